Source: an optimization exercise on an open RTL-to-GDS flow (aim: a short achievable clock period and few clock cycles). Production flows keep margins and buffers that such runs may drop. At most, simulation tests tie the RTL to the original design; equivalence was not proved. Order is by start time. A run may have started before the one above it ended, and the first run may already hold edits. Not every run is shown, and edits may drop behaviour that the tests do not exercise. Only the layout flow was run in run 2; the RTL was not checked for function there. Power and IR drop assume default switching activity.

==> design.v <==
`timescale 1ns / 1ps
module LC3(reset, clk, mem_addr, mem_wdata, mem_we, mem_rdata);
	input reset, clk;
	output [15:0] mem_addr, mem_wdata;
	output mem_we;
	input [15:0] mem_rdata;
	reg [15:0] R [0:7];
	reg fN, fZ, fP;
	reg [15:0] fpc;           
	reg ev;                   
	reg e_wr;                 
	reg e_setcc;              
	reg e_ld, e_st, e_br, e_jsr, e_jmp;
	reg [1:0] e_op;           
	reg [2:0] e_dr;
	reg [2:0] e_cc;           
	reg [15:0] e_a, e_b, e_sv, e_tgt;
	wire [15:0] alu = (e_op == 2'd0) ? e_a + e_b :
	                  (e_op == 2'd1) ? e_a & e_b : ~e_a;
	wire [15:0] wb = e_jsr ? fpc : alu;
	wire taken = (fN & e_cc[2]) | (fZ & e_cc[1]) | (fP & e_cc[0]);
	wire sel_tgt = ev & (e_ld | e_st | e_jsr | (e_br & taken));
	wire sel_a = ev & e_jmp;
	wire fetch = ~(ev & (e_ld | e_st));
	assign mem_addr = sel_tgt ? e_tgt : sel_a ? e_a : fpc;
	assign mem_wdata = e_sv;
	assign mem_we = ev & e_st;
	wire fwd_en = ev & e_wr;
	wire [15:0] ldv = mem_rdata;
	wire [15:0] ccv = e_ld ? ldv : alu;
	wire [15:0] ir = mem_rdata;
	wire [3:0] opc = ir[15:12];
	wire [15:0] s9 = {{7{ir[8]}}, ir[8:0]};
	wire [15:0] s11 = {{5{ir[10]}}, ir[10:0]};
	wire [15:0] s5 = {{11{ir[4]}}, ir[4:0]};
	wire [15:0] t9 = mem_addr + s9 + 16'd1;
	wire [15:0] t11 = mem_addr + s11 + 16'd1;
	function [15:0] rd;
		input [2:0] idx;
		begin
			rd = (fwd_en && e_dr == idx) ? wb : R[idx];
		end
	endfunction
	integer i;
	always @(posedge clk) begin
		if (reset) begin
			for (i = 0; i < 8; i = i + 1) R[i] <= 16'd0;
			fN <= 1'b0; fZ <= 1'b0; fP <= 1'b0;
			fpc <= 16'd0;
			ev <= 1'b0;
		end else begin
			if (ev & e_wr) R[e_dr] <= wb;
			if (ev & e_ld) R[e_dr] <= ldv;
			if (ev & (e_setcc | e_ld)) begin
				fN <= ccv[15];
				fZ <= (ccv == 16'd0);
				fP <= ~ccv[15] & (ccv != 16'd0);
			end
			ev <= fetch;
			if (fetch) fpc <= mem_addr + 16'd1;
		end
		e_setcc <= (opc == 4'b0001) | (opc == 4'b0101) | (opc == 4'b1001);
		e_wr <= (opc == 4'b0001) | (opc == 4'b0101) | (opc == 4'b1001) | (opc == 4'b0100);
		e_ld <= (opc == 4'b0010);
		e_st <= (opc == 4'b0011);
		e_br <= (opc == 4'b0000);
		e_jsr <= (opc == 4'b0100);
		e_jmp <= (opc == 4'b1100);
		e_op <= (opc == 4'b0001) ? 2'd0 : (opc == 4'b0101) ? 2'd1 : 2'd2;
		e_dr <= (opc == 4'b0100) ? 3'd7 : ir[11:9];
		e_cc <= ir[11:9];
		e_a <= rd(ir[8:6]);
		e_b <= ir[5] ? s5 : rd(ir[2:0]);
		e_sv <= rd(ir[11:9]);
		e_tgt <= (opc == 4'b0100) ? t11 : t9;
	end
endmodule
==> run.sh <==
#!/bin/bash
# synth_recipe.tcl (not shown) runs the flow's synth.tcl, then flattens the netlist and writes it again
# the make line also repeats each setting of config.mk as NAME=value (left out here)
make -C /OpenROAD-flow-scripts/flow DESIGN_CONFIG=/design/flow/config.mk WORK_HOME=/design/flow/orfs CLKGATE_MAP_FILE= SYNTH_SCRIPT=/design/flow/synth_recipe.tcl finish
==> config.mk <==
export PLATFORM = sky130hd
export DESIGN_NAME = LC3
export DESIGN_NICKNAME = LC3
export VERILOG_FILES = /design/flow/design.v
export SDC_FILE = /design/flow/constraint.sdc
export NUM_CORES = 4
export LEC_CHECK = 0
export CAP_MARGIN = 20
export CORE_MARGIN = 2
export CORE_UTILIZATION = 40
export SLEW_MARGIN = 20
==> constraint.sdc <==
create_clock -name core_clock -period 7.0 [get_ports {clk}]
set_input_delay 1.4000 -clock core_clock [delete_from_list [all_inputs] [get_ports {clk}]]
set_output_delay 1.4000 -clock core_clock [all_outputs]
set_load 0.01 [all_outputs]
==> out/qor.txt, run 1 <==
gr usage total -> 22.45%
Lkg Pwr -> 5.903 nW
endpoints failing setup -> 0
post-DP HPWL -> 28.61 mm
Core Area -> 34290 sq um
setup bufs post-CTS -> 0
cell area after synthesis -> 13820 sq um
FFs w/ async S/R, synth -> 0%
die area -> 36050 sq um
dominant cell by count in the synthesized netlist -> nor2_1
Mapped Cells -> 1266
Max stage delay on crit path -> 0.58 ns
CP bufs+invs -> 2
WL/cell -> 22.78 um
EDFF count, synth -> 128
CP top delay family -> multiplexers
Worst Path Arrival -> 3.19 ns
Ant. Diodes -> 0
Total Routed Length -> 40.07 mm
I/O pins -> 51
Fillers -> 3166
vias per cell -> 5.945
clock skew -> 0.01468 ns
Die Ht -> 189.9 um
Yosys top cell area share -> 27.81%
Slew HR -> 22.42%
vias in the first global route -> 10310
post-synthesis sequential area ratio -> 42.15%
PD cells -> 254.7 nW/um^2
unrepaired setup endpoints after global routing -> no
CTS buffer count -> 27
row count -> 68
Antenna Nets Post-Route -> 0
setup TNS -> 0 ns
clk latency of the worst-skew pair -> 0.54 ns
P&R area growth vs syn -> 12.94%
CP Cell Sequence -> nand2_1 -> mux2_2 -> mux2i_1 -> inv_1 -> clkdlybuf4s50_1
status -> no timing/DRC/antenna violations
initial antenna violation count -> 0
Avg Inst Size Synth -> 10.92 sq um
Die Wd -> 189.9 um
Initial DRC Count -> 934
Final nets -> 1345
fin util -> 45.52%
Yosys reg bits -> 227
Worst Path Max Fanout -> 16
Crit Path Category -> flop to output port
Fmax achieved -> 217.8 MHz
first-pass GRT wire length -> 62.47 mm
Port Buffers -> 50
largest net degree at the start of global routing -> 40
clock period minus worst slack -> 4.592 ns
layout cells sized above 1 -> 16.95%
Post-CTS Resized -> 0
Slowest cell on crit path -> dfxtp_1
Post-Syn Nets -> 1327
Primary FF master, synth -> edfxtp_1
distinct cell type count of the synthesized netlist -> 83
Root Buffer -> clkbuf_16
Area contributors post-synth -> edfxtp_1 (28%), mux4_2 (16%), dfxtp_1 (14%), nor2_1 (5.0%), mux2i_1 (4.2%)
critical path data required time -> 5.60 ns
final hold viol count -> 0
CTS tree -> built
Crit. End Element -> output port
number of H-tree levels -> 1
Worst Hold Class -> flop to flop
Worst Max-Slew Pin Slew -> 1.164 ns
gpl congestion -> 0.8848
Yosys warning total -> 1
1st-pass router iterations -> 7
Starting Density -> 40.31%
Max Transition Viols Final -> 0
max-cap violations -> 0
Max IR drop VDD -> 168.1 uV
cell taking the most area after synthesis -> edfxtp_1
Pwr Total -> 3.975 mW
Critical Path Start Type -> flop
Max clock buf depth -> 3
top cells by count, synth -> nor2_1 (185), edfxtp_1 (128), dfxtp_1 (99), mux4_2 (96), nand2_1 (90)
final period utilization -> 65.59%
GRT overflow -> 0
Num Clock Sinks -> 227
Post-CTS Hold Buffers -> 0
Clk pin slew, worst setup/hold paths -> 0.06 ns
via count -> 10460
DRC viols -> 0
==> path summary, 6_finish.rpt <==
kind	slack, ns	cells past startpoint	to	startpoint
max	2.41	5	mem_addr[15]	ev
min	0.47	2	fZ	fZ
max reg2reg	2.58	12	e_tgt[15]	ev
min reg2reg	0.47	2	fZ	fZ
==> worst reg2reg max path: stages (launching register included) <==
cell       delay (ns)
dfxtp_1          0.58
nand2_1          0.54
a221oi_1         0.63
nor2_1           0.19
ha_1             0.37
o21ai_0          0.17
a21oi_1          0.11
a211oi_1         0.54
o21ai_0          0.25
a2111oi_0        0.56
a211o_1          0.18
nand2_1          0.05
nor3_1           0.18
==> cells in the final DEF (no fill, tap or decap), types with 5 or more instances in the layout <==
| cell type | instances |
|---|---|
| clkdlybuf4s50_1 | 43 |
| nor3b_1 | 9 |
| nand3_1 | 15 |
| dfxtp_1 | 99 |
| o21ai_0 | 76 |
| nor2b_1 | 22 |
| clkbuf_16 | 29 |
| xnor2_1 | 23 |
| clkbuf_1 | 6 |
| mux4_2 | 96 |
| o21bai_1 | 5 |
| nand2b_1 | 15 |
| nor2_1 | 185 |
| o211ai_1 | 5 |
| nor4_2 | 5 |
| nor4_1 | 10 |
| mux2_2 | 27 |
| buf_2 | 7 |
| a21o_1 | 7 |
| nand2_1 | 90 |
| or3_1 | 15 |
| buf_4 | 18 |
| inv_1 | 23 |
| a211oi_1 | 26 |
| edfxtp_1 | 128 |
| xor2_1 | 17 |
| ha_1 | 41 |
| and3_1 | 7 |
| a21oi_1 | 65 |
| nor3_1 | 31 |
| mux2i_1 | 58 |
==> sequential cells by signal, indices dropped and copies added (netlist names), 2 cells and up <==
signal / flops
e_dr: 3
e_tgt: 16
e_b: 16
e_a: 16
fpc: 16
e_sv: 16
R: 128
e_cc: 3
e_op: 2
==> power breakdown <==
part	internal (mW)	switching, mW	leakage, nW	total (mW)
clock network	0.946	0.575	0.474	1.52
registers	1.52	0.0697	2.15	1.59
logic	0.358	0.503	3.28	0.862
total	2.83	1.15	5.90	3.97
==> metrics by stage <==
stage / hold slack, ns / worst slack (ns) / instance area, sq um / instances
6_report: 0.4735 / 2.408 / 15610 / 1759
4_1_cts: 0.4772 / 2.350 / 15610 / 1759
2_1_floorplan: 0.4240 / 2.463 / 13820 / 1266
5_1_grt: 0.5081 / 2.100 / 15610 / 1759
3_3_place_gp: 0.4515 / 2.151 / 14650 / 1710
3_5_place_dp: 0.4639 / 2.135 / 14650 / 1710
==> per-layer routing <==
layer | global-route usage [%] | vias to the layer above | share of wire, %
met5 | 0 | - | 0
met4 | 7.484 | 0 | 3.4
met3 | 3.339 | 94 | 7.0
met2 | 36.79 | 390 | 47
met1 | 30.59 | 5178 | 43
li1 | - | 4796 | -
==> cell families after synthesis <==
logic type / after synthesis / share of synthesized area [%]
compound gates: 239 / 10.86
mux: 181 / 22.04
simple gates: 433 / 15.10
flops: 227 / 42.15
buf+inv: 103 / 3.304
fa+ha+maj: 43 / 4.001
xor+xnor: 40 / 2.535
==> layout make-up <==
type | count | area [sq um] | share of cell area (%)
Clock inverter | 9 | 153.9 | 0.9860
Inverter | 24 | 90.09 | 0.5772
Clock buffer | 40 | 808.3 | 5.178
Multi-Input combinational cell | 936 | 7561 | 48.44
Sequential cell | 227 | 5826 | 37.32
Tap cell | 455 | 569.3 | 3.647
Timing Repair Buffer | 68 | 600.6 | 3.848
Testbench counts, summed over its fixed seeds: cycles 82,095.
==> run 2, diff against run 1 <==
==> design.v (replaced) <==
`timescale 1ns / 1ps
module LC3(reset, clk, mem_addr, mem_wdata, mem_we, mem_rdata);
	input reset, clk;
	output [15:0] mem_addr, mem_wdata;
	output mem_we;
	input [15:0] mem_rdata;
	reg [15:0] R [0:7];
	reg fN, fZ, fP;
	reg [15:0] ma, mw;
	reg we;
	reg fv;                   
	reg [15:0] npc;           
	reg ev;                   
	reg e_setcc;              
	reg e_ld;
	reg [1:0] e_op;           
	reg [2:0] e_dr;
	reg [15:0] e_a, e_b;
	assign mem_addr = ma;
	assign mem_wdata = mw;
	assign mem_we = we;
	wire [15:0] alu = (e_op == 2'd0) ? e_a + e_b :
	                  (e_op == 2'd1) ? e_a & e_b :
	                  (e_op == 2'd2) ? ~e_a : e_a;
	wire e_wr = ev & ~e_ld;               
	wire aN = alu[15];
	wire aZ = (alu == 16'd0);
	wire cN = (ev & e_setcc) ? aN : fN;
	wire cZ = (ev & e_setcc) ? aZ : fZ;
	wire cP = (ev & e_setcc) ? (~aN & ~aZ) : fP;
	wire [15:0] ir = mem_rdata;
	wire [3:0] opc = ir[15:12];
	wire i_add = (opc == 4'b0001);
	wire i_and = (opc == 4'b0101);
	wire i_not = (opc == 4'b1001);
	wire i_br  = (opc == 4'b0000);
	wire i_ld  = (opc == 4'b0010);
	wire i_st  = (opc == 4'b0011);
	wire i_jsr = (opc == 4'b0100);
	wire i_jmp = (opc == 4'b1100);
	wire [15:0] s9 = {{7{ir[8]}}, ir[8:0]};
	wire [15:0] s11 = {{5{ir[10]}}, ir[10:0]};
	wire [15:0] s5 = {{11{ir[4]}}, ir[4:0]};
	wire [15:0] pc1 = ma + 16'd1;
	wire [15:0] t9 = pc1 + s9;
	wire [15:0] t11 = pc1 + s11;
	wire taken = (cN & ir[11]) | (cZ & ir[10]) | (cP & ir[9]);
	function [15:0] rd;
		input [2:0] idx;
		begin
			rd = (e_wr && e_dr == idx) ? alu : R[idx];
		end
	endfunction
	wire [15:0] base = rd(ir[8:6]);
	wire [15:0] nfetch = (i_ld | i_st | (i_br & taken)) ? t9 :
	                     i_jsr ? t11 :
	                     i_jmp ? base : pc1;
	integer i;
	always @(posedge clk) begin
		if (reset) begin
			for (i = 0; i < 8; i = i + 1) R[i] <= 16'd0;
			fN <= 1'b0; fZ <= 1'b0; fP <= 1'b0;
			ma <= 16'd0;
			we <= 1'b0;
			fv <= 1'b1;
			ev <= 1'b0;
		end else begin
			if (e_wr) R[e_dr] <= alu;
			if (ev & e_ld) R[e_dr] <= mem_rdata;
			if (ev & e_setcc) begin
				fN <= aN; fZ <= aZ; fP <= ~aN & ~aZ;
			end
			if (ev & e_ld) begin
				fN <= mem_rdata[15];
				fZ <= (mem_rdata == 16'd0);
				fP <= ~mem_rdata[15] & (mem_rdata != 16'd0);
			end
			if (fv) begin
				ma <= nfetch;
				we <= i_st;
				fv <= ~(i_ld | i_st);
				ev <= i_add | i_and | i_not | i_jsr | i_ld;
			end else begin
				ma <= npc;
				we <= 1'b0;
				fv <= 1'b1;
				ev <= 1'b0;
			end
		end
		npc <= pc1;
		mw <= rd(ir[11:9]);
		e_setcc <= i_add | i_and | i_not;
		e_ld <= i_ld;
		e_op <= i_add ? 2'd0 : i_and ? 2'd1 : i_not ? 2'd2 : 2'd3;
		e_dr <= i_jsr ? 3'd7 : ir[11:9];
		e_a <= i_jsr ? pc1 : base;
		e_b <= ir[5] ? s5 : rd(ir[2:0]);
	end
endmodule
--- a/config.mk
+++ b/config.mk
@@ -7,2 +7,3 @@
 export LEC_CHECK = 0
+export ABC_CLOCK_PERIOD_IN_PS = 2200
 export CAP_MARGIN = 20
@@ -10,2 +11,3 @@
 export CORE_UTILIZATION = 40
+export SETUP_SLACK_MARGIN = 4.6
 export SLEW_MARGIN = 20
==> run 2 against run 1 <==
  * First-iteration DRC count grew 41%
  * Via count up 20%
  * Highest routed layer unchanged
  * Combinational power is 58% higher
  * Sequential power decreased by 3%
  * Critical path type is now flop to flop
  * Count of clock-buffer cells in the layout decreased by 9
  * Largest power group unchanged
  * Maximum frequency grew 22%
  * Sequential share of layout area decreased by 9.2 points
==> out/qor.txt, run 2 <==
status -> no timing/DRC/antenna violations
Post-Syn Nets -> 1367 (+3.0%)
Root Buffer -> clkbuf_16
max-cap violations -> 0 (unchanged)
register area -> 5761 sq um (-1.1%)
top cells by count, synth -> nor2_1 (217), edfxtp_1 (128), mux4_2 (96), dfxtp_1 (93), nand2_1 (85)
post-synthesis compound-gate area fraction -> 11.95% (+1.1 points)
Max IR drop VDD -> 169.5 uV (+0.84%)
largest net degree at the start of global routing -> 31 (-23%)
Avg Inst Size Synth -> 10.64 sq um (-2.6%)
clk latency of the worst-skew pair -> 0.55 ns (about the same)
vias in the first global route -> 12440 (+21%)
Die Ht -> 190.6 um (+0.37%)
Post-CTS Hold Buffers -> 0 (unchanged)
Lkg Pwr -> 7.626 nW (+29%)
most frequent cells in the layout -> nor2_1 (182), edfxtp_1 (128), buf_4 (97)
Clk pin slew, worst setup/hold paths -> 0.06 ns (about the same)
Ant. Diodes -> 0 (unchanged)
Yosys reg bits -> 221 (-2.6%)
post-DP HPWL -> 30.09 mm (+5.2%)
Final nets -> 1571 (+17%)
dominant cell by count in the synthesized netlist -> nor2_1
row count -> 68 (unchanged)
clock period minus worst slack -> 3.764 ns (-0.8276 ns)
Final Hold Slack -> 0.4361 ns (-0.03733 ns)
Largest register FFs -> 128 (unchanged)
P&R area growth vs syn -> 46.98%
clock skew -> 0.02721 ns (+0.01253 ns)
EDFF count, synth -> 128 (unchanged)
number of H-tree levels -> 1 (unchanged)
Initial DRC Count -> 1317 (+41%)
distinct cell type count of the synthesized netlist -> 75 (-9.6%)
Max Transition Viols Final -> 0 (unchanged)
Reg-to-Reg Start -> e_a[0]
Primary FF master, synth -> edfxtp_1
Yosys top cell area share -> 27.60% (-0.21 points)
Worst Path Arrival -> 4.20 ns (+1.01 ns)
Crit Path Category -> flop to flop
design internal power -> 2.949 mW (+4.3%)
setup TNS -> 0 ns (unchanged)
FFs w/ async S/R, synth -> 0% (unchanged)
Area contributors post-synth -> edfxtp_1 (28%), mux4_2 (16%), dfxtp_1 (13%), nor2_1 (5.8%), mux2i_1 (4.0%)
Worst Path Max Fanout -> 8 (-8)
Slew HR -> 36.61% (+14 points)
Core Area -> 34370 sq um (+0.25%)
placed inst area -> 15540 sq um (+6.1%)
Yosys warning total -> 1 (unchanged)
Fillers -> 2671 (-16%)
cell taking the most area after synthesis -> edfxtp_1
design area -> 20470 sq um (+31%)
first-pass GRT wire length -> 78.46 mm (+26%)
clock power share -> 32.5% (-5.8 points)
Max clock buf depth -> 3 (unchanged)
Adder-Cell Fraction of Synth Area -> 3.702% (-0.30 points)
layout cells sized above 1 -> 46.08% (+29 points)
Num Clock Sinks -> 221 (-2.6%)
fin util -> 59.54% (+14 points)
gpl congestion -> 0.8614 (-2.6%)
final hold viol count -> 0 (unchanged)
Worst Max-Slew Pin Slew -> 0.9324 ns (-0.2313 ns)
via count -> 12510 (+20%)
Starting Density -> 40.51% (+0.20 points)
switching share of total power -> 31.25% (+2.4 points)
1st-pass router iterations -> 5 (-2)
Critical Path Start Type -> flop
Comb power frac -> 31.7% (+10 points)
die area -> 36320 sq um (+0.74%)
Total Routed Length -> 54.07 mm (+35%)
combinational family with the most area after synthesis -> multiplexers
Hold Crit Start -> npc[3]
final period utilization -> 53.77% (-12 points)
Worst Hold Class -> flop to flop
CTS buffer count -> 26 (-3.7%)
simple-gate share of the synthesized area -> 15.69% (+0.59 points)
I/O pins -> 51 (unchanged)
commonest non-fill, non-tap cell in the layout -> nor2_1
Fmax achieved -> 265.7 MHz (+22%)
Multi-input gate area -> 9828 sq um (+30%)
WL/cell -> 27.21 um (+19%)
post-synthesis sequential area ratio -> 40.97% (-1.2 points)
vias per cell -> 6.296 (+5.9%)
mux share of post-synthesis cell area -> 20.94% (-1.1 points)
Antenna Nets Post-Route -> 0 (unchanged)
GRT overflow -> 0 (unchanged)
Crit. End Element -> flop
endpoints failing setup -> 0 (unchanged)
unrepaired setup endpoints after global routing -> yes
PD cells -> 209.6 nW/um^2 (-18%)
NetSw -> 1.341 mW (+17%)
largest reg by FF count -> R
initial antenna violation count -> 0 (unchanged)
Die Wd -> 190.6 um (+0.37%)
Port Buffers -> 50 (unchanged)
DRC viols -> 0 (unchanged)
CTS tree -> built
Worst Setup SP -> e_a[0]
Mapped Cells -> 1309 (+3.4%)
cell area after synthesis -> 13920 sq um (+0.75%)
Synth Area in XOR/XNOR -> 3.837% (+1.3 points)
Flop pwr share -> 35.9% (-4.2 points)
critical path data required time -> 7.44 ns (+1.84 ns)
gr usage total -> 29.18% (+6.7 points)
[run 2: changes by cell type after synthesis, sizes merged, moves of 10 or more]
cell    previous run  this run
a211oi            29        16
a21oi             66        78
buf               15        25
nand3             16        28
nor2             185       217
nor2b             22        11
o21ai             81        66
xor2              17        31
[run 2: worst paths after layout]
| check | slack, ns | end | cells past startpoint |
|---|---|---|---|
| max | 3.24 | ma[2] | 13 |
| min | 0.44 | ma[3] | 2 |
| max reg2reg | 3.24 | ma[2] | 13 |
| min reg2reg | 0.44 | ma[3] | 2 |
[run 2: critical path: stages (launching register included)]
cell and delay, ns:
dfxtp_2 0.34, ha_4 0.17, fa_2 0.40, a211oi_4 0.29, nor3_4 0.09, o31ai_4 0.32
a21oi_2 0.09, o211ai_1 0.19, buf_4 0.17, or4b_4 0.50, nor4b_4 0.32, a311oi_4 0.26
o31a_1 0.34, a22o_1 0.19
[run 2: final cells by class]
class / instances / area share (%)
Clock buffer: 31 / 3.375
Multi-Input combinational cell: 986 / 48.02
Inverter: 21 / 0.4096
Sequential cell: 221 / 28.15
Clock inverter: 16 / 0.8742
Timing Repair Buffer: 257 / 16.39
Tap cell: 455 / 2.782
[run 2: cells by family after synthesis]
family,Yosys count
multiplexers,169
AO/OA/AOI/OAI,253
XOR/XNOR,61
flip-flops,221
AND/OR/NAND/NOR,463
adder cells (fa/ha/maj),40
buffers and inverters,102
[run 2: power by group through the flow]
stage          logic (mW)  registers, mW  clock network [mW]
2_1_floorplan       0.686           1.54                   0
3_3_place_gp        0.942           1.55                   0
3_5_place_dp        0.946           1.56                   0
4_1_cts              1.21           1.53                1.40
5_1_grt              1.43           1.55                1.46
6_report             1.36           1.54                1.39
[run 2: through the flow]
stage	setup WS, ns	power [mW]	instances
global placement	2.384	2.495	1754
detailed placement	2.352	2.504	1754
floorplan	3.389	2.231	1309
CTS	3.294	4.145	1953
finish	3.236	4.289	1987
global route	3.114	4.432	1987
[run 2: layer usage]
metal	vias to the layer above	global-route usage, %	share of wire [%]
met5	-	0	0
met4	0	17.56	6.9
met3	238	4.122	8.8
met2	735	49.08	48
met1	6164	35.63	36
li1	5374	-	-
[run 2: what timing repair did]
item                                   in CTS  in global routing
gates resized for setup                   477                122
setup buffers                             130                 32
pin swaps                                  61                 47
endpoints found under the hold margin       0                  0
setup endpoints to repair                 362                346
gates cloned                               22                  2
==> run 3, diff against run 2 <==
==> design.v (replaced) <==
`timescale 1ns / 1ps
module LC3(reset, clk, mem_addr, mem_wdata, mem_we, mem_rdata);
	input reset, clk;
	output [15:0] mem_addr, mem_wdata;
	output mem_we;
	input [15:0] mem_rdata;
	reg [15:0] R [0:7];
	reg fN, fZ, fP;
	reg [15:0] fpc;           
	reg ev;                   
	reg e_wr;                 
	reg e_setcc;              
	reg e_ld, e_st, e_br, e_jsr, e_jmp;
	reg [1:0] e_op;           
	reg [2:0] e_dr;
	reg [2:0] e_cc;           
	reg [15:0] e_a, e_b, e_sv, e_tgt;
	wire [15:0] alu = (e_op == 2'd0) ? e_a + e_b :
	                  (e_op == 2'd1) ? e_a & e_b : ~e_a;
	wire [15:0] wb = e_jsr ? fpc : alu;
	wire taken = (fN & e_cc[2]) | (fZ & e_cc[1]) | (fP & e_cc[0]);
	wire sel_tgt = ev & (e_ld | e_st | e_jsr | (e_br & taken));
	wire sel_a = ev & e_jmp;
	wire fetch = ~(ev & (e_ld | e_st));
	assign mem_addr = sel_tgt ? e_tgt : sel_a ? e_a : fpc;
	assign mem_wdata = e_sv;
	assign mem_we = ev & e_st;
	wire fwd_en = ev & e_wr;
	wire [15:0] ldv = mem_rdata;
	wire [15:0] ccv = e_ld ? ldv : alu;
	wire [15:0] ir = mem_rdata;
	wire [3:0] opc = ir[15:12];
	wire [15:0] s9 = {{7{ir[8]}}, ir[8:0]};
	wire [15:0] s11 = {{5{ir[10]}}, ir[10:0]};
	wire [15:0] s5 = {{11{ir[4]}}, ir[4:0]};
	wire [15:0] t9 = mem_addr + s9 + 16'd1;
	wire [15:0] t11 = mem_addr + s11 + 16'd1;
	function [15:0] rd;
		input [2:0] idx;
		begin
			rd = (fwd_en && e_dr == idx) ? wb : R[idx];
		end
	endfunction
	integer i;
	always @(posedge clk) begin
		if (reset) begin
			for (i = 0; i < 8; i = i + 1) R[i] <= 16'd0;
			fN <= 1'b0; fZ <= 1'b0; fP <= 1'b0;
			fpc <= 16'd0;
			ev <= 1'b0;
		end else begin
			if (ev & e_wr) R[e_dr] <= wb;
			if (ev & e_ld) R[e_dr] <= ldv;
			if (ev & (e_setcc | e_ld)) begin
				fN <= ccv[15];
				fZ <= (ccv == 16'd0);
				fP <= ~ccv[15] & (ccv != 16'd0);
			end
			ev <= fetch;
			if (fetch) fpc <= mem_addr + 16'd1;
		end
		e_setcc <= (opc == 4'b0001) | (opc == 4'b0101) | (opc == 4'b1001);
		e_wr <= (opc == 4'b0001) | (opc == 4'b0101) | (opc == 4'b1001) | (opc == 4'b0100);
		e_ld <= (opc == 4'b0010);
		e_st <= (opc == 4'b0011);
		e_br <= (opc == 4'b0000);
		e_jsr <= (opc == 4'b0100);
		e_jmp <= (opc == 4'b1100);
		e_op <= (opc == 4'b0001) ? 2'd0 : (opc == 4'b0101) ? 2'd1 : 2'd2;
		e_dr <= (opc == 4'b0100) ? 3'd7 : ir[11:9];
		e_cc <= ir[11:9];
		e_a <= rd(ir[8:6]);
		e_b <= ir[5] ? s5 : rd(ir[2:0]);
		e_sv <= rd(ir[11:9]);
		e_tgt <= (opc == 4'b0100) ? t11 : t9;
	end
endmodule
==> run 3 against run 2 <==
  * Core utilization is 2.0 points lower
  * Hold slack improved by 0.016 ns
  * Critical path type is now flop to output port
  * Largest power group unchanged
  * First-iteration DRC count is 29% lower
  * Total power is 1.5% higher
  * Synthesized area decreased by 0.75%
==> out/qor.txt, run 3 <==
Max IR drop VDD -> 181.2 uV (+6.9%)
Crit. End Element -> output port
critical path data required time -> 5.60 ns (-1.84 ns)
Max clock buf depth -> 3 (unchanged)
switching share of total power -> 31.11% (-0.15 points)
Primary FF master, synth -> edfxtp_1
clk latency of the worst-skew pair -> 0.57 ns (+0.02 ns)
setup TNS -> 0 ns (unchanged)
Die Wd -> 189.9 um (-0.37%)
Slew HR -> 47.38% (+11 points)
vias in the first global route -> 11320 (-9.0%)
commonest non-fill, non-tap cell in the layout -> nor2_1
Worst Setup SP -> e_cc[1]
post-synthesis sequential area ratio -> 42.15% (+1.2 points)
Num Clock Sinks -> 227 (+2.7%)
CTS tree -> built
final worst setup slack -> 3.292 ns (+0.05630 ns)
Ant. Diodes -> 0 (unchanged)
PD cells -> 220.8 nW/um^2 (+5.3%)
Port Buffers -> 50 (unchanged)
Clk pin slew, worst setup/hold paths -> 0.06 ns (about the same)
initial antenna violation count -> 0 (unchanged)
Final nets -> 1550 (-1.3%)
via count -> 11660 (-6.8%)
Flop pwr share -> 37.2% (+1.3 points)
1st-pass router iterations -> 5 (unchanged)
max-cap violations -> 0 (unchanged)
Worst Path Arrival -> 2.31 ns (-1.89 ns)
vias per cell -> 5.942 (-5.6%)
number of H-tree levels -> 1 (unchanged)
Max Transition Viols Final -> 0 (unchanged)
Mapped Cells -> 1266 (-3.3%)
Crit Path Category -> flop to output port
largest net degree at the start of global routing -> 46 (+48%)
Yosys top cell area share -> 27.81% (+0.21 points)
post-DP HPWL -> 27.90 mm (-7.3%)
Total Routed Length -> 48.47 mm (-10%)
unrepaired setup endpoints after global routing -> yes
Worst R2R End -> e_tgt[14]
Worst Max-Slew Pin Slew -> 0.7877 ns (-0.1447 ns)
FFs w/ async S/R, synth -> 0% (unchanged)
clock period minus worst slack -> 3.708 ns (-0.05630 ns)
Reg2Reg Setup Slack -> 3.38 ns (+0.14 ns)
die area -> 36050 sq um (-0.73%)
worst slack at placement -> 2.465 ns (+0.1121 ns)
status -> no timing/DRC/antenna violations
cell area after synthesis -> 13820 sq um (-0.75%)
Avg Inst Size Synth -> 10.92 sq um (+2.6%)
largest reg by FF count -> R
Final Hold Slack -> 0.4520 ns (+0.01584 ns)
Fmax achieved -> 269.7 MHz (+1.5%)
Worst Path Max Fanout -> 6 (-2)
row count -> 68 (unchanged)
Antenna Nets Post-Route -> 0 (unchanged)
Worst Hold Class -> flop to flop
endpoints failing setup -> 0 (unchanged)
distinct cell type count of the synthesized netlist -> 83 (+11%)
worst setup path end -> mem_addr[1]
Critical Path Start Type -> flop
GRT overflow -> 0 (unchanged)
DRC viols -> 0 (unchanged)
clock skew -> 0.03382 ns (+0.006612 ns)
NetSw -> 1.355 mW (+1.1%)
WL/cell -> 24.69 um (-9.3%)
R2R cell count -> 17 (+4)
Initial DRC Count -> 933 (-29%)
most frequent cells in the layout -> nor2_1 (170), buf_4 (144), edfxtp_1 (128)
EDFF count, synth -> 128 (unchanged)
final hold viol count -> 0 (unchanged)
clock power share -> 32.0% (-0.5 points)
Post-Syn Nets -> 1327 (-2.9%)
I/O pins -> 51 (unchanged)
design internal power -> 3.001 mW (+1.8%)
gr usage total -> 25.82% (-3.4 points)
Core Area -> 34290 sq um (-0.25%)
Reg-to-Reg Start -> e_cc[1]
dominant cell by count in the synthesized netlist -> nor2_1
Lkg Pwr -> 7.619 nW (about the same)
Yosys warning total -> 1 (unchanged)
Die Ht -> 189.9 um (-0.37%)
Fillers -> 2713 (+1.6%)
Area contributors post-synth -> edfxtp_1 (28%), mux4_2 (16%), dfxtp_1 (14%), nor2_1 (5.0%), mux2i_1 (4.2%)
cell taking the most area after synthesis -> edfxtp_1
CTS buffer count -> 26 (unchanged)
Largest register FFs -> 128 (unchanged)
final period utilization -> 52.97% (-0.80 points)
Root Buffer -> clkbuf_16
P&R area growth vs syn -> 42.76%
gpl congestion -> 0.8735 (+1.4%)
Comb power frac -> 30.8% (-0.9 points)
first-pass GRT wire length -> 69.86 mm (-11%)
Yosys reg bits -> 227 (+2.7%)
top cells by count, synth -> nor2_1 (185), edfxtp_1 (128), dfxtp_1 (99), mux4_2 (96), nand2_1 (90)
Starting Density -> 40.31% (-0.20 points)
fin util -> 57.54% (-2.0 points)
layout cells sized above 1 -> 45.42% (-0.66 points)
[run 3: worst min path at each step]
stage / from / end / slack, ns / depth (start not counted)
5_1_grt: fZ / fZ / 0.47 / 2
3_3_place_gp: fZ / fZ / 0.45 / 2
6_report: fZ / fZ / 0.45 / 2
4_1_cts: fZ / fZ / 0.44 / 2
2_1_floorplan: fZ / fZ / 0.42 / 2
3_5_place_dp: fZ / fZ / 0.44 / 2
[run 3: kinds of logic (layout without fill, tap and decap cells)]
| group | after synthesis | after routing | synth area share (%) |
|---|---|---|---|
| flops | 227 | 227 | 42.15 |
| compound gates | 239 | 239 | 10.86 |
| xor+xnor | 40 | 40 | 2.535 |
| buf+inv | 103 | 345 | 3.304 |
| simple gates | 433 | 433 | 15.10 |
| mux | 181 | 181 | 22.04 |
| fa+ha+maj | 43 | 43 | 4.001 |
[run 3: layout make-up]
type / instances / area [sq um] / share of cell area [%]
Sequential cell: 227 / 5873 / 29.77
Multi-Input combinational cell: 936 / 9338 / 47.33
Clock buffer: 37 / 742.0 / 3.761
Timing Repair Buffer: 274 / 2978 / 15.09
Inverter: 24 / 100.1 / 0.5073
Tap cell: 455 / 569.3 / 2.885
Clock inverter: 10 / 130.1 / 0.6595
[run 3: stage by stage]
step	instances	instance area [sq um]	power, mW
final	1963	19730	4.355
after floorplan	1266	14970	2.302
after global routing	1963	19730	4.512
after global placement	1708	15410	2.561
after detailed placement	1708	15410	2.568
after CTS	1893	18600	4.218
[run 3: critical path, cell delays in order (launching register included)]
cell	delay, ns
dfxtp_1	0.30
a222oi_1	0.33
buf_4	0.19
buf_4	0.10
buf_6	0.08
o21a_4	0.19
nor3_2	0.08
or2_4	0.30
inv_4	0.06
buf_6	0.09
[run 3: power groups by stage]
stage / Clock [mW] / Sequential (mW) / Combinational [mW]
detailed placement: 0 / 1.63 / 0.936
global placement: 0 / 1.63 / 0.929
finish: 1.39 / 1.62 / 1.34
CTS: 1.41 / 1.61 / 1.20
floorplan: 0 / 1.60 / 0.700
global route: 1.47 / 1.63 / 1.42
[run 3: repair_timing]
action / 4_1_cts / 5_1_grt
hold buffers: 0 / 0
hold endpoints to repair: 0 / 0
pin swaps: 77 / 69
endpoints found under the setup margin: 376 / 321
gates resized for setup: 371 / 124
gates cloned: 8 / 3
setup buffers: 130 / 67
[run 3: per-layer routing]
layer  GRT usage, %  share of wire [%]  up-vias  wire [um]
met4          9.094                3.7        0       1805
met5              0                  0        -          0
met2          44.62                 50      498      24160
met3          4.243                7.9      105       3827
met1          32.78                 39     5826      18670
li1               -                  -     5235          -
Testbench counts for the RTL of run 3, summed over its fixed seeds: cycles 82,095.
==> run 4, diff against run 3 <==
==> design.v (replaced) <==
`timescale 1ns / 1ps
module LC3(reset, clk, mem_addr, mem_wdata, mem_we, mem_rdata);
	input reset, clk;
	output [15:0] mem_addr, mem_wdata;
	output mem_we;
	input [15:0] mem_rdata;
	function [16:0] ks16;
		input [15:0] a, b;
		input cin;
		reg [15:0] g, p, G, P;
		integer i, d;
		begin
			g = a & b;
			p = a ^ b;
			G = g;
			P = p;
			G[0] = g[0] | (p[0] & cin);
			for (d = 1; d < 16; d = d * 2)
				for (i = 15; i >= d; i = i - 1) begin
					G[i] = G[i] | (P[i] & G[i-d]);
					P[i] = P[i] & P[i-d];
				end
			ks16 = {G[15], p ^ {G[14:0], cin}};
		end
	endfunction
	reg [15:0] R [0:7];
	reg fN, fZ, fP;
	reg [15:0] ma, mw;
	reg we;
	reg fv;                   
	reg [15:0] npc;           
	reg ev;                   
	reg e_setcc;              
	reg e_ld;
	reg [1:0] e_op;           
	reg [2:0] e_dr;
	reg [15:0] e_a, e_b;
	assign mem_addr = ma;
	assign mem_wdata = mw;
	assign mem_we = we;
	wire [16:0] sum = ks16(e_a, e_b, 1'b0);
	wire [15:0] alu = (e_op == 2'd0) ? sum[15:0] :
	                  (e_op == 2'd1) ? e_a & e_b :
	                  (e_op == 2'd2) ? ~e_a : e_a;
	wire e_wr = ev & ~e_ld;               
	wire zadd = &((e_a ^ e_b) ~^ {e_a[14:0] | e_b[14:0], 1'b0});
	wire aN = alu[15];
	wire aZ = (e_op == 2'd0) ? zadd :
	          (e_op == 2'd1) ? ~|(e_a & e_b) :
	          (e_op == 2'd2) ? &e_a : ~|e_a;
	wire cN = (ev & e_setcc) ? aN : fN;
	wire cZ = (ev & e_setcc) ? aZ : fZ;
	wire cP = (ev & e_setcc) ? (~aN & ~aZ) : fP;
	wire [15:0] ir = mem_rdata;
	wire [3:0] opc = ir[15:12];
	wire i_add = (opc == 4'b0001);
	wire i_and = (opc == 4'b0101);
	wire i_not = (opc == 4'b1001);
	wire i_br  = (opc == 4'b0000);
	wire i_ld  = (opc == 4'b0010);
	wire i_st  = (opc == 4'b0011);
	wire i_jsr = (opc == 4'b0100);
	wire i_jmp = (opc == 4'b1100);
	wire [15:0] s5 = {{11{ir[4]}}, ir[4:0]};
	wire [16:0] pc1x = ks16(ma, 16'd0, 1'b1);
	wire [15:0] pc1 = pc1x[15:0];
	wire [16:0] hi_inc = ks16({9'd0, ma[15:9]}, 16'd0, 1'b1);
	wire [16:0] hi_dec = ks16({9'd0, ma[15:9]}, 16'hffff, 1'b0);
	wire [16:0] lo9 = ks16({7'd0, ma[8:0]}, {7'd0, ir[8:0]}, 1'b1);
	wire [6:0] t9hi = (ir[8] == lo9[9]) ? ma[15:9] : lo9[9] ? hi_inc[6:0] : hi_dec[6:0];
	wire [15:0] t9 = {t9hi, lo9[8:0]};
	wire [16:0] h5_inc = ks16({11'd0, ma[15:11]}, 16'd0, 1'b1);
	wire [16:0] h5_dec = ks16({11'd0, ma[15:11]}, 16'hffff, 1'b0);
	wire [16:0] lo11 = ks16({5'd0, ma[10:0]}, {5'd0, ir[10:0]}, 1'b1);
	wire [4:0] t11hi = (ir[10] == lo11[11]) ? ma[15:11] : lo11[11] ? h5_inc[4:0] : h5_dec[4:0];
	wire [15:0] t11 = {t11hi, lo11[10:0]};
	wire taken = (cN & ir[11]) | (cZ & ir[10]) | (cP & ir[9]);
	function [15:0] rd;
		input [2:0] idx;
		begin
			rd = (e_wr && e_dr == idx) ? alu : R[idx];
		end
	endfunction
	wire [15:0] base = rd(ir[8:6]);
	wire [15:0] nobr = i_jmp ? base :
	                   i_jsr ? t11 :
	                   (i_ld | i_st) ? t9 : pc1;
	wire [15:0] nfetch = (i_br & taken) ? t9 : nobr;
	integer i;
	always @(posedge clk) begin
		if (reset) begin
			for (i = 0; i < 8; i = i + 1) R[i] <= 16'd0;
			fN <= 1'b0; fZ <= 1'b0; fP <= 1'b0;
			ma <= 16'd0;
			we <= 1'b0;
			fv <= 1'b1;
			ev <= 1'b0;
		end else begin
			if (e_wr) R[e_dr] <= alu;
			if (ev & e_ld) R[e_dr] <= mem_rdata;
			if (ev & e_setcc) begin
				fN <= aN; fZ <= aZ; fP <= ~aN & ~aZ;
			end
			if (ev & e_ld) begin
				fN <= mem_rdata[15];
				fZ <= (mem_rdata == 16'd0);
				fP <= ~mem_rdata[15] & (mem_rdata != 16'd0);
			end
			if (fv) begin
				ma <= nfetch;
				we <= i_st;
				fv <= ~(i_ld | i_st);
				ev <= i_add | i_and | i_not | i_jsr | i_ld;
			end else begin
				ma <= npc;
				we <= 1'b0;
				fv <= 1'b1;
				ev <= 1'b0;
			end
		end
		npc <= pc1;
		mw <= rd(ir[11:9]);
		e_setcc <= i_add | i_and | i_not;
		e_ld <= i_ld;
		e_op <= i_add ? 2'd0 : i_and ? 2'd1 : i_not ? 2'd2 : 2'd3;
		e_dr <= i_jsr ? 3'd7 : ir[11:9];
		e_a <= i_jsr ? pc1 : base;
		e_b <= ir[5] ? s5 : rd(ir[2:0]);
	end
endmodule
==> run 4 against run 3 <==
  * Cell area increased by 7.2%
  * Cell count rose by 6.6%
  * Combinational power rose by 11%
  * Core utilization increased by 2.2 points
  * Die area grew 3.3%
  * Hold slack got worse by 0.023 ns
  * Via count increased by 9.8%
  * Total power up 2.6%
  * Global-route usage grew 3.2 points
  * Clock power hardly changed
  * Critical path depth up 4
  * Critical endpoint is now ma[13]
==> out/qor.txt, run 4 <==
Root Buffer -> clkbuf_16
distinct cell type count of the synthesized netlist -> 75 (-9.6%)
Crit. End Element -> flop
dominant cell by count in the synthesized netlist -> nor2_1
Worst R2R End -> ma[12]
CTS buffer count -> 27 (+3.8%)
routed wl met3 -> 5.031 mm (+31%)
Lkg Pwr -> 8.009 nW (+5.1%)
Reg2Reg Setup Slack -> 3.99 ns (+0.61 ns)
Largest register FFs -> 128 (unchanged)
Port Buffers -> 50 (unchanged)
gpl congestion -> 0.8973 (+2.7%)
Primary FF master, synth -> edfxtp_1
Avg Inst Size Synth -> 10.34 sq um (-5.3%)
Yosys reg bits -> 221 (-2.6%)
Critical Path Start Type -> primary input
Total Routed Length -> 55.79 mm (+15%)
critical path data required time -> 7.49 ns (+1.89 ns)
cell taking the most area after synthesis -> edfxtp_1
Mapped Cells -> 1382 (+9.2%)
via count -> 12810 (+9.8%)
Initial DRC Count -> 1284 (+38%)
clock skew -> 0.01560 ns (-0.01822 ns)
Num Clock Sinks -> 221 (-2.6%)
P&R area growth vs syn -> 48.08%
Area contributors post-synth -> edfxtp_1 (27%), mux4_2 (15%), dfxtp_1 (13%), nor2_1 (5.5%), ha_1 (4.1%)
Worst Hold Class -> flop to flop
Yosys warning total -> 1 (unchanged)
design internal power -> 3.000 mW (about the same)
Worst Path Arrival -> 3.75 ns (+1.44 ns)
DRC viols -> 0 (unchanged)
largest net degree at the start of global routing -> 53 (+15%)
hold path cells -> 2 (unchanged)
top cells by count, synth -> nor2_1 (209), edfxtp_1 (128), mux4_2 (96), nand2_1 (96), dfxtp_1 (93)
GRT overflow -> 0 (unchanged)
status -> no timing/DRC/antenna violations
setup TNS -> 0 ns (unchanged)
CTS tree -> built
vias in the first global route -> 12380 (+9.4%)
final period utilization -> 46.60% (-6.4 points)
row count -> 69 (+1.5%)
Post-Syn Nets -> 1449 (+9.2%)
number of H-tree levels -> 1 (unchanged)
Met2 Wirelength -> 27.24 mm (+13%)
final hold viol count -> 0 (unchanged)
die area -> 37250 sq um (+3.3%)
max-cap violations -> 0 (unchanged)
vias per cell -> 6.124 (+3.1%)
Final Hold Slack -> 0.4293 ns (-0.02270 ns)
NetSw -> 1.469 mW (+8.4%)
EDFF count, synth -> 128 (unchanged)
Flop pwr share -> 34.7% (-2.5 points)
Worst Max-Slew Pin Slew -> 0.7862 ns (-0.001561 ns)
endpoints failing setup -> 0 (unchanged)
Crit Path Category -> primary input to flop
Die Wd -> 193 um (+1.6%)
commonest non-fill, non-tap cell in the layout -> nor2_1
Worst Path Max Fanout -> 8 (+2)
switching share of total power -> 32.87% (+1.8 points)
Max Transition Viols Final -> 0 (unchanged)
Max clock buf depth -> 3 (unchanged)
Starting Density -> 40.37% (+0.060 points)
Inst Count DP -> 1826 (+6.9%)
Post-CTS Hold Buffers -> 0 (unchanged)
Worst Hold End -> ma[1]
Hold Crit Start -> npc[1]
unrepaired setup endpoints after global routing -> yes
Clk pin slew, worst setup/hold paths -> 0.06 ns (about the same)
DR top layer -> met4
Reg-to-Reg Start -> e_b[2]
Comb power frac -> 33.4% (+2.6 points)
Slew HR -> 47.48% (+0.10 points)
Fillers -> 2802 (+3.3%)
initial antenna violation count -> 0 (unchanged)
clock period minus worst slack -> 3.262 ns (-0.4454 ns)
worst slack at placement -> 1.956 ns (-0.5084 ns)
Ant. Diodes -> 0 (unchanged)
post-synthesis sequential area ratio -> 39.93% (-2.2 points)
clock power share -> 31.8% (-0.2 points)
clk latency of the worst-skew pair -> 0.57 ns (about the same)
I/O pins -> 51 (unchanged)
first-pass GRT wire length -> 79.44 mm (+14%)
FFs w/ async S/R, synth -> 0% (unchanged)
final non-filler cell total -> 2092 (+6.6%)
final worst setup slack -> 3.738 ns (+0.4454 ns)
WL/cell -> 26.67 um (+8.0%)
cell area after synthesis -> 14290 sq um (+3.4%)
Routed met1 length -> 20.98 mm (+12%)
Max IR drop VDD -> 187.2 uV (+3.4%)
Pwr Total -> 4.469 mW (+2.6%)
Fmax achieved -> 306.5 MHz (+14%)
Core Area -> 35400 sq um (+3.2%)
gr usage total -> 29.05% (+3.2 points)
most frequent cells in the layout -> nor2_1 (156), buf_4 (130), edfxtp_1 (128)
Die Ht -> 193 um (+1.6%)
Final nets -> 1677 (+8.2%)
layout cells sized above 1 -> 49.97% (+4.5 points)
PD cells -> 211.2 nW/um^2 (-4.3%)
Yosys top cell area share -> 26.90% (-0.91 points)
R2R cell count -> 14 (-3)
largest reg by FF count -> R
1st-pass router iterations -> 6 (+1)
post-DP HPWL -> 30.94 mm (+11%)
Antenna Nets Post-Route -> 0 (unchanged)
==> run 4: changes by cell type after synthesis, sizes merged, moves of 8 or more <==
cell | previous run | this run
or3 | 15 | 4
nand3 | 16 | 24
mux2 | 27 | 17
a211oi | 29 | 15
xnor2 | 23 | 34
mux2i | 58 | 47
nand2b | 15 | 7
o211ai | 5 | 14
o21a | 5 | 17
xor2 | 17 | 39
inv | 24 | 55
nor2 | 185 | 209
nor3 | 33 | 25
==> run 4: worst max-delay path: stages <==
cell	delay (ns)
buf_12	0.10
buf_12	0.12
ha_4	0.23
o21a_1	0.17
o31a_1	0.13
o31a_1	0.34
o211a_1	0.31
nor3_2	0.18
o211ai_1	0.11
buf_4	0.18
and2_4	0.15
a31o_1	0.20
a31oi_1	0.12
==> run 4: power by group through the flow <==
stage	combinational [mW]	clock [mW]	sequential, mW
after floorplan	0.681	0	1.55
final	1.49	1.42	1.55
after detailed placement	0.938	0	1.57
after global routing	1.57	1.49	1.56
after CTS	1.26	1.43	1.54
after global placement	0.935	0	1.57
==> run 4: what timing repair did <==
action,CTS,global route
buffers inserted,129,66
endpoints found under the setup margin,364,226
pin swaps,119,112
gates resized for setup,538,239
cloned,19,2
endpoints found under the hold margin,0,0
==> run 4: worst max-delay path by stage <==
stage	from	to	cells past startpoint
after detailed placement	mem_rdata[2]	ma[13]	12
after global routing	mem_rdata[1]	ma[15]	11
final	mem_rdata[2]	ma[13]	13
after CTS	mem_rdata[1]	ma[12]	11
after floorplan	mem_rdata[0]	ma[13]	13
after global placement	mem_rdata[2]	ma[13]	12
==> run 4: cell type report <==
type | instances | area (sq um) | share of cell area (%)
Clock buffer | 33 | 718.2 | 3.394
Clock inverter | 17 | 168.9 | 0.7983
Inverter | 57 | 265.3 | 1.254
Multi-Input combinational cell | 1020 | 10370 | 49.00
Sequential cell | 221 | 5832 | 27.56
Tap cell | 461 | 576.8 | 2.726
Timing Repair Buffer | 283 | 3229 | 15.26
==> run 4: kinds of logic after synthesis <==
family / Yosys count / synth area share, %
AOI/OAI and AO/OA: 290 / 13.35
and+or+nand+nor: 444 / 14.10
muxes: 160 / 19.79
adders and majority gates: 49 / 4.396
DFF: 221 / 39.93
buffers and inverters: 145 / 3.958
xor gates and xnor gates: 73 / 4.475
==> run 4: per-layer routing <==
metal	up-vias	track usage [%]
li1	5635	-
met5	-	0
met3	149	4.633
met2	681	48.55
met4	0	11.83
met1	6346	37.77
==> run 4: stage by stage <==
stage / instance area [sq um] / utilization (%)
final: 21160 / 59.78
after global routing: 21160 / 59.78
after global placement: 15870 / 44.83
after CTS: 19680 / 55.60
after detailed placement: 15870 / 44.83
after floorplan: 15460 / -
Testbench counts for the RTL of run 4, summed over its fixed seeds: cycles 82,095.
==> run 5, diff against run 4 <==
==> design.v (replaced) <==
`timescale 1ns / 1ps
module LC3_amux(s_t9, s_t11, s_base, s_pc1, s_npc, s_ma, t9, t11, base, pc1, npc, ma, y);
	input s_t9, s_t11, s_base, s_pc1, s_npc, s_ma;
	input [15:0] t9, t11, base, pc1, npc, ma;
	output [15:0] y;
	assign y = ({16{s_t9}} & t9) | ({16{s_t11}} & t11) | ({16{s_base}} & base) |
	           ({16{s_pc1}} & pc1) | ({16{s_npc}} & npc) | ({16{s_ma}} & ma);
endmodule
`timescale 1ns / 1ps
module LC3_nsel(reset, fv, opc, cc, setcc, aN, aZ, fN, fZ, fP, stall,
                s_t9, s_t11, s_base, s_pc1, s_npc, s_ma);
	input reset;
	input fv;                 
	input [3:0] opc;
	input [2:0] cc;           
	input setcc;              
	input aN, aZ, fN, fZ, fP;
	input stall;
	output s_t9, s_t11, s_base, s_pc1, s_npc, s_ma;
	wire f = fv & ~reset;
	wire i_br  = (opc == 4'b0000);
	wire i_ld  = (opc == 4'b0010);
	wire i_st  = (opc == 4'b0011);
	wire i_jsr = (opc == 4'b0100);
	wire i_jmp = (opc == 4'b1100);
	wire brE = f & i_br & setcc;          
	wire brR = f & i_br & ~setcc;         
	wire tR = (fN & cc[2]) | (fZ & cc[1]) | (fP & cc[0]);
	wire tE = (aN & cc[2]) | (aZ & cc[1]) | (~aN & ~aZ & cc[0]);
	wire seq = f & ~(i_br | i_ld | i_st | i_jsr | i_jmp);
	assign s_t9 = (f & (i_ld | i_st)) | (brR & tR) | (brE & tE);
	assign s_pc1 = seq | (brR & ~tR) | (brE & ~tE);
	assign s_t11 = f & i_jsr;
	assign s_base = f & i_jmp & ~stall;
	assign s_ma = f & i_jmp & stall;
	assign s_npc = ~fv & ~reset;
endmodule
`timescale 1ns / 1ps
module LC3_alu(a, b, op, y, n, z);
	input [15:0] a, b;
	input [1:0] op;           
	output [15:0] y;
	output n, z;
	reg [15:0] G, P;
	integer i, d;
	always @(*) begin
		G = a & b;
		P = a ^ b;
		for (d = 1; d < 16; d = d * 2)
			for (i = 15; i >= d; i = i - 1) begin
				G[i] = G[i] | (P[i] & G[i-d]);
				P[i] = P[i] & P[i-d];
			end
	end
	wire [15:0] sum = a ^ b ^ {G[14:0], 1'b0};
	assign y = (op == 2'd0) ? sum :
	           (op == 2'd1) ? a & b :
	           (op == 2'd2) ? ~a : a;
	wire zadd = &((a ^ b) ~^ {a[14:0] | b[14:0], 1'b0});
	assign n = y[15];
	assign z = (op == 2'd0) ? zadd :
	           (op == 2'd1) ? ~|(a & b) :
	           (op == 2'd2) ? &a : ~|a;
endmodule
`timescale 1ns / 1ps
module LC3_tgt(pc, off, t);
	parameter W = 9;
	input [15:0] pc;
	input [W-1:0] off;
	output [15:0] t;
	wire [W-1:0] a = pc[W-1:0];
	reg [W-1:0] G, P;
	integer i, d;
	always @(*) begin
		G = a & off;
		P = a ^ off;
		G[0] = G[0] | P[0];
		for (d = 1; d < W; d = d * 2)
			for (i = W - 1; i >= d; i = i - 1) begin
				G[i] = G[i] | (P[i] & G[i-d]);
				P[i] = P[i] & P[i-d];
			end
	end
	wire cout = G[W-1];
	assign t[W-1:0] = a ^ off ^ {G[W-2:0], 1'b1};
	wire [15-W:0] hi = pc[15:W];
	reg [15-W:0] hi_inc, hi_dec;
	integer k;
	always @(*)
		for (k = 0; k <= 15 - W; k = k + 1) begin
			hi_inc[k] = hi[k] ^ (&(hi | ~({{(16-W){1'b1}}} >> (16 - W - k))));
			hi_dec[k] = hi[k] ^ ~(|(hi & ({{(16-W){1'b1}}} >> (16 - W - k))));
		end
	assign t[15:W] = (off[W-1] == cout) ? hi : cout ? hi_inc : hi_dec;
endmodule
`timescale 1ns / 1ps
module LC3_inc(a, y);
	input [15:0] a;
	output [15:0] y;
	reg [15:0] P;
	integer i, d;
	always @(*) begin
		P = a;
		for (d = 1; d < 16; d = d * 2)
			for (i = 15; i >= d; i = i - 1)
				P[i] = P[i] & P[i-d];
	end
	assign y = a ^ {P[14:0], 1'b1};
endmodule
`timescale 1ns / 1ps
module LC3_rread(r0, r1, r2, r3, r4, r5, r6, r7, idx, fwd, wsel, wval, y);
	input [15:0] r0, r1, r2, r3, r4, r5, r6, r7;
	input [2:0] idx, wsel;
	input fwd;
	input [15:0] wval;
	output [15:0] y;
	reg [15:0] r;
	always @(*)
		case (idx)
			3'd0: r = r0;
			3'd1: r = r1;
			3'd2: r = r2;
			3'd3: r = r3;
			3'd4: r = r4;
			3'd5: r = r5;
			3'd6: r = r6;
			default: r = r7;
		endcase
	assign y = (fwd && wsel == idx) ? wval : r;
endmodule
`timescale 1ns / 1ps
module LC3(reset, clk, mem_addr, mem_wdata, mem_we, mem_rdata);
	input reset, clk;
	output [15:0] mem_addr, mem_wdata;
	output mem_we;
	input [15:0] mem_rdata;
	reg [15:0] R0, R1, R2, R3, R4, R5, R6, R7;
	reg fN, fZ, fP;
	reg [15:0] ma, mw;
	reg we;
	reg fv;                   
	reg [15:0] npc;           
	reg ev;                   
	reg e_setcc;              
	reg e_ld;
	reg [1:0] e_op;           
	reg [2:0] e_dr;
	reg [15:0] e_a, e_b;
	assign mem_addr = ma;
	assign mem_wdata = mw;
	assign mem_we = we;
	wire [15:0] alu;
	wire aN, aZ;
	LC3_alu ualu(.a(e_a), .b(e_b), .op(e_op), .y(alu), .n(aN), .z(aZ));
	wire e_wr = ev & ~e_ld;               
	wire [15:0] ir = mem_rdata;
	wire [3:0] opc = ir[15:12];
	wire i_add = (opc == 4'b0001);
	wire i_and = (opc == 4'b0101);
	wire i_not = (opc == 4'b1001);
	wire i_ld  = (opc == 4'b0010);
	wire i_st  = (opc == 4'b0011);
	wire i_jsr = (opc == 4'b0100);
	wire i_jmp = (opc == 4'b1100);
	wire [15:0] s5 = {{11{ir[4]}}, ir[4:0]};
	wire [15:0] pc1, t9, t11;
	LC3_inc uinc(.a(ma), .y(pc1));
	LC3_tgt #(.W(9)) ut9(.pc(ma), .off(ir[8:0]), .t(t9));
	LC3_tgt #(.W(11)) ut11(.pc(ma), .off(ir[10:0]), .t(t11));
	wire [15:0] base, rsv, rsb;
	LC3_rread urb(.r0(R0), .r1(R1), .r2(R2), .r3(R3), .r4(R4), .r5(R5), .r6(R6), .r7(R7),
	              .idx(ir[8:6]), .fwd(1'b0), .wsel(e_dr), .wval(alu), .y(base));
	LC3_rread urs(.r0(R0), .r1(R1), .r2(R2), .r3(R3), .r4(R4), .r5(R5), .r6(R6), .r7(R7),
	              .idx(ir[11:9]), .fwd(e_wr), .wsel(e_dr), .wval(alu), .y(rsv));
	LC3_rread urt(.r0(R0), .r1(R1), .r2(R2), .r3(R3), .r4(R4), .r5(R5), .r6(R6), .r7(R7),
	              .idx(ir[2:0]), .fwd(e_wr), .wsel(e_dr), .wval(alu), .y(rsb));
	wire [15:0] ra = (e_wr && e_dr == ir[8:6]) ? alu : base;
	wire jstall = e_wr & (e_dr == ir[8:6]);
	wire s_t9, s_t11, s_base, s_pc1, s_npc, s_ma;
	LC3_nsel unsel(.reset(reset), .fv(fv), .opc(opc), .cc(ir[11:9]), .setcc(ev & e_setcc),
	               .aN(aN), .aZ(aZ), .fN(fN), .fZ(fZ), .fP(fP), .stall(jstall & i_jmp),
	               .s_t9(s_t9), .s_t11(s_t11), .s_base(s_base), .s_pc1(s_pc1),
	               .s_npc(s_npc), .s_ma(s_ma));
	wire [15:0] nma;
	LC3_amux umux(.s_t9(s_t9), .s_t11(s_t11), .s_base(s_base), .s_pc1(s_pc1),
	              .s_npc(s_npc), .s_ma(s_ma), .t9(t9), .t11(t11), .base(base),
	              .pc1(pc1), .npc(npc), .ma(ma), .y(nma));
	wire [15:0] wval = (ev & e_ld) ? mem_rdata : alu;
	wire wen = ev;            
	always @(posedge clk) begin
		if (reset) begin
			R0 <= 16'd0; R1 <= 16'd0; R2 <= 16'd0; R3 <= 16'd0;
			R4 <= 16'd0; R5 <= 16'd0; R6 <= 16'd0; R7 <= 16'd0;
			fN <= 1'b0; fZ <= 1'b0; fP <= 1'b0;
			we <= 1'b0;
			fv <= 1'b1;
			ev <= 1'b0;
		end else begin
			if (wen && e_dr == 3'd0) R0 <= wval;
			if (wen && e_dr == 3'd1) R1 <= wval;
			if (wen && e_dr == 3'd2) R2 <= wval;
			if (wen && e_dr == 3'd3) R3 <= wval;
			if (wen && e_dr == 3'd4) R4 <= wval;
			if (wen && e_dr == 3'd5) R5 <= wval;
			if (wen && e_dr == 3'd6) R6 <= wval;
			if (wen && e_dr == 3'd7) R7 <= wval;
			if (ev & e_setcc) begin
				fN <= aN; fZ <= aZ; fP <= ~aN & ~aZ;
			end
			if (ev & e_ld) begin
				fN <= mem_rdata[15];
				fZ <= (mem_rdata == 16'd0);
				fP <= ~mem_rdata[15] & (mem_rdata != 16'd0);
			end
			if (fv) begin
				we <= i_st;
				fv <= ~(i_ld | i_st);
				ev <= i_add | i_and | i_not | i_jsr | i_ld;
			end else begin
				we <= 1'b0;
				fv <= 1'b1;
				ev <= 1'b0;
			end
		end
		ma <= nma;
		npc <= pc1;
		mw <= rsv;
		e_setcc <= i_add | i_and | i_not;
		e_ld <= i_ld;
		e_op <= i_add ? 2'd0 : i_and ? 2'd1 : i_not ? 2'd2 : 2'd3;
		e_dr <= i_jsr ? 3'd7 : ir[11:9];
		e_a <= i_jsr ? pc1 : ra;
		e_b <= ir[5] ? s5 : rsb;
	end
endmodule
--- a/config.mk
+++ b/config.mk
@@ -7,3 +7,2 @@
 export LEC_CHECK = 0
-export ABC_CLOCK_PERIOD_IN_PS = 2200
 export CAP_MARGIN = 20
@@ -13 +12,3 @@
 export SLEW_MARGIN = 20
+export SYNTH_HIERARCHICAL = 1
+export SYNTH_MINIMUM_KEEP_SIZE = 0
==> run 5 against run 4 <==
  * The layout now fails its checks (max-slew violations)
  * Non-clock buffer count down 64
  * Core utilization down 5.7 points
  * Global-route usage down 0.72 points
  * Combinational power down about 20%
  * Sequential power down about 10%
  * Sequential cell count unchanged
  * Count of clock-buffer cells in the layout up 7
  * Sequential share of layout area down 5.7 points
  * Clock skew up 0.0030 ns
  * Die area up 8.8%
  * Via count up 23%
  * Total power down 9.1%
  * Largest cell class unchanged
  * Largest power group is now the clock network
==> out/qor.txt, run 5 <==
gr usage total -> 28.33% (-0.72 points)
vias in the first global route -> 14750 (+19%)
Primary FF master, synth -> dfxtp_1
SO Faults -> max-slew violations
Num Clock Sinks -> 221 (unchanged)
status -> failed layout checks
Hold Crit Start -> npc[7]
Critical Path Start Type -> flop
P&R area growth vs syn -> 33.80%
cell area after synthesis -> 15570 sq um (+9.0%)
1st-pass router iterations -> 6 (unchanged)
hold path cells -> 2 (unchanged)
cell taking the most area after synthesis -> dfxtp_1
CTS tree -> built
final worst setup slack -> 3.683 ns (-0.05510 ns)
Crit. End Element -> flop
dominant cell by count in the synthesized netlist -> nor2_1
vias per cell -> 6.256 (+2.2%)
Total Routed Length -> 61.35 mm (+10%)
final non-filler cell total -> 2522 (+21%)
Root Buffer -> clkbuf_16
Die Ht -> 201.3 um (+4.3%)
WL/cell -> 24.33 um (-8.8%)
Mapped Cells -> 1884 (+36%)
Area contributors post-synth -> dfxtp_1 (28%), mux2i_1 (8.0%), a211oi_1 (6.8%), nor2_1 (6.5%), ha_1 (4.2%)
I/O pins -> 51 (unchanged)
distinct cell type count of the synthesized netlist -> 89 (+19%)
EDFF count, synth -> 0 (-100%)
die area -> 40520 sq um (+8.8%)
GRT overflow -> 0 (unchanged)
final hold viol count -> 0 (unchanged)
unrepaired setup endpoints after global routing -> yes
Worst Max-Slew Pin Slew -> 2.214 ns (+1.428 ns)
clk latency of the worst-skew pair -> 0.56 ns (about the same)
Avg Inst Size Synth -> 8.265 sq um (-20%)
Clk pin slew, worst setup/hold paths -> 0.06 ns (about the same)
Starting Density -> 40.38% (about the same)
row count -> 72 (+4.3%)
post-synthesis sequential area ratio -> 28.41% (-12 points)
critical path data required time -> 7.43 ns (-0.06 ns)
Worst Hold Class -> flop to flop
R2R cell count -> 16 (+2)
Worst Path Arrival -> 3.75 ns (about the same)
largest net degree at the start of global routing -> 84 (+58%)
DRC viols -> 0 (unchanged)
clock period minus worst slack -> 3.317 ns (+0.05510 ns)
Die Wd -> 201.3 um (+4.3%)
Core Area -> 38560 sq um (+8.9%)
Antenna Nets Post-Route -> 0 (unchanged)
Max Transition Viols Final -> 33 (+33)
first-pass GRT wire length -> 90.10 mm (+13%)
max-cap violations -> 0 (unchanged)
Slew HR -> -47.58% (-95 points)
Reg2Reg Setup Slack -> 3.68 ns (-0.31 ns)
Lkg Pwr -> 7.528 nW (-6.0%)
number of H-tree levels -> 1 (unchanged)
clock skew -> 0.01862 ns (+0.003014 ns)
initial antenna violation count -> 2 (+2)
layout cells sized above 1 -> 32.40% (-18 points)
Worst R2R End -> ma[12]
Yosys top cell area share -> 28.41% (+1.5 points)
worst slack at placement -> 2.639 ns (+0.6826 ns)
Initial DRC Count -> 1615 (+26%)
Reg-to-Reg Start -> e_a[1]
Yosys warning total -> 12 (+11)
Final nets -> 2058 (+23%)
Port Buffers -> 50 (unchanged)
Max clock buf depth -> 3 (unchanged)
Max IR drop VDD -> 169.4 uV (-9.5%)
endpoints failing setup -> 0 (unchanged)
Worst Path Max Fanout -> 8 (unchanged)
Inst Count DP -> 2331 (+28%)
Fmax achieved -> 301.4 MHz (-1.7%)
gpl congestion -> 0.8776 (-2.2%)
via count -> 15780 (+23%)
Yosys reg bits -> 221 (unchanged)
final period utilization -> 47.39% (+0.79 points)
FFs w/ async S/R, synth -> 0% (unchanged)
setup TNS -> 0 ns (unchanged)
post-DP HPWL -> 35.58 mm (+15%)
Worst Hold End -> ma[7]
CTS buffer count -> 26 (-3.7%)
Fillers -> 3402 (+21%)
most frequent cells in the layout -> nor2_1 (258), dfxtp_1 (172), mux2i_1 (111)
PD cells -> 194.9 nW/um^2 (-7.7%)
commonest non-fill, non-tap cell in the layout -> nor2_1
top cells by count, synth -> nor2_1 (270), dfxtp_1 (221), a211oi_1 (142), mux2i_1 (124), nand2_1 (107)
Post-Syn Nets -> 1957 (+35%)
Crit Path Category -> flop to flop
-- run 5: area by class of cell --
type	instances	area (sq um)	area share [%]
clock buffers	40	815.8	3.915
flip-flops and latches	221	4546	21.82
inverters	67	280.3	1.345
repair buffers	219	2630	12.62
multi-input cells	1450	11810	56.67
well taps	518	648.1	3.111
clock inverters	6	105.1	0.5044
diodes	1	2.502	0.01201
-- run 5: worst max path at each step --
stage                 startpoint      to  slack [ns]  cells past startpoint
floorplan           mem_rdata[0]  ma[10]        3.84                     12
global placement    mem_rdata[2]  ma[12]        2.72                      9
detailed placement  mem_rdata[2]  ma[14]        2.64                      9
CTS                       e_b[1]  ma[12]        3.70                     16
global route              e_a[3]  ma[12]        3.61                     16
finish                    e_a[1]  ma[12]        3.68                     16
-- run 5: critical path, stage by stage (launching register included) --
cell,delay (ns)
dfxtp_4,0.37
inv_2,0.05
ha_4,0.24
a21oi_4,0.14
nor2b_4,0.05
a311o_1,0.34
a31oi_4,0.18
o21ai_2,0.10
xnor2_1,0.20
a21oi_2,0.10
buf_6,0.15
or3b_4,0.38
a32oi_2,0.23
o22ai_2,0.16
buf_6,0.19
a22oi_2,0.22
nand3_1,0.09
-- run 5: logic make-up (layout without fill, tap and decap cells) --
| logic type | Yosys count | after routing | share of synthesized area, % |
|---|---|---|---|
| AND/OR/NAND/NOR | 632 | 633 | 19.82 |
| AO/OA/AOI/OAI | 537 | 539 | 25.62 |
| flip-flops | 221 | 221 | 28.41 |
| buffers and inverters | 216 | 332 | 7.770 |
| multiplexers | 136 | 136 | 8.951 |
| XOR/XNOR | 86 | 86 | 4.837 |
| adder cells (fa/ha/maj) | 55 | 55 | 4.564 |
| other | 1 | 2 | 0.02408 |
-- run 5: Yosys stat by module (local to each module, per instance), a selection --
module	copies in the design	flops+latches	cells
LC3_inc	1	0	38
LC3_rread	3	0	209
LC3_alu	1	0	254
LC3_amux	1	0	76
LC3	1	221	676
LC3_nsel	1	0	26
-- run 5: metal layers --
metal,vias up,track usage [%],wire length [um]
met4,2,13.94,3646
met3,235,5.232,5666
li1,7125,-,-
met1,7555,36.91,24380
met5,-,0,18
met2,860,45.08,27640
-- run 5: what timing repair did --
action | CTS | global route
pin swaps | 38 | 60
gates cloned | 11 | 5
hold buffers | 0 | 0
setup buffers | 102 | 26
resized for setup | 411 | 176
endpoints found under the setup margin | 234 | 220
hold endpoints to repair | 0 | 0
-- run 5: power breakdown --
part	internal [mW]	switching, mW
Combinational	0.524	0.668
Sequential	1.32	0.0723
Clock	0.906	0.571
Total	2.75	1.31
-- run 5: through the flow --
step | instance area, sq um | hold slack (ns) | util (%) | total power, mW
floorplan | 16170 | 0.4248 | - | 2.002
global placement | 16470 | 0.4419 | 42.73 | 2.232
detailed placement | 16470 | 0.4476 | 42.73 | 2.241
CTS | 19690 | 0.4609 | 51.06 | 3.917
global route | 20830 | 0.4767 | 54.03 | 4.185
finish | 20840 | 0.4617 | 54.04 | 4.061
Testbench counts for the RTL of run 5, summed over its fixed seeds: cycles 82,095.
==> run 6, diff against run 5 <==
--- a/design.v
+++ b/design.v
@@ -1,8 +1,14 @@
 `timescale 1ns / 1ps
-module LC3_amux(s_t9, s_t11, s_base, s_pc1, s_npc, s_ma, t9, t11, base, pc1, npc, ma, y);
-	input s_t9, s_t11, s_base, s_pc1, s_npc, s_ma;
-	input [15:0] t9, t11, base, pc1, npc, ma;
-	output [15:0] y;
-	assign y = ({16{s_t9}} & t9) | ({16{s_t11}} & t11) | ({16{s_base}} & base) |
+module LC3_amux(s_t11, s_base, s_pc1, s_npc, s_ma, t11, base, pc1, npc, ma, y);
+	input s_t11, s_base, s_pc1, s_npc, s_ma;
+	input [15:0] t11, base, pc1, npc, ma;
+	output [15:0] y;
+	assign y = ({16{s_t11}} & t11) | ({16{s_base}} & base) |
 	           ({16{s_pc1}} & pc1) | ({16{s_npc}} & npc) | ({16{s_ma}} & ma);
+endmodule
+module LC3_fmux(s, a, b, y);
+	input s;
+	input [15:0] a, b;
+	output [15:0] y;
+	assign y = s ? b : a;
 endmodule
@@ -29,5 +35,4 @@
 	wire tE = (aN & cc[2]) | (aZ & cc[1]) | (~aN & ~aZ & cc[0]);
-	wire seq = f & ~(i_br | i_ld | i_st | i_jsr | i_jmp);
 	assign s_t9 = (f & (i_ld | i_st)) | (brR & tR) | (brE & tE);
-	assign s_pc1 = seq | (brR & ~tR) | (brE & ~tE);
+	assign s_pc1 = (f & ~(i_ld | i_st | i_jsr | i_jmp) & ~(i_br & ~setcc & tR));
 	assign s_t11 = f & i_jsr;
@@ -38,3 +43,3 @@
 `timescale 1ns / 1ps
-module LC3_alu(a, b, op, y, n, z);
+module LC3_alu(a, b, op, y);
 	input [15:0] a, b;
@@ -42,3 +47,2 @@
 	output [15:0] y;
-	output n, z;
 	reg [15:0] G, P;
@@ -58,7 +62,2 @@
 	           (op == 2'd2) ? ~a : a;
-	wire zadd = &((a ^ b) ~^ {a[14:0] | b[14:0], 1'b0});
-	assign n = y[15];
-	assign z = (op == 2'd0) ? zadd :
-	           (op == 2'd1) ? ~|(a & b) :
-	           (op == 2'd2) ? &a : ~|a;
 endmodule
@@ -94,2 +93,27 @@
 	assign t[15:W] = (off[W-1] == cout) ? hi : cout ? hi_inc : hi_dec;
+endmodule
+`timescale 1ns / 1ps
+module LC3_flags(a, b, op, n, z);
+	input [15:0] a, b;
+	input [1:0] op;           
+	output n, z;
+	reg [14:0] G, P;
+	integer i, d;
+	always @(*) begin
+		G = a[14:0] & b[14:0];
+		P = a[14:0] ^ b[14:0];
+		for (d = 1; d < 15; d = d * 2)
+			for (i = 14; i >= d; i = i - 1) begin
+				G[i] = G[i] | (P[i] & G[i-d]);
+				P[i] = P[i] & P[i-d];
+			end
+	end
+	wire n_add = a[15] ^ b[15] ^ G[14];
+	wire z_add = &((a ^ b) ~^ {a[14:0] | b[14:0], 1'b0});
+	assign n = (op == 2'd0) ? n_add :
+	           (op == 2'd1) ? a[15] & b[15] :
+	           (op == 2'd2) ? ~a[15] : a[15];
+	assign z = (op == 2'd0) ? z_add :
+	           (op == 2'd1) ? ~|(a & b) :
+	           (op == 2'd2) ? &a : ~|a;
 endmodule
@@ -129,2 +153,18 @@
 	assign y = (fwd && wsel == idx) ? wval : r;
+endmodule
+module LC3_rmux(r0, r1, r2, r3, r4, r5, r6, r7, idx, y);
+	input [15:0] r0, r1, r2, r3, r4, r5, r6, r7;
+	input [2:0] idx;
+	output reg [15:0] y;
+	always @(*)
+		case (idx)
+			3'd0: y = r0;
+			3'd1: y = r1;
+			3'd2: y = r2;
+			3'd3: y = r3;
+			3'd4: y = r4;
+			3'd5: y = r5;
+			3'd6: y = r6;
+			default: y = r7;
+		endcase
 endmodule
@@ -153,3 +193,4 @@
 	wire aN, aZ;
-	LC3_alu ualu(.a(e_a), .b(e_b), .op(e_op), .y(alu), .n(aN), .z(aZ));
+	LC3_alu ualu(.a(e_a), .b(e_b), .op(e_op), .y(alu));
+	LC3_flags uflags(.a(e_a), .b(e_b), .op(e_op), .n(aN), .z(aZ));
 	wire e_wr = ev & ~e_ld;               
@@ -170,4 +211,4 @@
 	wire [15:0] base, rsv, rsb;
-	LC3_rread urb(.r0(R0), .r1(R1), .r2(R2), .r3(R3), .r4(R4), .r5(R5), .r6(R6), .r7(R7),
-	              .idx(ir[8:6]), .fwd(1'b0), .wsel(e_dr), .wval(alu), .y(base));
+	LC3_rmux urb(.r0(R0), .r1(R1), .r2(R2), .r3(R3), .r4(R4), .r5(R5), .r6(R6), .r7(R7),
+	             .idx(ir[8:6]), .y(base));
 	LC3_rread urs(.r0(R0), .r1(R1), .r2(R2), .r3(R3), .r4(R4), .r5(R5), .r6(R6), .r7(R7),
@@ -183,6 +224,7 @@
 	               .s_npc(s_npc), .s_ma(s_ma));
-	wire [15:0] nma;
-	LC3_amux umux(.s_t9(s_t9), .s_t11(s_t11), .s_base(s_base), .s_pc1(s_pc1),
-	              .s_npc(s_npc), .s_ma(s_ma), .t9(t9), .t11(t11), .base(base),
-	              .pc1(pc1), .npc(npc), .ma(ma), .y(nma));
+	wire [15:0] nrest, nma;
+	LC3_amux umux(.s_t11(s_t11), .s_base(s_base), .s_pc1(s_pc1),
+	              .s_npc(s_npc), .s_ma(s_ma), .t11(t11), .base(base),
+	              .pc1(pc1), .npc(npc), .ma(ma), .y(nrest));
+	LC3_fmux ufmux(.s(s_t9), .a(nrest), .b(t9), .y(nma));
 	wire [15:0] wval = (ev & e_ld) ? mem_rdata : alu;
==> run 6 against run 5 <==
  * Now clean on timing, DRC and antenna
  * Cell count increased by 1.5%
  * Count of clock-buffer cells in the layout decreased by 6
  * Core utilization increased by 2.9 points
  * Critical path depth decreased by 2
  * Sequential share of layout area decreased by 0.98 points
  * Global-route usage increased by 1.8 points
  * Largest cell class unchanged
  * Non-clock buffer count increased by 48
  * Die area decreased by 0.42%
  * Critical endpoint is now ma[8]
  * Sequential power about the same
  * Largest power group unchanged
==> out/qor.txt, run 6 <==
status -> no timing/DRC/antenna violations
hold path cells -> 2 (unchanged)
Crit. End Element -> flop
Area contributors post-synth -> dfxtp_1 (29%), a211oi_1 (6.9%), mux2i_1 (6.2%), nor2_1 (5.9%), ha_1 (5.5%)
setup TNS -> 0 ns (unchanged)
initial antenna violation count -> 2 (unchanged)
Post-CTS Hold Buffers -> 0 (unchanged)
Fillers -> 3229 (-5.1%)
Port Buffers -> 50 (unchanged)
clock period minus worst slack -> 3.229 ns (-0.08853 ns)
max-cap violations -> 0 (unchanged)
P&R area growth vs syn -> 41.17%
Worst Path Arrival -> 3.67 ns (-0.08 ns)
1st-pass router iterations -> 6 (unchanged)
final hold viol count -> 0 (unchanged)
commonest non-fill, non-tap cell in the layout -> nor2_1
largest net degree at the start of global routing -> 73 (-13%)
most frequent cells in the layout -> nor2_1 (230), dfxtp_1 (172), buf_4 (124)
register area -> 4561 sq um (+0.33%)
Final nets -> 2109 (+2.5%)
EDFF count, synth -> 0 (unchanged)
CTS tree -> built
unrepaired setup endpoints after global routing -> yes
Starting Density -> 40.31% (-0.078 points)
Initial DRC Count -> 1723 (+6.7%)
Critical Path Start Type -> primary input
Primary FF master, synth -> dfxtp_1
CTS buffer count -> 27 (+3.8%)
Fmax achieved -> 309.7 MHz (+2.7%)
Num Clock Sinks -> 221 (unchanged)
gr usage total -> 30.15% (+1.8 points)
PD cells -> 197.1 nW/um^2 (+1.1%)
Avg Inst Size Synth -> 8.349 sq um (+1.0%)
post-DP HPWL -> 37.98 mm (+6.7%)
final period utilization -> 46.13% (-1.3 points)
switching share of total power -> 33.49% (+1.2 points)
DRC viols -> 0 (unchanged)
Core Area -> 38470 sq um (-0.23%)
dominant cell by count in the synthesized netlist -> nor2_1
R2R cell count -> 12 (-4)
Slew HR -> 32.50% (+80 points)
distinct cell type count of the synthesized netlist -> 96 (+7.9%)
Multi-input gate area -> 12360 sq um (+4.7%)
clock skew -> 0.03594 ns (+0.01732 ns)
gpl congestion -> 0.9524 (+8.5%)
layout cells sized above 1 -> 37.78% (+5.4 points)
Root Buffer -> clkbuf_16
Die Ht -> 200.9 um (-0.21%)
Yosys reg bits -> 221 (unchanged)
fin util -> 56.90% (+2.9 points)
vias in the first global route -> 15420 (+4.5%)
endpoints failing setup -> 0 (unchanged)
post-synthesis sequential area ratio -> 28.53% (+0.12 points)
Crit Path Category -> primary input to flop
Worst Max-Slew Pin Slew -> 1.009 ns (-1.205 ns)
cell taking the most area after synthesis -> dfxtp_1
clock power share -> 34.0% (-2.4 points)
Yosys warning total -> 14 (+2)
Ant. Diodes -> 0 (-1)
WL/cell -> 25.50 um (+4.8%)
clk latency of the worst-skew pair -> 0.56 ns (about the same)
design internal power -> 2.869 mW (+4.4%)
via count -> 16320 (+3.4%)
Comb power frac -> 33.3% (+4.0 points)
GRT overflow -> 0 (unchanged)
NetSw -> 1.445 mW (+10%)
die area -> 40350 sq um (-0.42%)
Post-Syn Nets -> 1946 (-0.56%)
Clk pin slew, worst setup/hold paths -> 0.06 ns (about the same)
Worst Hold Class -> flop to flop
critical path data required time -> 7.45 ns (+0.02 ns)
Mapped Cells -> 1857 (-1.4%)
Antenna Nets Post-Route -> 0 (unchanged)
Lkg Pwr -> 8.248 nW (+9.6%)
cell area after synthesis -> 15500 sq um (-0.43%)
Flop pwr share -> 32.7% (-1.6 points)
I/O pins -> 51 (unchanged)
number of H-tree levels -> 1 (unchanged)
Die Wd -> 200.9 um (-0.21%)
first-pass GRT wire length -> 95.09 mm (+5.5%)
Max clock buf depth -> 3 (unchanged)
Yosys top cell area share -> 28.53% (+0.12 points)
FFs w/ async S/R, synth -> 0% (unchanged)
row count -> 72 (unchanged)
vias per cell -> 6.377 (+1.9%)
Max Transition Viols Final -> 0 (-100%)
Max IR drop VDD -> 169.4 uV (about the same)
top cells by count, synth -> nor2_1 (243), dfxtp_1 (221), a211oi_1 (143), nand2_1 (133), a21oi_1 (97)
Worst Path Max Fanout -> 3 (-5)
Total Routed Length -> 65.25 mm (+6.3%)
==> run 6: modules after synthesis (local to each module, per instance), a selection <==
module / area [sq um] / flops+latches
LC3: 7042 / 221
LC3_alu: 1171 / 0
LC3_flags: 953.4 / 0
LC3_fmux: 249.0 / 0
LC3_inc: 282.8 / 0
LC3_nsel: 138.9 / 0
LC3_rmux: 1026 / 0
LC3_rread: 1451 / 0
==> run 6: cell families after synthesis <==
kind of cell,Yosys count,share of synthesized area [%]
xor+xnor,87,4.914
buf+inv,201,6.883
flops,221,28.53
simple gates,599,18.73
mux,127,8.828
fa+ha+maj,71,5.875
compound gates,551,26.24
==> run 6: critical path: stages <==
cell and delay, ns:
buf_16 0.12, inv_12 0.04, ha_4 0.12, inv_2 0.03, fa_2 0.34, a211oi_2 0.22
o21bai_2 0.11, a31oi_2 0.20, nand2b_1 0.10, a21oi_2 0.16, xnor2_1 0.11, a222oi_1 0.36
nand2_1 0.08, mux2_4 0.27
==> run 6: layout make-up <==
class	instances	area share [%]
Multi-Input combinational cell	1437	56.48
Sequential cell	221	20.84
Inverter	66	1.246
Tap cell	518	2.961
Clock inverter	16	0.8917
Clock buffer	34	3.298
Timing Repair Buffer	267	14.29
==> run 6: what timing repair did <==
| action | 4_1_cts | 5_1_grt |
|---|---|---|
| gates resized for setup | 526 | 219 |
| pin swaps | 83 | 100 |
| gates cloned | 14 | 2 |
| setup endpoints to repair | 234 | 218 |
| endpoints found under the hold margin | 0 | 0 |
| buffers inserted | 118 | 53 |
==> run 6: path summary, 6_finish.rpt <==
kind                              startpoint  endpoint  slack, ns
worst max register to register        e_a[1]     ma[5]       3.87
worst min register to register            fv        ev       0.52
worst max-delay path            mem_rdata[0]     ma[8]       3.77
worst min-delay path                      fv        ev       0.52
==> run 6: metal layers <==
metal	global-route usage, %	wire (um)	share of wire, %	vias to the layer above
met4	16.98	4560	7.0	0
met1	39.20	25710	39	7896
met5	0	0	0	-
li1	-	-	-	7202
met2	46.24	28390	44	916
met3	6.591	6578	10	306
==> run 6: stage by stage <==
step / setup slack (ns) / std cells / hold slack, ns / total power, mW / area [sq um]
global placement: 2.282 / 2322 / 0.4908 / 2.341 / 16540
finish: 3.771 / 2559 / 0.5240 / 4.314 / 21890
detailed placement: 2.234 / 2322 / 0.5214 / 2.354 / 16550
global route: 3.600 / 2559 / 0.5581 / 4.440 / 21890
floorplan: 3.542 / 1857 / 0.4578 / 2.078 / 16120
CTS: 3.752 / 2504 / 0.5296 / 4.078 / 20280
==> run 6: power groups by stage <==
stage	clock network, mW	registers, mW	logic (mW)
after floorplan	0	1.42	0.654
after global placement	0	1.45	0.892
after detailed placement	0	1.45	0.904
after CTS	1.47	1.40	1.20
after global routing	1.52	1.42	1.50
final	1.47	1.41	1.44
Testbench counts for the RTL of run 6, summed over its fixed seeds: cycles 82,095.
==> run 7, diff against run 6 <==
--- a/design.v
+++ b/design.v
@@ -1,14 +1,17 @@
 `timescale 1ns / 1ps
-module LC3_amux(s_t11, s_base, s_pc1, s_npc, s_ma, t11, base, pc1, npc, ma, y);
-	input s_t11, s_base, s_pc1, s_npc, s_ma;
-	input [15:0] t11, base, pc1, npc, ma;
-	output [15:0] y;
-	assign y = ({16{s_t11}} & t11) | ({16{s_base}} & base) |
-	           ({16{s_pc1}} & pc1) | ({16{s_npc}} & npc) | ({16{s_ma}} & ma);
-endmodule
-module LC3_fmux(s, a, b, y);
-	input s;
-	input [15:0] a, b;
-	output [15:0] y;
-	assign y = s ? b : a;
+module LC3_amux(s_base, s_pc1, s_npc, s_ma, base, pc1, npc, ma, y);
+	input s_base, s_pc1, s_npc, s_ma;
+	input [15:0] base, pc1, npc, ma;
+	output [15:0] y;
+	assign y = ({16{s_base}} & base) | ({16{s_pc1}} & pc1) |
+	           ({16{s_npc}} & npc) | ({16{s_ma}} & ma);
+endmodule
+module LC3_fmux(s_t9, s_t11, lo, t9hi, t11hi, rest, y);
+	input s_t9, s_t11;
+	input [8:0] lo;
+	input [6:0] t9hi, t11hi;
+	input [15:0] rest;
+	output [15:0] y;
+	assign y[8:0] = (s_t9 | s_t11) ? lo : rest[8:0];
+	assign y[15:9] = s_t9 ? t9hi : s_t11 ? t11hi : rest[15:9];
 endmodule
@@ -64,16 +67,18 @@
 `timescale 1ns / 1ps
-module LC3_tgt(pc, off, t);
-	parameter W = 9;
+module LC3_tgt(pc, ir, lo, t9hi, t11hi);
 	input [15:0] pc;
-	input [W-1:0] off;
-	output [15:0] t;
-	wire [W-1:0] a = pc[W-1:0];
-	reg [W-1:0] G, P;
-	integer i, d;
-	always @(*) begin
-		G = a & off;
-		P = a ^ off;
+	input [10:0] ir;
+	output [8:0] lo;
+	output [6:0] t9hi;        
+	output [6:0] t11hi;       
+	wire [8:0] a = pc[8:0];
+	wire [8:0] b = ir[8:0];
+	reg [8:0] G, P;
+	integer i, d;
+	always @(*) begin
+		G = a & b;
+		P = a ^ b;
 		G[0] = G[0] | P[0];
-		for (d = 1; d < W; d = d * 2)
-			for (i = W - 1; i >= d; i = i - 1) begin
+		for (d = 1; d < 9; d = d * 2)
+			for (i = 8; i >= d; i = i - 1) begin
 				G[i] = G[i] | (P[i] & G[i-d]);
@@ -82,13 +87,28 @@
 	end
-	wire cout = G[W-1];
-	assign t[W-1:0] = a ^ off ^ {G[W-2:0], 1'b1};
-	wire [15-W:0] hi = pc[15:W];
-	reg [15-W:0] hi_inc, hi_dec;
+	wire c9 = G[8];
+	assign lo = a ^ b ^ {G[7:0], 1'b1};
+	wire [6:0] h = pc[15:9];
+	reg [6:0] h_inc, h_dec;
+	reg [4:0] g_inc, g_dec;
 	integer k;
-	always @(*)
-		for (k = 0; k <= 15 - W; k = k + 1) begin
-			hi_inc[k] = hi[k] ^ (&(hi | ~({{(16-W){1'b1}}} >> (16 - W - k))));
-			hi_dec[k] = hi[k] ^ ~(|(hi & ({{(16-W){1'b1}}} >> (16 - W - k))));
+	always @(*) begin
+		for (k = 0; k < 7; k = k + 1) begin
+			h_inc[k] = h[k] ^ (&(h | ~(7'h7f >> (7 - k))));
+			h_dec[k] = h[k] ^ ~(|(h & (7'h7f >> (7 - k))));
 		end
-	assign t[15:W] = (off[W-1] == cout) ? hi : cout ? hi_inc : hi_dec;
+		for (k = 0; k < 5; k = k + 1) begin
+			g_inc[k] = h[k+2] ^ (&(h[6:2] | ~(5'h1f >> (5 - k))));
+			g_dec[k] = h[k+2] ^ ~(|(h[6:2] & (5'h1f >> (5 - k))));
+		end
+	end
+	assign t9hi = (ir[8] == c9) ? h : c9 ? h_inc : h_dec;
+	wire [1:0] m = pc[10:9];
+	wire [1:0] n = ir[10:9];
+	wire [1:0] s0 = {m[1] ^ n[1] ^ (m[0] & n[0]), m[0] ^ n[0]};
+	wire [1:0] s1 = {m[1] ^ n[1] ^ (m[0] | n[0]), ~(m[0] ^ n[0])};
+	wire c11_0 = (m[1] & n[1]) | ((m[1] | n[1]) & m[0] & n[0]);
+	wire c11_1 = (m[1] & n[1]) | ((m[1] | n[1]) & (m[0] | n[0]));
+	wire c11 = c9 ? c11_1 : c11_0;
+	assign t11hi[1:0] = c9 ? s1 : s0;
+	assign t11hi[6:2] = (ir[10] == c11) ? h[6:2] : c11 ? g_inc : g_dec;
 endmodule
@@ -206,6 +226,7 @@
 	wire [15:0] s5 = {{11{ir[4]}}, ir[4:0]};
-	wire [15:0] pc1, t9, t11;
+	wire [15:0] pc1;
+	wire [8:0] tlo;
+	wire [6:0] t9hi, t11hi;
 	LC3_inc uinc(.a(ma), .y(pc1));
-	LC3_tgt #(.W(9)) ut9(.pc(ma), .off(ir[8:0]), .t(t9));
-	LC3_tgt #(.W(11)) ut11(.pc(ma), .off(ir[10:0]), .t(t11));
+	LC3_tgt utgt(.pc(ma), .ir(ir[10:0]), .lo(tlo), .t9hi(t9hi), .t11hi(t11hi));
 	wire [15:0] base, rsv, rsb;
@@ -225,6 +246,6 @@
 	wire [15:0] nrest, nma;
-	LC3_amux umux(.s_t11(s_t11), .s_base(s_base), .s_pc1(s_pc1),
-	              .s_npc(s_npc), .s_ma(s_ma), .t11(t11), .base(base),
-	              .pc1(pc1), .npc(npc), .ma(ma), .y(nrest));
-	LC3_fmux ufmux(.s(s_t9), .a(nrest), .b(t9), .y(nma));
+	LC3_amux umux(.s_base(s_base), .s_pc1(s_pc1), .s_npc(s_npc), .s_ma(s_ma),
+	              .base(base), .pc1(pc1), .npc(npc), .ma(ma), .y(nrest));
+	LC3_fmux ufmux(.s_t9(s_t9), .s_t11(s_t11), .lo(tlo), .t9hi(t9hi), .t11hi(t11hi),
+	               .rest(nrest), .y(nma));
 	wire [15:0] wval = (ev & e_ld) ? mem_rdata : alu;
==> run 7 against run 6 <==
  * Largest cell class unchanged
  * Sequential cell count unchanged
  * Still clean
  * Die area down 1.5%
  * Synthesized cell count down 2.0%
  * Critical endpoint is now ma[15]
  * Cell count down 1.1%
  * Highest routed layer unchanged
==> out/qor.txt, run 7 <==
Multi-input gate area -> 12330 sq um (-0.28%)
vias in the first global route -> 15260 (-1.1%)
Port Buffers -> 50 (unchanged)
Die Wd -> 199.3 um (-0.77%)
Crit. End Element -> flop
GR peak layer -> met2
PD cells -> 190.3 nW/um^2 (-3.4%)
Antenna Nets Post-Route -> 0 (unchanged)
Yosys top cell area share -> 28.99% (+0.45 points)
fin util -> 58.66% (+1.8 points)
CTS buffer count -> 26 (-3.7%)
CTS tree -> built
Max stage delay on crit path -> 0.38 ns (+0.02 ns)
cell taking the most area after synthesis -> dfxtp_1
I/O pins -> 51 (unchanged)
clk latency of the worst-skew pair -> 0.57 ns (about the same)
first-pass GRT wire length -> 93.76 mm (-1.4%)
row count -> 71 (-1.4%)
met2 GRT Util -> 50.17% (+3.9 points)
design area -> 22100 sq um (+0.95%)
most frequent cells in the layout -> nor2_1 (232), dfxtp_1 (169), buf_4 (131)
final hold viol count -> 0 (unchanged)
Slew HR -> 46.94% (+14 points)
via count -> 16280 (-0.24%)
Fmax achieved -> 309.7 MHz (about the same)
Avg Inst Size Synth -> 8.386 sq um (+0.44%)
Max Transition Viols Final -> 0 (unchanged)
Die Ht -> 199.3 um (-0.77%)
Critical Path Start Type -> primary input
Worst Path Arrival -> 3.71 ns (+0.04 ns)
Max clock buf depth -> 3 (unchanged)
final worst setup slack -> 3.771 ns (-0.0001500 ns)
Worst Path Max Fanout -> 4 (+1)
gpl congestion -> 0.9355 (-1.8%)
die area -> 39740 sq um (-1.5%)
Post-Syn Nets -> 1901 (-2.3%)
GRT overflow -> 0 (unchanged)
Primary FF master, synth -> dfxtp_1
Max IR drop VDD -> 168.5 uV (-0.54%)
Yosys reg bits -> 221 (unchanged)
top cells by count, synth -> nor2_1 (248), dfxtp_1 (221), a211oi_1 (144), nand2_1 (136), mux2i_1 (101)
number of H-tree levels -> 1 (unchanged)
Slowest cell on crit path -> o31ai_4
cell area after synthesis -> 15260 sq um (-1.6%)
Num Clock Sinks -> 221 (unchanged)
most frequent CP cell -> buf_12
gr usage total -> 30.99% (+0.84 points)
Final nets -> 2081 (-1.3%)
dominant cell by count in the synthesized netlist -> nor2_1
WL/cell -> 26.10 um (+2.4%)
distinct cell type count of the synthesized netlist -> 90 (-6.3%)
Lkg Pwr -> 8.098 nW (-1.8%)
Pwr Total -> 4.205 mW (-2.5%)
unrepaired setup endpoints after global routing -> yes
Area contributors post-synth -> dfxtp_1 (29%), a211oi_1 (7.1%), mux2i_1 (6.6%), nor2_1 (6.1%), ha_1 (5.0%)
status -> no timing/DRC/antenna violations
FFs w/ async S/R, synth -> 0% (unchanged)
post-synthesis sequential area ratio -> 28.99% (+0.45 points)
CP top delay family -> compound AO/OA/AOI/OAI gates
CP bufs+invs -> 3 (unchanged)
GRT met3 Usage -> 5.722% (-0.87 points)
largest net degree at the start of global routing -> 81 (+11%)
initial antenna violation count -> 0 (-2)
1st-pass router iterations -> 6 (unchanged)
CP Cell Sequence -> buf_12 -> buf_12 -> ha_4 -> nor2b_4 -> o2111a_2 -> o21a_4 -> o31ai_4 -> buf_12 -> o21ai_2 -> a221oi_2 -> mux2i_1 -> o21ai_1
Yosys warning total -> 13 (-1)
max-cap violations -> 0 (unchanged)
Worst Hold Class -> flop to flop
Clk pin slew, worst setup/hold paths -> 0.06 ns (about the same)
Crit Path Category -> primary input to flop
Starting Density -> 40.52% (+0.22 points)
post-DP HPWL -> 36.73 mm (-3.3%)
register area -> 4589 sq um (+0.63%)
final period utilization -> 46.13% (about the same)
Mapped Cells -> 1820 (-2.0%)
EDFF count, synth -> 0 (unchanged)
commonest non-fill, non-tap cell in the layout -> nor2_1
Initial DRC Count -> 1721 (-0.12%)
Fillers -> 3084 (-4.5%)
clock skew -> 0.03298 ns (-0.002962 ns)
P&R area growth vs syn -> 44.77%
GRT met1 Usage -> 38.92% (-0.28 points)
DRC viols -> 0 (unchanged)
Root Buffer -> clkbuf_16
critical path data required time -> 7.48 ns (+0.03 ns)
Post-CTS Hold Buffers -> 0 (unchanged)
worst slack at placement -> 2.378 ns (+0.1449 ns)
endpoints failing setup -> 0 (unchanged)
vias per cell -> 6.430 (+0.82%)
Worst Max-Slew Pin Slew -> 0.7951 ns (-0.2136 ns)
Total Routed Length -> 66.08 mm (+1.3%)
clock period minus worst slack -> 3.229 ns (+0.0001500 ns)
setup TNS -> 0 ns (unchanged)
placed inst area -> 16190 sq um (-2.1%)
Core Area -> 37670 sq um (-2.1%)
layout cells sized above 1 -> 43.12% (+5.3 points)
run 7: cell type report:
| cell class | instances | area share, % |
|---|---|---|
| clock inverters | 12 | 0.3398 |
| flip-flops and latches | 221 | 20.77 |
| diodes | 1 | 0.01133 |
| multi-input cells | 1395 | 55.79 |
| clock buffers | 36 | 3.573 |
| well taps | 511 | 2.894 |
| inverters | 69 | 1.302 |
| repair buffers | 287 | 15.32 |
run 7: cells by family after synthesis:
| kind of cell | count (synthesis) | synth area share, % |
|---|---|---|
| mux | 125 | 8.755 |
| compound gates | 540 | 26.70 |
| simple gates | 581 | 18.27 |
| buf+inv | 207 | 7.263 |
| flops | 221 | 28.99 |
| fa+ha+maj | 63 | 5.263 |
| xor+xnor | 83 | 4.763 |
run 7: metal layers:
metal,share of wire (%),vias to the layer above
met3,9.1,348
met2,45,985
met1,39,7875
li1,-,7073
met4,7.3,0
met5,0,-
run 7: worst paths after layout:
| kind | start | cells past startpoint | end | slack [ns] |
|---|---|---|---|---|
| setup / recovery | mem_rdata[1] | 12 | ma[15] | 3.77 |
| hold / removal | ma[0] | 1 | npc[0] | 0.51 |
| setup reg to reg | e_a[0] | 15 | R1[12] | 3.88 |
| hold reg to reg | ma[0] | 1 | npc[0] | 0.51 |
run 7: power breakdown:
group	switching (mW)	leakage (nW)	internal, mW
sequential	0.0857	1.83	1.33
combinational	0.765	5.84	0.644
clock	0.596	0.428	0.788
total	1.45	8.10	2.76
run 7: per-module statistics from Yosys (local to each module, per instance):
module	times used	cell area, sq um	cells inside
LC3_alu	1	1200	170
LC3_amux	1	464.2	56
LC3_flags	1	953.4	131
LC3_inc	1	282.8	38
LC3_nsel	1	138.9	22
LC3	1	7042	675
LC3_tgt	1	950.9	123
LC3_fmux	1	302.8	33
LC3_rread	2	1451	209
LC3_rmux	1	1026	154
run 7: through the flow:
stage / cells / hold slack (ns)
global placement: 2272 / 0.5052
floorplan: 1820 / 0.4578
detailed placement: 2272 / 0.5127
CTS: 2457 / 0.5202
finish: 2532 / 0.5088
global route: 2531 / 0.5211
run 7: what timing repair did:
item / 4_1_cts / 5_1_grt
pin swaps: 71 / 119
setup buffers: 119 / 71
setup endpoints to repair: 232 / 213
gates resized for setup: 514 / 322
cloned: 18 / 3
Testbench counts for the RTL of run 7, summed over its fixed seeds: cycles 82,095.
==> run 8, diff against run 7 <==
==> flow/run.sh (new file) <==
#!/bin/bash
# The standard layout (standard.sh: the standard flow's own ORFS run, unchanged synthesis,
# floorplan, power grid, placement, CTS and routing), with one change: the
# buffers ORFS puts on every input and output port are buf_8 instead of the
# smallest buffer, which the later repair does not always upsize.
# make's output goes to standard.log; each ORFS step logs to orfs/logs/.
set -euo pipefail
bash standard.sh 'BUFFER_PORTS_ARGS=-buffer_cell sky130_fd_sc_hd__buf_8' finish > standard.log 2>&1
==> standard.sh (new file) <==
#!/bin/bash
# synth_recipe.tcl (not shown) runs the flow's synth.tcl, then flattens the netlist and writes it again
# the make line also repeats each setting of config.mk as NAME=value (left out here)
make -C /OpenROAD-flow-scripts/flow DESIGN_CONFIG=/design/flow/config.mk WORK_HOME=/design/flow/orfs CLKGATE_MAP_FILE= SYNTH_SCRIPT=/design/flow/synth_recipe.tcl "${@:-finish}"
removed: run.sh
==> run 8 against run 7 <==
  * Register-to-register slack gained 0.04 ns
  * Synthesized cell count unchanged
  * Routed wire length decreased by 8.2%
  * Clock power up 9%
  * Sequential power hardly changed
  * Via count down 5.3%
  * Maximum frequency up 5.0%
==> out/qor.txt, run 8 <==
final hold viol count -> 0 (unchanged)
FFs w/ async S/R, synth -> 0% (unchanged)
cell area after synthesis -> 15260 sq um (unchanged)
distinct cell type count of the synthesized netlist -> 90 (unchanged)
Worst Max-Slew Pin Slew -> 1.245 ns (+0.4503 ns)
clock skew -> 0.01924 ns (-0.01374 ns)
Area contributors post-synth -> dfxtp_1 (29%), a211oi_1 (7.1%), mux2i_1 (6.6%), nor2_1 (6.1%), ha_1 (5.0%)
via count -> 15420 (-5.3%)
Comb power frac -> 30.7% (-2.8 points)
Worst Hold Class -> flop to flop
top cells by count, synth -> nor2_1 (248), dfxtp_1 (221), a211oi_1 (144), nand2_1 (136), mux2i_1 (101)
WL/cell -> 24.77 um (-5.1%)
Clk pin slew, worst setup/hold paths -> 0.06 ns (about the same)
P&R area growth vs syn -> 36.08%
simple-gate share of the synthesized area -> 18.27% (unchanged)
most frequent cells in the layout -> nor2_1 (237), dfxtp_1 (165), nand2_1 (106)
GR peak layer -> met2
combinational family with the most area after synthesis -> compound AO/OA/AOI/OAI gates
Post-Syn Nets -> 1901 (unchanged)
layout cells sized above 1 -> 35.81% (-7.3 points)
Avg Inst Size Synth -> 8.386 sq um (unchanged)
Crit Path Category -> flop to flop
Max stage delay on crit path -> 0.51 ns (+0.13 ns)
max-cap violations -> 0 (unchanged)
final period utilization -> 43.95% (-2.2 points)
Lkg Pwr -> 7.505 nW (-7.3%)
first-pass GRT wire length -> 87.37 mm (-6.8%)
Synth Area in XOR/XNOR -> 4.763% (unchanged)
Fmax achieved -> 325.1 MHz (+5.0%)
vias in the first global route -> 14370 (-5.8%)
Worst Path Max Fanout -> 4 (unchanged)
EDFF count, synth -> 0 (unchanged)
critical path data required time -> 7.45 ns (-0.03 ns)
vias per cell -> 6.294 (-2.1%)
I/O pins -> 51 (unchanged)
Flop pwr share -> 33.5% (about the same)
Starting Density -> 40.52% (unchanged)
Core Area -> 37670 sq um (unchanged)
cell taking the most area after synthesis -> dfxtp_1
Max IR drop VDD -> 187.0 uV (+11%)
post-synthesis sequential area ratio -> 28.99% (unchanged)
Slowest cell on crit path -> or4_4
NetSw -> 1.372 mW (-5.1%)
gr usage total -> 28.50% (-2.5 points)
Root Buffer -> clkbuf_16
clk latency of the worst-skew pair -> 0.56 ns (about the same)
Yosys warning total -> 13 (unchanged)
CP Cell Sequence -> inv_1 -> ha_1 -> nand2_1 -> o21a_1 -> nor2_1 -> or4_4 -> a31o_4 -> a22o_1 -> a211oi_2 -> o21ai_4 -> nor2_4 -> mux2_4
clock period minus worst slack -> 3.076 ns (-0.1527 ns)
final non-filler cell total -> 2450 (-3.2%)
Adder-Cell Fraction of Synth Area -> 5.263% (unchanged)
design internal power -> 2.852 mW (+3.4%)
Antenna Nets Post-Route -> 0 (unchanged)
dominant cell by count in the synthesized netlist -> nor2_1
Reg2Reg Setup Slack -> 3.92 ns (+0.04 ns)
Yosys reg bits -> 221 (unchanged)
DRC viols -> 0 (unchanged)
unrepaired setup endpoints after global routing -> yes
setup TNS -> 0 ns (unchanged)
1st-pass router iterations -> 7 (+1)
final worst setup slack -> 3.924 ns (+0.1527 ns)
Fillers -> 3297 (+6.9%)
Num Clock Sinks -> 221 (unchanged)
Yosys top cell area share -> 28.99% (unchanged)
Final nets -> 1999 (-3.9%)
die area -> 39740 sq um (unchanged)
largest net degree at the start of global routing -> 138 (+70%)
mux share of post-synthesis cell area -> 8.755% (unchanged)
status -> no timing/DRC/antenna violations
Critical Path Start Type -> flop
GRT met1 Usage -> 37.42% (-1.5 points)
gpl congestion -> 0.8839 (-5.5%)
GRT overflow -> 0 (unchanged)
Die Wd -> 199.3 um (unchanged)
row count -> 71 (unchanged)
Mapped Cells -> 1820 (unchanged)
Initial DRC Count -> 1549 (-10%)
Max Transition Viols Final -> 0 (unchanged)
Primary FF master, synth -> dfxtp_1
Max clock buf depth -> 3 (unchanged)
clock power share -> 35.7% (+2.8 points)
Crit. End Element -> flop
post-synthesis compound-gate area fraction -> 26.70% (unchanged)
worst slack at placement -> 2.886 ns (+0.5076 ns)
GRT met3 Usage -> 3.797% (-1.9 points)
CTS tree -> built
post-DP HPWL -> 35.87 mm (-2.3%)
CTS buffer count -> 27 (+3.8%)
switching share of total power -> 32.49% (-1.9 points)
register area -> 4582 sq um (-0.16%)
commonest non-fill, non-tap cell in the layout -> nor2_1
Slew HR -> 16.97% (-30 points)
Total Routed Length -> 60.69 mm (-8.2%)
Die Ht -> 199.3 um (unchanged)
Port Buffers -> 50 (unchanged)
PD cells -> 203.4 nW/um^2 (+6.9%)
initial antenna violation count -> 2 (+2)
endpoints failing setup -> 0 (unchanged)
Multi-input gate area -> 11730 sq um (-4.8%)
Worst Path Arrival -> 3.52 ns (-0.19 ns)
met2 GRT Util -> 46.30% (-3.9 points)
Inst Count DP -> 2261 (-0.48%)
number of H-tree levels -> 1 (unchanged)
Post-CTS Hold Buffers -> 0 (unchanged)
run 8: cell type report:
cell class,count,area share (%)
Multi-Input combinational cell,1397,56.49
Sequential cell,221,22.06
Timing Repair Buffer,202,12.34
Clock buffer,42,4.054
Tap cell,511,3.078
Inverter,69,1.373
Clock inverter,7,0.5904
Antenna cell,1,0.01205
run 8: cell families after synthesis:
group | after synthesis
AO/OA/AOI/OAI | 540
flip-flops | 221
adder cells (fa/ha/maj) | 63
AND/OR/NAND/NOR | 581
multiplexers | 125
buffers and inverters | 207
XOR/XNOR | 83
run 8: per-stage QoR:
stage	cell area (sq um)	power [mW]	util (%)	hold slack [ns]
6_report	20770	4.224	55.14	0.5319
4_1_cts	19610	4.065	52.07	0.5270
3_5_place_dp	16390	2.314	43.51	0.5194
2_1_floorplan	15820	2.024	-	0.4578
5_1_grt	20770	4.353	55.14	0.5588
3_3_place_gp	16390	2.304	43.51	0.5160
run 8: power by group through the flow:
stage          registers [mW]  logic, mW  clock network [mW]
6_report                 1.42       1.30                1.51
5_1_grt                  1.42       1.36                1.57
4_1_cts                  1.42       1.13                1.52
3_5_place_dp             1.46      0.855                   0
3_3_place_gp             1.46      0.845                   0
2_1_floorplan            1.42      0.606                   0
run 8: critical path, delay by kind of cell (launching register included):
kind | cells | cell delay [ns]
AOI/OAI and AO/OA | 5 | 0.99
adders and majority gates | 1 | 0.30
buffers and inverters | 1 | 0.07
DFF | 1 | 0.40
muxes | 1 | 0.32
and+or+nand+nor | 4 | 0.88
run 8: path summary, 6_finish.rpt:
check | startpoint | end | cells past startpoint
worst min register to register | fv | ev | 2
worst min-delay path | fv | ev | 2
worst max-delay path | e_b[9] | ma[4] | 12
worst max register to register | e_b[9] | ma[4] | 12
run 8: Yosys stat by module, one instance, submodules excluded, a selection:
module | cells inside | area [sq um] | times used
LC3_rread | 209 | 1451 | 2
LC3_tgt | 123 | 950.9 | 1
LC3_inc | 38 | 282.8 | 1
LC3 | 675 | 7042 | 1
LC3_nsel | 22 | 138.9 | 1
LC3_amux | 56 | 464.2 | 1
LC3_fmux | 33 | 302.8 | 1
run 8: metal layers:
metal | routed length [um] | share of wire (%)
met1 | 24930 | 41
met2 | 27850 | 46
met3 | 4807 | 7.9
met4 | 3109 | 5.1
met5 | 0 | 0
run 8: timing repair:
action                                  4_1_cts  5_1_grt
gates cloned                                  8        6
endpoints found under the setup margin      218      222
gates resized for setup                     303      130
pin swaps                                    63       55
setup buffers                                86       38
==> run 9, diff against run 8 <==
--- a/design.v
+++ b/design.v
@@ -1,21 +1,33 @@
 `timescale 1ns / 1ps
-module LC3_amux(s_base, s_pc1, s_npc, s_ma, base, pc1, npc, ma, y);
-	input s_base, s_pc1, s_npc, s_ma;
+module LC3_amux(s_t11, s_base, s_pc1, s_npc, s_ma, lo, t11_c1, t11_c0, base, pc1, npc, ma,
+                ylo, yhi_c1, yhi_c0);
+	input s_t11, s_base, s_pc1, s_npc, s_ma;
+	input [8:0] lo;
+	input [6:0] t11_c1, t11_c0;
 	input [15:0] base, pc1, npc, ma;
-	output [15:0] y;
-	assign y = ({16{s_base}} & base) | ({16{s_pc1}} & pc1) |
-	           ({16{s_npc}} & npc) | ({16{s_ma}} & ma);
+	output [8:0] ylo;
+	output [6:0] yhi_c1, yhi_c0;
+	wire [15:0] rest = ({16{s_base}} & base) | ({16{s_pc1}} & pc1) |
+	                   ({16{s_npc}} & npc) | ({16{s_ma}} & ma);
+	assign ylo = s_t11 ? lo : rest[8:0];
+	assign yhi_c1 = s_t11 ? t11_c1 : rest[15:9];
+	assign yhi_c0 = s_t11 ? t11_c0 : rest[15:9];
 endmodule
-module LC3_fmux(s_t9, s_t11, lo, t9hi, t11hi, rest, y);
-	input s_t9, s_t11;
-	input [8:0] lo;
-	input [6:0] t9hi, t11hi;
-	input [15:0] rest;
+module LC3_cmux(c9, t9_c1, t9_c0, yhi_c1, yhi_c0, t9hi, yhi);
+	input c9;
+	input [6:0] t9_c1, t9_c0, yhi_c1, yhi_c0;
+	output [6:0] t9hi, yhi;
+	assign t9hi = c9 ? t9_c1 : t9_c0;
+	assign yhi = c9 ? yhi_c1 : yhi_c0;
+endmodule
+module LC3_fmux(s_t9, lo, t9hi, ylo, yhi, y);
+	input s_t9;
+	input [8:0] lo, ylo;
+	input [6:0] t9hi, yhi;
 	output [15:0] y;
-	assign y[8:0] = (s_t9 | s_t11) ? lo : rest[8:0];
-	assign y[15:9] = s_t9 ? t9hi : s_t11 ? t11hi : rest[15:9];
+	assign y = s_t9 ? {t9hi, lo} : {yhi, ylo};
 endmodule
 `timescale 1ns / 1ps
-module LC3_nsel(reset, fv, opc, cc, setcc, aN, aZ, fN, fZ, fP, stall,
-                s_t9, s_t11, s_base, s_pc1, s_npc, s_ma);
+module LC3_nsel(reset, fv, opc, cc, setcc, aZ, fN, fZ, fP, stall,
+                t9_n1, t9_n0, s_t11, s_base, s_pc1, s_npc, s_ma);
 	input reset;
@@ -25,5 +37,6 @@
 	input setcc;              
-	input aN, aZ, fN, fZ, fP;
+	input aZ;                 
+	input fN, fZ, fP;
 	input stall;
-	output s_t9, s_t11, s_base, s_pc1, s_npc, s_ma;
+	output t9_n1, t9_n0, s_t11, s_base, s_pc1, s_npc, s_ma;
 	wire f = fv & ~reset;
@@ -35,7 +48,7 @@
 	wire brE = f & i_br & setcc;          
-	wire brR = f & i_br & ~setcc;         
 	wire tR = (fN & cc[2]) | (fZ & cc[1]) | (fP & cc[0]);
-	wire tE = (aN & cc[2]) | (aZ & cc[1]) | (~aN & ~aZ & cc[0]);
-	assign s_t9 = (f & (i_ld | i_st)) | (brR & tR) | (brE & tE);
-	assign s_pc1 = (f & ~(i_ld | i_st | i_jsr | i_jmp) & ~(i_br & ~setcc & tR));
+	wire early9 = f & (i_ld | i_st | (i_br & ~setcc & tR));
+	assign t9_n1 = early9 | (brE & cc[2]);
+	assign t9_n0 = early9 | (brE & (aZ ? cc[1] : cc[0]));
+	assign s_pc1 = f & ~(i_ld | i_st | i_jsr | i_jmp);
 	assign s_t11 = f & i_jsr;
@@ -45,2 +58,7 @@
 endmodule
+module LC3_tsel(n, t9_n1, t9_n0, s_t9);
+	input n, t9_n1, t9_n0;
+	output s_t9;
+	assign s_t9 = n ? t9_n1 : t9_n0;
+endmodule
 `timescale 1ns / 1ps
@@ -67,10 +85,7 @@
 `timescale 1ns / 1ps
-module LC3_tgt(pc, ir, lo, t9hi, t11hi);
+module LC3_tadd(pc, ir, lo, c9);
 	input [15:0] pc;
-	input [10:0] ir;
+	input [8:0] ir;
 	output [8:0] lo;
-	output [6:0] t9hi;        
-	output [6:0] t11hi;       
-	wire [8:0] a = pc[8:0];
-	wire [8:0] b = ir[8:0];
+	output c9;
 	reg [8:0] G, P;
@@ -78,4 +93,4 @@
 	always @(*) begin
-		G = a & b;
-		P = a ^ b;
+		G = pc[8:0] & ir;
+		P = pc[8:0] ^ ir;
 		G[0] = G[0] | P[0];
@@ -87,4 +102,10 @@
 	end
-	wire c9 = G[8];
-	assign lo = a ^ b ^ {G[7:0], 1'b1};
+	assign c9 = G[8];
+	assign lo = pc[8:0] ^ ir ^ {G[7:0], 1'b1};
+endmodule
+module LC3_hsel(pc, ir, t9_c1, t9_c0, t11_c1, t11_c0);
+	input [15:0] pc;
+	input [10:8] ir;
+	output [6:0] t9_c1, t9_c0;        
+	output [6:0] t11_c1, t11_c0;      
 	wire [6:0] h = pc[15:9];
@@ -103,3 +124,4 @@
 	end
-	assign t9hi = (ir[8] == c9) ? h : c9 ? h_inc : h_dec;
+	assign t9_c1 = ir[8] ? h : h_inc;
+	assign t9_c0 = ir[8] ? h_dec : h;
 	wire [1:0] m = pc[10:9];
@@ -110,11 +132,10 @@
 	wire c11_1 = (m[1] & n[1]) | ((m[1] | n[1]) & (m[0] | n[0]));
-	wire c11 = c9 ? c11_1 : c11_0;
-	assign t11hi[1:0] = c9 ? s1 : s0;
-	assign t11hi[6:2] = (ir[10] == c11) ? h[6:2] : c11 ? g_inc : g_dec;
+	assign t11_c1 = {(ir[10] == c11_1) ? h[6:2] : c11_1 ? g_inc : g_dec, s1};
+	assign t11_c0 = {(ir[10] == c11_0) ? h[6:2] : c11_0 ? g_inc : g_dec, s0};
 endmodule
 `timescale 1ns / 1ps
-module LC3_flags(a, b, op, n, z);
+module LC3_nflag(a, b, op, n);
 	input [15:0] a, b;
 	input [1:0] op;           
-	output n, z;
+	output n;
 	reg [14:0] G, P;
@@ -131,3 +152,2 @@
 	wire n_add = a[15] ^ b[15] ^ G[14];
-	wire z_add = &((a ^ b) ~^ {a[14:0] | b[14:0], 1'b0});
 	assign n = (op == 2'd0) ? n_add :
@@ -135,2 +155,8 @@
 	           (op == 2'd2) ? ~a[15] : a[15];
+endmodule
+module LC3_zflag(a, b, op, z);
+	input [15:0] a, b;
+	input [1:0] op;           
+	output z;
+	wire z_add = &((a ^ b) ~^ {a[14:0] | b[14:0], 1'b0});
 	assign z = (op == 2'd0) ? z_add :
@@ -214,3 +240,4 @@
 	LC3_alu ualu(.a(e_a), .b(e_b), .op(e_op), .y(alu));
-	LC3_flags uflags(.a(e_a), .b(e_b), .op(e_op), .n(aN), .z(aZ));
+	LC3_nflag unflag(.a(e_a), .b(e_b), .op(e_op), .n(aN));
+	LC3_zflag uzflag(.a(e_a), .b(e_b), .op(e_op), .z(aZ));
 	wire e_wr = ev & ~e_ld;               
@@ -228,5 +255,8 @@
 	wire [8:0] tlo;
-	wire [6:0] t9hi, t11hi;
+	wire c9;
+	wire [6:0] t9_c1, t9_c0, t11_c1, t11_c0;
 	LC3_inc uinc(.a(ma), .y(pc1));
-	LC3_tgt utgt(.pc(ma), .ir(ir[10:0]), .lo(tlo), .t9hi(t9hi), .t11hi(t11hi));
+	LC3_tadd utadd(.pc(ma), .ir(ir[8:0]), .lo(tlo), .c9(c9));
+	LC3_hsel uhsel(.pc(ma), .ir(ir[10:8]), .t9_c1(t9_c1), .t9_c0(t9_c0),
+	               .t11_c1(t11_c1), .t11_c0(t11_c0));
 	wire [15:0] base, rsv, rsb;
@@ -240,12 +270,17 @@
 	wire jstall = e_wr & (e_dr == ir[8:6]);
-	wire s_t9, s_t11, s_base, s_pc1, s_npc, s_ma;
+	wire t9_n1, t9_n0, s_t9, s_t11, s_base, s_pc1, s_npc, s_ma;
 	LC3_nsel unsel(.reset(reset), .fv(fv), .opc(opc), .cc(ir[11:9]), .setcc(ev & e_setcc),
-	               .aN(aN), .aZ(aZ), .fN(fN), .fZ(fZ), .fP(fP), .stall(jstall & i_jmp),
-	               .s_t9(s_t9), .s_t11(s_t11), .s_base(s_base), .s_pc1(s_pc1),
-	               .s_npc(s_npc), .s_ma(s_ma));
-	wire [15:0] nrest, nma;
-	LC3_amux umux(.s_base(s_base), .s_pc1(s_pc1), .s_npc(s_npc), .s_ma(s_ma),
-	              .base(base), .pc1(pc1), .npc(npc), .ma(ma), .y(nrest));
-	LC3_fmux ufmux(.s_t9(s_t9), .s_t11(s_t11), .lo(tlo), .t9hi(t9hi), .t11hi(t11hi),
-	               .rest(nrest), .y(nma));
+	               .aZ(aZ), .fN(fN), .fZ(fZ), .fP(fP), .stall(jstall & i_jmp),
+	               .t9_n1(t9_n1), .t9_n0(t9_n0), .s_t11(s_t11), .s_base(s_base),
+	               .s_pc1(s_pc1), .s_npc(s_npc), .s_ma(s_ma));
+	LC3_tsel utsel(.n(aN), .t9_n1(t9_n1), .t9_n0(t9_n0), .s_t9(s_t9));
+	wire [8:0] ylo;
+	wire [6:0] yhi_c1, yhi_c0, t9hi, yhi;
+	wire [15:0] nma;
+	LC3_amux umux(.s_t11(s_t11), .s_base(s_base), .s_pc1(s_pc1), .s_npc(s_npc), .s_ma(s_ma),
+	              .lo(tlo), .t11_c1(t11_c1), .t11_c0(t11_c0), .base(base), .pc1(pc1),
+	              .npc(npc), .ma(ma), .ylo(ylo), .yhi_c1(yhi_c1), .yhi_c0(yhi_c0));
+	LC3_cmux ucmux(.c9(c9), .t9_c1(t9_c1), .t9_c0(t9_c0), .yhi_c1(yhi_c1), .yhi_c0(yhi_c0),
+	               .t9hi(t9hi), .yhi(yhi));
+	LC3_fmux ufmux(.s_t9(s_t9), .lo(tlo), .t9hi(t9hi), .ylo(ylo), .yhi(yhi), .y(nma));
 	wire [15:0] wval = (ev & e_ld) ? mem_rdata : alu;
==> run 9 against run 8 <==
  * Sequential power is essentially flat
  * Via count grew 7.3%
  * Cell count increased by 3.8%
  * Synthesized cell count rose by 3.1%
  * Non-clock buffer count increased by 37
  * Hold slack better by 0.0012 ns
  * Count of clock-buffer cells in the layout fell by 4
==> out/qor.txt, run 9 <==
Antenna Nets Post-Route -> 0 (unchanged)
Num Clock Sinks -> 221 (unchanged)
CP Cell Sequence -> inv_2 -> ha_4 -> xor2_1 -> nand4_1 -> nor4_4 -> a221o_2 -> mux2i_1 -> a22o_1 -> o21ai_1 -> mux2_4 -> buf_12 -> mux2_4
Total Routed Length -> 67.46 mm (+11%)
Reg2Reg Setup Slack -> 4.02 ns (+0.09 ns)
Clk pin slew, worst setup/hold paths -> 0.06 ns (about the same)
Worst Hold Class -> flop to flop
WL/cell -> 26.52 um (+7.0%)
row count -> 72 (+1.4%)
Final nets -> 2116 (+5.9%)
first-pass GRT wire length -> 94.14 mm (+7.7%)
Primary FF master, synth -> dfxtp_1
Mapped Cells -> 1876 (+3.1%)
PD cells -> 193.8 nW/um^2 (-4.7%)
initial antenna violation count -> 2 (unchanged)
FFs w/ async S/R, synth -> 0% (unchanged)
dominant cell by count in the synthesized netlist -> nor2_1
Max stage delay on crit path -> 0.41 ns (-0.10 ns)
Slowest cell on crit path -> dfxtp_4
Core Area -> 38920 sq um (+3.3%)
commonest non-fill, non-tap cell in the layout -> nor2_1
Max clock buf depth -> 3 (unchanged)
Crit Path Category -> flop to flop
Root Buffer -> clkbuf_16
Yosys warning total -> 14 (+1)
final hold viol count -> 0 (unchanged)
setup TNS -> 0 ns (unchanged)
unrepaired setup endpoints after global routing -> yes
Ant. Diodes -> 0 (-1)
Yosys reg bits -> 221 (unchanged)
Pwr Total -> 4.202 mW (-0.53%)
Avg Inst Size Synth -> 8.459 sq um (+0.86%)
CP bufs+invs -> 2 (+1)
Lkg Pwr -> 8.092 nW (+7.8%)
cell area after synthesis -> 15870 sq um (+4.0%)
Crit. End Element -> flop
most frequent cells in the layout -> nor2_1 (231), dfxtp_1 (160), buf_4 (117)
Area contributors post-synth -> dfxtp_1 (28%), ha_1 (6.8%), a211oi_1 (6.6%), mux2i_1 (6.2%), nor2_1 (5.7%)
placed inst area -> 16890 sq um (+3.1%)
Worst Hold End -> ev
P&R area growth vs syn -> 36.59%
design area -> 21680 sq um (+4.4%)
most frequent CP cell -> mux2_4
Hold Crit Start -> fv
CP top delay family -> multiplexers
via count -> 16550 (+7.3%)
max-cap violations -> 0 (unchanged)
number of H-tree levels -> 1 (unchanged)
final period utilization -> 42.62% (-1.3 points)
Max Transition Viols Final -> 0 (unchanged)
final worst setup slack -> 4.017 ns (+0.09290 ns)
I/O pins -> 51 (unchanged)
EDFF count, synth -> 0 (unchanged)
Reg-to-Reg Start -> e_b[7]
Die Wd -> 203.2 um (+1.9%)
cell taking the most area after synthesis -> dfxtp_1
critical path data required time -> 7.42 ns (-0.03 ns)
largest net degree at the start of global routing -> 138 (unchanged)
hold path cells -> 2 (unchanged)
DRC viols -> 0 (unchanged)
clk latency of the worst-skew pair -> 0.56 ns (about the same)
post-synthesis sequential area ratio -> 27.88% (-1.1 points)
Slew HR -> 19.24% (+2.3 points)
Worst Path Arrival -> 3.41 ns (-0.11 ns)
Post-Syn Nets -> 1983 (+4.3%)
top cells by count, synth -> nor2_1 (241), dfxtp_1 (221), a211oi_1 (140), nand2_1 (112), mux2i_1 (98)
Fmax achieved -> 335.2 MHz (+3.1%)
vias per cell -> 6.507 (+3.4%)
Worst Path Max Fanout -> 5 (+1)
endpoints failing setup -> 0 (unchanged)
gr usage total -> 29.70% (+1.2 points)
Post-CTS Hold Buffers -> 0 (unchanged)
post-DP HPWL -> 36.89 mm (+2.8%)
GRT overflow -> 0 (unchanged)
Yosys top cell area share -> 27.88% (-1.1 points)
CTS buffer count -> 26 (-3.7%)
Die Ht -> 203.2 um (+1.9%)
1st-pass router iterations -> 9 (+2)
distinct cell type count of the synthesized netlist -> 91 (+1.1%)
Critical Path Start Type -> flop
R2R cell count -> 12 (unchanged)
Worst Max-Slew Pin Slew -> 1.207 ns (-0.03829 ns)
vias in the first global route -> 14910 (+3.7%)
clock period minus worst slack -> 2.983 ns (-0.09290 ns)
Max IR drop VDD -> 152.6 uV (-18%)
CTS tree -> built
Worst R2R End -> ma[9]
Starting Density -> 40.78% (+0.25 points)
gpl congestion -> 0.9248 (+4.6%)
clock skew -> 0.03572 ns (+0.01648 ns)
layout cells sized above 1 -> 36.72% (+0.91 points)
die area -> 41280 sq um (+3.9%)
Port Buffers -> 50 (unchanged)
worst slack at placement -> 2.609 ns (-0.2771 ns)
status -> no timing/DRC/antenna violations
Initial DRC Count -> 2212 (+43%)
==> run 9: cell count changes in the layout (fill, tap and decap cells not counted), sizes merged, moves of 12 or more <==
| cell | delta |
|---|---|
| ha | +25 |
| buf | +29 |
| nand2 | -23 |
| a2bb2oi | +15 |
| mux2 | +26 |
| nor3 | -12 |
==> run 9: layout make-up <==
| class | count | area (sq um) |
|---|---|---|
| clock buffers | 38 | 767.0 |
| multi-input cells | 1441 | 12180 |
| clock inverters | 7 | 43.79 |
| fillers | 3354 | 17240 |
| repair inverters | 2 | 15.01 |
| flip-flops and latches | 221 | 4613 |
| inverters | 78 | 320.3 |
| well taps | 518 | 648.1 |
| repair buffers | 239 | 3090 |
==> run 9: cells by family after synthesis <==
family | Yosys count | share of synthesized area (%)
AO/OA/AOI/OAI | 556 | 25.62
buffers and inverters | 219 | 7.230
flip-flops | 221 | 27.88
XOR/XNOR | 82 | 4.526
adder cells (fa/ha/maj) | 89 | 7.159
multiplexers | 148 | 10.12
AND/OR/NAND/NOR | 561 | 17.46
==> run 9: layer usage <==
layer	wire (um)	global-route usage [%]	up-vias
li1	-	-	7219
met1	26170	38.34	7969
met2	29660	45.34	1063
met3	7252	6.312	300
met4	4362	18.14	2
met5	14	0	-
==> run 9: worst min-delay path, cell delays in order, from the launching register on <==
cell and delay (ns):
dfxtp_1 0.35, inv_1 0.09, nor3_1 0.05
==> run 9: worst max path at each step <==
stage                             from     end  slack, ns  cells after the start
final                           e_b[7]   ma[9]       4.02                     12
after global routing           e_a[14]   ma[0]       3.93                     12
after CTS                       e_a[1]   ma[9]       4.05                     12
after detailed placement  mem_rdata[7]  ma[14]       2.61                     11
after global placement    mem_rdata[7]  ma[12]       2.23                     10
after floorplan           mem_rdata[6]  ma[14]       3.51                     13
==> run 9: where the power goes <==
| part | total (mW) | internal, mW | switching, mW |
|---|---|---|---|
| Clock | 1.33 | 0.754 | 0.572 |
| Combinational | 1.43 | 0.668 | 0.767 |
| Sequential | 1.44 | 1.33 | 0.107 |
==> run 9: Yosys stat by module (local to each module, per instance), a selection <==
module	cells inside	flip-flops and latches
LC3_cmux	15	0
LC3	675	221
LC3_alu	169	0
LC3_tadd	46	0
LC3_zflag	102	0
LC3_hsel	101	0
==> run 9: per-stage QoR <==
stage               std cells  hold WS, ns  util (%)
floorplan                1876       0.4665         -
global placement         2324       0.5051     43.38
detailed placement       2325       0.5175     43.40
CTS                      2458       0.5246     50.79
global route             2544       0.5504     55.70
finish                   2544       0.5331     55.70
==> run 9: what timing repair did <==
action | 4_1_cts | 5_1_grt
resized for setup | 254 | 226
pin swaps | 45 | 90
cloned | 19 | 8
buffers inserted | 69 | 78
endpoints found under the setup margin | 222 | 205
Testbench counts for the RTL of run 9, summed over its fixed seeds: cycles 82,095.
==> run 10, diff against run 9 <==
--- a/design.v
+++ b/design.v
@@ -30,4 +30,4 @@
 `timescale 1ns / 1ps
-module LC3_nsel(reset, fv, opc, cc, setcc, aZ, fN, fZ, fP, stall,
-                t9_n1, t9_n0, s_t11, s_base, s_pc1, s_npc, s_ma);
+module LC3_nsel(reset, fv, opc, cc, setcc, fN, fZ, fP, stall,
+                t9_n1, t9_z1, t9_z0, s_t11, s_base, s_pc1, s_npc, s_ma);
 	input reset;
@@ -37,6 +37,5 @@
 	input setcc;              
-	input aZ;                 
 	input fN, fZ, fP;
 	input stall;
-	output t9_n1, t9_n0, s_t11, s_base, s_pc1, s_npc, s_ma;
+	output t9_n1, t9_z1, t9_z0, s_t11, s_base, s_pc1, s_npc, s_ma;
 	wire f = fv & ~reset;
@@ -51,3 +50,4 @@
 	assign t9_n1 = early9 | (brE & cc[2]);
-	assign t9_n0 = early9 | (brE & (aZ ? cc[1] : cc[0]));
+	assign t9_z1 = early9 | (brE & cc[1]);
+	assign t9_z0 = early9 | (brE & cc[0]);
 	assign s_pc1 = f & ~(i_ld | i_st | i_jsr | i_jmp);
@@ -58,6 +58,6 @@
 endmodule
-module LC3_tsel(n, t9_n1, t9_n0, s_t9);
-	input n, t9_n1, t9_n0;
+module LC3_tsel(n, z, t9_n1, t9_z1, t9_z0, s_t9);
+	input n, z, t9_n1, t9_z1, t9_z0;
 	output s_t9;
-	assign s_t9 = n ? t9_n1 : t9_n0;
+	assign s_t9 = n ? t9_n1 : z ? t9_z1 : t9_z0;
 endmodule
@@ -270,8 +270,8 @@
 	wire jstall = e_wr & (e_dr == ir[8:6]);
-	wire t9_n1, t9_n0, s_t9, s_t11, s_base, s_pc1, s_npc, s_ma;
+	wire t9_n1, t9_z1, t9_z0, s_t9, s_t11, s_base, s_pc1, s_npc, s_ma;
 	LC3_nsel unsel(.reset(reset), .fv(fv), .opc(opc), .cc(ir[11:9]), .setcc(ev & e_setcc),
-	               .aZ(aZ), .fN(fN), .fZ(fZ), .fP(fP), .stall(jstall & i_jmp),
-	               .t9_n1(t9_n1), .t9_n0(t9_n0), .s_t11(s_t11), .s_base(s_base),
+	               .fN(fN), .fZ(fZ), .fP(fP), .stall(jstall & i_jmp),
+	               .t9_n1(t9_n1), .t9_z1(t9_z1), .t9_z0(t9_z0), .s_t11(s_t11), .s_base(s_base),
 	               .s_pc1(s_pc1), .s_npc(s_npc), .s_ma(s_ma));
-	LC3_tsel utsel(.n(aN), .t9_n1(t9_n1), .t9_n0(t9_n0), .s_t9(s_t9));
+	LC3_tsel utsel(.n(aN), .z(aZ), .t9_n1(t9_n1), .t9_z1(t9_z1), .t9_z0(t9_z0), .s_t9(s_t9));
 	wire [8:0] ylo;
==> run 10 against run 9 <==
  * Sequential share of layout area decreased by 0.38 points
  * Sequential cell count is the same
  * Critical endpoint is now ma[10]
  * Sequential power is essentially flat
  * Global-route usage fell by 0.25 points
  * Count of clock-buffer cells in the layout decreased by 3
  * Largest power group unchanged
  * Largest cell class unchanged
  * Routed wire length decreased by 1.5%
  * Clock skew down 0.010 ns
  * Still clean
  * Via count is 1.3% lower
  * Cell count about the same
  * Synthesized area about the same
  * Critical path type is now primary input to flop
  * Hold slack gained 0.0028 ns
  * Maximum frequency increased by 2.8%
==> out/qor.txt, run 10 <==
status -> no timing/DRC/antenna violations
Area contributors post-synth -> dfxtp_1 (28%), ha_1 (6.8%), a211oi_1 (6.5%), mux2i_1 (6.2%), nor2_1 (5.7%)
I/O pins -> 51 (unchanged)
critical path data required time -> 7.43 ns (about the same)
FFs w/ async S/R, synth -> 0% (unchanged)
clock skew -> 0.02530 ns (-0.01041 ns)
gpl congestion -> 0.8939 (-3.3%)
Root Buffer -> clkbuf_16
commonest non-fill, non-tap cell in the layout -> nor2_1
clock period minus worst slack -> 2.901 ns (-0.08208 ns)
Lkg Pwr -> 8.195 nW (+1.3%)
vias per cell -> 6.427 (-1.2%)
unrepaired setup endpoints after global routing -> yes
Max IR drop VDD -> 174.3 uV (+14%)
Primary FF master, synth -> dfxtp_1
Yosys warning total -> 14 (unchanged)
Num Clock Sinks -> 221 (unchanged)
Starting Density -> 40.80% (about the same)
Clk pin slew, worst setup/hold paths -> 0.07 ns (about the same)
DRC viols -> 0 (unchanged)
Avg Inst Size Synth -> 8.450 sq um (-0.10%)
1st-pass router iterations -> 7 (-2)
Comb power frac -> 33.1% (-1.0 points)
Worst Hold Class -> flop to flop
Fmax achieved -> 344.7 MHz (+2.8%)
CTS buffer count -> 26 (unchanged)
gr usage total -> 29.45% (-0.25 points)
Crit. End Element -> flop
Pwr Total -> 4.333 mW (+3.1%)
Flop pwr share -> 33.7% (-0.6 points)
Post-Syn Nets -> 1986 (+0.15%)
post-synthesis sequential area ratio -> 27.86% (about the same)
Critical Path Start Type -> primary input
switching share of total power -> 33.60% (-0.81 points)
GRT overflow -> 0 (unchanged)
row count -> 72 (unchanged)
cell area after synthesis -> 15880 sq um (about the same)
Core Area -> 38920 sq um (unchanged)
Yosys top cell area share -> 27.86% (about the same)
Fillers -> 3243 (-3.3%)
Yosys reg bits -> 221 (unchanged)
Final nets -> 2113 (-0.14%)
via count -> 16340 (-1.3%)
Slowest cell on crit path -> a222oi_1
post-DP HPWL -> 36.73 mm (-0.43%)
Slew HR -> 16.56% (-2.7 points)
Port Buffers -> 50 (unchanged)
CP bufs+invs -> 2 (unchanged)
CTS tree -> built
Max stage delay on crit path -> 0.41 ns (about the same)
Initial DRC Count -> 2101 (-5.0%)
design internal power -> 2.877 mW (+4.4%)
Max clock buf depth -> 3 (unchanged)
initial antenna violation count -> 3 (+1)
CP Cell Sequence -> buf_16 -> xnor2_2 -> and4_4 -> and4_4 -> inv_4 -> nor2_4 -> a222oi_1 -> a2bb2oi_1 -> mux2_2 -> mux2_4
die area -> 41300 sq um (about the same)
top cells by count, synth -> nor2_1 (240), dfxtp_1 (221), a211oi_1 (137), nand2_1 (116), mux2i_1 (98)
largest net degree at the start of global routing -> 70 (-49%)
Die Ht -> 203.2 um (about the same)
register area -> 4577 sq um (-0.79%)
Post-CTS Hold Buffers -> 0 (unchanged)
CP top delay family -> multiplexers
clock power share -> 33.2% (+1.6 points)
layout cells sized above 1 -> 37.55% (+0.83 points)
final hold viol count -> 0 (unchanged)
endpoints failing setup -> 0 (unchanged)
first-pass GRT wire length -> 93.59 mm (-0.58%)
WL/cell -> 26.14 um (-1.4%)
Worst Max-Slew Pin Slew -> 1.247 ns (+0.04007 ns)
NetSw -> 1.456 mW (+0.70%)
Crit Path Category -> primary input to flop
Mapped Cells -> 1879 (+0.16%)
setup TNS -> 0 ns (unchanged)
most frequent cells in the layout -> nor2_1 (229), dfxtp_1 (157), a211oi_2 (99)
Antenna Nets Post-Route -> 0 (unchanged)
Ant. Diodes -> 0 (unchanged)
cell taking the most area after synthesis -> dfxtp_1
max-cap violations -> 0 (unchanged)
clk latency of the worst-skew pair -> 0.56 ns (about the same)
most frequent CP cell -> and4_4
Max Transition Viols Final -> 0 (unchanged)
final period utilization -> 41.45% (-1.2 points)
dominant cell by count in the synthesized netlist -> nor2_1
Worst Path Arrival -> 3.33 ns (-0.08 ns)
distinct cell type count of the synthesized netlist -> 90 (-1.1%)
Total Routed Length -> 66.44 mm (-1.5%)
vias in the first global route -> 15050 (+0.99%)
EDFF count, synth -> 0 (unchanged)
P&R area growth vs syn -> 37.93%
Die Wd -> 203.2 um (about the same)
number of H-tree levels -> 1 (unchanged)
Multi-input gate area -> 12310 sq um (+1.1%)
Worst Path Max Fanout -> 18 (+13)
PD cells -> 197.8 nW/um^2 (+2.1%)
## run 10: through the flow
step / hold WS [ns] / cell area, sq um / utilization, % / cells / worst slack [ns]
3_3_place_gp: 0.5057 / 16890 / 43.40 / 2326 / 2.210
3_5_place_dp: 0.5177 / 16900 / 43.43 / 2326 / 2.507
4_1_cts: 0.5300 / 19980 / 51.34 / 2468 / 4.052
2_1_floorplan: 0.4669 / 16310 / - / 1879 / 3.512
5_1_grt: 0.5651 / 21900 / 56.27 / 2542 / 4.038
6_report: 0.5359 / 21900 / 56.27 / 2542 / 4.099
## run 10: repair_timing
| item | CTS | global route |
|---|---|---|
| resized for setup | 260 | 230 |
| endpoints found under the setup margin | 218 | 201 |
| pin swaps | 51 | 71 |
| cloned | 17 | 11 |
| hold endpoints to repair | 0 | 0 |
| setup buffers | 79 | 63 |
## run 10: tightest hold or removal path: cells and delay by family, from the launching register on
kind                   cells  cell delay, ns
and+or+nand+nor            1            0.05
DFF                        1            0.35
buffers and inverters      1            0.09
## run 10: logic make-up after synthesis
| group | synth area share, % |
|---|---|
| multiplexers | 10.02 |
| buffers and inverters | 7.234 |
| adder cells (fa/ha/maj) | 7.155 |
| AO/OA/AOI/OAI | 25.55 |
| flip-flops | 27.86 |
| AND/OR/NAND/NOR | 17.60 |
| XOR/XNOR | 4.578 |
## run 10: final cells by class
cell class	instances	share of cell area, %
Tap cell	518	2.959
Inverter	76	1.434
Timing Repair inverter	2	0.06856
Clock buffer	35	3.457
Sequential cell	221	20.90
Timing Repair Buffer	234	14.35
Multi-Input combinational cell	1445	56.21
Clock inverter	11	0.6227
## run 10: modules after synthesis (local to each module, per instance), excerpt
module     cells inside  flops+latches
LC3_cmux             15              0
LC3_nflag            42              0
LC3_rmux            154              0
LC3_rread           209              0
LC3_nsel             22              0
LC3                 675            221
LC3_hsel            101              0
LC3_fmux             18              0
LC3_tadd             46              0
LC3_alu             171              0
LC3_inc              38              0
## run 10: path summary, 6_finish.rpt
check                                to          from  slack, ns  cells past startpoint
worst min register to register       ev            fv       0.54                      2
worst max-delay path             ma[10]  mem_rdata[8]       4.10                     10
worst min-delay path                 ev            fv       0.54                      2
worst max register to register  e_a[12]        e_b[0]       4.20                     14
## run 10: power groups by stage
stage | clock, mW | combinational [mW] | sequential, mW
floorplan | 0 | 0.665 | 1.43
global placement | 0 | 0.930 | 1.48
detailed placement | 0 | 0.944 | 1.48
CTS | 1.44 | 1.19 | 1.45
global route | 1.49 | 1.50 | 1.47
finish | 1.44 | 1.43 | 1.46
## run 10: per-layer routing
layer | up-vias | GRT usage, % | routed length [um]
li1 | 7211 | - | -
met4 | 4 | 14.62 | 4274
met1 | 7891 | 38.29 | 26140
met2 | 933 | 46.66 | 29400
met5 | - | 0 | 17
met3 | 299 | 5.673 | 6614
Testbench counts for the RTL of run 10, summed over its fixed seeds: cycles 82,095.
==> run 11, diff against run 10 <==
--- a/design.v
+++ b/design.v
@@ -180,7 +180,7 @@
 `timescale 1ns / 1ps
-module LC3_rread(r0, r1, r2, r3, r4, r5, r6, r7, idx, fwd, wsel, wval, y);
+module LC3_rmux(r0, r1, r2, r3, r4, r5, r6, r7, idx, wv, wdr, wres, y);
 	input [15:0] r0, r1, r2, r3, r4, r5, r6, r7;
-	input [2:0] idx, wsel;
-	input fwd;
-	input [15:0] wval;
+	input [2:0] idx, wdr;
+	input wv;
+	input [15:0] wres;
 	output [15:0] y;
@@ -198,19 +198,15 @@
 		endcase
-	assign y = (fwd && wsel == idx) ? wval : r;
+	assign y = (wv && wdr == idx) ? wres : r;
 endmodule
-module LC3_rmux(r0, r1, r2, r3, r4, r5, r6, r7, idx, y);
-	input [15:0] r0, r1, r2, r3, r4, r5, r6, r7;
-	input [2:0] idx;
-	output reg [15:0] y;
-	always @(*)
-		case (idx)
-			3'd0: y = r0;
-			3'd1: y = r1;
-			3'd2: y = r2;
-			3'd3: y = r3;
-			3'd4: y = r4;
-			3'd5: y = r5;
-			3'd6: y = r6;
-			default: y = r7;
-		endcase
+module LC3_fwd(s, alu, x, y);
+	input s;
+	input [15:0] alu, x;
+	output [15:0] y;
+	assign y = s ? alu : x;
+endmodule
+module LC3_eq3(a, b, en, y);
+	input [2:0] a, b;
+	input en;
+	output y;
+	assign y = en & (a == b);
 endmodule
@@ -234,2 +230,5 @@
 	reg [15:0] e_a, e_b;
+	reg w_v;
+	reg [2:0] w_dr;
+	reg [15:0] w_res;
 	assign mem_addr = ma;
@@ -263,12 +262,19 @@
 	LC3_rmux urb(.r0(R0), .r1(R1), .r2(R2), .r3(R3), .r4(R4), .r5(R5), .r6(R6), .r7(R7),
-	             .idx(ir[8:6]), .y(base));
-	LC3_rread urs(.r0(R0), .r1(R1), .r2(R2), .r3(R3), .r4(R4), .r5(R5), .r6(R6), .r7(R7),
-	              .idx(ir[11:9]), .fwd(e_wr), .wsel(e_dr), .wval(alu), .y(rsv));
-	LC3_rread urt(.r0(R0), .r1(R1), .r2(R2), .r3(R3), .r4(R4), .r5(R5), .r6(R6), .r7(R7),
-	              .idx(ir[2:0]), .fwd(e_wr), .wsel(e_dr), .wval(alu), .y(rsb));
-	wire [15:0] ra = (e_wr && e_dr == ir[8:6]) ? alu : base;
-	wire jstall = e_wr & (e_dr == ir[8:6]);
+	             .idx(ir[8:6]), .wv(w_v), .wdr(w_dr), .wres(w_res), .y(base));
+	LC3_rmux urs(.r0(R0), .r1(R1), .r2(R2), .r3(R3), .r4(R4), .r5(R5), .r6(R6), .r7(R7),
+	             .idx(ir[11:9]), .wv(w_v), .wdr(w_dr), .wres(w_res), .y(rsv));
+	LC3_rmux urt(.r0(R0), .r1(R1), .r2(R2), .r3(R3), .r4(R4), .r5(R5), .r6(R6), .r7(R7),
+	             .idx(ir[2:0]), .wv(w_v), .wdr(w_dr), .wres(w_res), .y(rsb));
+	wire fa, fb, fs, jstall;
+	LC3_eq3 ueqa(.a(ir[8:6]), .b(e_dr), .en(e_wr & ~i_jsr), .y(fa));
+	LC3_eq3 ueqb(.a(ir[2:0]), .b(e_dr), .en(e_wr & ~ir[5]), .y(fb));
+	LC3_eq3 ueqs(.a(ir[11:9]), .b(e_dr), .en(e_wr), .y(fs));
+	LC3_eq3 ueqj(.a(ir[8:6]), .b(e_dr), .en(e_wr & i_jmp), .y(jstall));
+	wire [15:0] na, nb, nw;
+	LC3_fwd ufa(.s(fa), .alu(alu), .x(i_jsr ? pc1 : base), .y(na));
+	LC3_fwd ufb(.s(fb), .alu(alu), .x(ir[5] ? s5 : rsb), .y(nb));
+	LC3_fwd ufs(.s(fs), .alu(alu), .x(rsv), .y(nw));
 	wire t9_n1, t9_z1, t9_z0, s_t9, s_t11, s_base, s_pc1, s_npc, s_ma;
 	LC3_nsel unsel(.reset(reset), .fv(fv), .opc(opc), .cc(ir[11:9]), .setcc(ev & e_setcc),
-	               .fN(fN), .fZ(fZ), .fP(fP), .stall(jstall & i_jmp),
+	               .fN(fN), .fZ(fZ), .fP(fP), .stall(jstall),
 	               .t9_n1(t9_n1), .t9_z1(t9_z1), .t9_z0(t9_z0), .s_t11(s_t11), .s_base(s_base),
@@ -285,4 +291,3 @@
 	LC3_fmux ufmux(.s_t9(s_t9), .lo(tlo), .t9hi(t9hi), .ylo(ylo), .yhi(yhi), .y(nma));
-	wire [15:0] wval = (ev & e_ld) ? mem_rdata : alu;
-	wire wen = ev;            
+	wire ldw = ev & e_ld;
 	always @(posedge clk) begin
@@ -295,11 +300,13 @@
 			ev <= 1'b0;
+			w_v <= 1'b0;
 		end else begin
-			if (wen && e_dr == 3'd0) R0 <= wval;
-			if (wen && e_dr == 3'd1) R1 <= wval;
-			if (wen && e_dr == 3'd2) R2 <= wval;
-			if (wen && e_dr == 3'd3) R3 <= wval;
-			if (wen && e_dr == 3'd4) R4 <= wval;
-			if (wen && e_dr == 3'd5) R5 <= wval;
-			if (wen && e_dr == 3'd6) R6 <= wval;
-			if (wen && e_dr == 3'd7) R7 <= wval;
+			if ((ldw && e_dr == 3'd0) || (w_v && w_dr == 3'd0)) R0 <= (ldw && e_dr == 3'd0) ? mem_rdata : w_res;
+			if ((ldw && e_dr == 3'd1) || (w_v && w_dr == 3'd1)) R1 <= (ldw && e_dr == 3'd1) ? mem_rdata : w_res;
+			if ((ldw && e_dr == 3'd2) || (w_v && w_dr == 3'd2)) R2 <= (ldw && e_dr == 3'd2) ? mem_rdata : w_res;
+			if ((ldw && e_dr == 3'd3) || (w_v && w_dr == 3'd3)) R3 <= (ldw && e_dr == 3'd3) ? mem_rdata : w_res;
+			if ((ldw && e_dr == 3'd4) || (w_v && w_dr == 3'd4)) R4 <= (ldw && e_dr == 3'd4) ? mem_rdata : w_res;
+			if ((ldw && e_dr == 3'd5) || (w_v && w_dr == 3'd5)) R5 <= (ldw && e_dr == 3'd5) ? mem_rdata : w_res;
+			if ((ldw && e_dr == 3'd6) || (w_v && w_dr == 3'd6)) R6 <= (ldw && e_dr == 3'd6) ? mem_rdata : w_res;
+			if ((ldw && e_dr == 3'd7) || (w_v && w_dr == 3'd7)) R7 <= (ldw && e_dr == 3'd7) ? mem_rdata : w_res;
+			w_v <= e_wr;
 			if (ev & e_setcc) begin
@@ -323,4 +330,6 @@
 		ma <= nma;
+		w_dr <= e_dr;
+		w_res <= alu;
 		npc <= pc1;
-		mw <= rsv;
+		mw <= nw;
 		e_setcc <= i_add | i_and | i_not;
@@ -329,4 +338,4 @@
 		e_dr <= i_jsr ? 3'd7 : ir[11:9];
-		e_a <= i_jsr ? pc1 : ra;
-		e_b <= ir[5] ? s5 : rsb;
+		e_a <= na;
+		e_b <= nb;
 	end
==> run 11 against run 10 <==
  * Cell count rose by 14%
  * Synthesized area rose by 23%
  * Still clean
  * Critical path depth rose by 2
  * Total power rose by 3.7%
  * Cell area rose by 16%
  * Clock power rose by 8%
  * Worst setup slack improved by 0.0071 ns
  * Critical path type unchanged
  * Die area rose by 23%
  * Via count rose by 17%
  * Maximum frequency rose by 0.24%
  * Clock skew rose by 0.0052 ns
==> out/qor.txt, run 11 <==
Yosys warning total -> 13 (-1)
status -> no timing/DRC/antenna violations
Worst Hold Class -> flop to flop
Port Buffers -> 50 (unchanged)
Fillers -> 4142 (+28%)
Worst Max-Slew Pin Slew -> 0.8856 ns (-0.3616 ns)
max-cap violations -> 0 (unchanged)
Starting Density -> 40.75% (-0.050 points)
Max Transition Viols Final -> 0 (unchanged)
Worst R2R End -> ma[1]
CP top delay family -> compound AO/OA/AOI/OAI gates
clock power share -> 34.8% (+1.6 points)
Reg2Reg Setup Slack -> 4.22 ns (+0.02 ns)
Final nets -> 2357 (+12%)
Critical Path Start Type -> primary input
initial antenna violation count -> 0 (-3)
Reg-to-Reg Start -> e_a[2]
Clk pin slew, worst setup/hold paths -> 0.06 ns (about the same)
most frequent cells in the layout -> mux2i_1 (223), dfxtp_1 (177), nor3_1 (131)
Slew HR -> 40.74% (+24 points)
P&R area growth vs syn -> 30.32%
via count -> 19150 (+17%)
Yosys top cell area share -> 24.69% (-3.2 points)
Post-Syn Nets -> 2276 (+15%)
vias per cell -> 6.631 (+3.2%)
Inst Count DP -> 2640 (+13%)
Final Hold Slack -> 0.4722 ns (-0.06375 ns)
Hold Crit Start -> fP
first-pass GRT wire length -> 118.0 mm (+26%)
Post-CTS Hold Buffers -> 0 (unchanged)
clock skew -> 0.03046 ns (+0.005159 ns)
Slowest cell on crit path -> fa_2
number of H-tree levels -> 1 (unchanged)
Critical Path Stages -> 12 (+2)
setup TNS -> 0 ns (unchanged)
Max clock buf depth -> 3 (unchanged)
Flop pwr share -> 35.9% (+2.2 points)
final hold viol count -> 0 (unchanged)
Worst Path Max Fanout -> 4 (-14)
worst setup path end -> ma[8]
post-DP HPWL -> 43.79 mm (+19%)
PD cells -> 176.5 nW/um^2 (-11%)
Mapped Cells -> 2169 (+15%)
Area contributors post-synth -> dfxtp_1 (25%), mux2i_1 (12%), ha_1 (5.5%), mux2_2 (3.5%), nor3_1 (3.4%)
Root Buffer -> clkbuf_16
Worst Setup SP -> mem_rdata[0]
Comb power frac -> 29.2% (-3.9 points)
CTS buffer count -> 29 (+12%)
cell area after synthesis -> 19540 sq um (+23%)
clock period minus worst slack -> 2.894 ns (-0.007060 ns)
Die Wd -> 225.0 um (+11%)
design internal power -> 2.986 mW (+3.8%)
post-synthesis sequential area ratio -> 24.69% (-3.2 points)
Primary FF master, synth -> dfxtp_1
Total Routed Length -> 82.27 mm (+24%)
Max stage delay on crit path -> 0.42 ns (about the same)
NetSw -> 1.509 mW (+3.6%)
R2R cell count -> 9 (-5)
CP bufs+invs -> 2 (unchanged)
WL/cell -> 28.50 um (+9.0%)
CTS tree -> built
gr usage total -> 30.57% (+1.1 points)
Crit Path Category -> primary input to flop
Pwr Total -> 4.495 mW (+3.7%)
distinct cell type count of the synthesized netlist -> 92 (+2.2%)
EDFF count, synth -> 0 (unchanged)
Lkg Pwr -> 9.411 nW (+15%)
Avg Inst Size Synth -> 9.008 sq um (+6.6%)
Yosys reg bits -> 241 (+9.0%)
unrepaired setup endpoints after global routing -> yes
final non-filler cell total -> 2887 (+14%)
DRC viols -> 0 (unchanged)
critical path data required time -> 7.51 ns (+0.08 ns)
vias in the first global route -> 18420 (+22%)
endpoints failing setup -> 0 (unchanged)
commonest non-fill, non-tap cell in the layout -> mux2i_1
Num Clock Sinks -> 241 (+9.0%)
Worst Path Arrival -> 3.41 ns (+0.08 ns)
dominant cell by count in the synthesized netlist -> dfxtp_1
Core Area -> 47950 sq um (+23%)
switching share of total power -> 33.57% (about the same)
Crit. End Element -> flop
top cells by count, synth -> dfxtp_1 (241), mux2i_1 (227), nor3_1 (133), nor2_1 (131), nand2_1 (90)
final period utilization -> 41.35% (-0.10 points)
largest net degree at the start of global routing -> 70 (unchanged)
gpl congestion -> 0.8844 (-1.1%)
Initial DRC Count -> 2422 (+15%)
CP Cell Sequence -> buf_16 -> inv_8 -> ha_4 -> fa_2 -> nor2b_4 -> o211ai_1 -> a21boi_2 -> o41ai_2 -> xnor2_1 -> nor2b_1 -> a31oi_1 -> mux2_4
Antenna Nets Post-Route -> 0 (unchanged)
row count -> 80 (+11%)
1st-pass router iterations -> 6 (-1)
die area -> 50630 sq um (+23%)
FFs w/ async S/R, synth -> 0% (unchanged)
clk latency of the worst-skew pair -> 0.59 ns (+0.03 ns)
I/O pins -> 51 (unchanged)
GRT overflow -> 0 (unchanged)
cell taking the most area after synthesis -> dfxtp_1
Fmax achieved -> 345.5 MHz (+0.24%)
Die Ht -> 225.0 um (+11%)
Ant. Diodes -> 0 (unchanged)
Max IR drop VDD -> 152.8 uV (-12%)
layout cells sized above 1 -> 37.94% (+0.39 points)
-- run 11: worst reg2reg max path, cell delays in order (launching register included) --
cell and delay, ns:
dfxtp_4 0.38, ha_1 0.33, a21oi_2 0.13, a21oi_1 0.09, o211a_1 0.24, or3_1 0.37, a31o_4 0.31, o21ai_4 0.28
buf_12 0.19, mux2_2 0.35
-- run 11: cell families after synthesis --
kind of cell	after synthesis	synth area share, %
AO/OA/AOI/OAI	511	21.09
XOR/XNOR	97	4.348
adder cells (fa/ha/maj)	89	5.815
buffers and inverters	293	9.004
flip-flops	241	24.69
multiplexers	328	18.22
AND/OR/NAND/NOR	610	16.83
-- run 11: power groups by stage --
stage          Sequential [mW]  Combinational [mW]  Clock [mW]
2_1_floorplan             1.56               0.668           0
3_3_place_gp              1.64               0.878           0
3_5_place_dp              1.64               0.892           0
4_1_cts                   1.61                1.13        1.57
5_1_grt                   1.62                1.36        1.62
6_report                  1.62                1.31        1.56
-- run 11: how the worst min path moves through the flow --
| stage | to | slack (ns) | cells after the start |
|---|---|---|---|
| after CTS | fP | 0.47 | 2 |
| after detailed placement | fP | 0.47 | 2 |
| after global placement | fP | 0.46 | 2 |
| after global routing | fP | 0.48 | 2 |
| after floorplan | fP | 0.44 | 2 |
| final | fP | 0.47 | 2 |
-- run 11: through the flow --
step,util [%],setup slack [ns],area [sq um]
2_1_floorplan,-,3.660,20140
3_3_place_gp,42.13,2.938,20200
3_5_place_dp,42.13,2.882,20200
4_1_cts,49.89,4.083,23920
5_1_grt,53.10,4.081,25460
6_report,53.10,4.106,25460
-- run 11: what timing repair did --
action,4_1_cts,5_1_grt
pin swaps,63,86
setup buffers,94,69
cloned,27,4
setup endpoints to repair,158,192
resized for setup,298,174
-- run 11: final cells by class --
class                           instances  area (sq um)  area share [%]
Clock inverter                         14         137.6          0.5406
Timing Repair inverter                  2         15.01         0.05897
Sequential cell                       241          4987           19.59
Tap cell                              615         769.5           3.022
Timing Repair Buffer                  261          3478           13.66
Multi-Input combinational cell       1640         14930           58.65
Clock buffer                           39         833.3           3.273
Inverter                               75         307.8           1.209
-- run 11: layer usage --
layer  track usage (%)  part of all wire (%)
met2             48.59                    45
met4             16.58                   6.7
met5                 0                     0
met1             38.90                    39
met3             6.115                   9.8
-- run 11: per-module statistics from Yosys, one instance, submodules excluded, a selection --
module	cells inside	area, sq um
LC3_rmux	209	1451
LC3_nsel	22	145.1
LC3_eq3	4	35.03
LC3_cmux	15	168.9
LC3	852	9413
LC3_fwd	18	249.0
LC3_zflag	102	797.0
LC3_inc	38	282.8
LC3_amux	74	544.3
LC3_tsel	3	18.77
Testbench counts for the RTL of run 11, summed over its fixed seeds: cycles 82,095.
==> run 12, diff against run 11 <==
--- a/design.v
+++ b/design.v
@@ -85,3 +85,3 @@
 `timescale 1ns / 1ps
-module LC3_tadd(pc, ir, lo, c9);
+module LC3_tadd(pc, ir, lo);
 	input [15:0] pc;
@@ -89,3 +89,2 @@
 	output [8:0] lo;
-	output c9;
 	reg [8:0] G, P;
@@ -102,5 +101,22 @@
 	end
-	assign c9 = G[8];
 	assign lo = pc[8:0] ^ ir ^ {G[7:0], 1'b1};
 endmodule
+module LC3_c9(pc, ir, c9);
+	input [8:0] pc;
+	input [8:0] ir;
+	output c9;
+	reg [8:0] G, P;
+	integer i, d;
+	always @(*) begin
+		G = pc & ir;
+		P = pc ^ ir;
+		G[0] = G[0] | P[0];
+		for (d = 1; d < 9; d = d * 2)
+			for (i = 8; i >= d; i = i - 1) begin
+				G[i] = G[i] | (P[i] & G[i-d]);
+				P[i] = P[i] & P[i-d];
+			end
+	end
+	assign c9 = G[8];
+endmodule
 module LC3_hsel(pc, ir, t9_c1, t9_c0, t11_c1, t11_c0);
@@ -257,3 +273,4 @@
 	LC3_inc uinc(.a(ma), .y(pc1));
-	LC3_tadd utadd(.pc(ma), .ir(ir[8:0]), .lo(tlo), .c9(c9));
+	LC3_tadd utadd(.pc(ma), .ir(ir[8:0]), .lo(tlo));
+	LC3_c9 uc9(.pc(ma[8:0]), .ir(ir[8:0]), .c9(c9));
 	LC3_hsel uhsel(.pc(ma), .ir(ir[10:8]), .t9_c1(t9_c1), .t9_c0(t9_c0),
==> run 12 against run 11 <==
  * Still clean on timing, DRC and antenna
  * Synthesized area rose by 0.92%
  * Die area rose by 0.90%
  * Hold slack improved by 0.014 ns
  * Via count rose by 2.0%
  * Clock power rose by 6%
  * Routed wire length rose by 4.5%
==> out/qor.txt, run 12 <==
post-synthesis sequential area ratio -> 24.47% (-0.22 points)
Critical Path Start Type -> flop
Lkg Pwr -> 9.749 nW (+3.6%)
Max IR drop VDD -> 176.2 uV (+15%)
hold path cells -> 2 (unchanged)
I/O pins -> 51 (unchanged)
Worst Path Arrival -> 3.32 ns (-0.09 ns)
largest net degree at the start of global routing -> 60 (-14%)
CTS buffer count -> 29 (unchanged)
placed inst area -> 20410 sq um (+1.0%)
post-DP HPWL -> 43.99 mm (+0.44%)
Starting Density -> 40.45% (-0.30 points)
Post-CTS Hold Buffers -> 0 (unchanged)
Root Buffer -> clkbuf_16
number of H-tree levels -> 1 (unchanged)
CP Cell Sequence -> buf_6 -> buf_6 -> inv_2 -> fa_2 -> and2b_1 -> o211ai_1 -> buf_4 -> a31o_4 -> o211ai_4 -> xnor2_2 -> a221oi_4 -> mux2_4
Port Buffers -> 50 (unchanged)
commonest non-fill, non-tap cell in the layout -> mux2i_1
distinct cell type count of the synthesized netlist -> 91 (-1.1%)
EDFF count, synth -> 0 (unchanged)
WL/cell -> 28.74 um (+0.86%)
Antenna Nets Post-Route -> 0 (unchanged)
clock skew -> 0.03622 ns (+0.005760 ns)
endpoints failing setup -> 0 (unchanged)
GRT overflow -> 0 (unchanged)
Die Wd -> 226.0 um (+0.45%)
gpl congestion -> 0.9029 (+2.1%)
CTS tree -> built
Ant. Diodes -> 0 (unchanged)
Fmax achieved -> 356.2 MHz (+3.1%)
top cells by count, synth -> dfxtp_1 (241), mux2i_1 (227), nor3_1 (135), nor2_1 (130), nand2_1 (96)
Yosys top cell area share -> 24.47% (-0.22 points)
clock period minus worst slack -> 2.808 ns (-0.08674 ns)
Worst Max-Slew Pin Slew -> 0.9343 ns (+0.04874 ns)
Area contributors post-synth -> dfxtp_1 (24%), mux2i_1 (12%), ha_1 (5.9%), mux2_2 (3.5%), nor3_1 (3.4%)
max-cap violations -> 0 (unchanged)
final period utilization -> 40.11% (-1.2 points)
Core Area -> 48750 sq um (+1.7%)
most frequent cells in the layout -> mux2i_1 (224), dfxtp_1 (176), buf_4 (136)
unrepaired setup endpoints after global routing -> yes
Yosys warning total -> 14 (+1)
Worst Path Max Fanout -> 4 (unchanged)
fin util -> 54.63% (+1.5 points)
layout cells sized above 1 -> 40.12% (+2.2 points)
Num Clock Sinks -> 241 (unchanged)
Slew HR -> 37.48% (-3.3 points)
design internal power -> 3.141 mW (+5.2%)
Crit Path Category -> flop to flop
1st-pass router iterations -> 6 (unchanged)
Max clock buf depth -> 3 (unchanged)
Final nets -> 2421 (+2.7%)
Clk pin slew, worst setup/hold paths -> 0.06 ns (about the same)
Slowest cell on crit path -> a221oi_4
via count -> 19540 (+2.0%)
Yosys reg bits -> 241 (unchanged)
NetSw -> 1.584 mW (+5.0%)
vias in the first global route -> 18770 (+1.9%)
initial antenna violation count -> 0 (unchanged)
Flop pwr share -> 34.0% (-1.9 points)
Comb power frac -> 30.9% (+1.7 points)
clock power share -> 35.0% (+0.2 points)
Avg Inst Size Synth -> 8.978 sq um (-0.32%)
DRC viols -> 0 (unchanged)
P&R area growth vs syn -> 35.07%
Crit. End Element -> flop
Die Ht -> 226.0 um (+0.45%)
vias per cell -> 6.529 (-1.5%)
R2R cell count -> 12 (+3)
die area -> 51080 sq um (+0.90%)
PD cells -> 177.4 nW/um^2 (+0.52%)
Worst Hold Class -> flop to flop
gr usage total -> 31.92% (+1.3 points)
FFs w/ async S/R, synth -> 0% (unchanged)
clk latency of the worst-skew pair -> 0.60 ns (about the same)
Total Routed Length -> 85.99 mm (+4.5%)
cell taking the most area after synthesis -> dfxtp_1
switching share of total power -> 33.52% (-0.046 points)
most frequent CP cell -> buf_6
Primary FF master, synth -> dfxtp_1
first-pass GRT wire length -> 122.8 mm (+4.0%)
Initial DRC Count -> 2530 (+4.5%)
Fillers -> 4054 (-2.1%)
cell area after synthesis -> 19720 sq um (+0.92%)
critical path data required time -> 7.51 ns (about the same)
Post-Syn Nets -> 2310 (+1.5%)
setup TNS -> 0 ns (unchanged)
Mapped Cells -> 2196 (+1.2%)
row count -> 81 (+1.3%)
dominant cell by count in the synthesized netlist -> dfxtp_1
final hold viol count -> 0 (unchanged)
status -> no timing/DRC/antenna violations
Max stage delay on crit path -> 0.43 ns (about the same)
design area -> 26630 sq um (+4.6%)
Max Transition Viols Final -> 0 (unchanged)
## run 12: cell types whose count changed in the layout (fill, tap and decap cells not counted), moves of 8 or more
cell     change
buf_4       +19
ha_4        +14
inv_2       +12
buf_6       +11
dfxtp_4     +11
a21oi_4     +10
dfxtp_2     -10
inv_1        -9
o31ai_4      +9
ha_1         -8
nor2_1       -8
o31ai_2      -8
## run 12: path summary, 6_finish.rpt
check | slack [ns] | to | from
worst max-delay path | 4.19 | mw[12] | e_b[1]
worst min-delay path | 0.49 | fP | fP
worst max register to register | 4.19 | mw[12] | e_b[1]
worst min register to register | 0.49 | fP | fP
## run 12: repair_timing
action,in CTS,in global routing
gates resized for setup,428,160
hold endpoints to repair,0,0
cloned,33,5
setup endpoints to repair,224,196
pin swaps,124,97
setup buffers,142,43
## run 12: final cells by class
| class | count | area (sq um) | area share, % |
|---|---|---|---|
| multi-input cells | 1665 | 15540 | 58.36 |
| flip-flops and latches | 241 | 5016 | 18.83 |
| repair buffers | 291 | 3902 | 14.65 |
| clock buffers | 42 | 854.6 | 3.209 |
| well taps | 664 | 830.8 | 3.120 |
| inverters | 78 | 317.8 | 1.193 |
| clock inverters | 10 | 160.2 | 0.6014 |
| repair inverters | 1 | 7.507 | 0.02819 |
## run 12: per-stage QoR
stage	cells	hold slack [ns]	worst slack, ns	power [mW]
5_1_grt	2992	0.4973	4.160	4.841
6_report	2992	0.4863	4.192	4.726
2_1_floorplan	2196	0.4449	3.696	2.248
3_5_place_dp	2717	0.4781	2.630	2.563
4_1_cts	2944	0.4878	4.260	4.544
3_3_place_gp	2717	0.4621	2.663	2.546
## run 12: power groups by stage
| stage | sequential, mW | combinational, mW | clock, mW |
|---|---|---|---|
| after detailed placement | 1.65 | 0.914 | 0 |
| after CTS | 1.60 | 1.30 | 1.65 |
| after global routing | 1.61 | 1.52 | 1.71 |
| after floorplan | 1.56 | 0.685 | 0 |
| final | 1.61 | 1.46 | 1.66 |
| after global placement | 1.65 | 0.897 | 0 |
## run 12: cell families after synthesis
family                   after synthesis  share of synthesized area, %
adder cells (fa/ha/maj)               96                         6.206
buffers and inverters                296                         8.980
XOR/XNOR                              96                         4.264
AO/OA/AOI/OAI                        516                         21.08
multiplexers                         328                         18.05
flip-flops                           241                         24.47
AND/OR/NAND/NOR                      623                         16.95
## run 12: routing by layer
metal / share of wire [%] / GRT usage [%] / vias to the layer above
li1: - / - / 8403
met1: 37 / 39.31 / 9451
met2: 44 / 50.53 / 1271
met3: 11 / 7.637 / 411
met4: 7.5 / 19.08 / 0
met5: 0 / 0 / -
## run 12: modules after synthesis, one instance, submodules excluded, excerpt
module | cells inside | times used | flip-flops and latches
LC3_zflag | 102 | 1 | 0
LC3_hsel | 101 | 1 | 0
LC3_amux | 74 | 1 | 0
LC3_nflag | 42 | 1 | 0
LC3_fwd | 18 | 3 | 0
LC3_c9 | 20 | 1 | 0
LC3_cmux | 15 | 1 | 0
LC3_nsel | 22 | 1 | 0
## run 12: critical path: cells and delay by family (launching register included)
kind,cells,cell delay (ns)
and+or+nand+nor,1,0.23
buffers and inverters,4,0.41
AOI/OAI and AO/OA,4,1.01
xor gates and xnor gates,1,0.11
muxes,1,0.24
adders and majority gates,1,0.32
DFF,1,0.40
Testbench counts for the RTL of run 12, summed over its fixed seeds: cycles 82,095.
==> run 13, diff against run 12 <==
--- a/design.v
+++ b/design.v
@@ -68,2 +68,9 @@
 	output [15:0] y;
+	wire [15:0] sum;
+	LC3_add16 uadd(.a(a), .b(b), .s(sum));
+	LC3_opmux umux(.a(a), .b(b), .op(op), .sum(sum), .y(y));
+endmodule
+module LC3_add16(a, b, s);
+	input [15:0] a, b;
+	output [15:0] s;
 	reg [15:0] G, P;
@@ -79,6 +86,10 @@
 	end
-	wire [15:0] sum = a ^ b ^ {G[14:0], 1'b0};
-	assign y = (op == 2'd0) ? sum :
-	           (op == 2'd1) ? a & b :
-	           (op == 2'd2) ? ~a : a;
+	assign s = a ^ b ^ {G[14:0], 1'b0};
+endmodule
+module LC3_opmux(a, b, op, sum, y);
+	input [15:0] a, b, sum;
+	input [1:0] op;
+	output [15:0] y;
+	wire [15:0] other = (op == 2'd1) ? a & b : (op == 2'd2) ? ~a : a;
+	assign y = (op == 2'd0) ? sum : other;
 endmodule
==> run 13 against run 12 <==
  * Core utilization increased by 0.51 points
  * Sequential cell count stayed put
  * Hold slack improved by 0.021 ns
  * Maximum frequency is 2.7% lower
  * Via count up 2.1%
  * Largest cell class unchanged
  * Highest routed layer is now met5
==> out/qor.txt, run 13 <==
Initial DRC Count -> 2643 (+4.5%)
dominant cell by count in the synthesized netlist -> mux2i_1
Ant. Diodes -> 0 (unchanged)
max-cap violations -> 0 (unchanged)
Comb power frac -> 31.9% (+1.0 points)
I/O pins -> 51 (unchanged)
Yosys top cell area share -> 24.29% (-0.18 points)
distinct cell type count of the synthesized netlist -> 88 (-3.3%)
post-synthesis sequential area ratio -> 24.29% (-0.18 points)
critical path data required time -> 7.44 ns (-0.07 ns)
vias in the first global route -> 19540 (+4.1%)
FFs w/ async S/R, synth -> 0% (unchanged)
via count -> 19950 (+2.1%)
Die Ht -> 226.8 um (+0.37%)
Post-Syn Nets -> 2308 (-0.087%)
CTS buffer count -> 29 (unchanged)
Core Area -> 48950 sq um (+0.42%)
Max Transition Viols Final -> 0 (unchanged)
status -> no timing/DRC/antenna violations
EDFF count, synth -> 0 (unchanged)
clock power share -> 34.3% (-0.7 points)
Post-CTS Hold Buffers -> 0 (unchanged)
top cells by count, synth -> mux2i_1 (243), dfxtp_1 (241), nor3_1 (136), nor2_1 (123), nand2_1 (93)
Worst Path Arrival -> 3.33 ns (about the same)
Starting Density -> 40.58% (+0.13 points)
Num Clock Sinks -> 241 (unchanged)
clk latency of the worst-skew pair -> 0.58 ns (-0.02 ns)
Mapped Cells -> 2195 (-0.046%)
Worst Path Max Fanout -> 8 (+4)
Worst Hold Class -> flop to flop
cell area after synthesis -> 19860 sq um (+0.75%)
vias per cell -> 6.607 (+1.2%)
Avg Inst Size Synth -> 9.050 sq um (+0.79%)
1st-pass router iterations -> 8 (+2)
P&R area growth vs syn -> 35.88%
Critical Path Start Type -> flop
setup TNS -> 0 ns (unchanged)
first-pass GRT wire length -> 127.3 mm (+3.7%)
DRC viols -> 0 (unchanged)
Max IR drop VDD -> 171.9 uV (-2.5%)
row count -> 81 (unchanged)
Crit. End Element -> flop
Yosys reg bits -> 241 (unchanged)
Final Hold Slack -> 0.5070 ns (+0.02077 ns)
final non-filler cell total -> 3019 (+0.90%)
clock period minus worst slack -> 2.886 ns (+0.07860 ns)
Die Wd -> 226.8 um (+0.37%)
cell taking the most area after synthesis -> dfxtp_1
PD cells -> 175.0 nW/um^2 (-1.4%)
Primary FF master, synth -> dfxtp_1
gr usage total -> 32.92% (+1.0 points)
WL/cell -> 29.37 um (+2.2%)
Fmax achieved -> 346.5 MHz (-2.7%)
Crit Path Category -> flop to flop
Worst Max-Slew Pin Slew -> 1.010 ns (+0.07557 ns)
final period utilization -> 41.23% (+1.1 points)
NetSw -> 1.590 mW (+0.34%)
GRT overflow -> 0 (unchanged)
endpoints failing setup -> 0 (unchanged)
Root Buffer -> clkbuf_16
Total Routed Length -> 88.66 mm (+3.1%)
final hold viol count -> 0 (unchanged)
Clk pin slew, worst setup/hold paths -> 0.06 ns (about the same)
hold path cells -> 2 (unchanged)
CTS tree -> built
Antenna Nets Post-Route -> 0 (unchanged)
initial antenna violation count -> 1 (+1)
post-DP HPWL -> 44.91 mm (+2.1%)
Port Buffers -> 50 (unchanged)
number of H-tree levels -> 1 (unchanged)
Flop pwr share -> 33.8% (-0.2 points)
Lkg Pwr -> 10.05 nW (+3.1%)
largest net degree at the start of global routing -> 69 (+15%)
gpl congestion -> 0.8939 (-1.0%)
Yosys warning total -> 14 (unchanged)
commonest non-fill, non-tap cell in the layout -> mux2i_1
Slew HR -> 32.67% (-4.8 points)
design internal power -> 3.133 mW (-0.27%)
Inst Count DP -> 2715 (-0.074%)
unrepaired setup endpoints after global routing -> yes
Final nets -> 2448 (+1.1%)
switching share of total power -> 33.66% (+0.13 points)
Max clock buf depth -> 3 (unchanged)
Area contributors post-synth -> dfxtp_1 (24%), mux2i_1 (12%), ha_1 (5.8%), mux2_2 (3.5%), nor3_1 (3.4%)
clock skew -> 0.03218 ns (-0.004038 ns)
R2R cell count -> 11 (-1)
die area -> 51460 sq um (+0.74%)
layout cells sized above 1 -> 41.53% (+1.4 points)
most frequent cells in the layout -> mux2i_1 (229), dfxtp_1 (176), buf_4 (153)
## run 13: changes by cell type in the layout (fill, tap and decap cells not counted), sizes merged, moves of 7 or more
cell    delta
a221oi    +12
buf       +36
mux2i     +16
nor2       -7
nor2b     +14
xor2      -12
## run 13: stage by stage
stage	instance area [sq um]	power [mW]	setup WS (ns)	util, %
2_1_floorplan	20430	2.242	3.696	-
4_1_cts	25620	4.502	4.239	52.34
6_report	26990	4.723	4.114	55.14
3_5_place_dp	20520	2.545	2.648	41.93
3_3_place_gp	20520	2.530	2.709	41.91
5_1_grt	26990	4.822	4.080	55.14
## run 13: cell type report
type                       instances  area (sq um)
clock buffer                      41         860.8
clock inverter                    10         130.1
fill                            3987         21960
inverter                          77         320.3
multi-input combinational       1663         15630
sequential                       241          5016
tap                              664         830.8
timing repair buffer             321          4190
timing repair inverter             2         15.01
## run 13: worst paths after layout
kind,slack (ns),start,end
max,4.11,e_a[9],ma[5]
min,0.51,fP,fP
max reg2reg,4.11,e_a[9],ma[5]
min reg2reg,0.51,fP,fP
## run 13: power by group through the flow
| stage | clock, mW | sequential [mW] | combinational (mW) |
|---|---|---|---|
| 3_5_place_dp | 0 | 1.63 | 0.914 |
| 5_1_grt | 1.67 | 1.60 | 1.56 |
| 4_1_cts | 1.61 | 1.59 | 1.31 |
| 3_3_place_gp | 0 | 1.63 | 0.898 |
| 2_1_floorplan | 0 | 1.56 | 0.685 |
| 6_report | 1.62 | 1.59 | 1.51 |
## run 13: per-module statistics from Yosys (local to each module, per instance), a selection
| module | area [sq um] | copies in the design | flops+latches |
|---|---|---|---|
| LC3 | 9413 | 1 | 241 |
| LC3_c9 | 175.2 | 1 | 0 |
| LC3_nsel | 145.1 | 1 | 0 |
| LC3_hsel | 777.0 | 1 | 0 |
| LC3_cmux | 168.9 | 1 | 0 |
| LC3_inc | 282.8 | 1 | 0 |
| LC3_fmux | 249.0 | 1 | 0 |
| LC3_zflag | 797.0 | 1 | 0 |
| LC3_eq3 | 35.03 | 4 | 0 |
| LC3_tadd | 382.9 | 1 | 0 |
| LC3_add16 | 769.5 | 1 | 0 |
| LC3_opmux | 549.3 | 1 | 0 |
| LC3_nflag | 350.3 | 1 | 0 |
| LC3_tsel | 18.77 | 1 | 0 |
## run 13: kinds of logic after synthesis
family / after synthesis / synth area share, %
muxes: 344 / 18.73
DFF: 241 / 24.29
adders and majority gates: 95 / 6.097
and+or+nand+nor: 627 / 17.06
buffers and inverters: 297 / 9.159
AOI/OAI and AO/OA: 509 / 21.05
xor gates and xnor gates: 82 / 3.616
## run 13: critical path, stage by stage (launching register included)
cell     delay [ns]
dfxtp_4        0.40
inv_1          0.08
ha_4           0.27
xor2_1         0.25
nand4_1        0.17
nor4_2         0.34
a221o_2        0.30
mux2i_4        0.30
o21ai_4        0.08
buf_6          0.13
buf_16         0.15
mux2_4         0.30
## run 13: layer usage
layer / part of all wire, % / GRT usage (%) / vias to the layer above / routed length (um)
met4: 7.9 / 19.86 / 2 / 7002
li1: - / - / 8503 / -
met5: 0.014 / 0 / - / 12
met2: 44 / 52.20 / 1315 / 39080
met3: 11 / 8.436 / 423 / 9336
met1: 37 / 40.00 / 9703 / 33230
## run 13: what timing repair did
action | CTS | global route
gates cloned | 37 | 2
buffers inserted | 164 | 50
setup endpoints to repair | 165 | 146
pin swaps | 111 | 104
resized for setup | 422 | 184
Testbench counts for the RTL of run 13, summed over its fixed seeds: cycles 82,095.
==> run 14, diff against run 13 <==
--- a/design.v
+++ b/design.v
@@ -22,4 +22,4 @@
 endmodule
-module LC3_fmux(s_t9, lo, t9hi, ylo, yhi, y);
-	input s_t9;
+module LC3_fmux(s_t9, s_t9h, lo, t9hi, ylo, yhi, y);
+	input s_t9, s_t9h;        
 	input [8:0] lo, ylo;
@@ -27,3 +27,4 @@
 	output [15:0] y;
-	assign y = s_t9 ? {t9hi, lo} : {yhi, ylo};
+	assign y[8:0] = s_t9 ? lo : ylo;
+	assign y[15:9] = s_t9h ? t9hi : yhi;
 endmodule
@@ -179,5 +180,4 @@
 	wire n_add = a[15] ^ b[15] ^ G[14];
-	assign n = (op == 2'd0) ? n_add :
-	           (op == 2'd1) ? a[15] & b[15] :
-	           (op == 2'd2) ? ~a[15] : a[15];
+	wire n_other = (op == 2'd1) ? a[15] & b[15] : (op == 2'd2) ? ~a[15] : a[15];
+	assign n = (op == 2'd0) ? n_add : n_other;
 endmodule
@@ -188,5 +188,4 @@
 	wire z_add = &((a ^ b) ~^ {a[14:0] | b[14:0], 1'b0});
-	assign z = (op == 2'd0) ? z_add :
-	           (op == 2'd1) ? ~|(a & b) :
-	           (op == 2'd2) ? &a : ~|a;
+	wire z_other = (op == 2'd1) ? ~|(a & b) : (op == 2'd2) ? &a : ~|a;
+	assign z = (op == 2'd0) ? z_add : z_other;
 endmodule
@@ -309,3 +308,5 @@
 	               .s_pc1(s_pc1), .s_npc(s_npc), .s_ma(s_ma));
+	wire s_t9h;
 	LC3_tsel utsel(.n(aN), .z(aZ), .t9_n1(t9_n1), .t9_z1(t9_z1), .t9_z0(t9_z0), .s_t9(s_t9));
+	LC3_tsel utselh(.n(aN), .z(aZ), .t9_n1(t9_n1), .t9_z1(t9_z1), .t9_z0(t9_z0), .s_t9(s_t9h));
 	wire [8:0] ylo;
@@ -318,3 +319,3 @@
 	               .t9hi(t9hi), .yhi(yhi));
-	LC3_fmux ufmux(.s_t9(s_t9), .lo(tlo), .t9hi(t9hi), .ylo(ylo), .yhi(yhi), .y(nma));
+	LC3_fmux ufmux(.s_t9(s_t9), .s_t9h(s_t9h), .lo(tlo), .t9hi(t9hi), .ylo(ylo), .yhi(yhi), .y(nma));
 	wire ldw = ev & e_ld;
==> run 14 against run 13 <==
  * Largest cell class unchanged
  * Synthesized area increased by 0.16%
  * Count of clock-buffer cells in the layout is 2 lower
  * Still clean on timing, DRC and antenna
  * Total power rose by 4.7%
  * Global-route usage fell by 0.79 points
  * Sequential cell count stayed put
==> out/qor.txt, run 14 <==
status -> no timing/DRC/antenna violations
Mapped Cells -> 2198 (+0.14%)
1st-pass router iterations -> 9 (+1)
FFs w/ async S/R, synth -> 0% (unchanged)
Die Wd -> 227.0 um (about the same)
die area -> 51540 sq um (+0.16%)
cell area after synthesis -> 19900 sq um (+0.16%)
Yosys top cell area share -> 24.25% (-0.040 points)
Multi-input gate area -> 15860 sq um (+1.4%)
top cells by count, synth -> mux2i_1 (244), dfxtp_1 (241), nor3_1 (136), nor2_1 (123), nand2_1 (94)
Yosys warning total -> 14 (unchanged)
commonest non-fill, non-tap cell in the layout -> mux2i_1
Post-CTS Hold Buffers -> 0 (unchanged)
Lkg Pwr -> 9.903 nW (-1.5%)
Root Buffer -> clkbuf_16
most frequent cells in the layout -> mux2i_1 (229), dfxtp_1 (177), buf_4 (157)
row count -> 81 (unchanged)
Max clock buf depth -> 3 (unchanged)
Num Clock Sinks -> 241 (unchanged)
Worst Max-Slew Pin Slew -> 1.241 ns (+0.2306 ns)
CTS tree -> built
Yosys reg bits -> 241 (unchanged)
critical path data required time -> 7.47 ns (+0.03 ns)
max-cap violations -> 0 (unchanged)
endpoints failing setup -> 0 (unchanged)
unrepaired setup endpoints after global routing -> yes
Final Hold Slack -> 0.4726 ns (-0.03441 ns)
post-DP HPWL -> 44.54 mm (-0.81%)
largest net degree at the start of global routing -> 69 (unchanged)
distinct cell type count of the synthesized netlist -> 88 (unchanged)
vias in the first global route -> 18910 (-3.2%)
CTS buffer count -> 29 (unchanged)
DRC viols -> 0 (unchanged)
cell taking the most area after synthesis -> dfxtp_1
Antenna Nets Post-Route -> 0 (unchanged)
initial antenna violation count -> 3 (+2)
Max Transition Viols Final -> 0 (unchanged)
worst slack at placement -> 2.602 ns (-0.04593 ns)
Primary FF master, synth -> dfxtp_1
Worst Path Max Fanout -> 12 (+4)
most frequent CP cell -> mux2_4
I/O pins -> 51 (unchanged)
Die Ht -> 227.0 um (about the same)
register area -> 5015 sq um (about the same)
via count -> 19810 (-0.67%)
Starting Density -> 40.56% (about the same)
EDFF count, synth -> 0 (unchanged)
clk latency of the worst-skew pair -> 0.59 ns (about the same)
final worst setup slack -> 4.145 ns (+0.03098 ns)
Final nets -> 2425 (-0.94%)
Clk pin slew, worst setup/hold paths -> 0.07 ns (about the same)
Max IR drop VDD -> 189.7 uV (+10%)
Max stage delay on crit path -> 0.36 ns (-0.04 ns)
final hold viol count -> 0 (unchanged)
post-synthesis sequential area ratio -> 24.25% (-0.040 points)
final period utilization -> 40.79% (-0.44 points)
Port Buffers -> 50 (unchanged)
Worst Hold Class -> flop to flop
dominant cell by count in the synthesized netlist -> mux2i_1
Slowest cell on crit path -> a222oi_1
Avg Inst Size Synth -> 9.052 sq um (about the same)
Worst Path Arrival -> 3.32 ns (about the same)
vias per cell -> 6.609 (about the same)
layout cells sized above 1 -> 41.11% (-0.42 points)
Post-Syn Nets -> 2311 (+0.13%)
Total Routed Length -> 87.54 mm (-1.3%)
clock skew -> 0.02171 ns (-0.01047 ns)
first-pass GRT wire length -> 124.3 mm (-2.3%)
PD cells -> 183.3 nW/um^2 (+4.7%)
GRT overflow -> 0 (unchanged)
Crit. End Element -> flop
Crit Path Category -> primary input to flop
WL/cell -> 29.20 um (-0.57%)
CP Cell Sequence -> buf_16 -> xnor2_2 -> and4_4 -> inv_1 -> nor2_1 -> buf_6 -> a222oi_1 -> buf_4 -> a2bb2oi_1 -> mux2_4 -> mux2_4
Initial DRC Count -> 2570 (-2.8%)
fin util -> 55.01% (-0.13 points)
gr usage total -> 32.13% (-0.79 points)
P&R area growth vs syn -> 35.61%
clock period minus worst slack -> 2.855 ns (-0.03098 ns)
Slew HR -> 17.21% (-15 points)
Core Area -> 49050 sq um (+0.21%)
setup TNS -> 0 ns (unchanged)
Fmax achieved -> 350.2 MHz (+1.1%)
Area contributors post-synth -> dfxtp_1 (24%), mux2i_1 (12%), ha_1 (5.8%), mux2_4 (3.5%), nor3_1 (3.4%)
gpl congestion -> 0.9012 (+0.82%)
Fillers -> 4078 (+2.3%)
Critical Path Start Type -> primary input
number of H-tree levels -> 1 (unchanged)
run 14: per-module statistics from Yosys, one instance, submodules excluded, a selection:
module     cells  cell area (sq um)  times used
LC3_opmux     57              549.3           1
LC3_amux      74              544.3           1
LC3_add16    101              769.5           1
LC3_cmux      15              168.9           1
LC3_c9        20              175.2           1
LC3_fwd       18              249.0           3
LC3_nflag     42              350.3           1
LC3_zflag    102              797.0           1
LC3_rmux     209               1451           3
LC3_hsel     101              777.0           1
LC3_tsel       3              18.77           2
run 14: worst paths after layout:
check | from | endpoint | slack, ns | cells after the start
setup reg to reg | e_a[13] | ma[7] | 4.27 | 8
setup / recovery | mem_rdata[7] | ma[14] | 4.14 | 11
hold reg to reg | fP | fP | 0.47 | 2
hold / removal | fP | fP | 0.47 | 2
run 14: critical path, delay by kind of cell:
family / cells / cell delay, ns
buffers and inverters: 4 / 0.54
multiplexers: 2 / 0.54
AO/OA/AOI/OAI: 2 / 0.43
AND/OR/NAND/NOR: 2 / 0.27
XOR/XNOR: 1 / 0.13
run 14: area by class of cell:
| class | count | share of cell area, % |
|---|---|---|
| Antenna cell | 1 | 0.009274 |
| Clock buffer | 39 | 3.014 |
| Clock inverter | 13 | 1.196 |
| Inverter | 77 | 1.164 |
| Multi-Input combinational cell | 1665 | 58.76 |
| Sequential cell | 241 | 18.59 |
| Tap cell | 664 | 3.079 |
| Timing Repair Buffer | 296 | 14.13 |
| Timing Repair inverter | 2 | 0.05565 |
run 14: power breakdown:
group	leakage, nW	switching, mW	internal, mW
clock	0.553	0.672	1.18
sequential	2.00	0.152	1.45
combinational	7.35	0.778	0.719
run 14: cells by family (layout without fill, tap and decap cells):
group / count (synthesis) / count (layout) / share of synthesized area, %
AND/OR/NAND/NOR: 628 / 633 / 17.05
AO/OA/AOI/OAI: 510 / 510 / 21.04
multiplexers: 345 / 345 / 18.86
buffers and inverters: 297 / 427 / 9.100
flip-flops: 241 / 241 / 24.25
adder cells (fa/ha/maj): 95 / 95 / 6.087
XOR/XNOR: 82 / 82 / 3.610
other: 0 / 1 / 0
run 14: what timing repair did:
action / in CTS / in global routing
gates cloned: 31 / 3
setup endpoints to repair: 163 / 137
buffers inserted: 141 / 53
pin swaps: 91 / 116
gates resized for setup: 363 / 223
run 14: metrics by stage:
stage / cells / power [mW] / cell area [sq um]
4_1_cts: 2941 / 4.715 / 25230
5_1_grt: 2997 / 5.048 / 26980
3_3_place_gp: 2717 / 2.540 / 20550
3_5_place_dp: 2717 / 2.555 / 20550
2_1_floorplan: 2198 / 2.247 / 20460
6_report: 2998 / 4.945 / 26980
run 14: routing by layer:
metal  GRT usage [%]  share of wire [%]  vias up
met1           39.52                 38     9589
met4           17.96                7.0        8
met3           9.035                 11      419
li1                -                  -     8440
met5          0.8539               0.11        -
met2           50.50                 44     1357
Testbench counts for the RTL of run 14, summed over its fixed seeds: cycles 82,095.
==> run 15, diff against run 14 <==
--- a/design.v
+++ b/design.v
@@ -15,4 +15,4 @@
 endmodule
-module LC3_cmux(c9, t9_c1, t9_c0, yhi_c1, yhi_c0, t9hi, yhi);
-	input c9;
+module LC3_cmux(c9, c9r, t9_c1, t9_c0, yhi_c1, yhi_c0, t9hi, yhi);
+	input c9, c9r;            
 	input [6:0] t9_c1, t9_c0, yhi_c1, yhi_c0;
@@ -20,6 +20,6 @@
 	assign t9hi = c9 ? t9_c1 : t9_c0;
-	assign yhi = c9 ? yhi_c1 : yhi_c0;
+	assign yhi = c9r ? yhi_c1 : yhi_c0;
 endmodule
-module LC3_fmux(s_t9, s_t9h, lo, t9hi, ylo, yhi, y);
-	input s_t9, s_t9h;        
+module LC3_fmux(s_t9, lo, t9hi, ylo, yhi, y);
+	input s_t9;
 	input [8:0] lo, ylo;
@@ -27,4 +27,3 @@
 	output [15:0] y;
-	assign y[8:0] = s_t9 ? lo : ylo;
-	assign y[15:9] = s_t9h ? t9hi : yhi;
+	assign y = s_t9 ? {t9hi, lo} : {yhi, ylo};
 endmodule
@@ -180,4 +179,5 @@
 	wire n_add = a[15] ^ b[15] ^ G[14];
-	wire n_other = (op == 2'd1) ? a[15] & b[15] : (op == 2'd2) ? ~a[15] : a[15];
-	assign n = (op == 2'd0) ? n_add : n_other;
+	assign n = (op == 2'd0) ? n_add :
+	           (op == 2'd1) ? a[15] & b[15] :
+	           (op == 2'd2) ? ~a[15] : a[15];
 endmodule
@@ -188,4 +188,5 @@
 	wire z_add = &((a ^ b) ~^ {a[14:0] | b[14:0], 1'b0});
-	wire z_other = (op == 2'd1) ? ~|(a & b) : (op == 2'd2) ? &a : ~|a;
-	assign z = (op == 2'd0) ? z_add : z_other;
+	assign z = (op == 2'd0) ? z_add :
+	           (op == 2'd1) ? ~|(a & b) :
+	           (op == 2'd2) ? &a : ~|a;
 endmodule
@@ -284,3 +285,5 @@
 	LC3_tadd utadd(.pc(ma), .ir(ir[8:0]), .lo(tlo));
+	wire c9r;
 	LC3_c9 uc9(.pc(ma[8:0]), .ir(ir[8:0]), .c9(c9));
+	LC3_c9 uc9r(.pc(ma[8:0]), .ir(ir[8:0]), .c9(c9r));
 	LC3_hsel uhsel(.pc(ma), .ir(ir[10:8]), .t9_c1(t9_c1), .t9_c0(t9_c0),
@@ -308,5 +311,3 @@
 	               .s_pc1(s_pc1), .s_npc(s_npc), .s_ma(s_ma));
-	wire s_t9h;
 	LC3_tsel utsel(.n(aN), .z(aZ), .t9_n1(t9_n1), .t9_z1(t9_z1), .t9_z0(t9_z0), .s_t9(s_t9));
-	LC3_tsel utselh(.n(aN), .z(aZ), .t9_n1(t9_n1), .t9_z1(t9_z1), .t9_z0(t9_z0), .s_t9(s_t9h));
 	wire [8:0] ylo;
@@ -317,5 +318,5 @@
 	              .npc(npc), .ma(ma), .ylo(ylo), .yhi_c1(yhi_c1), .yhi_c0(yhi_c0));
-	LC3_cmux ucmux(.c9(c9), .t9_c1(t9_c1), .t9_c0(t9_c0), .yhi_c1(yhi_c1), .yhi_c0(yhi_c0),
+	LC3_cmux ucmux(.c9(c9), .c9r(c9r), .t9_c1(t9_c1), .t9_c0(t9_c0), .yhi_c1(yhi_c1), .yhi_c0(yhi_c0),
 	               .t9hi(t9hi), .yhi(yhi));
-	LC3_fmux ufmux(.s_t9(s_t9), .s_t9h(s_t9h), .lo(tlo), .t9hi(t9hi), .ylo(ylo), .yhi(yhi), .y(nma));
+	LC3_fmux ufmux(.s_t9(s_t9), .lo(tlo), .t9hi(t9hi), .ylo(ylo), .yhi(yhi), .y(nma));
 	wire ldw = ev & e_ld;
==> run 15 against run 14 <==
  * Count of clock-buffer cells in the layout is 4 higher
  * Worst setup slack better by 0.036 ns
  * First-iteration DRC count is 6.0% lower
  * Hold slack better by 0.0014 ns
  * Non-clock buffer count is 14 higher
  * Cell area is 1.0% higher
  * Combinational power hardly changed
  * Critical endpoint is now ma[7]
  * Clock skew is 0.0096 ns lower
  * Cell count is 1.2% higher
  * Highest routed layer is now met4
  * Still clean
==> out/qor.txt, run 15 <==
status -> no timing/DRC/antenna violations
PD cells -> 170.1 nW/um^2 (-7.2%)
FFs w/ async S/R, synth -> 0% (unchanged)
Worst Hold Class -> flop to flop
critical path data required time -> 7.46 ns (about the same)
GRT overflow -> 0 (unchanged)
Yosys top cell area share -> 24.00% (-0.25 points)
1st-pass router iterations -> 6 (-3)
Critical Path Start Type -> flop
commonest non-fill, non-tap cell in the layout -> mux2i_1
die area -> 52070 sq um (+1.0%)
vias per cell -> 6.645 (+0.54%)
hold path cells -> 2 (unchanged)
clk latency of the worst-skew pair -> 0.58 ns (about the same)
cell area after synthesis -> 20100 sq um (+1.0%)
Lkg Pwr -> 10.06 nW (+1.5%)
Post-Syn Nets -> 2337 (+1.1%)
unrepaired setup endpoints after global routing -> yes
vias in the first global route -> 19330 (+2.2%)
layout cells sized above 1 -> 41.24% (+0.13 points)
Primary FF master, synth -> dfxtp_1
Max stage delay on crit path -> 0.38 ns (+0.02 ns)
Yosys reg bits -> 241 (unchanged)
worst slack at placement -> 2.606 ns (+0.004010 ns)
Crit Path Category -> flop to flop
Slew HR -> 33.84% (+17 points)
P&R area growth vs syn -> 35.59% (about the same)
Worst Setup SP -> e_a[4]
Antenna Nets Post-Route -> 0 (unchanged)
top cells by count, synth -> mux2i_1 (243), dfxtp_1 (241), nor3_1 (136), nor2_1 (123), ha_1 (100)
final hold viol count -> 0 (unchanged)
Fmax achieved -> 354.8 MHz (+1.3%)
row count -> 82 (+1.2%)
Worst Hold End -> fP
setup TNS -> 0 ns (unchanged)
Starting Density -> 40.32% (-0.25 points)
initial antenna violation count -> 0 (-3)
Crit. End Element -> flop
via count -> 20160 (+1.8%)
Die Ht -> 228.2 um (+0.51%)
number of H-tree levels -> 1 (unchanged)
Clk pin slew, worst setup/hold paths -> 0.06 ns (about the same)
final non-filler cell total -> 3034 (+1.2%)
max-cap violations -> 0 (unchanged)
Port Buffers -> 50 (unchanged)
Worst Max-Slew Pin Slew -> 0.9924 ns (-0.2481 ns)
CP Cell Sequence -> buf_6 -> buf_4 -> nor4_1 -> nand4_1 -> o22ai_2 -> a221o_2 -> mux2i_4 -> o21ai_4 -> buf_6 -> buf_16 -> mux2_4
endpoints failing setup -> 0 (unchanged)
Core Area -> 49860 sq um (+1.7%)
Yosys warning total -> 14 (unchanged)
Initial DRC Count -> 2417 (-6.0%)
Final Hold Slack -> 0.4740 ns (+0.001381 ns)
WL/cell -> 29.57 um (+1.3%)
Avg Inst Size Synth -> 9.072 sq um (+0.22%)
most frequent CP cell -> buf_6
gpl congestion -> 0.8863 (-1.7%)
clock skew -> 0.01212 ns (-0.009590 ns)
Reg2Reg Setup Slack -> 4.18 ns (-0.09 ns)
Slowest cell on crit path -> dfxtp_4
R2R cell count -> 11 (+3)
Max clock buf depth -> 3 (unchanged)
Mapped Cells -> 2216 (+0.82%)
Hold Crit Start -> fP
Reg-to-Reg Start -> e_a[4]
Area contributors post-synth -> dfxtp_1 (24%), mux2i_1 (12%), ha_1 (6.2%), mux2_4 (4.0%), nor3_1 (3.4%)
CTS tree -> built
largest net degree at the start of global routing -> 69 (unchanged)
distinct cell type count of the synthesized netlist -> 88 (unchanged)
DRC viols -> 0 (unchanged)
post-DP HPWL -> 44.95 mm (+0.91%)
post-synthesis sequential area ratio -> 24.00% (-0.25 points)
Ant. Diodes -> 0 (-1)
Worst Path Arrival -> 3.28 ns (-0.04 ns)
Die Wd -> 228.2 um (+0.51%)
dominant cell by count in the synthesized netlist -> mux2i_1
CP top delay family -> compound AO/OA/AOI/OAI gates
Worst R2R End -> ma[7]
gr usage total -> 32.01% (-0.13 points)
most frequent cells in the layout -> mux2i_1 (233), dfxtp_1 (175), buf_4 (148)
Total Routed Length -> 89.70 mm (+2.5%)
cell taking the most area after synthesis -> dfxtp_1
first-pass GRT wire length -> 127.9 mm (+2.9%)
final worst setup slack -> 4.181 ns (+0.03647 ns)
EDFF count, synth -> 0 (unchanged)
clock period minus worst slack -> 2.819 ns (-0.03647 ns)
Final nets -> 2465 (+1.6%)
I/O pins -> 51 (unchanged)
CTS buffer count -> 29 (unchanged)
Max Transition Viols Final -> 0 (unchanged)
final period utilization -> 40.27% (-0.52 points)
Inst Count DP -> 2739 (+0.81%)
fin util -> 54.66% (-0.34 points)
Worst Path Max Fanout -> 8 (-4)
CP bufs+invs -> 4 (unchanged)
Root Buffer -> clkbuf_16
Fillers -> 4144 (+1.6%)
Num Clock Sinks -> 241 (unchanged)
Max IR drop VDD -> 148.2 uV (-22%)
run 15: cell count changes after synthesis, sizes merged:
cell    previous run  this run
ha                92       100
a21oi             81        83
nand2             94        96
a211o              5         6
a211oi           135       136
and3               4         5
buf              155       156
inv               77        78
mux2i            244       243
o211ai            10        11
o221ai            46        47
run 15: logic make-up (layout without fill, tap and decap cells):
family | after synthesis | in the layout | share of synthesized area, %
compound gates | 516 | 516 | 21.07
xor+xnor | 82 | 82 | 3.573
fa+ha+maj | 103 | 103 | 6.523
buf+inv | 299 | 438 | 9.124
flops | 241 | 241 | 24.00
mux | 344 | 344 | 18.77
simple gates | 631 | 638 | 16.95
run 15: worst max-delay path by stage:
stage                     endpoint  slack, ns  cells after the start
final                        ma[7]       4.18                     11
after global routing         ma[9]       4.16                     11
after floorplan             ma[14]       3.69                     13
after detailed placement    ma[10]       2.61                      9
after global placement      ma[10]       2.66                      9
after CTS                   ma[14]       4.28                     11
run 15: stage by stage:
stage / area [sq um] / total power [mW]
final: 27260 / 4.637
after global routing: 27260 / 4.749
after CTS: 25920 / 4.444
after detailed placement: 20750 / 2.585
after global placement: 20750 / 2.569
after floorplan: 20700 / 2.274
run 15: where the power goes:
group | switching (mW) | leakage (nW) | internal (mW)
logic | 0.792 | 7.61 | 0.731
clock network | 0.650 | 0.446 | 0.865
registers | 0.154 | 2.00 | 1.45
total | 1.60 | 10.1 | 3.04
run 15: layout make-up:
type                            count  area, sq um  share of cell area [%]
Clock inverter                      6        61.31                  0.2249
Tap cell                          672        840.8                   3.085
Inverter                           78        325.3                   1.193
Multi-Input combinational cell   1683        16020                   58.77
Sequential cell                   241         5025                   18.43
Timing Repair inverter              1        7.507                 0.02754
Timing Repair Buffer              310         4129                   15.15
Clock buffer                       43        848.3                   3.112
run 15: tightest hold or removal path: cells and delay by family, from the launching register on:
kind,cells,cell delay (ns)
flops,1,0.31
compound gates,1,0.06
buf+inv,1,0.05
run 15: metal layers:
layer / global-route usage, % / part of all wire, % / vias to the layer above
met5: 0 / 0 / -
met4: 20.00 / 8.1 / 0
met3: 8.612 / 11 / 486
met2: 50.71 / 44 / 1361
met1: 38.51 / 37 / 9778
li1: - / - / 8535
run 15: what timing repair did:
item | CTS | global route
pin swaps | 134 | 96
gates cloned | 37 | 3
setup endpoints to repair | 147 | 159
hold buffers | 0 | 0
setup buffers | 162 | 44
gates resized for setup | 431 | 157
run 15: Yosys stat by module (local to each module, per instance), excerpt:
| module | cells inside | area [sq um] | flip-flops and latches |
|---|---|---|---|
| LC3_nflag | 42 | 350.3 | 0 |
| LC3_fmux | 18 | 249.0 | 0 |
| LC3_c9 | 20 | 175.2 | 0 |
| LC3_nsel | 22 | 145.1 | 0 |
| LC3_tadd | 53 | 382.9 | 0 |
| LC3_inc | 38 | 282.8 | 0 |
| LC3_hsel | 101 | 777.0 | 0 |
| LC3_opmux | 57 | 549.3 | 0 |
| LC3_eq3 | 4 | 35.03 | 0 |
| LC3_cmux | 16 | 232.7 | 0 |
| LC3_tsel | 3 | 18.77 | 0 |
| LC3_zflag | 102 | 797.0 | 0 |
| LC3_fwd | 18 | 249.0 | 0 |
Testbench counts for the RTL of run 15, summed over its fixed seeds: cycles 82,095.

[separate check: timing with driven ports]
The results above use ideal ports. As a check the final layouts listed here were re-extracted and re-timed, cells and wires unchanged.
Step 1 (the two cells are an assumption about what drives the block):
set clk [get_ports {clk}]
set_driving_cell -lib_cell sky130_fd_sc_hd__clkbuf_16 $clk
set_driving_cell -lib_cell sky130_fd_sc_hd__buf_2 [delete_from_list [all_inputs] $clk]
Step 2 also shifts input and output timing later by t, the mid clock arrival at the registers, as if the neighbouring blocks saw the same clock.
Slacks: ideal / step 1 / step 2; pairs: ideal / step 1.
run	t, ns	setup slack, ns	hold WS [ns]
run 1	0.585	2.408 / 2.357 / 2.125	0.473 / 0.473 / 0.473
run 2	0.585	3.236 / 3.236 / 2.762	0.436 / 0.436 / 0.436
run 3	0.605	3.292 / 3.240 / 3.055	0.452 / 0.452 / 0.452
run 4	0.614	3.738 / 3.745 / 3.131	0.429 / 0.429 / 0.429
run 5	0.609	3.683 / 3.683 / 3.191	0.462 / 0.462 / 0.462
run 6	0.598	3.771 / 3.765 / 3.167	0.524 / 0.524 / 0.524
run 7	0.609	3.771 / 3.765 / 3.156	0.509 / 0.509 / 0.509
run 8	0.601	3.924 / 3.858 / 3.257	0.532 / 0.532 / 0.532
run 9	0.602	4.017 / 3.855 / 3.253	0.533 / 0.533 / 0.533
run 10	0.595	4.099 / 3.908 / 3.313	0.536 / 0.536 / 0.536
run 11	0.637	4.106 / 3.830 / 3.193	0.472 / 0.472 / 0.472
run 12	0.645	4.192 / 3.731 / 3.086	0.486 / 0.486 / 0.486
run 13	0.621	4.114 / 3.752 / 3.131	0.507 / 0.507 / 0.507
run 14	0.636	4.145 / 3.789 / 3.153	0.473 / 0.473 / 0.473
run 15	0.629	4.181 / 3.723 / 3.094	0.474 / 0.474 / 0.474
For run 12, which loses most, drivers alone change the setup slack by -0.461 ns; drivers and shift together by -1.106 ns.
